Source: an optimization exercise on an open RTL-to-GDS flow (aim: a short achievable clock period and few clock cycles). Production flows keep margins and buffers that such runs may drop. Where RTL was checked, it was by simulation tests only, not by an equivalence proof against the original. Runs are listed by start time; runs that overlapped did not see each other's results, and the first one shown may already differ from the original design. Not every run is shown, and edits may drop behaviour that the tests do not exercise. For runs 1 to 3, only the layout was checked, not whether the RTL still works. Power figures rest on the tool's default switching activity, not on a simulated workload.

==> design.v <==
`timescale 1ns / 1ps
module Mux1_2#(parameter DATA_BITS = 32)(mux_select,mux_data_in_0,mux_data_in_1,mux_data_out);
    input mux_select;
    input [DATA_BITS-1:0]mux_data_in_0;
    input [DATA_BITS-1:0]mux_data_in_1;
    output reg[DATA_BITS-1:0]mux_data_out;
    always@(*)
    begin
        if (mux_select)
            mux_data_out = mux_data_in_1;
        else
            mux_data_out = mux_data_in_0;
    end
endmodule
`timescale 1ns / 1ps
module Mux2_4#(parameter DATA_BITS = 32)(mux_select,mux_data_in_0,mux_data_in_1,mux_data_in_2,mux_data_in_3,mux_data_out);
    input [1:0]mux_select;
    input [DATA_BITS-1:0]mux_data_in_0;
    input [DATA_BITS-1:0]mux_data_in_1;
    input [DATA_BITS-1:0]mux_data_in_2;
    input [DATA_BITS-1:0]mux_data_in_3;
    output reg[DATA_BITS-1:0]mux_data_out;
    integer i;
    always@(*)
    begin
        case(mux_select)
            2'b00:mux_data_out = mux_data_in_0;
            2'b01:mux_data_out = mux_data_in_1;
            2'b10:mux_data_out = mux_data_in_2;
            2'b11:mux_data_out = mux_data_in_3;
            default:mux_data_out = 0;
        endcase
    end
endmodule
`timescale 1ns / 1ps
module Extender 
#(  parameter BIT_WIDTH_IN=16,
    parameter BIT_WIDTH_OUT = 32,
    parameter TYPE=0
 )
(
    input [BIT_WIDTH_IN-1:0] ext_data_in,
    output [BIT_WIDTH_OUT-1:0] ext_data_out
); 
    wire [BIT_WIDTH_OUT-1:0]signed_ext;
    wire [BIT_WIDTH_OUT-1:0]unsigned_ext;
    assign signed_ext=({{( BIT_WIDTH_OUT - BIT_WIDTH_IN){ ext_data_in[BIT_WIDTH_IN-1] } }, ext_data_in });
    assign unsigned_ext=({{( BIT_WIDTH_OUT - BIT_WIDTH_IN){ 1'b0 } }, ext_data_in });
    assign ext_data_out = TYPE?signed_ext:unsigned_ext;
endmodule
`timescale 1ns / 1ps
module Register #(parameter DATA_BITS = 32)(clk, rst, reg_enable, reg_data_in, reg_data_out);
  input clk;
  input rst;
  input reg_enable;
  input [DATA_BITS - 1: 0] reg_data_in;
  output [DATA_BITS - 1: 0] reg_data_out;
  reg [DATA_BITS - 1: 0] reg_data;
  always @(posedge clk or posedge rst)
  begin
  	if (rst == 1)
  	begin
  		reg_data <= 0;
  	end
  	else if (reg_enable == 1)
  	begin
  	  reg_data <= reg_data_in;
  	end
  end
  assign reg_data_out = reg_data;
endmodule
`timescale 1ns / 1ps
module RegFile(clk, reg1_no, reg2_no, reg_no_in,
reg_write, reg_data_in, reg1_data, reg2_data);
  input clk;
  input [4:0] reg1_no;
  input [4:0] reg2_no;
  input [4:0] reg_no_in;
  input reg_write;
  input [31:0] reg_data_in;
  output [31:0] reg1_data;
  output [31:0] reg2_data;
  reg [31:0] register [31:0];
  wire wr = reg_write && (reg_no_in != 0);
  always @(posedge clk)
  begin
    if (wr)
    begin
      register[reg_no_in] <= reg_data_in;
    end
  end
  assign reg1_data = (reg1_no == 0) ? 32'd0 : ((wr && reg_no_in == reg1_no) ? reg_data_in : register[reg1_no]);
  assign reg2_data = (reg2_no == 0) ? 32'd0 : ((wr && reg_no_in == reg2_no) ? reg_data_in : register[reg2_no]);
endmodule
`timescale 1ns / 1ps
module ALU(
	input[31:0] alu_a_data,
	input[31:0] alu_b_data,
	input[3:0] alu_op,
	input[4:0] alu_shmat,
	output alu_equal,
	output reg[31:0] alu_result1,
	output reg[31:0] alu_result2
    );
assign alu_equal = ((alu_a_data == alu_b_data) ? 1 :0);
always @(alu_a_data or alu_b_data or alu_op or alu_shmat)
begin
case(alu_op[3:0])
	4'b0000: 
	begin
		alu_result1 = alu_b_data << alu_shmat;
		alu_result2 = 0;
	end
 	4'b0001: 
 	begin
 		alu_result1 = (($signed(alu_b_data)) >>> alu_shmat);
 		alu_result2 = 0;
 	end
 	4'b0010:
	begin
		alu_result1 = alu_b_data >> alu_shmat;
		alu_result2 = 0;
	end 
 	4'b0101: 
	begin
		alu_result1 = alu_a_data + alu_b_data;
		alu_result2 = 0;
	end 
 	4'b0110:
	begin
		alu_result1 = alu_a_data - alu_b_data;
		alu_result2 = 0;
	end 
 	4'b0111:
	begin
		alu_result1 = alu_a_data & alu_b_data;
		alu_result2 = 0;
	end 
 	4'b1000:
	begin
		alu_result1 = alu_a_data | alu_b_data;
		alu_result2 = 0;
	end 
 	4'b1001:
	begin
		alu_result1 = alu_a_data ^ alu_b_data;
		alu_result2 = 0;
	end 
 	4'b1010:
	begin
		alu_result1 = ~(alu_a_data | alu_b_data);
		alu_result2 = 0;
	end 
 	4'b1011:
	begin
	alu_result1 = ($signed(alu_a_data) < $signed(alu_b_data)) ? 1 : 0;
    alu_result2 = 0;
	end 
 	4'b1100:
	begin
		alu_result1 = (alu_a_data < alu_b_data) ? 1 : 0;
		alu_result2 = 0;
	end 
 	default:  
 	begin
 		alu_result1 = 0;
 		alu_result2 = 0;
 	end
endcase
end
endmodule
`timescale 1ns / 1ps
module Controller(
	input[5:0] op,
	input[5:0] func,
	output beq,
	output bne,
	output mem_to_reg,
	output mem_write,
	output[3:0] alu_op,
	output alu_src_b,
	output reg_write,
	output reg_dst,
	output signed_ext,
	output jal,
	output jmp,
	output jr,
	output [1:0]my_A_signal,
	output syscall,
	output my_B_signal
    );
	assign my_B_signal = 0;	 
	assign my_A_signal = 2'b00;	
    wire SLL, SRA, SRL, ADD, ADDU, SUB, AND, OR, NOR, SLT, SLTU, JR, SYSCALL;
	wire J, JAL, BEQ, BNE, ADDI, ADDIU, SLTI, ANDI, ORI, LW, SRAV, SLTIU, SW;
	wire S3, S2, S1, S0;
	assign SLL = (op == 6'd0) & (func == 6'd0);
	assign SRA = (op == 6'd0) & (func == 6'd3);
	assign SRL = (op == 6'd0) & (func == 6'd2);
	assign ADD = (op == 6'd0) & (func == 6'd32);
	assign ADDU = (op == 6'd0) & (func == 6'd33);
	assign SUB = (op == 6'd0) & (func == 6'd34);
	assign AND = (op == 6'd0) & (func == 6'd36);
	assign OR = (op == 6'd0) & (func == 6'd37);
	assign NOR = (op == 6'd0) & (func == 6'd39);
	assign SLT = (op == 6'd0) & (func == 6'd42);
	assign SLTU = (op == 6'd0) & (func == 6'd43);
	assign JR = (op == 6'd0) & (func == 6'd8);
	assign SYSCALL = (op == 6'd0) & (func == 6'd12);
	assign J = (op == 6'd2);
	assign JAL = (op == 6'd3);
	assign BEQ = (op == 6'd4);
	assign BNE = (op == 6'd5);
	assign ADDI = (op == 6'd8);
	assign ANDI = (op == 6'd12);
	assign ADDIU = (op == 6'd9);
	assign SLTI = (op == 6'd10);
	assign ORI = (op == 6'd13);
	assign LW = (op == 6'd35);
	assign SW = (op == 6'd43);
	assign mem_to_reg = LW;
	assign mem_write = SW;
	assign alu_src_b = ADDI | ANDI | ADDIU | SLTI | ORI | LW | SW;
	assign reg_write = SLL | SRA | SRL | ADD | ADDU | SUB | AND | OR | NOR | SLT | SLTU | JAL | ADDI | ANDI | ADDIU | SLTI | ORI | LW;
	assign syscall = SYSCALL;
	assign signed_ext = BEQ | BNE | ADDI | SLTI | LW | SW;
	assign reg_dst = SLL | SRA | SRL | ADD | ADDU | SUB | AND | OR | NOR | SLT | SLTU ;
	assign beq = BEQ;
	assign bne = BNE;
	assign jr = JR;
	assign jmp = J;
	assign jal = JAL;
	assign S3 = OR | NOR | SLT | SLTU | SLTI | ORI;
	assign S2 = ADD | ADDU | SUB | AND | SLTU | ADDI | ANDI | ADDIU | LW | SW;
	assign S1 = SRL | SUB | AND | NOR | SLT | ANDI | SLTI;
	assign S0 = SRA | ADD | ADDU | AND | SLT | ADDI | ANDI | ADDIU | SLTI | LW | SW;
	assign alu_op = {S3,S2,S1,S0};
endmodule
`timescale 1ns / 1ps
module RegisterUsage(
	input [5:0]OP,
	input [5:0]Func,
	output R1_Used,
	output R2_Used);
	assign R1_Used = (OP == 0)? (Func == 8 || Func == 12 || Func == 32 || Func == 33 || Func == 34 ||
                                 Func == 36 || Func == 37 || Func == 39 || Func == 42 || Func == 43):
                    (OP == 4 || OP == 5 || OP == 8 || OP == 12 || OP == 9 || OP == 10 || OP == 13 || OP == 35 || OP == 43);
    assign R2_Used = (OP == 0)? (Func == 0 || Func == 2 || Func == 3 || Func == 32 || Func == 33 || Func == 34 ||
                                 Func == 36 || Func == 37 || Func == 39 || Func == 42 || Func == 43 || Func == 12):         
                     (OP == 4 || OP == 5 || OP == 43);
endmodule
`timescale 1ns / 1ps
module CorrelationDetec(
    input R1_Used,
    input R2_Used,
    input EX_RegWrite,
    input MEM_RegWrite,
    input [4:0]R1_no,
    input [4:0]R2_no,
    input [4:0]EX_WriteReg,
    input [4:0]MEM_WriteReg,
    output R1_EX_Related,
    output R1_MEM_Related,
    output R2_EX_Related,
    output R2_MEM_Related
    );
    assign R1_EX_Related = R1_Used && (~(R1_no==0)) && (EX_RegWrite && (R1_no==EX_WriteReg));
    assign R1_MEM_Related = R1_Used && (~(R1_no==0)) && (MEM_RegWrite && (R1_no==MEM_WriteReg));
    assign R2_EX_Related = R2_Used && (~(R2_no==0)) && (EX_RegWrite && (R2_no==EX_WriteReg));
    assign R2_MEM_Related = R2_Used && (~(R2_no==0)) && (MEM_RegWrite && (R2_no==MEM_WriteReg));
endmodule
`timescale 1ns / 1ps
module IF_ID(
	input clk,
	input Enable,
	input rst,
	input Effective_in,
	input [31:0]PC_in,
	input [31:0]IR_in,
	output reg Effective_out,
    output reg [31:0]PC_out,
	output reg [31:0]IR_out
	);
	always@ (posedge clk) begin
		if (!Enable && !rst) begin
			PC_out <= PC_in;
			IR_out <= IR_in;
			Effective_out <= Effective_in;
			end
		else if (!Enable && rst) begin
			PC_out <= 0;
			IR_out <= 0;
			Effective_out <= 0;
			end
		end
endmodule
`timescale 1ns / 1ps
module ID_EX(
	input clk,
	input Enable,
	input rst,
	input Effective_in,
	input [31:0]PC_in,
	input [31:0]IR_in,
	input Syscall_in,
	input JAL_in,
	input RegWrite_in,
	input MemToReg_in,
	input MemWrite_in,
	input JR_in,
	input JMP_in,
	input Beq_in,
	input Bne_in,
	input [3:0]AluOP_in,
	input AluSrcB_in,
	input [1:0]My_A_Signal_in,
	input My_B_Signal_in,
	input [31:0]R1_in,
	input [31:0]R2_in,
	input [4:0]Rd_no_in,
	input [31:0]Imm_in,
	input [4:0]Shamt_in,
	input [25:0]J_Addr_in,
	input[1:0] R1_forward_in,
	input[1:0] R2_forward_in,	
	output reg Effective_out,
	output reg [31:0]PC_out,
	output reg [31:0]IR_out,
	output reg Syscall_out,
	output reg JAL_out,
	output reg RegWrite_out,
	output reg MemToReg_out,
	output reg MemWrite_out,
	output reg JR_out,
	output reg JMP_out,
	output reg Beq_out,
	output reg Bne_out,
	output reg [3:0]AluOP_out,
	output reg AluSrcB_out,
	output reg [1:0]My_A_Signal_out,
	output reg My_B_Signal_out,
	output reg [31:0]R1_out,
	output reg [31:0]R2_out,
	output reg [4:0]Rd_no_out,
	output reg [31:0]Imm_out,
	output reg [4:0]Shamt_out,
	output reg [25:0]J_Addr_out,
	output reg [1:0]R1_forward_out,	
	output reg [1:0]R2_forward_out
	);
	always@ (posedge clk) begin
		if (!Enable && !rst) begin
			PC_out <= PC_in;
			IR_out <= IR_in;
			Effective_out <= Effective_in;
			Syscall_out <= Syscall_in;
			JAL_out <= JAL_in;
			RegWrite_out <= RegWrite_in;
			MemToReg_out <= MemToReg_in;
			MemWrite_out <= MemWrite_in;
			JR_out <= JR_in;
			JMP_out <= JMP_in;
			Beq_out <= Beq_in;
			Bne_out <= Bne_in;
			AluOP_out <= AluOP_in;
			AluSrcB_out <= AluSrcB_in;
			My_A_Signal_out <= My_A_Signal_in;
			My_B_Signal_out <= My_B_Signal_in;
			R1_out <= R1_in;
			R2_out <= R2_in;
			Rd_no_out <= Rd_no_in;
			Imm_out <= Imm_in;
			Shamt_out <= Shamt_in;
			J_Addr_out <= J_Addr_in;	
			R1_forward_out <= R1_forward_in;
			R2_forward_out <= R2_forward_in;
			end
		else if (!Enable && rst) begin
			PC_out <= 0;
			IR_out <= 0;
			Effective_out <= 0;
			Syscall_out <= 0;
			JAL_out <= 0;
			RegWrite_out <= 0;
			MemToReg_out <= 0;
			MemWrite_out <= 0;
			JR_out <= 0;
			JMP_out <= 0;
			Beq_out <= 0;
			Bne_out <= 0;
			AluOP_out <= 0;
			AluSrcB_out <= 0;
			My_A_Signal_out <= 0;
			My_B_Signal_out <= 0;
			R1_out <= 0;
			R2_out <= 0;
			Rd_no_out <= 0;
			Imm_out <= 0;
			Shamt_out <= 0;
			J_Addr_out <= 0;
			R1_forward_out <= 0;
			R2_forward_out <= 0;
			end
		end
endmodule
`timescale 1ns / 1ps
module EX_MEM(
    input clk,   
    input Enable,    
    input rst,   
    input Effective_in,      
    input [31:0]IR_in,       
    input [31:0]PC_in,       
    input Syscall_in,        
    input JAL_in,            
    input RegWrite_in,       
    input MemToReg_in,       
    input MemWrite_in,       
    input [1:0]My_A_SIgnal_in,       
    input [31:0]Alu_Result_in,       
    input [31:0]R1_in,               
    input [31:0]R2_in,               
    input [4:0]Rd_no_in,             
    output reg Effective_out,
    output reg [31:0]IR_out,
    output reg [31:0]PC_out,
    output reg Syscall_out,
    output reg JAL_out,
    output reg RegWrite_out,
    output reg MemToReg_out,
    output reg MemWrite_out,
    output reg [1:0]My_A_SIgnal_out,
    output reg [31:0]Alu_Result_out,
    output reg [31:0]R1_out,
    output reg [31:0]R2_out,
    output reg [4:0]Rd_no_out
    );
    always@ (posedge clk) begin
        if (!Enable && !rst) begin       
        Effective_out <= Effective_in;
        IR_out <= IR_in;
        PC_out <= PC_in;
        Syscall_out <= Syscall_in;
        JAL_out <= JAL_in;
        RegWrite_out <= RegWrite_in;
        MemToReg_out <= MemToReg_in;
        MemWrite_out <= MemWrite_in;
        My_A_SIgnal_out <= My_A_SIgnal_in;
        Alu_Result_out <= Alu_Result_in;
        R1_out <= R1_in;
        R2_out <= R2_in;
        Rd_no_out <= Rd_no_in;
        end
        else if (rst) begin      
        Effective_out <= 0;
        IR_out <= 0;
        PC_out <= 0;
        Syscall_out <= 0;
        JAL_out <= 0;
        RegWrite_out <= 0;
        MemToReg_out <= 0;
        MemWrite_out <= 0;
        My_A_SIgnal_out <= 0;
        Alu_Result_out <= 0;
        R1_out <= 0;
        R2_out <= 0;
        Rd_no_out <= 0;
        end
    end
endmodule
`timescale 1ns / 1ps
module MEM_WB(
    input clk,   
    input Enable,    
    input rst,   
    input Effective_in,      
    input [31:0]IR_in,       
    input [31:0]PC_in,       
    input Syscall_in,        
    input JAL_in,            
    input RegWrite_in,       
    input [31:0]WriteBack_in,       
    input [31:0]R1_in,               
    input [31:0]R2_in,               
    input [4:0]Rd_no_in,             
    output reg Effective_out,
    output reg [31:0]IR_out,
    output reg [31:0]PC_out,
    output reg Syscall_out,
    output reg JAL_out,
    output reg RegWrite_out,
    output reg [31:0]WriteBack_out,
    output reg [31:0]R1_out,
    output reg [31:0]R2_out,
    output reg [4:0]Rd_no_out
    );
    always@ (posedge clk) begin
        if (!Enable && !rst) begin       
        Effective_out <= Effective_in;
        IR_out <= IR_in;
        PC_out <= PC_in;
        Syscall_out <= Syscall_in;
        JAL_out <= JAL_in;
        RegWrite_out <= RegWrite_in;
        WriteBack_out <= WriteBack_in;
        R1_out <= R1_in;
        R2_out <= R2_in;
        Rd_no_out <= Rd_no_in;
        end
        else if (rst) begin      
        Effective_out <= 0;
        IR_out <= 0;
        PC_out <= 0;
        Syscall_out <= 0;
        JAL_out <= 0;
        RegWrite_out <= 0;
        WriteBack_out <= 0;
        R1_out <= 0;
        R2_out <= 0;
        Rd_no_out <= 0;
        end
    end
endmodule
`timescale 1ns / 1ps
module CPU#(parameter ADDR_BITS=12)(clk, rst, go, rom_data_out, ram_data_out, rom_addr, ram_addr,
            ram_data_in, ram_rw, led_data_in, halt);
	input clk, rst, go;
	input [31:0]rom_data_out;
	input [31:0]ram_data_out;
	output [9:0]rom_addr;
	output [ADDR_BITS-3:0]ram_addr;
	output [31:0]ram_data_in;
	output [31:0]led_data_in;
	output ram_rw;
	output halt;
    wire JR;
    wire HALT;
    wire LoadUse;
    wire con_if,uncon_if;
    wire Rst1,Rst2,Rst3,Rst4;
    wire Enable1,Enable2,Enable3,Enable4;
    wire IF_Effective,ID_Effective,EX_Effective,MEM_Effective,WB_Effective;
    wire [31:0]IF_IR,ID_IR,EX_IR,MEM_IR,WB_IR;
    wire [31:0]IF_PC,ID_PC,EX_PC,MEM_PC,WB_PC;
    wire pc_enable;
    wire [1:0]pc_select;
    wire [31:0]next_pc,b_pc,j_pc,jr_pc,right_pc,cur_pc;
    assign pc_select = {uncon_if,{con_if|JR}};
    assign pc_enable = (~LoadUse)&(go|(~HALT));
    Mux2_4 #(32)pc_mux(pc_select,next_pc,b_pc,j_pc,jr_pc,right_pc);                                                                                                                    
    Register #(32)PC(clk, rst, pc_enable, right_pc, cur_pc);
    assign rom_addr=cur_pc[11:2];
    assign next_pc = cur_pc+4;
    assign Rst1=rst|con_if|uncon_if;
    assign Enable1=LoadUse|((~go)&HALT);
    assign IF_Effective=1'b1;
    assign IF_PC=next_pc;
    assign IF_IR=rom_data_out;
    wire [5:0]OP;
    wire [5:0]Func;
    wire [4:0]RS,RT,RD,ID_Shamt,R1_no,R2_no;
    wire [15:0]Imm;
    wire [25:0]ID_J_Addr;
    wire R1_Used,R2_Used;
    wire EX_RegWrite,MEM_RegWrite,WB_RegWrite;
    wire [4:0]EX_WriteReg,MEM_WriteReg;
    wire R1_EX_Related,R2_EX_Related,R1_MEM_Related,R2_MEM_Related;
    wire EX_MemToReg;
    wire SignedExt,RegDst;
    wire ID_RegWrite,ID_MemToReg,ID_MemWrite,ID_JMP,ID_JR,ID_Beq,ID_Bne,ID_My_B_Signal,ID_AluSrcB,ID_JAL,ID_Syscall;
    wire [1:0]ID_MemAccess;
    wire [3:0]ID_AluOP;
    wire [4:0]Dst_no,ID_RD_no,WB_RD_no;
    wire [31:0]signedImm,unsignedImm,ID_Imm;
    wire [1:0]ID_R1_Forward,ID_R2_Forward;
    wire [31:0]ID_R1_Data,ID_R2_Data,WB_RD_Data;
    assign OP=ID_IR[31:26];
    assign Func=ID_IR[5:0];
    assign RS=ID_IR[25:21];
    assign RT=ID_IR[20:16];
    assign RD=ID_IR[15:11];
    assign Imm=ID_IR[15:0];
    assign ID_Shamt=ID_IR[10:6];
    assign ID_J_Addr=ID_IR[25:0];
    RegisterUsage usage(OP,Func,R1_Used,R2_Used);
    CorrelationDetec detec(R1_Used,R2_Used,EX_RegWrite,MEM_RegWrite,R1_no,R2_no,EX_WriteReg,MEM_WriteReg,
                           R1_EX_Related,R1_MEM_Related,R2_EX_Related,R2_MEM_Related);
    Controller controller(OP,Func,ID_Beq,ID_Bne,ID_MemToReg,ID_MemWrite,
                          ID_AluOP,ID_AluSrcB,ID_RegWrite,RegDst,SignedExt,ID_JAL,
                          ID_JMP,ID_JR,ID_MemAccess,ID_Syscall,ID_My_B_Signal);  
    Mux1_2 #(5)selRS(ID_Syscall,RS,5'b00010,R1_no);
    Mux1_2 #(5)selRT(ID_Syscall,RT,5'b00100,R2_no);
    Mux1_2 #(5)selRD(RegDst,RT,RD,Dst_no);
    Mux1_2 #(5)selID_RD(ID_JAL,Dst_no,5'b11111,ID_RD_no);
    RegFile regfile(clk,R1_no, R2_no, WB_RD_no,WB_RegWrite,WB_RD_Data,ID_R1_Data,ID_R2_Data);
    Extender #(16,32,0)unsignedExt(Imm,unsignedImm);
    Extender #(16,32,1)signedExt(Imm,signedImm);
    Mux1_2 #(32)selExt(SignedExt,unsignedImm,signedImm,ID_Imm);
    assign LoadUse=EX_MemToReg&(R1_EX_Related|R2_EX_Related);
    assign ID_R1_Forward={R1_EX_Related,R1_MEM_Related};
    assign ID_R2_Forward={R2_EX_Related,R2_MEM_Related};
    assign Rst2=rst|con_if|uncon_if|LoadUse;
    assign Enable2=(~go)&HALT;
    wire EX_Syscall, EX_JAL, EX_MemWrite, EX_JR, EX_JMP, EX_Beq, EX_Bne, EX_AluSrcB, EX_My_B_Signal;
    wire [1:0] EX_MemAccess;
    wire [1:0] EX_R1_Forward;
    wire [1:0] EX_R2_Forward;
    wire [31:0] EX_R1_Data;
    wire [31:0] EX_R2_Data;
    wire [4:0] EX_RD_no;
    wire [31:0] EX_Imm;
    wire [4:0] EX_Shamt;
    wire [25:0] EX_J_Addr;
    wire [3:0] EX_AluOP;
    wire [31:0]MEM_Redirect;
    wire [31:0]EX_Redirect;
    wire [31:0]EX_jump_addr_extend;
    wire [31:0]EX_alu_a_input;
    wire [31:0]EX_alu_b_input;
    wire [31:0]EX_alu_b_final_input;
    wire EX_alu_equal;
    wire [31:0]EX_alu_result1;
    wire [31:0]EX_alu_result2;
    Mux2_4 #(32)alu_src_a_mux(EX_R1_Forward, EX_R1_Data, MEM_Redirect, EX_Redirect, EX_Redirect, EX_alu_a_input);
    Mux2_4 #(32)alu_src_b_mux(EX_R2_Forward, EX_R2_Data, MEM_Redirect, EX_Redirect, EX_Redirect, EX_alu_b_input);
    Mux1_2 #(32)alu_src_b_final_mux(EX_AluSrcB, EX_alu_b_input, EX_Imm, EX_alu_b_final_input);
    ALU EX_alu(.alu_a_data(EX_alu_a_input), .alu_b_data(EX_alu_b_final_input), 
    .alu_op(EX_AluOP), .alu_shmat(EX_Shamt), .alu_equal(EX_alu_equal), .alu_result1(EX_alu_result1), .alu_result2(EX_alu_result2));
    assign con_if = (EX_Beq & EX_alu_equal) | (EX_Bne & (~EX_alu_equal))  ;
    assign uncon_if = EX_JAL | EX_JR | EX_JMP;
    assign b_pc = (EX_Imm << 2) + EX_PC;  
    Extender #(26, 32, 0)j_addr_ext
            (.ext_data_in(EX_J_Addr), .ext_data_out(EX_jump_addr_extend));
    assign j_pc = EX_jump_addr_extend << 2;
    assign jr_pc = EX_alu_a_input;
    assign JR = EX_JR;
    assign Enable3 = (~go) & HALT;
    assign Rst3 = rst;
    assign EX_WriteReg = EX_RD_no;
    wire MEM_Syscall;
    wire MEM_JAL;
    wire MEM_MemWrite;
    wire MEM_MemToReg;
    wire [31:0]MEM_Alu_Result;
    wire [31:0]MEM_R1_data;
    wire [31:0]MEM_R2_data;
    wire [4:0]MEM_RD_no;
    wire [1:0]MEM_MemAccess;
    assign ram_addr = MEM_Alu_Result[11:2];
    assign ram_data_in = MEM_R2_data;
    assign ram_rw = MEM_MemWrite;
    assign MEM_WriteReg = MEM_RD_no;
    Mux1_2 #(32)MEM_result(MEM_MemToReg, MEM_Alu_Result, ram_data_out, EX_Redirect);
    assign Enable4 = (~go) & HALT;
    assign Rst4 = rst;
    wire WB_Syscall,WB_JAL;
    wire [31:0]WB_R1_Data,WB_R2_Data;
    Mux1_2 #(32)selWBData(WB_JAL,MEM_Redirect,WB_PC,WB_RD_Data);
    wire led_cpu_enable;
    assign HALT=(~(WB_R1_Data==34))&(WB_Syscall);
    assign led_cpu_enable=(WB_R1_Data==34)&WB_Syscall;
    assign halt = HALT;
    Register #(32)ledData(clk, rst, led_cpu_enable, WB_R2_Data, led_data_in);
    IF_ID if_id(clk,Enable1,Rst1,IF_Effective,IF_PC,IF_IR,ID_Effective,ID_PC,ID_IR);
    ID_EX id_ex(clk,Enable2,Rst2,
                ID_Effective,ID_PC,ID_IR,ID_Syscall,ID_JAL,ID_RegWrite,ID_MemToReg,ID_MemWrite,ID_JR,ID_JMP,
                ID_Beq,ID_Bne,ID_AluOP,ID_AluSrcB,ID_MemAccess,ID_My_B_Signal,ID_R1_Data,ID_R2_Data,
                ID_RD_no,ID_Imm,ID_Shamt,ID_J_Addr,ID_R1_Forward,ID_R2_Forward,
                EX_Effective,EX_PC,EX_IR,EX_Syscall,EX_JAL,EX_RegWrite,EX_MemToReg,EX_MemWrite,EX_JR,EX_JMP,
                EX_Beq,EX_Bne,EX_AluOP,EX_AluSrcB,EX_MemAccess,EX_My_B_Signal,EX_R1_Data,EX_R2_Data,
                EX_RD_no,EX_Imm,EX_Shamt,EX_J_Addr,EX_R1_Forward,EX_R2_Forward);
    EX_MEM ex_mem(clk, Enable3, Rst3,
                  EX_Effective, EX_IR, EX_PC, EX_Syscall, EX_JAL, EX_RegWrite, EX_MemToReg, EX_MemWrite,
                  EX_MemAccess, EX_alu_result1, EX_alu_a_input, EX_alu_b_input, EX_RD_no, 
                  MEM_Effective, MEM_IR, MEM_PC, MEM_Syscall, MEM_JAL, MEM_RegWrite, MEM_MemToReg, MEM_MemWrite,
                  MEM_MemAccess, MEM_Alu_Result, MEM_R1_data, MEM_R2_data, MEM_RD_no);
    MEM_WB mem_wb(clk, Enable4, Rst4,
                  MEM_Effective, MEM_IR, MEM_PC, MEM_Syscall, MEM_JAL, MEM_RegWrite, EX_Redirect,
                  MEM_R1_data, MEM_R2_data, MEM_RD_no, 
                  WB_Effective, WB_IR, WB_PC, WB_Syscall, WB_JAL, WB_RegWrite, MEM_Redirect, 
                  WB_R1_Data, WB_R2_Data, WB_RD_no);
endmodule
==> run.sh <==
#!/bin/bash
# synth_recipe.tcl (not shown) runs the flow's synth.tcl, then flattens the netlist and writes it again
# the make line also repeats each setting of config.mk as NAME=value (left out here)
make -C /OpenROAD-flow-scripts/flow DESIGN_CONFIG=/design/flow/config.mk WORK_HOME=/design/flow/orfs CLKGATE_MAP_FILE= SYNTH_SCRIPT=/design/flow/synth_recipe.tcl finish
==> config.mk <==
export PLATFORM = sky130hd
export DESIGN_NAME = CPU
export DESIGN_NICKNAME = CPU
export VERILOG_FILES = /design/flow/design.v
export SDC_FILE = /design/flow/constraint.sdc
export NUM_CORES = 4
export LEC_CHECK = 0
export CAP_MARGIN = 20
export CORE_MARGIN = 2
export CORE_UTILIZATION = 40
export SLEW_MARGIN = 20
==> constraint.sdc <==
create_clock -name core_clock -period 10.0 [get_ports {clk}]
set_input_delay 2.0000 -clock core_clock [delete_from_list [all_inputs] [get_ports {clk}]]
set_output_delay 2.0000 -clock core_clock [all_outputs]
set_load 0.01 [all_outputs]
==> results of run 1 <==
## Yosys cell counts (all sizes together) (24+ instances only)
library cell  instances
inv                 123
nor2                508
mux2i               392
a211oi              103
a221oi               36
and2                252
ha                  134
a21o                 31
nand2b               30
nand2              1163
mux4                 24
a21oi               345
o32ai                39
nor3                164
o221ai              258
clkbuf              464
a31oi               127
mux2                253
dfrtp                64
xnor2                61
o22ai               115
o31ai                25
o21ai               303
nor2b                49
and3                208
buf                 181
o211ai              119
edfxtp             1508
nand3               228
a311oi               93
nor4                 87
## layout make-up
cell class / instances / area, sq um / share of cell area
Tap cell: 2821 / 3530 / 0.03690
Timing Repair Buffer: 343 / 3128 / 0.03270
Multi-Input combinational cell: 5496 / 35660 / 0.3728
Inverter: 126 / 484.2 / 0.005063
Antenna cell: 9 / 22.52 / 0.0002355
Clock inverter: 105 / 1236 / 0.01292
Sequential cell: 1572 / 46890 / 0.4902
Clock buffer: 219 / 4701 / 0.04915
## worst paths after layout
check,to
worst max-delay path,id_ex.R2_forward_out[0]$_SDFFCE_PN0P_
worst min-delay path,ledData.reg_data[24]$_DFFE_PP0P_
worst max register to register,id_ex.R2_forward_out[0]$_SDFFCE_PN0P_
worst min register to register,ledData.reg_data[24]$_DFFE_PP0P_
max in group asynchronous,PC.reg_data[30]$_DFFE_PP0P_
min in group asynchronous,ledData.reg_data[31]$_DFFE_PP0P_
## stage by stage
stage	area (sq um)	setup slack (ps)
finish	95640	2332
global route	95620	1865
CTS	95620	2509
detailed placement	89680	1649
global placement	89670	1680
floorplan	85240	326.5
## worst max-delay path, stage by stage
cell             delay (ps)
clkdlybuf4s50_1         570
mux2_2                  370
mux2i_1                 590
o21ai_0                 260
inv_1                   130
ha_1                    470
nor4_1                  580
nand3_1                 220
nor4_4                  580
mux2i_1                 250
buf_4                   250
nand2_2                 330
a211oi_4                490
buf_4                   720
nand2_1                 170
nor4_1                  290
## where the power goes
| group | switching [mW] | total (mW) | internal [mW] | leakage [nW] |
|---|---|---|---|---|
| Sequential | 0.298 | 7.86 | 7.56 | 16.1 |
| Combinational | 2.31 | 3.37 | 1.07 | 15.3 |
| Clock | 2.81 | 6.70 | 3.89 | 2.87 |
| Total | 5.41 | 17.9 | 12.5 | 34.3 |
## logic make-up after synthesis
| logic type | Yosys count |
|---|---|
| simple gates | 2780 |
| compound gates | 1796 |
| flops | 1572 |
| buf+inv | 771 |
| mux | 669 |
| fa+ha+maj | 137 |
| xor+xnor | 82 |
| other cells | 1 |
## metal layers
layer / wire (um) / GRT usage / vias up / part of all wire
met2: 158500 / 0.4923 / 4754 / 0.44
met3: 37260 / 0.06737 / 1056 / 0.10
met5: 101 / 0 / - / 0.00028
li1: - / - / 29410 / -
met1: 137200 / 0.4175 / 34820 / 0.38
met4: 23840 / 0.1827 / 14 / 0.067
==> out/results.ini, run 1 <==
[drt]
drt-total-wl_um = 356900
drc = 0
ant_nets = 0
initialDrtViolationCount = 10220
num_vias = 70060
dr.pass1.iters = 9
wl_per_cell_um = 33.38
viasPerCell = 6.553

[yosys]
synthCells = 7808
synth_xor_area_frac = 0.008437
async_flop_share = 0.04071
yosysUniqueCellTypes = 105
ys.flop_type = edfxtp_1
syn_area_per_cell_sq_um = 10.90
synth_compound_gate_area_share = 0.1454
synth-simple-area-share = 0.1514
synth.top_cell.area_share = 0.5320
syn-cell-area_sq_um = 85120
netlist_top_cells_area = edfxtp_1 (53%), nand2_1 (5.1%), mux2i_1 (4.6%)
synth_warnings = 10
ys_seq_elements = 1572
yosys.area_share.adder = 0.02040
synth-edff-count = 1508
synth.largest_area_cell = edfxtp_1
synth_seq_area_share = 0.5508
synth_top_family_by_area = simple AND/OR/NAND/NOR gates
synthMuxAreaShare = 0.08600

[place]
io_buffers = 152
dp_cells = 10360
dp_hpwl_um = 225300
routabilityCongestion = 1.010

[layout]
largest_reg_flops = 1024
final_common_cell = edfxtp_1
largest-register = regfile.register
layout-drive-gt1-share = 0.1066
fin_nets = 7917
post-route-util = 0.4514
final_cell_mix = edfxtp_1 (1508), nand2_1 (1151), nor2_1 (466)
fin_cells = 10690
n_fill_cell = 19340
area_growth_pct = 12.36

[sta]
tightest_slew_ps = 1196
hold_viol_final = 0
fin_setup_tns_ps = 0
fin_crit_ps = 7668
fmax_ghz = 0.1304
whs_ps = 466.4
finalSetupViolCount = 0
fin_skew_ps = 71.22
slew_headroom = 0.1963
rsz0062_at_grt = no
slew_violations = 0
period_share = 0.7668

[worst_setup_path]
timing.rr.start = id_ex.R2_forward_out[0]$_SDFFCE_PN0P_
startpoint_type = input pin
crit_type = in -> reg
end_kind = flop
worstPathArrival_ps = 8310
cp_max_fo = 89
startpoint = ram_data_out[19]
reg2reg_depth = 15
crit_required_ps = 10640
rrSetupSlack_ps = 2410

[global_route]
grt_pass1_vias = 65590
grt_overflow = 0
antenna_found_initial = 27
grt_usage = 0.3195
grt_max_degree = 129
grt_pass1_wl_um = 498600

[worst_hold_path]
min_path_cells = 1
worstHoldStart = mem_wb.R2_out[24]$_SDFFCE_PN0P_
hold_path_class = reg -> reg

[clock_network]
cts_inserted_buffers = 174
cts.repair.resized = 0
cts_setup_buffers = 0
clkSinkCount = 1572
htree_levels = 4
clock_latency_ps = 860
cts_hold_buf = 0
root_buffer = clkbuf_16
cts.clk_slew.worst_paths_ps = 70
cts_tree = built
cts_buffer_depth = 3

[run_status]
status = finished clean

[floorplanning]
coreArea_sq_um = 211900
initial_core_util = 0.4018
die_area_sq_um = 216500
die_x_um = 465.3
std_cell_rows = 169
num_io_pins = 153
fp.dieH_um = 465.3

[power_and_ir_drop]
p_leak_nw = 34.31
power_mw = 17.93
ir_worst_vdd_uv = 187.5
powerDensity_nw_per_um2 = 187.5

[run]
cap_violations = 0

==> inputs of run 2 (changes only) <==
==> design.v (replaced) <==
`timescale 1ns / 1ps
module CPU#(parameter ADDR_BITS=12)(clk, rst, go, rom_data_out, ram_data_out, rom_addr, ram_addr,
            ram_data_in, ram_rw, led_data_in, halt);
    input clk, rst, go;
    input [31:0]rom_data_out;
    input [31:0]ram_data_out;
    output [9:0]rom_addr;
    output [ADDR_BITS-3:0]ram_addr;
    output [31:0]ram_data_in;
    output [31:0]led_data_in;
    output ram_rw;
    output halt;
    reg         e_valid;
    reg  [31:0] e_A, e_B, e_B2, e_v0, e_a0;
    reg  [4:0]  e_shamt, e_rd;
    reg         e_wr;
    reg         s_add, s_sub, s_and, s_or, s_nor, s_slt, s_sltu, s_sll, s_srl, s_sra, s_link, s_lw;
    reg         e_sw, e_br, e_bne, e_pt, e_jr, e_sys;
    reg  [31:0] e_alt, e_jrp, e_link;
    wire        redirect;
    wire [31:0] redir_tgt;
    wire        stall;
    wire [31:0] e_res;
    reg  [9:0]  pc_lo;
    reg         f_abs;
    reg  [19:0] f_hi;
    reg  [1:0]  f_b10;
    reg  [5:0]  f_dhi;
    reg         f_c;
    reg  [31:0] ras;
    assign rom_addr = pc_lo;
    wire [31:0] fi = rom_data_out;
    wire [5:0]  f_op = fi[31:26];
    wire        f_isj  = (f_op == 6'd2) | (f_op == 6'd3);
    wire        f_isbr = (f_op == 6'd4) | (f_op == 6'd5);
    wire        f_isjr = (f_op == 6'd0) & (fi[5:0] == 6'd8);
    wire        f_same = (fi[25:21] == fi[20:16]);
    wire        f_pt   = f_isbr & (f_same ? ~fi[26] : (fi[15] | fi[26]));
    wire [10:0] f_seq  = {1'b0, pc_lo} + 11'd1;
    wire [10:0] f_bt   = {1'b0, pc_lo} + {1'b0, fi[9:0]} + 11'd1;
    always @(posedge clk or posedge rst) begin
        if (rst) begin
            pc_lo <= 10'd0; f_abs <= 1'b1; f_hi <= 20'd0; f_b10 <= 2'd0; f_dhi <= 6'd0; f_c <= 1'b0;
        end else if (redirect) begin
            pc_lo <= redir_tgt[11:2]; f_abs <= 1'b1; f_hi <= redir_tgt[31:12]; f_b10 <= redir_tgt[1:0];
        end else if (!stall) begin
            if (f_isj) begin
                pc_lo <= fi[9:0]; f_abs <= 1'b1; f_hi <= {4'b0000, fi[25:10]}; f_b10 <= 2'd0;
            end else if (f_isjr) begin
                pc_lo <= ras[11:2]; f_abs <= 1'b1; f_hi <= ras[31:12]; f_b10 <= ras[1:0];
            end else if (f_pt) begin
                pc_lo <= f_bt[9:0]; f_abs <= 1'b0; f_dhi <= fi[15:10]; f_c <= f_bt[10];
            end else begin
                pc_lo <= f_seq[9:0]; f_abs <= 1'b0; f_dhi <= 6'd0; f_c <= f_seq[10];
            end
        end
    end
    reg         d_valid;
    reg  [31:0] d_ir;
    reg  [9:0]  d_lo;
    reg         d_abs;
    reg  [19:0] d_hiabs;
    reg  [1:0]  d_b10abs;
    reg  [5:0]  d_dhi;
    reg         d_c;
    reg         d_pt;
    reg  [31:0] d_jrp;
    always @(posedge clk) begin
        if (rst | redirect) d_valid <= 1'b0;
        else if (!stall) d_valid <= 1'b1;
        if (!stall) begin
            d_ir <= fi; d_lo <= pc_lo; d_abs <= f_abs; d_hiabs <= f_hi; d_b10abs <= f_b10;
            d_dhi <= f_dhi; d_c <= f_c; d_pt <= f_pt; d_jrp <= ras;
        end
    end
    reg  [19:0] last_hi;
    reg  [1:0]  last_b10;
    wire [19:0] d_hi  = d_abs ? d_hiabs : (last_hi + {{14{d_dhi[5]}}, d_dhi} + {19'd0, d_c});
    wire [1:0]  d_b10 = d_abs ? d_b10abs : last_b10;
    wire [31:0] d_pc  = {d_hi, d_lo, d_b10};
    wire [31:0] d_pc4 = d_pc + 32'd4;
    wire [5:0] op = d_ir[31:26];
    wire [5:0] fn = d_ir[5:0];
    wire [4:0] rs = d_ir[25:21];
    wire [4:0] rt = d_ir[20:16];
    wire [4:0] rd = d_ir[15:11];
    wire [15:0] imm = d_ir[15:0];
    wire rtype = (op == 6'd0);
    wire i_sll  = rtype & (fn == 6'd0);
    wire i_srl  = rtype & (fn == 6'd2);
    wire i_sra  = rtype & (fn == 6'd3);
    wire i_jr   = rtype & (fn == 6'd8);
    wire i_sys  = rtype & (fn == 6'd12);
    wire i_add  = rtype & ((fn == 6'd32) | (fn == 6'd33));
    wire i_sub  = rtype & (fn == 6'd34);
    wire i_and  = rtype & (fn == 6'd36);
    wire i_or   = rtype & (fn == 6'd37);
    wire i_nor  = rtype & (fn == 6'd39);
    wire i_slt  = rtype & (fn == 6'd42);
    wire i_sltu = rtype & (fn == 6'd43);
    wire i_jal  = (op == 6'd3);
    wire i_beq  = (op == 6'd4);
    wire i_bne  = (op == 6'd5);
    wire i_addi = (op == 6'd8);
    wire i_addiu= (op == 6'd9);
    wire i_slti = (op == 6'd10);
    wire i_andi = (op == 6'd12);
    wire i_ori  = (op == 6'd13);
    wire i_lw   = (op == 6'd35);
    wire i_sw   = (op == 6'd43);
    wire r_alu  = i_sll | i_srl | i_sra | i_add | i_sub | i_and | i_or | i_nor | i_slt | i_sltu;
    wire i_alu  = i_addi | i_addiu | i_slti | i_andi | i_ori | i_lw;
    wire [4:0] dst = i_jal ? 5'd31 : (r_alu ? rd : rt);
    wire wr = (r_alu | i_alu | i_jal) & (dst != 5'd0);
    wire use_imm = i_addi | i_addiu | i_slti | i_andi | i_ori | i_lw | i_sw;
    wire sext = i_addi | i_slti | i_lw | i_sw;
    wire [31:0] immv = {{16{sext & imm[15]}}, imm};
    wire [31:0] d_bt = d_pc4 + {{14{imm[15]}}, imm, 2'b00};
    reg [31:0] rf [1:31];
    wire e_w = e_valid & e_wr;
    wire [31:0] rf_s  = (rs == 5'd0) ? 32'd0 : rf[rs];
    wire [31:0] rf_t  = (rt == 5'd0) ? 32'd0 : rf[rt];
    wire byp_s = e_w & (e_rd == rs);
    wire byp_t = e_w & (e_rd == rt);
    wire [31:0] rs_v  = byp_s ? e_res : rf_s;
    wire [31:0] rt_v  = byp_t ? e_res : rf_t;
    wire [31:0] b2_v  = (byp_t & ~use_imm) ? e_res : (use_imm ? immv : rf_t);
    wire [31:0] v0_v  = (e_w & (e_rd == 5'd2)) ? e_res : rf[2];
    wire [31:0] a0_v  = (e_w & (e_rd == 5'd4)) ? e_res : rf[4];
    always @(posedge clk) begin
        if (e_w) rf[e_rd] <= e_res;
    end
    always @(posedge clk) begin
        if (!stall) begin
            last_hi <= d_hi; last_b10 <= d_b10;
        end
        if (!stall & d_valid & i_jal) ras <= d_pc4;
    end
    always @(posedge clk) begin
        if (rst | redirect) e_valid <= 1'b0;
        else if (!stall) e_valid <= d_valid;
        if (!stall) begin
            e_A <= rs_v; e_B <= rt_v; e_B2 <= b2_v; e_v0 <= v0_v; e_a0 <= a0_v;
            e_shamt <= d_ir[10:6]; e_rd <= dst; e_wr <= wr;
            s_add <= i_add | i_addi | i_addiu; s_sub <= i_sub; s_and <= i_and | i_andi;
            s_or <= i_or | i_ori; s_nor <= i_nor; s_slt <= i_slt | i_slti; s_sltu <= i_sltu;
            s_sll <= i_sll; s_srl <= i_srl; s_sra <= i_sra; s_link <= i_jal; s_lw <= i_lw;
            e_sw <= i_sw; e_br <= i_beq | i_bne; e_bne <= i_bne; e_pt <= d_pt;
            e_jr <= i_jr; e_sys <= i_sys;
            e_alt <= d_pt ? d_pc4 : d_bt;
            e_jrp <= d_jrp; e_link <= d_pc4;
        end
    end
    wire [31:0] sum  = e_A + e_B2;
    wire [31:0] diff = e_A - e_B2;
    wire        lt   = $signed(e_A) < $signed(e_B2);
    wire        ltu  = e_A < e_B2;
    wire [31:0] shl  = e_B2 << e_shamt;
    wire [31:0] shr  = e_B2 >> e_shamt;
    wire [31:0] sar  = $signed(e_B2) >>> e_shamt;
    assign e_res = ({32{s_add}} & sum) | ({32{s_sub}} & diff) | ({32{s_and}} & (e_A & e_B2)) |
                   ({32{s_or}} & (e_A | e_B2)) | ({32{s_nor}} & ~(e_A | e_B2)) |
                   ({32{s_slt}} & {31'd0, lt}) | ({32{s_sltu}} & {31'd0, ltu}) |
                   ({32{s_sll}} & shl) | ({32{s_srl}} & shr) | ({32{s_sra}} & sar) |
                   ({32{s_link}} & e_link) | ({32{s_lw}} & ram_data_out);
    wire [11:0] maddr = e_A[11:0] + e_B2[11:0];
    assign ram_addr    = maddr[11:2];
    assign ram_data_in = e_B;
    assign ram_rw      = e_valid & e_sw;
    wire eq    = (e_A == e_B);
    wire taken = eq ^ e_bne;
    assign redirect  = e_valid & ((e_br & (taken ^ e_pt)) | (e_jr & (e_A != e_jrp)));
    assign redir_tgt = e_jr ? e_A : e_alt;
    wire is34  = (e_v0 == 32'd34);
    wire pause = e_valid & e_sys & ~is34;
    reg  [1:0] hst;
    assign stall = pause & (hst != 2'd2);
    assign halt  = (hst == 2'd1);
    always @(posedge clk) begin
        if (rst) hst <= 2'd0;
        else case (hst)
            2'd0: if (pause) hst <= 2'd1;
            2'd1: if (go) hst <= 2'd2;
            default: hst <= 2'd0;
        endcase
    end
    reg [31:0] led;
    always @(posedge clk or posedge rst) begin
        if (rst) led <= 32'd0;
        else if (e_valid & e_sys & is34) led <= e_a0;
    end
    assign led_data_in = led;
endmodule
==> run 2 against run 1 <==
Clock skew down 34 ps. Non-clock buffer count down 42. Worst hold slack worse by 50 ps. Combinational power up 5%. Count of clock-buffer cells in the layout down 14. Final cell count down 23%. Sequential power up 0.9%. Critical endpoint is now ram_addr[9].
==> out/results.ini, run 2 <==
[run_status]
status = finished clean  ; unchanged

[worst_setup_path]
end_kind = primary output  ; was flop
crit_required_ps = 8000  ; was 10640 ps
startpoint_type = flop  ; was input pin
crit_type = reg -> out  ; was in -> reg
cp_max_fo = 7  ; was 89
slowest_stage = edfxtp_1  ; was buf_4
reg2reg_depth = 22  ; was 15
cpPeakStageDelay_ps = 730  ; was 720 ps
worstPathArrival_ps = 4240  ; was 8310 ps
path_cells = inv_1 > ha_1 > a211oi_1 > o21ai_0 > a31oi_1 > o21bai_1 > nand3_1 > nand2_1 > xnor2_1 > clkdlybuf4s50_1  ; was clkdlybuf4s50_1 > mux2_2 > mux2i_1 > o21ai_0 > inv_1 > ha_1 > nor4_1 > nand3_1 > nor4_4 > mux2i_1 > buf_4 > nand2_2 > a211oi_4 > buf_4 > nand2_1 > nor4_1

[power_and_ir_drop]
p_leak_nw = 30.87  ; was 34.31 nW
powerDensity_nw_per_um2 = 194.5  ; was 187.5 nW/um^2
power_mw = 17.34  ; was 17.93 mW
ir_worst_vdd_uv = 186.7  ; was 187.5 uV

[drt]
viasPerCell = 6.389  ; was 6.553
wl_per_cell_um = 33.93  ; was 33.38 um
ant_nets = 0  ; unchanged
dr.pass1.iters = 12  ; was 9
drc = 0  ; unchanged
initialDrtViolationCount = 7074  ; was 10220
num_vias = 52430  ; was 70060
drt-total-wl_um = 278400  ; was 356900 um

[layout]
final_common_cell = edfxtp_1  ; unchanged
fin_cells = 8206  ; was 10690
layout-drive-gt1-share = 0.2127  ; was 0.1066
n_fill_cell = 17290  ; was 19340
area_growth_pct = 12.74  ; was 12.36%
largest-register = rf  ; was regfile.register
fin_nets = 5668  ; was 7917
largest_reg_flops = 992  ; was 1024
final_cell_mix = edfxtp_1 (1432), mux4_2 (588), nor2_1 (302)  ; was edfxtp_1 (1508), nand2_1 (1151), nor2_1 (466)

[global_route]
grt_max_degree = 143  ; was 129
antenna_found_initial = 14  ; was 27
grt_overflow = 0  ; unchanged
grt_usage = 0.2717  ; was 0.3195
grt_pass1_vias = 51590  ; was 65590
grt_pass1_wl_um = 392200  ; was 498600 um

[yosys]
synth_commonest_cells = edfxtp_1 (1432), mux4_2 (588), nor2_1 (331), nand2_1 (291), clkbuf_1 (254)  ; was edfxtp_1 (1508), nand2_1 (1160), nor2_1 (506), clkbuf_1 (464), mux2i_1 (390)
synth.largest_area_cell = edfxtp_1  ; unchanged
synthCells = 5331  ; was 7808
synth-edff-count = 1432  ; was 1508
syn_area_per_cell_sq_um = 14.84  ; was 10.90 sq um
synth.top_cell.area_share = 0.5436  ; was 0.5320
synthMostInstantiatedCell = edfxtp_1  ; unchanged
ys.flop_type = edfxtp_1  ; unchanged
ys_seq_elements = 1518  ; was 1572
synth_seq_area_share = 0.5699  ; was 0.5508
async_flop_share = 0.04743  ; was 0.04071
synth_warnings = 1  ; was 10
syn-cell-area_sq_um = 79110  ; was 85120 sq um
yosysUniqueCellTypes = 95  ; was 105
netlist_top_cells_area = edfxtp_1 (54%), mux4_2 (17%), mux2i_1 (3.0%)  ; was edfxtp_1 (53%), nand2_1 (5.1%), mux2i_1 (4.6%)

[sta]
tightest_slew_ps = 1168  ; was 1196 ps
hold_viol_final = 0  ; unchanged
fmax_ghz = 0.1602  ; was 0.1304 GHz
whs_ps = 416.8  ; was 466.4 ps
finalSetupViolCount = 0  ; unchanged
slew_violations = 0  ; unchanged
slew_headroom = 0.2160  ; was 0.1963
period_share = 0.6241  ; was 0.7668
fin_setup_tns_ps = 0  ; unchanged
fin_crit_ps = 6241  ; was 7668 ps
rsz0062_at_grt = no  ; unchanged
fin_skew_ps = 37.24  ; was 71.22 ps

[clock_network]
clkSinkCount = 1518  ; was 1572
cts_hold_buf = 0  ; unchanged
cts_setup_buffers = 0  ; unchanged
cts.clk_slew.worst_paths_ps = 60  ; was 70 ps
clock_latency_ps = 820  ; was 860 ps
cts_inserted_buffers = 162  ; was 174
cts_tree = built  ; unchanged
root_buffer = clkbuf_16  ; unchanged
cts.repair.resized = 0  ; unchanged
cts_buffer_depth = 3  ; unchanged
htree_levels = 4  ; unchanged

[floorplanning]
die_area_sq_um = 201300  ; was 216500 sq um
num_io_pins = 153  ; unchanged
fp.dieH_um = 448.7  ; was 465.3 um
die_x_um = 448.7  ; was 465.3 um
initial_core_util = 0.4015  ; was 0.4018
std_cell_rows = 163  ; was 169
coreArea_sq_um = 197000  ; was 211900 sq um

[place]
dp_cells = 7912  ; was 10360
routabilityCongestion = 1.016  ; was 1.010
io_buffers = 152  ; unchanged
dp_hpwl_um = 182800  ; was 225300 um

[worst_hold_path]
hold_path_class = reg -> reg  ; unchanged
min_path_cells = 0  ; was 1

[run]
cap_violations = 0  ; unchanged

-- run 2: cell types whose count changed after synthesis, moves of 98 or more --
cell	previous run	this run
a21oi_1	345	211
a31oi_1	127	29
and2_1	249	21
and3_1	208	19
clkbuf_1	464	254
mux2_2	251	118
mux2i_1	390	238
mux4_2	24	588
nand2_1	1160	291
nand3_1	228	105
nor2_1	506	331
nor3_1	164	50
o221ai_1	257	15
-- run 2: path summary, 6_finish.rpt --
path,start,to,slack (ps)
worst max register to register,d_dhi[0]$_DFFE_PN_,e_alt[30]$_DFFE_PN_,4290
worst max-delay path,e_A[1]$_DFFE_PN_,ram_addr[9],3760
worst min-delay path,d_jrp[11]$_DFFE_PN_,e_jrp[11]$_DFFE_PN_,420
min in group asynchronous,rst,led[29]$_DFFE_PP0P_,1880
max in group asynchronous,rst,f_hi[14]$_DFFE_PP0P_,6840
worst min register to register,d_jrp[11]$_DFFE_PN_,e_jrp[11]$_DFFE_PN_,420
-- run 2: cell families after synthesis --
family,share of synthesized area
AO/OA/AOI/OAI,0.08326
XOR/XNOR,0.02026
adder cells (fa/ha/maj),0.02667
buffers and inverters,0.02542
flip-flops,0.5699
multiplexers,0.2151
AND/OR/NAND/NOR,0.05934
-- run 2: layer usage --
metal,part of all wire,wire (um),global-route usage
met2,0.47,131700,0.4369
met5,0.00014,40,0
met4,0.065,18200,0.1524
met1,0.38,105600,0.3494
met3,0.082,22890,0.04702
-- run 2: metrics by stage --
step,instance area [sq um],utilization,setup slack (ps)
finish,89180,0.4527,3759
global route,89170,0.4526,3586
CTS,89170,0.4526,3764
detailed placement,84090,0.4269,4272
global placement,84090,0.4268,4317
floorplan,79110,-,1727
-- run 2: worst max-delay path, delay by kind of cell (launching register included) --
family,cells,cell delay [ps]
AO/OA/AOI/OAI,4,1020
buffers and inverters,2,760
flip-flops,1,730
adder cells (fa/ha/maj),1,360
AND/OR/NAND/NOR,2,280
XOR/XNOR,1,250
-- run 2: cell type report --
type                    count  area, sq um  share of cell area
repair buffers            301         2728             0.03058
clock inverters            85        790.8            0.008867
well taps                2640         3303             0.03704
multi-input cells        3290        32330              0.3626
clock buffers             205         4287             0.04807
diodes                      4        10.01           0.0001122
inverters                 163        613.1            0.006875
flip-flops and latches   1518        45120              0.5059
-- run 2: power by group --
| part | internal [mW] | switching [mW] |
|---|---|---|
| clock | 3.33 | 2.55 |
| combinational | 1.41 | 2.13 |
| sequential | 7.46 | 0.473 |
==> inputs of run 3 (changes only) <==
--- a/config.mk
+++ b/config.mk
@@ -8,4 +8,5 @@
 export CAP_MARGIN = 20
 export CORE_MARGIN = 2
 export CORE_UTILIZATION = 40
+export SETUP_SLACK_MARGIN = 5
 export SLEW_MARGIN = 20
==> run 3 against run 2 <==
Combinational power increased by 14%. Critical endpoint unchanged. Maximum frequency is 17% higher. Critical path type unchanged. Die area stayed put. Still clean.
==> out/results.ini, run 3 <==
[worst_setup_path]
startpoint_type = flop  ; unchanged
worstPathArrival_ps = 3320  ; was 4240 ps
crit_family = compound AO/OA/AOI/OAI gates  ; unchanged
reg2reg_depth = 21  ; was 22
slowest_stage = edfxtp_1  ; unchanged
end_kind = primary output  ; unchanged
cp_max_fo = 3  ; was 7
crit_type = reg -> out  ; unchanged
cp_num_cells = 12  ; was 10
cpPeakStageDelay_ps = 530  ; was 730 ps
crit_buf_inv = 4  ; was 2
crit_required_ps = 8000  ; about the same
path_cells = buf_4 > buf_6 > inv_2 > ha_4 > a211oi_4 > o21ai_2 > a31oi_1 > o21bai_1 > nand3_1 > nand2_2 > xnor2_2 > buf_2  ; was inv_1 > ha_1 > a211oi_1 > o21ai_0 > a31oi_1 > o21bai_1 > nand3_1 > nand2_1 > xnor2_1 > clkdlybuf4s50_1

[layout]
largest_reg_flops = 992  ; unchanged
final_common_cell = edfxtp_1  ; unchanged
largest-register = rf  ; unchanged
layout-drive-gt1-share = 0.2499  ; was 0.2127
area_growth_pct = 15.25  ; was 12.74%
multiInputGateArea_sq_um = 33160  ; was 32330 sq um
fin_cells = 8315  ; was 8206
regArea_sq_um = 45120  ; unchanged
fin_nets = 5770  ; was 5668
final_cell_mix = edfxtp_1 (1432), mux4_2 (588), nor2_1 (294)  ; was edfxtp_1 (1432), mux4_2 (588), nor2_1 (302)
n_fill_cell = 17170  ; was 17290

[sta]
fin_crit_ps = 5317  ; was 6241 ps
slew_headroom = 0.1997  ; was 0.2160
fin_setup_tns_ps = 0  ; unchanged
fin_skew_ps = 52.59  ; was 37.24 ps
worst_slack_ps = 4683  ; was 3759 ps
slew_violations = 0  ; unchanged
fmax_ghz = 0.1881  ; was 0.1602 GHz
finalSetupViolCount = 0  ; unchanged
rsz0062_at_grt = yes  ; was no
tightest_slew_ps = 1189  ; was 1168 ps
hold_viol_final = 0  ; unchanged
period_share = 0.5317  ; was 0.6241

[yosys]
synth_compound_gate_area_share = 0.08326  ; unchanged
synth-edff-count = 1432  ; unchanged
synth.top_cell.area_share = 0.5436  ; unchanged
yosys.area_share.adder = 0.02667  ; unchanged
ys.flop_type = edfxtp_1  ; unchanged
synthCells = 5331  ; unchanged
synth_warnings = 1  ; unchanged
synth_commonest_cells = edfxtp_1 (1432), mux4_2 (588), nor2_1 (331), nand2_1 (291), clkbuf_1 (254)  ; unchanged
synth-simple-area-share = 0.05934  ; unchanged
netlist_top_cells_area = edfxtp_1 (54%), mux4_2 (17%), mux2i_1 (3.0%)  ; unchanged
async_flop_share = 0.04743  ; unchanged
synthMuxAreaShare = 0.2151  ; unchanged
synthMostInstantiatedCell = edfxtp_1  ; unchanged
synth_top_family_by_area = multiplexers  ; unchanged
ys_seq_elements = 1518  ; unchanged
syn_area_per_cell_sq_um = 14.84  ; unchanged
yosysUniqueCellTypes = 95  ; unchanged
syn-cell-area_sq_um = 79110  ; unchanged
synth_seq_area_share = 0.5699  ; unchanged
synth_xor_area_frac = 0.02026  ; unchanged
synth.largest_area_cell = edfxtp_1  ; unchanged

[power_and_ir_drop]
p_leak_nw = 31.65  ; was 30.87 nW
powerDensity_nw_per_um2 = 197.8  ; was 194.5 nW/um^2
power_mw = 18.04  ; was 17.34 mW
ir_worst_vdd_uv = 154.0  ; was 186.7 uV

[place]
dp_hpwl_um = 187500  ; was 182800 um
routabilityCongestion = 0.9879  ; was 1.016
io_buffers = 152  ; unchanged
dp_cells = 7915  ; was 7912
pre_cts_slack_ps = 4063  ; was 4272 ps

[floorplanning]
die_x_um = 448.7  ; unchanged
num_io_pins = 153  ; unchanged
std_cell_rows = 163  ; unchanged
initial_core_util = 0.4015  ; unchanged
coreArea_sq_um = 197000  ; unchanged
fp.dieH_um = 448.7  ; unchanged
die_area_sq_um = 201300  ; unchanged

[clock_network]
clock_latency_ps = 840  ; was 820 ps
clkSinkCount = 1518  ; unchanged
root_buffer = clkbuf_16  ; unchanged
cts_tree = built  ; unchanged
cts_inserted_buffers = 163  ; was 162
cts_buffer_depth = 3  ; unchanged
cts_hold_buf = 0  ; unchanged
htree_levels = 4  ; unchanged
cts.clk_slew.worst_paths_ps = 60  ; about the same

[run_status]
status = finished clean  ; unchanged

[global_route]
grt_pass1_wl_um = 396000  ; was 392200 um
grt_max_degree = 160  ; was 143
grt_overflow = 0  ; unchanged
grt_usage = 0.2749  ; was 0.2717
antenna_found_initial = 9  ; was 14
grt_pass1_vias = 51420  ; was 51590

[worst_hold_path]
min_path_cells = 0  ; unchanged
hold_path_class = reg -> reg  ; unchanged

[drt]
dr.pass1.iters = 10  ; was 12
drt-total-wl_um = 281900  ; was 278400 um
viasPerCell = 6.344  ; was 6.389
wl_per_cell_um = 33.90  ; was 33.93 um
num_vias = 52750  ; was 52430
initialDrtViolationCount = 7046  ; was 7074
ant_nets = 0  ; unchanged
drc = 0  ; unchanged

[run]
cap_violations = 0  ; unchanged

## run 3: routing by layer
layer	part of all wire	GRT usage	wire [um]	vias to the layer above
met1	0.38	0.3601	108200	27590
met2	0.48	0.4461	134900	2711
li1	-	-	-	21880
met3	0.081	0.04346	22840	561
met4	0.057	0.1357	16030	2
met5	0.000046	0	13	-
## run 3: path summary, 6_finish.rpt
check	from	slack, ps	end
max in group asynchronous	rst	6950	led[9]$_DFFE_PP0P_
worst min-delay path	d_jrp[1]$_DFFE_PN_	420	e_jrp[1]$_DFFE_PN_
worst max register to register	last_hi[0]$_DFFE_PN_	4790	e_alt[31]$_DFFE_PN_
min in group asynchronous	rst	1780	f_b10[1]$_DFFE_PP0P_
worst max-delay path	e_A[1]$_DFFE_PN_	4680	ram_addr[9]
worst min register to register	d_jrp[1]$_DFFE_PN_	420	e_jrp[1]$_DFFE_PN_
## run 3: cell type report
class,instances,area share
flip-flops and latches,1518,0.4949
multi-input cells,3290,0.3637
clock buffers,211,0.04910
repair buffers,397,0.03827
well taps,2640,0.03623
clock inverters,82,0.01013
inverters,163,0.007013
repair inverters,5,0.0004117
diodes,9,0.0002470
## run 3: per-stage QoR
step,hold slack [ps],cell area (sq um),utilization
finish,418.5,91170,0.4628
global route,424.7,91150,0.4627
CTS,416.4,90510,0.4594
detailed placement,405.6,84140,0.4271
global placement,403.4,84140,0.4271
floorplan,400.3,79130,-
## run 3: power by group
group          switching [mW]  internal [mW]  leakage [nW]
combinational            2.39           1.63          14.1
sequential              0.434           7.45          14.9
clock                    2.61           3.52          2.62
total                    5.43           12.6          31.6
## run 3: timing repair
action	4_1_cts	5_1_grt
buffers inserted	56	37
cloned	1	4
pin swaps	27	30
resized for setup	129	81
endpoints found under the setup margin	483	354
## run 3: kinds of logic (layout without fill, tap and decap cells)
| family | after synthesis | in the layout |
|---|---|---|
| DFF | 1518 | 1518 |
| and+or+nand+nor | 1012 | 1012 |
| AOI/OAI and AO/OA | 981 | 981 |
| muxes | 949 | 949 |
| buffers and inverters | 523 | 858 |
| xor gates and xnor gates | 183 | 183 |
| adders and majority gates | 165 | 165 |
| other | 0 | 9 |
==> inputs of run 4 (changes only) <==
--- a/design.v
+++ b/design.v
@@ -17,8 +17,13 @@
     reg         s_add, s_sub, s_and, s_or, s_nor, s_slt, s_sltu, s_sll, s_srl, s_sra, s_link, s_lw;
     reg         e_sw, e_br, e_bne, e_pt, e_jr, e_sys;
     reg  [31:0] e_alt, e_jrp, e_link;
+    reg  [9:0]  e_maddr;
+    reg         e_rw;
     wire        redirect;
     wire [31:0] redir_tgt;
+    wire        d_redir;           
+    wire        d_taken;
+    wire [10:0] d_rlo;             
     wire        stall;
     wire [31:0] e_res;
     reg  [9:0]  pc_lo;
@@ -43,6 +48,8 @@
             pc_lo <= 10'd0; f_abs <= 1'b1; f_hi <= 20'd0; f_b10 <= 2'd0; f_dhi <= 6'd0; f_c <= 1'b0;
         end else if (redirect) begin
             pc_lo <= redir_tgt[11:2]; f_abs <= 1'b1; f_hi <= redir_tgt[31:12]; f_b10 <= redir_tgt[1:0];
+        end else if (d_redir) begin
+            pc_lo <= d_rlo[9:0]; f_abs <= 1'b0; f_dhi <= d_taken ? d_ir[15:10] : 6'd0; f_c <= d_rlo[10];
         end else if (!stall) begin
             if (f_isj) begin
                 pc_lo <= fi[9:0]; f_abs <= 1'b1; f_hi <= {4'b0000, fi[25:10]}; f_b10 <= 2'd0;
@@ -66,7 +73,7 @@
     reg         d_pt;
     reg  [31:0] d_jrp;
     always @(posedge clk) begin
-        if (rst | redirect) d_valid <= 1'b0;
+        if (rst | redirect | d_redir) d_valid <= 1'b0;
         else if (!stall) d_valid <= 1'b1;
         if (!stall) begin
             d_ir <= fi; d_lo <= pc_lo; d_abs <= f_abs; d_hiabs <= f_hi; d_b10abs <= f_b10;
@@ -116,6 +123,15 @@
     wire sext = i_addi | i_slti | i_lw | i_sw;
     wire [31:0] immv = {{16{sext & imm[15]}}, imm};
     wire [31:0] d_bt = d_pc4 + {{14{imm[15]}}, imm, 2'b00};
+    wire [31:0] zk = {e_A[30:0] | e_B2[30:0], 1'b0};
+    wire        sum0 = ((e_A ^ e_B2) == zk);
+    wire        d_fast = d_valid & (i_beq | i_bne) & e_valid & e_wr & s_add &
+                         (((e_rd == rs) & (rt == 5'd0)) | ((e_rd == rt) & (rs == 5'd0)));
+    assign d_taken = sum0 ^ i_bne;
+    assign d_redir = d_fast & (d_taken ^ d_pt) & ~redirect;
+    wire [10:0] d_seq = {1'b0, d_lo} + 11'd1;
+    wire [10:0] d_tk  = {1'b0, d_lo} + {1'b0, imm[9:0]} + 11'd1;
+    assign d_rlo = d_taken ? d_tk : d_seq;
     reg [31:0] rf [1:31];
     wire e_w = e_valid & e_wr;
     wire [31:0] rf_s  = (rs == 5'd0) ? 32'd0 : rf[rs];
@@ -125,30 +141,32 @@
     wire [31:0] rs_v  = byp_s ? e_res : rf_s;
     wire [31:0] rt_v  = byp_t ? e_res : rf_t;
     wire [31:0] b2_v  = (byp_t & ~use_imm) ? e_res : (use_imm ? immv : rf_t);
+    wire [11:0] d_maddr = rs_v[11:0] + imm[11:0];
     wire [31:0] v0_v  = (e_w & (e_rd == 5'd2)) ? e_res : rf[2];
     wire [31:0] a0_v  = (e_w & (e_rd == 5'd4)) ? e_res : rf[4];
     always @(posedge clk) begin
         if (e_w) rf[e_rd] <= e_res;
     end
     always @(posedge clk) begin
-        if (!stall) begin
+        if (!stall & d_valid) begin
             last_hi <= d_hi; last_b10 <= d_b10;
         end
         if (!stall & d_valid & i_jal) ras <= d_pc4;
     end
     always @(posedge clk) begin
-        if (rst | redirect) e_valid <= 1'b0;
-        else if (!stall) e_valid <= d_valid;
+        if (rst | redirect) begin e_valid <= 1'b0; e_rw <= 1'b0; end
+        else if (!stall) begin e_valid <= d_valid; e_rw <= d_valid & i_sw; end
         if (!stall) begin
             e_A <= rs_v; e_B <= rt_v; e_B2 <= b2_v; e_v0 <= v0_v; e_a0 <= a0_v;
             e_shamt <= d_ir[10:6]; e_rd <= dst; e_wr <= wr;
             s_add <= i_add | i_addi | i_addiu; s_sub <= i_sub; s_and <= i_and | i_andi;
             s_or <= i_or | i_ori; s_nor <= i_nor; s_slt <= i_slt | i_slti; s_sltu <= i_sltu;
             s_sll <= i_sll; s_srl <= i_srl; s_sra <= i_sra; s_link <= i_jal; s_lw <= i_lw;
-            e_sw <= i_sw; e_br <= i_beq | i_bne; e_bne <= i_bne; e_pt <= d_pt;
+            e_sw <= i_sw; e_br <= i_beq | i_bne; e_bne <= i_bne; e_pt <= d_fast ? d_taken : d_pt;
             e_jr <= i_jr; e_sys <= i_sys;
             e_alt <= d_pt ? d_pc4 : d_bt;
             e_jrp <= d_jrp; e_link <= d_pc4;
+            e_maddr <= d_maddr[11:2];
         end
     end
     wire [31:0] sum  = e_A + e_B2;
@@ -163,26 +181,23 @@
                    ({32{s_slt}} & {31'd0, lt}) | ({32{s_sltu}} & {31'd0, ltu}) |
                    ({32{s_sll}} & shl) | ({32{s_srl}} & shr) | ({32{s_sra}} & sar) |
                    ({32{s_link}} & e_link) | ({32{s_lw}} & ram_data_out);
-    wire [11:0] maddr = e_A[11:0] + e_B2[11:0];
-    assign ram_addr    = maddr[11:2];
+    assign ram_addr    = e_maddr;
     assign ram_data_in = e_B;
-    assign ram_rw      = e_valid & e_sw;
+    assign ram_rw      = e_rw;
     wire eq    = (e_A == e_B);
     wire taken = eq ^ e_bne;
     assign redirect  = e_valid & ((e_br & (taken ^ e_pt)) | (e_jr & (e_A != e_jrp)));
     assign redir_tgt = e_jr ? e_A : e_alt;
     wire is34  = (e_v0 == 32'd34);
     wire pause = e_valid & e_sys & ~is34;
-    reg  [1:0] hst;
-    assign stall = pause & (hst != 2'd2);
-    assign halt  = (hst == 2'd1);
-    always @(posedge clk) begin
-        if (rst) hst <= 2'd0;
-        else case (hst)
-            2'd0: if (pause) hst <= 2'd1;
-            2'd1: if (go) hst <= 2'd2;
-            default: hst <= 2'd0;
-        endcase
+    reg  h_halt, h_rel;
+    assign stall = pause & ~h_rel;
+    assign halt  = h_halt;
+    always @(posedge clk) begin
+        if (rst) begin h_halt <= 1'b0; h_rel <= 1'b0; end
+        else if (h_halt) begin if (go) begin h_halt <= 1'b0; h_rel <= 1'b1; end end
+        else if (h_rel) h_rel <= 1'b0;
+        else if (pause) h_halt <= 1'b1;
     end
     reg [31:0] led;
     always @(posedge clk or posedge rst) begin
==> flow/run.sh (new file) <==
#!/bin/bash
# Own flow: the standard layout (standard synthesis included), with the
# setup repair asked to leave a larger slack margin at the design's own clock
# period and constraints, so that repair_timing keeps working below 5 ns.
set -euo pipefail
export SETUP_SLACK_MARGIN=6.8
bash standard.sh > standard_flow.log 2>&1
==> standard.sh (new file) <==
#!/bin/bash
# synth_recipe.tcl (not shown) runs the flow's synth.tcl, then flattens the netlist and writes it again
# the make line also repeats each setting of config.mk as NAME=value (left out here)
make -C /OpenROAD-flow-scripts/flow DESIGN_CONFIG=/design/flow/config.mk WORK_HOME=/design/flow/orfs CLKGATE_MAP_FILE= SYNTH_SCRIPT=/design/flow/synth_recipe.tcl "${@:-finish}"
--- a/config.mk
+++ b/config.mk
@@ -8,5 +8,4 @@
 export CAP_MARGIN = 20
 export CORE_MARGIN = 2
 export CORE_UTILIZATION = 40
-export SETUP_SLACK_MARGIN = 5
 export SLEW_MARGIN = 20
removed: run.sh
==> run 4 against run 3 <==
Maximum frequency is 2.8% higher. First-iteration DRC count is 22% higher. Routed wire length is 18% higher. Setup slack better by 140 ps. Critical endpoint is now e_alt[30]$_DFFE_PN_. Highest routed layer unchanged.
==> out/results.ini, run 4 <==
[clock_network]
cts.clk_slew.worst_paths_ps = 60  ; about the same
cts_hold_buf = 0  ; unchanged
clkSinkCount = 1530  ; was 1518
root_buffer = clkbuf_16  ; unchanged
htree_levels = 4  ; unchanged
cts_buffer_depth = 3  ; unchanged
cts_inserted_buffers = 164  ; was 163
clock_latency_ps = 850  ; was 840 ps
cts_tree = built  ; unchanged

[yosys]
synth_warnings = 1  ; unchanged
synth_seq_area_share = 0.5637  ; was 0.5699
ys.flop_type = edfxtp_1  ; unchanged
synth-edff-count = 1443  ; was 1432
synthCells = 5502  ; was 5331
synth.largest_area_cell = edfxtp_1  ; unchanged
netlist_top_cells_area = edfxtp_1 (54%), mux4_2 (17%), mux2i_1 (3.4%)  ; was edfxtp_1 (54%), mux4_2 (17%), mux2i_1 (3.0%)
synth_commonest_cells = edfxtp_1 (1443), mux4_2 (592), nor2_1 (337), nand2_1 (322), mux2i_1 (275)  ; was edfxtp_1 (1432), mux4_2 (588), nor2_1 (331), nand2_1 (291), clkbuf_1 (254)
yosysUniqueCellTypes = 101  ; was 95
synthMostInstantiatedCell = edfxtp_1  ; unchanged
syn_area_per_cell_sq_um = 14.65  ; was 14.84 sq um
ys_seq_elements = 1530  ; was 1518
synth.top_cell.area_share = 0.5376  ; was 0.5436
syn-cell-area_sq_um = 80600  ; was 79110 sq um
async_flop_share = 0.04706  ; was 0.04743

[place]
pre_cts_slack_ps = 4181  ; was 4063 ps
dp_cells = 8116  ; was 7915
io_buffers = 152  ; unchanged
dp_hpwl_um = 195400  ; was 187500 um
routabilityCongestion = 1.028  ; was 0.9879

[layout]
final_cell_mix = edfxtp_1 (1443), mux4_2 (592), buf_4 (461)  ; was edfxtp_1 (1432), mux4_2 (588), nor2_1 (294)
final_common_cell = edfxtp_1  ; unchanged
layout-drive-gt1-share = 0.4274  ; was 0.2499
fin_cells = 9185  ; was 8315
largest-register = rf  ; unchanged
area_growth_pct = 32.07  ; was 15.25%
largest_reg_flops = 992  ; unchanged
fin_nets = 6641  ; was 5770

[worst_setup_path]
cp_max_fo = 4  ; was 3
crit_family = compound AO/OA/AOI/OAI gates  ; unchanged
crit_type = reg -> reg  ; was reg -> out
worstPathArrival_ps = 5750  ; was 3320 ps
end_kind = flop  ; was primary output
crit_buf_inv = 2  ; was 4
slowest_stage = fa_2  ; was edfxtp_1
path_cells = fa_2 > a211o_1 > a211oi_4 > nor2_2 > o21a_1 > o21a_1 > o31ai_4 > buf_4 > buf_6 > xor2_4 > ha_4 > a21o_1 > a21oi_2 > nand2_1 > or4_4 > a31oi_4 > o21ai_2 > nand4_1 > nand3_2 > o41ai_2 > xnor2_1 > mux2_2  ; was buf_4 > buf_6 > inv_2 > ha_4 > a211oi_4 > o21ai_2 > a31oi_1 > o21bai_1 > nand3_1 > nand2_2 > xnor2_2 > buf_2
cpPeakStageDelay_ps = 460  ; was 530 ps
crit_required_ps = 10570  ; was 8000 ps
startpoint_type = flop  ; unchanged
timing.rr.start = d_dhi[0]$_DFFE_PN_  ; was last_hi[0]$_DFFE_PN_
cpMostUsedCell = o21a_1
startpoint = d_dhi[0]$_DFFE_PN_  ; was e_A[1]$_DFFE_PN_

[drt]
wl_per_cell_um = 36.33  ; was 33.90 um
drc = 0  ; unchanged
viasPerCell = 6.478  ; was 6.344
dr.pass1.iters = 9  ; was 10
drt-total-wl_um = 333700  ; was 281900 um
num_vias = 59500  ; was 52750
initialDrtViolationCount = 8566  ; was 7046
ant_nets = 0  ; unchanged

[power_and_ir_drop]
ir_worst_vdd_uv = 152.0  ; was 154.0 uV
powerDensity_nw_per_um2 = 182.1  ; was 197.8 nW/um^2
p_leak_nw = 38.40  ; was 31.65 nW

[sta]
fin_crit_ps = 5173  ; was 5317 ps
slew_violations = 0  ; unchanged
finalSetupViolCount = 0  ; unchanged
fin_skew_ps = 65.63  ; was 52.59 ps
hold_viol_final = 0  ; unchanged
whs_ps = 416.8  ; was 418.5 ps
rsz0062_at_grt = yes  ; unchanged
fin_setup_tns_ps = 0  ; unchanged
period_share = 0.5173  ; was 0.5317
tightest_slew_ps = 1152  ; was 1189 ps
fmax_ghz = 0.1933  ; was 0.1881 GHz
slew_headroom = 0.2323  ; was 0.1997
worst_slack_ps = 4827  ; was 4683 ps

[run_status]
status = finished clean  ; unchanged

[global_route]
grt_pass1_vias = 57710  ; was 51420
grt_usage = 0.3172  ; was 0.2749
antenna_found_initial = 6  ; was 9
grt_overflow = 0  ; unchanged
grt_pass1_wl_um = 455100  ; was 396000 um
grt_max_degree = 75  ; was 160

[run]
cap_violations = 0  ; unchanged

[worst_hold_path]
worstHoldStart = d_jrp[2]$_DFFE_PN_  ; was d_jrp[1]$_DFFE_PN_
hold_path_class = reg -> reg  ; unchanged

[floorplanning]
initial_core_util = 0.4029  ; was 0.4015
coreArea_sq_um = 200100  ; was 197000 sq um
num_io_pins = 153  ; unchanged
fp.dieH_um = 452.9  ; was 448.7 um
die_area_sq_um = 205100  ; was 201300 sq um
std_cell_rows = 164  ; was 163
die_x_um = 452.9  ; was 448.7 um

-- run 4: changes by cell type after synthesis, sizes merged, moves of 24 or more --
cell,before,now
a21o,35,59
a211oi,136,88
clkbuf,254,224
o21ai,229,272
mux2i,238,275
xnor2,100,147
nand2,291,323
a21oi,211,270
nand3,105,77
-- run 4: cell families (layout without fill, tap and decap cells) --
family,after synthesis,in the layout,share of synthesized area
flip-flops,1530,1530,0.5637
AND/OR/NAND/NOR,1032,1033,0.05868
AO/OA/AOI/OAI,1017,1029,0.08133
multiplexers,981,981,0.2155
buffers and inverters,519,1529,0.02555
XOR/XNOR,240,240,0.02617
adder cells (fa/ha/maj),183,183,0.02906
other,0,4,0
-- run 4: area by class of cell --
class / instances / area (sq um)
Fill cell: 15970 / 93620
Tap cell: 2656 / 3323
Timing Repair Buffer: 1050 / 12390
Clock buffer: 217 / 4394
Antenna cell: 4 / 10.01
Clock inverter: 83 / 847.1
Inverter: 166 / 738.2
Sequential cell: 1530 / 45490
Multi-Input combinational cell: 3466 / 39160
Timing Repair inverter: 13 / 97.59
-- run 4: path summary, 6_finish.rpt --
check	end	slack [ps]	cells past startpoint
max	e_alt[30]$_DFFE_PN_	4830	22
min	e_jrp[2]$_DFFE_PN_	420	0
max reg2reg	e_alt[30]$_DFFE_PN_	4830	22
min reg2reg	e_jrp[2]$_DFFE_PN_	420	0
max in group asynchronous	f_hi[18]$_DFFE_PP0P_	7170	3
min in group asynchronous	pc_lo[3]$_DFFE_PP0P_	1760	2
-- run 4: worst register-to-register path, cell delays in order, from the launching register on --
cell and delay (ps):
edfxtp_1 400, fa_2 460, a211o_1 340, a211oi_4 240, nor2_2 100, o21a_1 210, o21a_1 200, o31ai_4 250
buf_4 160, buf_6 100, xor2_4 220, ha_4 260, a21o_1 190, a21oi_2 160, nand2_1 70, or4_4 430
a31oi_4 190, o21ai_2 120, nand4_1 120, nand3_2 90, o41ai_2 240, xnor2_1 100, mux2_2 260
-- run 4: routing by layer --
metal	up-vias	share of wire	track usage
met5	-	0.000024	0
met4	2	0.079	0.1994
met3	1015	0.11	0.08881
met2	3993	0.45	0.4832
met1	30680	0.36	0.4001
li1	23800	-	-
-- run 4: per-stage QoR --
step,utilization,cell area (sq um),power [mW]
6_report,0.5321,106400,19.38
3_3_place_gp,0.4312,86260,11.32
4_1_cts,0.5138,102800,18.77
2_1_floorplan,-,81350,9.923
3_5_place_dp,0.4313,86290,11.32
5_1_grt,0.5320,106400,19.89
-- run 4: timing repair --
| action | CTS | global route |
|---|---|---|
| endpoints found under the setup margin | 2034 | 1548 |
| gates resized for setup | 1685 | 459 |
| pin swaps | 267 | 217 |
| buffers inserted | 496 | 160 |
| cloned | 90 | 18 |
-- run 4: power by group --
group / total (mW) / leakage [nW] / switching [mW] / internal [mW]
Clock: 5.98 / 2.52 / 2.65 / 3.33
Sequential: 7.74 / 14.9 / 0.328 / 7.41
Combinational: 5.66 / 20.9 / 3.11 / 2.55
Total: 19.4 / 38.4 / 6.09 / 13.3
Testbench counts for the RTL of run 4, summed over its fixed seeds: cycles 72,601.
==> inputs of run 5 (changes only) <==
==> run.sh (new file) <==
#!/bin/bash
# synth_recipe.tcl (not shown) runs the flow's synth.tcl, then flattens the netlist and writes it again
# the make line also repeats each setting of config.mk as NAME=value (left out here)
make -C /OpenROAD-flow-scripts/flow DESIGN_CONFIG=/design/flow/config.mk WORK_HOME=/design/flow/orfs CLKGATE_MAP_FILE= SYNTH_SCRIPT=/design/flow/synth_recipe.tcl finish
--- a/config.mk
+++ b/config.mk
@@ -8,4 +8,5 @@
 export CAP_MARGIN = 20
 export CORE_MARGIN = 2
 export CORE_UTILIZATION = 40
+export SETUP_SLACK_MARGIN = 5
 export SLEW_MARGIN = 20
removed: flow/run.sh
removed: standard.sh
==> run 5 against run 4 <==
Still clean. Power down 8.5%. Count of clock-buffer cells in the layout down 14. Via count decreased by 9.5%. Worst hold slack about the same. Global-route usage decreased by 4.0 points. Routed wire length decreased by 14%. Highest routed layer unchanged.
==> out/results.ini, run 5 <==
[layout]
final_common_cell = edfxtp_1  ; unchanged
layout-drive-gt1-share = 0.2423  ; was 0.4274
largest-register = rf  ; unchanged
largest_reg_flops = 992  ; unchanged
post-route-util = 0.4639  ; was 0.5321
fin_nets = 5967  ; was 6641
finalInstanceArea_sq_um = 92810  ; was 106400 sq um
fin_cells = 8515  ; was 9185
final_cell_mix = edfxtp_1 (1443), mux4_2 (592), nand2_1 (320)  ; was edfxtp_1 (1443), mux4_2 (592), buf_4 (461)
area_growth_pct = 15.14  ; was 32.07%

[clock_network]
root_buffer = clkbuf_16  ; unchanged
clkSinkCount = 1530  ; unchanged
clock_latency_ps = 840  ; was 850 ps
htree_levels = 4  ; unchanged
cts_tree = built  ; unchanged
cts_inserted_buffers = 165  ; was 164
cts_buffer_depth = 3  ; unchanged
cts.clk_slew.worst_paths_ps = 60  ; about the same

[drt]
ant_nets = 0  ; unchanged
dr.pass1.iters = 8  ; was 9
drc = 0  ; unchanged
drt-total-wl_um = 288000  ; was 333700 um
viasPerCell = 6.326  ; was 6.478
initialDrtViolationCount = 7050  ; was 8566
num_vias = 53860  ; was 59500
wl_per_cell_um = 33.82  ; was 36.33 um

[worst_hold_path]
hold_path_class = reg -> reg  ; unchanged

[place]
pre_cts_slack_ps = 3747  ; was 4181 ps
routabilityCongestion = 0.9901  ; was 1.028
dp_cells = 8114  ; was 8116
place_area_sq_um = 85720  ; was 86290 sq um
dp_hpwl_um = 191600  ; was 195400 um
io_buffers = 152  ; unchanged

[yosys]
syn_area_per_cell_sq_um = 14.65  ; unchanged
synthMostInstantiatedCell = edfxtp_1  ; unchanged
synth_commonest_cells = edfxtp_1 (1443), mux4_2 (592), nor2_1 (337), nand2_1 (322), mux2i_1 (275)  ; unchanged
synth_seq_area_share = 0.5637  ; unchanged
netlist_top_cells_area = edfxtp_1 (54%), mux4_2 (17%), mux2i_1 (3.4%)  ; unchanged
syn-cell-area_sq_um = 80600  ; unchanged
ys_seq_elements = 1530  ; unchanged
yosysUniqueCellTypes = 101  ; unchanged
synth-edff-count = 1443  ; unchanged
ys.flop_type = edfxtp_1  ; unchanged
synthCells = 5502  ; unchanged
synth.largest_area_cell = edfxtp_1  ; unchanged
async_flop_share = 0.04706  ; unchanged
synth_warnings = 1  ; unchanged
synth.top_cell.area_share = 0.5376  ; unchanged

[sta]
tightest_slew_ps = 1135  ; was 1152 ps
fin_crit_ps = 5151  ; was 5173 ps
slew_headroom = 0.2371  ; was 0.2323
slew_violations = 0  ; unchanged
finalSetupViolCount = 0  ; unchanged
period_share = 0.5151  ; was 0.5173
fin_skew_ps = 55.20  ; was 65.63 ps
whs_ps = 416.8  ; about the same
fin_setup_tns_ps = 0  ; unchanged
worst_slack_ps = 4849  ; was 4827 ps
hold_viol_final = 0  ; unchanged
rsz0062_at_grt = yes  ; unchanged
fmax_ghz = 0.1942  ; was 0.1933 GHz

[run]
cap_violations = 0  ; unchanged

[worst_setup_path]
cp_max_fo = 6  ; was 4
crit_required_ps = 10560  ; was 10570 ps
end_kind = flop  ; unchanged
slowest_stage = fa_2  ; unchanged
worstPathArrival_ps = 5710  ; was 5750 ps
startpoint_type = flop  ; unchanged
crit_type = reg -> reg  ; unchanged
cpPeakStageDelay_ps = 460  ; about the same

[global_route]
grt_usage = 0.2774  ; was 0.3172
grt_pass1_wl_um = 403600  ; was 455100 um
antenna_found_initial = 7  ; was 6
grt_pass1_vias = 52620  ; was 57710
grt_max_degree = 178  ; was 75
grt_overflow = 0  ; unchanged

[floorplanning]
die_x_um = 452.9  ; unchanged
die_area_sq_um = 205100  ; unchanged
fp.dieH_um = 452.9  ; unchanged
initial_core_util = 0.4029  ; unchanged
std_cell_rows = 164  ; unchanged
coreArea_sq_um = 200100  ; unchanged
num_io_pins = 153  ; unchanged

[run_status]
status = finished clean  ; unchanged

[power_and_ir_drop]
p_leak_nw = 32.52  ; was 38.40 nW
powerDensity_nw_per_um2 = 191.2  ; was 182.1 nW/um^2
power_mw = 17.74  ; was 19.38 mW
ir_worst_vdd_uv = 222.4  ; was 152.0 uV

run 5: cell counts after synthesis:
No cell type changed its count.
run 5: layout make-up:
type / instances / area (sq um)
Clock inverter: 104 / 1247
Tap cell: 2656 / 3323
Fill cell: 17300 / 107300
Clock buffer: 203 / 4437
Antenna cell: 2 / 5.005
Multi-Input combinational cell: 3453 / 34100
Sequential cell: 1530 / 45470
Inverter: 166 / 644.4
Timing Repair inverter: 4 / 30.03
Timing Repair Buffer: 397 / 3548
run 5: cells by family after synthesis:
kind of cell / share of synthesized area
AND/OR/NAND/NOR: 0.05868
buffers and inverters: 0.02555
adder cells (fa/ha/maj): 0.02906
XOR/XNOR: 0.02617
flip-flops: 0.5637
AO/OA/AOI/OAI: 0.08133
multiplexers: 0.2155
run 5: critical path: cells and delay by family (launching register included):
kind	cells	cell delay (ps)
AOI/OAI and AO/OA	8	1530
and+or+nand+nor	8	1060
DFF	1	410
xor gates and xnor gates	3	500
adders and majority gates	3	920
muxes	1	260
buffers and inverters	2	210
run 5: final timing paths:
check	startpoint	to	slack [ps]	cells after the start
min in group asynchronous	rst	pc_lo[2]$_DFFE_PP0P_	1660	2
setup / recovery	d_dhi[0]$_DFFE_PN_	e_alt[30]$_DFFE_PN_	4850	25
setup reg to reg	d_dhi[0]$_DFFE_PN_	e_alt[30]$_DFFE_PN_	4850	25
hold reg to reg	d_jrp[23]$_DFFE_PN_	e_jrp[23]$_DFFE_PN_	420	0
hold / removal	d_jrp[23]$_DFFE_PN_	e_jrp[23]$_DFFE_PN_	420	0
max in group asynchronous	rst	f_dhi[3]$_DFFE_PP0P_	7260	3
run 5: repair_timing:
action | 4_1_cts | 5_1_grt
endpoints found under the setup margin | 209 | 147
gates resized for setup | 88 | 60
buffers inserted | 33 | 54
pin swaps | 13 | 25
endpoints found under the hold margin | 0 | 0
hold buffers | 0 | 0
cloned | 3 | 1
run 5: layer usage:
| metal | vias to the layer above | part of all wire | track usage |
|---|---|---|---|
| li1 | 22390 | - | - |
| met1 | 27970 | 0.38 | 0.3657 |
| met2 | 2933 | 0.47 | 0.4437 |
| met3 | 570 | 0.085 | 0.04562 |
| met4 | 4 | 0.060 | 0.1420 |
| met5 | - | 0.00012 | 0 |
run 5: power breakdown:
part / internal (mW) / switching (mW)
registers: 7.41 / 0.395
logic: 1.39 / 2.12
clock network: 3.79 / 2.64
total: 12.6 / 5.16
==> inputs of run 6 (changes only) <==
--- a/design.v
+++ b/design.v
@@ -11,12 +11,16 @@
     output ram_rw;
     output halt;
     reg         e_valid;
-    reg  [31:0] e_A, e_B, e_B2, e_v0, e_a0;
+    reg  [31:0] e_A, e_B, e_B2;
     reg  [4:0]  e_shamt, e_rd;
     reg         e_wr;
     reg         s_add, s_sub, s_and, s_or, s_nor, s_slt, s_sltu, s_sll, s_srl, s_sra, s_link, s_lw;
     reg         e_sw, e_br, e_bne, e_pt, e_jr, e_sys;
-    reg  [31:0] e_alt, e_jrp, e_link;
+    reg  [31:0] e_jrp, e_link;
+    reg  [19:0] e_hi;              
+    reg  [1:0]  e_b10;
+    reg  [10:0] e_alo;             
+    reg  [5:0]  e_adhi;            
     reg  [9:0]  e_maddr;
     reg         e_rw;
     wire        redirect;
@@ -88,8 +92,6 @@
     wire [31:0] d_pc4 = d_pc + 32'd4;
     wire [5:0] op = d_ir[31:26];
     wire [5:0] fn = d_ir[5:0];
-    wire [4:0] rs = d_ir[25:21];
-    wire [4:0] rt = d_ir[20:16];
     wire [4:0] rd = d_ir[15:11];
     wire [15:0] imm = d_ir[15:0];
     wire rtype = (op == 6'd0);
@@ -115,14 +117,15 @@
     wire i_ori  = (op == 6'd13);
     wire i_lw   = (op == 6'd35);
     wire i_sw   = (op == 6'd43);
+    wire [4:0] rs = i_sys ? 5'd2 : d_ir[25:21];
+    wire [4:0] rt = i_sys ? 5'd4 : d_ir[20:16];
     wire r_alu  = i_sll | i_srl | i_sra | i_add | i_sub | i_and | i_or | i_nor | i_slt | i_sltu;
     wire i_alu  = i_addi | i_addiu | i_slti | i_andi | i_ori | i_lw;
-    wire [4:0] dst = i_jal ? 5'd31 : (r_alu ? rd : rt);
+    wire [4:0] dst = i_jal ? 5'd31 : (r_alu ? rd : d_ir[20:16]);
     wire wr = (r_alu | i_alu | i_jal) & (dst != 5'd0);
     wire use_imm = i_addi | i_addiu | i_slti | i_andi | i_ori | i_lw | i_sw;
     wire sext = i_addi | i_slti | i_lw | i_sw;
     wire [31:0] immv = {{16{sext & imm[15]}}, imm};
-    wire [31:0] d_bt = d_pc4 + {{14{imm[15]}}, imm, 2'b00};
     wire [31:0] zk = {e_A[30:0] | e_B2[30:0], 1'b0};
     wire        sum0 = ((e_A ^ e_B2) == zk);
     wire        d_fast = d_valid & (i_beq | i_bne) & e_valid & e_wr & s_add &
@@ -132,21 +135,44 @@
     wire [10:0] d_seq = {1'b0, d_lo} + 11'd1;
     wire [10:0] d_tk  = {1'b0, d_lo} + {1'b0, imm[9:0]} + 11'd1;
     assign d_rlo = d_taken ? d_tk : d_seq;
-    reg [31:0] rf [1:31];
-    wire e_w = e_valid & e_wr;
-    wire [31:0] rf_s  = (rs == 5'd0) ? 32'd0 : rf[rs];
-    wire [31:0] rf_t  = (rt == 5'd0) ? 32'd0 : rf[rt];
+    reg  [31:0] rf [1:31];
+    reg         w_wr;
+    reg  [4:0]  w_rd;
+    reg  [31:0] w_res;
+    always @(posedge clk) begin
+        if (w_wr) rf[w_rd] <= w_res;
+    end
+    wire [31:0] rf_s = (rs == 5'd0) ? 32'd0 : ((w_wr & (w_rd == rs)) ? w_res : rf[rs]);
+    wire [31:0] rf_t = (rt == 5'd0) ? 32'd0 : ((w_wr & (w_rd == rt)) ? w_res : rf[rt]);
+    wire e_w   = e_valid & e_wr;
     wire byp_s = e_w & (e_rd == rs);
     wire byp_t = e_w & (e_rd == rt);
-    wire [31:0] rs_v  = byp_s ? e_res : rf_s;
-    wire [31:0] rt_v  = byp_t ? e_res : rf_t;
-    wire [31:0] b2_v  = (byp_t & ~use_imm) ? e_res : (use_imm ? immv : rf_t);
-    wire [11:0] d_maddr = rs_v[11:0] + imm[11:0];
-    wire [31:0] v0_v  = (e_w & (e_rd == 5'd2)) ? e_res : rf[2];
-    wire [31:0] a0_v  = (e_w & (e_rd == 5'd4)) ? e_res : rf[4];
-    always @(posedge clk) begin
-        if (e_w) rf[e_rd] <= e_res;
-    end
+    wire [31:0] sum, diff, oth;
+    wire        lt, ltu;
+    wire e_cadd = s_add, e_csub = s_sub, e_cslt = s_slt | s_sltu;
+    wire e_coth = ~(s_add | s_sub);
+    wire a_add = byp_s & e_cadd, a_sub = byp_s & e_csub, a_oth = byp_s & e_coth, a_rf = ~byp_s;
+    wire bt    = byp_t & ~use_imm;
+    wire b_add = byp_t & e_cadd, b_sub = byp_t & e_csub, b_oth = byp_t & e_coth, b_rf = ~byp_t;
+    wire c_add = bt & e_cadd, c_sub = bt & e_csub, c_oth = bt & e_coth, c_rf = ~bt & ~use_imm;
+    wire [31:0] rs_v = ({32{a_add}} & sum) | ({32{a_sub}} & diff) | ({32{a_oth}} & oth) | ({32{a_rf}} & rf_s);
+    wire [31:0] rt_v = ({32{b_add}} & sum) | ({32{b_sub}} & diff) | ({32{b_oth}} & oth) | ({32{b_rf}} & rf_t);
+    wire [31:0] b2_v = ({32{c_add}} & sum) | ({32{c_sub}} & diff) | ({32{c_oth}} & oth) | ({32{c_rf}} & rf_t) |
+                       ({32{use_imm}} & immv);
+    wire [11:0] ad_rf  = rf_s[11:0] + imm[11:0];
+    wire [11:0] ad_oth = oth[11:0] + imm[11:0];
+    wire [11:0] ad_i1  = imm[11:0] + 12'd1;
+    wire [11:0] ad_slt = ((s_slt ? lt : ltu) ? ad_i1 : imm[11:0]);
+    wire [11:0] cs_s   = e_A[11:0] ^ e_B2[11:0] ^ imm[11:0];
+    wire [11:0] cs_c   = (e_A[11:0] & e_B2[11:0]) | (e_A[11:0] & imm[11:0]) | (e_B2[11:0] & imm[11:0]);
+    wire [11:0] ad_add = cs_s + {cs_c[10:0], 1'b0};
+    wire [11:0] nb     = ~e_B2[11:0];
+    wire [11:0] cd_s   = e_A[11:0] ^ nb ^ imm[11:0];
+    wire [11:0] cd_c   = (e_A[11:0] & nb) | (e_A[11:0] & imm[11:0]) | (nb & imm[11:0]);
+    wire [11:0] ad_sub = cd_s + {cd_c[10:0], 1'b1};
+    wire [11:0] d_maddr = ({12{~byp_s}} & ad_rf) | ({12{byp_s & e_cadd}} & ad_add) |
+                          ({12{byp_s & e_csub}} & ad_sub) | ({12{byp_s & e_cslt}} & ad_slt) |
+                          ({12{byp_s & e_coth & ~e_cslt}} & ad_oth);
     always @(posedge clk) begin
         if (!stall & d_valid) begin
             last_hi <= d_hi; last_b10 <= d_b10;
@@ -156,42 +182,53 @@
     always @(posedge clk) begin
         if (rst | redirect) begin e_valid <= 1'b0; e_rw <= 1'b0; end
         else if (!stall) begin e_valid <= d_valid; e_rw <= d_valid & i_sw; end
+        e_A <= rs_v; e_B <= rt_v; e_B2 <= b2_v;
+        e_shamt <= d_ir[10:6]; e_rd <= dst;
+        e_maddr <= d_maddr[11:2];
+        s_add <= i_add | i_addi | i_addiu; s_sub <= i_sub; s_and <= i_and | i_andi;
+        s_or <= i_or | i_ori; s_nor <= i_nor; s_slt <= i_slt | i_slti; s_sltu <= i_sltu;
+        s_sll <= i_sll; s_srl <= i_srl; s_sra <= i_sra; s_link <= i_jal; s_lw <= i_lw;
+        e_link <= d_pc4;
         if (!stall) begin
-            e_A <= rs_v; e_B <= rt_v; e_B2 <= b2_v; e_v0 <= v0_v; e_a0 <= a0_v;
-            e_shamt <= d_ir[10:6]; e_rd <= dst; e_wr <= wr;
-            s_add <= i_add | i_addi | i_addiu; s_sub <= i_sub; s_and <= i_and | i_andi;
-            s_or <= i_or | i_ori; s_nor <= i_nor; s_slt <= i_slt | i_slti; s_sltu <= i_sltu;
-            s_sll <= i_sll; s_srl <= i_srl; s_sra <= i_sra; s_link <= i_jal; s_lw <= i_lw;
+            e_wr <= wr;
             e_sw <= i_sw; e_br <= i_beq | i_bne; e_bne <= i_bne; e_pt <= d_fast ? d_taken : d_pt;
             e_jr <= i_jr; e_sys <= i_sys;
-            e_alt <= d_pt ? d_pc4 : d_bt;
-            e_jrp <= d_jrp; e_link <= d_pc4;
-            e_maddr <= d_maddr[11:2];
-        end
-    end
-    wire [31:0] sum  = e_A + e_B2;
-    wire [31:0] diff = e_A - e_B2;
-    wire        lt   = $signed(e_A) < $signed(e_B2);
-    wire        ltu  = e_A < e_B2;
+            e_hi <= d_hi; e_b10 <= d_b10;
+            e_alo <= d_pt ? d_seq : d_tk; e_adhi <= d_pt ? 6'd0 : d_ir[15:10];
+            e_jrp <= d_jrp;
+        end
+    end
+    wire        c_sum, c_diff;
+    Add32 u_sum (.a(e_A), .b(e_B2), .ci(1'b0), .s(sum), .co(c_sum));
+    Add32 u_diff(.a(e_A), .b(~e_B2), .ci(1'b1), .s(diff), .co(c_diff));
+    assign ltu = ~c_diff;
+    assign lt  = (e_A[31] ^ e_B2[31]) ? e_A[31] : diff[31];
     wire [31:0] shl  = e_B2 << e_shamt;
     wire [31:0] shr  = e_B2 >> e_shamt;
     wire [31:0] sar  = $signed(e_B2) >>> e_shamt;
-    assign e_res = ({32{s_add}} & sum) | ({32{s_sub}} & diff) | ({32{s_and}} & (e_A & e_B2)) |
-                   ({32{s_or}} & (e_A | e_B2)) | ({32{s_nor}} & ~(e_A | e_B2)) |
-                   ({32{s_slt}} & {31'd0, lt}) | ({32{s_sltu}} & {31'd0, ltu}) |
-                   ({32{s_sll}} & shl) | ({32{s_srl}} & shr) | ({32{s_sra}} & sar) |
-                   ({32{s_link}} & e_link) | ({32{s_lw}} & ram_data_out);
+    assign oth = ({32{s_and}} & (e_A & e_B2)) |
+                 ({32{s_or}} & (e_A | e_B2)) | ({32{s_nor}} & ~(e_A | e_B2)) |
+                 ({32{s_slt}} & {31'd0, lt}) | ({32{s_sltu}} & {31'd0, ltu}) |
+                 ({32{s_sll}} & shl) | ({32{s_srl}} & shr) | ({32{s_sra}} & sar) |
+                 ({32{s_link}} & e_link) | ({32{s_lw}} & ram_data_out);
+    assign e_res = ({32{s_add}} & sum) | ({32{s_sub}} & diff) | oth;
+    always @(posedge clk) begin
+        w_wr <= ~rst & e_w;
+        w_rd <= e_rd;
+        w_res <= e_res;
+    end
     assign ram_addr    = e_maddr;
     assign ram_data_in = e_B;
     assign ram_rw      = e_rw;
     wire eq    = (e_A == e_B);
     wire taken = eq ^ e_bne;
     assign redirect  = e_valid & ((e_br & (taken ^ e_pt)) | (e_jr & (e_A != e_jrp)));
-    assign redir_tgt = e_jr ? e_A : e_alt;
-    wire is34  = (e_v0 == 32'd34);
+    wire [19:0] alt_hi = e_hi + {{14{e_adhi[5]}}, e_adhi} + {19'd0, e_alo[10]};
+    assign redir_tgt = e_jr ? e_A : {alt_hi, e_alo[9:0], e_b10};
+    wire is34  = (e_A == 32'd34);
     wire pause = e_valid & e_sys & ~is34;
     reg  h_halt, h_rel;
-    assign stall = pause & ~h_rel;
+    assign stall = h_halt | (pause & ~h_rel);
     assign halt  = h_halt;
     always @(posedge clk) begin
         if (rst) begin h_halt <= 1'b0; h_rel <= 1'b0; end
@@ -202,7 +239,30 @@
     reg [31:0] led;
     always @(posedge clk or posedge rst) begin
         if (rst) led <= 32'd0;
-        else if (e_valid & e_sys & is34) led <= e_a0;
+        else if (e_valid & e_sys & is34 & ~h_halt & ~h_rel) led <= e_B;
     end
     assign led_data_in = led;
 endmodule
+module Add32(input [31:0] a, input [31:0] b, input ci, output [31:0] s, output co);
+    wire [31:0] p0 = a ^ b;
+    wire [31:0] g0 = (a & b);
+    wire [31:0] gi = {g0[31:1], g0[0] | (p0[0] & ci)};
+    wire [31:0] g1, p1, g2, p2, g3, p3, g4, p4, g5, p5;
+    genvar i;
+    generate
+        for (i = 0; i < 32; i = i + 1) begin : lv
+            if (i >= 1)  begin assign g1[i] = gi[i] | (p0[i] & gi[i-1]);  assign p1[i] = p0[i] & p0[i-1]; end
+            else         begin assign g1[i] = gi[i];                       assign p1[i] = p0[i]; end
+            if (i >= 2)  begin assign g2[i] = g1[i] | (p1[i] & g1[i-2]);  assign p2[i] = p1[i] & p1[i-2]; end
+            else         begin assign g2[i] = g1[i];                       assign p2[i] = p1[i]; end
+            if (i >= 4)  begin assign g3[i] = g2[i] | (p2[i] & g2[i-4]);  assign p3[i] = p2[i] & p2[i-4]; end
+            else         begin assign g3[i] = g2[i];                       assign p3[i] = p2[i]; end
+            if (i >= 8)  begin assign g4[i] = g3[i] | (p3[i] & g3[i-8]);  assign p4[i] = p3[i] & p3[i-8]; end
+            else         begin assign g4[i] = g3[i];                       assign p4[i] = p3[i]; end
+            if (i >= 16) begin assign g5[i] = g4[i] | (p4[i] & g4[i-16]); assign p5[i] = p4[i] & p4[i-16]; end
+            else         begin assign g5[i] = g4[i];                       assign p5[i] = p4[i]; end
+        end
+    endgenerate
+    assign s  = p0 ^ {g5[30:0], ci};
+    assign co = g5[31];
+endmodule
==> flow/run.sh (new file) <==
#!/bin/bash
# Own flow: the standard layout (standard synthesis included), with the
# setup repair asked to leave a larger slack margin at the design's own clock
# period and constraints, so that repair_timing keeps working below 5 ns.
set -euo pipefail
export SETUP_SLACK_MARGIN=6.8
bash standard.sh > standard_flow.log 2>&1
==> standard.sh (new file) <==
#!/bin/bash
# synth_recipe.tcl (not shown) runs the flow's synth.tcl, then flattens the netlist and writes it again
# the make line also repeats each setting of config.mk as NAME=value (left out here)
make -C /OpenROAD-flow-scripts/flow DESIGN_CONFIG=/design/flow/config.mk WORK_HOME=/design/flow/orfs CLKGATE_MAP_FILE= SYNTH_SCRIPT=/design/flow/synth_recipe.tcl "${@:-finish}"
--- a/config.mk
+++ b/config.mk
@@ -8,5 +8,4 @@
 export CAP_MARGIN = 20
 export CORE_MARGIN = 2
 export CORE_UTILIZATION = 40
-export SETUP_SLACK_MARGIN = 5
 export SLEW_MARGIN = 20
removed: run.sh
==> run 6 against run 5 <==
Via count up 44%. Sequential power shrank 2%. Power grew 10%. Core utilization grew 6.2 points. Maximum frequency grew 6.7%. Final cell count is 31% higher. Critical path depth down 11. Largest cell class unchanged. Highest routed layer unchanged.
==> out/results.ini, run 6 <==
[global_route]
grt_usage = 0.3767  ; was 0.2774
grt_overflow = 0  ; unchanged
grt_pass1_vias = 71450  ; was 52620
grt_pass1_wl_um = 559100  ; was 403600 um
antenna_found_initial = 21  ; was 7
grt_max_degree = 75  ; was 178

[layout]
final_common_cell = edfxtp_1  ; unchanged
fin_nets = 8606  ; was 5967
largest_reg_flops = 992  ; unchanged
final_cell_mix = edfxtp_1 (1228), nand2_1 (1102), buf_4 (495)  ; was edfxtp_1 (1443), mux4_2 (592), nand2_1 (320)
area_growth_pct = 30.53  ; was 15.14%
layout-drive-gt1-share = 0.2778  ; was 0.2423
largest-register = rf  ; unchanged

[run]
cap_violations = 0  ; unchanged

[yosys]
ys_seq_elements = 1503  ; was 1530
netlist_top_cells_area = edfxtp_1 (45%), nand2_1 (5.2%), dfxtp_1 (4.9%)  ; was edfxtp_1 (54%), mux4_2 (17%), mux2i_1 (3.4%)
synth.largest_area_cell = edfxtp_1  ; unchanged
synth_warnings = 1  ; unchanged
syn_area_per_cell_sq_um = 10.68  ; was 14.65 sq um
synth_seq_area_share = 0.5182  ; was 0.5637
synth_xor_area_frac = 0.02884  ; was 0.02617
synth-edff-count = 1228  ; was 1443
synth-simple-area-share = 0.1365  ; was 0.05868
yosysUniqueCellTypes = 101  ; unchanged
synthMostInstantiatedCell = edfxtp_1  ; unchanged
synth.top_cell.area_share = 0.4471  ; was 0.5376
ys.flop_type = edfxtp_1  ; unchanged
yosys.area_share.adder = 0.03704  ; was 0.02906
synth_top_family_by_area = compound AO/OA/AOI/OAI gates  ; was multiplexers
synthMuxAreaShare = 0.06829  ; was 0.2155
synth_compound_gate_area_share = 0.1721  ; was 0.08133
syn-cell-area_sq_um = 82480  ; was 80600 sq um
synth_commonest_cells = edfxtp_1 (1228), nand2_1 (1142), a21oi_1 (437), nor2_1 (405), clkbuf_1 (366)  ; was edfxtp_1 (1443), mux4_2 (592), nor2_1 (337), nand2_1 (322), mux2i_1 (275)
async_flop_share = 0.04790  ; was 0.04706
synthCells = 7720  ; was 5502

[drt]
drc = 0  ; unchanged
num_vias = 77520  ; was 53860
ant_nets = 0  ; unchanged
wl_per_cell_um = 37.67  ; was 33.82 um
initialDrtViolationCount = 14470  ; was 7050
dr.pass1.iters = 13  ; was 8
drt-total-wl_um = 419800  ; was 288000 um
viasPerCell = 6.956  ; was 6.326

[power_and_ir_drop]
powerDensity_nw_per_um2 = 181.5  ; was 191.2 nW/um^2
p_leak_nw = 40.26  ; was 32.52 nW
pwr-share-seq = 0.390  ; was 0.440
swShare = 0.3321  ; was 0.2905
clockPowerShare = 0.329  ; was 0.362
p_sw_mw = 6.490  ; was 5.155 mW
ir_worst_vdd_uv = 202.4  ; was 222.4 uV
p_comb_frac = 0.280  ; was 0.198
p_int_mw = 13.05  ; was 12.59 mW
power_mw = 19.54  ; was 17.74 mW

[floorplanning]
std_cell_rows = 166  ; was 164
coreArea_sq_um = 204800  ; was 200100 sq um
initial_core_util = 0.4028  ; was 0.4029
die_x_um = 458.1  ; was 452.9 um
fp.dieH_um = 458.1  ; was 452.9 um
die_area_sq_um = 209900  ; was 205100 sq um
num_io_pins = 153  ; unchanged

[place]
routabilityCongestion = 1.079  ; was 0.9901
pre_cts_slack_ps = 4134  ; was 3747 ps
dp_hpwl_um = 227500  ; was 191600 um
io_buffers = 152  ; unchanged

[clock_network]
cts_tree = built  ; unchanged
root_buffer = clkbuf_16  ; unchanged
cts.clk_slew.worst_paths_ps = 60  ; about the same
cts_inserted_buffers = 166  ; was 165
cts_buffer_depth = 3  ; unchanged
htree_levels = 4  ; unchanged
clkSinkCount = 1503  ; was 1530
cts_hold_buf = 0  ; unchanged
clock_latency_ps = 870  ; was 840 ps

[sta]
period_share = 0.4829  ; was 0.5151
tightest_slew_ps = 1183  ; was 1135 ps
worst_slack_ps = 5171  ; was 4849 ps
hold_viol_final = 0  ; unchanged
finalSetupViolCount = 0  ; unchanged
fin_skew_ps = 68.76  ; was 55.20 ps
slew_violations = 0  ; unchanged
fin_setup_tns_ps = 0  ; unchanged
fmax_ghz = 0.2071  ; was 0.1942 GHz
rsz0062_at_grt = yes  ; unchanged
slew_headroom = 0.2116  ; was 0.2371
fin_crit_ps = 4829  ; was 5151 ps

[worst_setup_path]
worstPathArrival_ps = 5550  ; was 5710 ps
cp_max_fo = 71  ; was 6
crit_required_ps = 10720  ; was 10560 ps
end_kind = flop  ; unchanged
rrSetupSlack_ps = 5170  ; was 4850 ps
startpoint_type = flop  ; unchanged
crit_type = reg -> reg  ; unchanged

[run_status]
status = finished clean  ; unchanged

[worst_hold_path]
hold_path_class = reg -> reg  ; unchanged

-- run 6: cell count changes after synthesis, sizes merged, moves of 106 or more --
cell	delta
edfxtp	-215
dfxtp	+188
a21oi	+167
a211oi	+122
clkbuf	+142
and3	+106
a221oi	+162
mux4	-526
nor3	+108
nand3	+227
nand2	+819
-- run 6: logic make-up (layout without fill, tap and decap cells) --
group,count (synthesis),after routing
xor+xnor,270,270
buf+inv,796,1521
compound gates,1974,1976
flops,1503,1503
other cells,0,4
fa+ha+maj,225,225
simple gates,2489,2494
mux,463,463
-- run 6: per-stage QoR --
step	hold slack [ps]	utilization	std cells	area (sq um)
CTS	413.9	0.5032	10930	103100
finish	399.0	0.5257	11140	107700
global placement	403.1	0.4291	10180	87880
global route	414.2	0.5257	11140	107700
floorplan	382.5	-	7720	83840
detailed placement	404.5	0.4292	10180	87900
-- run 6: critical path, cell delays in order (launching register included) --
cell      delay (ps)
edfxtp_1         860
inv_1            560
a41oi_4          360
buf_12           410
a31oi_4          330
a211oi_2         350
ha_2             340
o21a_1           110
o21ai_1          110
nand2b_1         100
and2_4           170
a31oi_4          140
o21bai_1         110
xor2_1           170
a211o_1          250
-- run 6: path summary, 6_finish.rpt --
kind / start / endpoint / cells after the start
setup reg to reg: d_ir[24]$_DFFE_PP_ / e_maddr[6]$_DFF_P_ / 14
hold reg to reg: d_jrp[5]$_DFFE_PP_ / e_jrp[5]$_DFFE_PP_ / 0
setup / recovery: d_ir[24]$_DFFE_PP_ / e_maddr[6]$_DFF_P_ / 14
hold / removal: d_jrp[5]$_DFFE_PP_ / e_jrp[5]$_DFFE_PP_ / 0
max in group asynchronous: rst / pc_lo[5]$_DFFE_PP0P_ / 4
min in group asynchronous: rst / led[11]$_DFFE_PP0P_ / 2
-- run 6: per-layer routing --
layer,vias to the layer above,GRT usage,share of wire
met5,-,0,0.00032
met4,22,0.3082,0.099
met3,1941,0.1370,0.16
met2,7116,0.5362,0.41
met1,37710,0.4556,0.33
li1,30730,-,-
-- run 6: power groups by stage --
stage / sequential (mW) / clock, mW / combinational, mW
floorplan: 7.52 / 0 / 2.55
global placement: 7.77 / 0 / 3.95
detailed placement: 7.77 / 0 / 3.95
CTS: 7.60 / 6.42 / 4.86
global route: 7.62 / 6.67 / 5.64
finish: 7.63 / 6.44 / 5.48
-- run 6: area by class of cell --
type	instances	area (sq um)
Fill cell	17120	97130
Timing Repair Buffer	991	12230
Antenna cell	4	10.01
Inverter	219	963.4
Multi-Input combinational cell	5428	42370
Clock inverter	81	1035
Timing Repair inverter	5	48.80
Tap cell	2688	3363
Clock buffer	225	4542
Sequential cell	1503	43100
-- run 6: repair_timing --
item / in CTS / in global routing
resized for setup: 1446 / 512
cloned: 94 / 26
buffers inserted: 344 / 186
endpoints found under the setup margin: 625 / 506
pin swaps: 254 / 311
Testbench counts for the RTL of run 6, summed over its fixed seeds: cycles 72,601.
==> inputs of run 7 (changes only) <==
--- a/design.v
+++ b/design.v
@@ -11,7 +11,7 @@
     output ram_rw;
     output halt;
     reg         e_valid;
-    reg  [31:0] e_A, e_B, e_B2;
+    reg  [31:0] e_A, e_B, e_B2, e_Ax, e_B2x;
     reg  [4:0]  e_shamt, e_rd;
     reg         e_wr;
     reg         s_add, s_sub, s_and, s_or, s_nor, s_slt, s_sltu, s_sll, s_srl, s_sra, s_link, s_lw;
@@ -46,6 +46,28 @@
     wire        f_same = (fi[25:21] == fi[20:16]);
     wire        f_pt   = f_isbr & (f_same ? ~fi[26] : (fi[15] | fi[26]));
     wire [10:0] f_seq  = {1'b0, pc_lo} + 11'd1;
+    wire        d_wrn;             
+    wire [4:0]  d_dst;
+    wire        e_w;
+    wire        f_sys  = (f_op == 6'd0) & (fi[5:0] == 6'd12);
+    wire [4:0]  f_rs   = f_sys ? 5'd2 : fi[25:21];
+    wire [4:0]  f_rt   = f_sys ? 5'd4 : fi[20:16];
+    wire        f_eS   = d_wrn & (d_dst == f_rs);
+    wire        f_eT   = d_wrn & (d_dst == f_rt);
+    wire        f_wS   = e_w & (e_rd == f_rs) & ~f_eS;
+    wire        f_wT   = e_w & (e_rd == f_rt) & ~f_eT;
+    wire [31:0] f_oS, f_oT;
+    genvar gk;
+    generate
+        for (gk = 0; gk < 32; gk = gk + 1) begin : sel
+            if (gk == 0) begin
+                assign f_oS[gk] = 1'b0; assign f_oT[gk] = 1'b0;
+            end else begin
+                assign f_oS[gk] = (f_rs == gk) & ~f_eS & ~f_wS;
+                assign f_oT[gk] = (f_rt == gk) & ~f_eT & ~f_wT;
+            end
+        end
+    endgenerate
     wire [10:0] f_bt   = {1'b0, pc_lo} + {1'b0, fi[9:0]} + 11'd1;
     always @(posedge clk or posedge rst) begin
         if (rst) begin
@@ -76,12 +98,16 @@
     reg         d_c;
     reg         d_pt;
     reg  [31:0] d_jrp;
+    reg         d_eS, d_eT, d_wS, d_wT, d_rs0, d_rt0;
+    reg  [31:0] d_oS, d_oT;
     always @(posedge clk) begin
         if (rst | redirect | d_redir) d_valid <= 1'b0;
         else if (!stall) d_valid <= 1'b1;
         if (!stall) begin
             d_ir <= fi; d_lo <= pc_lo; d_abs <= f_abs; d_hiabs <= f_hi; d_b10abs <= f_b10;
             d_dhi <= f_dhi; d_c <= f_c; d_pt <= f_pt; d_jrp <= ras;
+            d_eS <= f_eS; d_eT <= f_eT; d_wS <= f_wS; d_wT <= f_wT; d_oS <= f_oS; d_oT <= f_oT;
+            d_rs0 <= (f_rs == 5'd0); d_rt0 <= (f_rt == 5'd0);
         end
     end
     reg  [19:0] last_hi;
@@ -117,37 +143,46 @@
     wire i_ori  = (op == 6'd13);
     wire i_lw   = (op == 6'd35);
     wire i_sw   = (op == 6'd43);
-    wire [4:0] rs = i_sys ? 5'd2 : d_ir[25:21];
-    wire [4:0] rt = i_sys ? 5'd4 : d_ir[20:16];
     wire r_alu  = i_sll | i_srl | i_sra | i_add | i_sub | i_and | i_or | i_nor | i_slt | i_sltu;
     wire i_alu  = i_addi | i_addiu | i_slti | i_andi | i_ori | i_lw;
     wire [4:0] dst = i_jal ? 5'd31 : (r_alu ? rd : d_ir[20:16]);
     wire wr = (r_alu | i_alu | i_jal) & (dst != 5'd0);
+    assign d_wrn = d_valid & wr;
+    assign d_dst = dst;
     wire use_imm = i_addi | i_addiu | i_slti | i_andi | i_ori | i_lw | i_sw;
     wire sext = i_addi | i_slti | i_lw | i_sw;
     wire [31:0] immv = {{16{sext & imm[15]}}, imm};
-    wire [31:0] zk = {e_A[30:0] | e_B2[30:0], 1'b0};
-    wire        sum0 = ((e_A ^ e_B2) == zk);
+    wire [31:0] zk = {e_Ax[30:0] | e_B2x[30:0], 1'b0};
+    wire        sum0 = ((e_Ax ^ e_B2x) == zk);
     wire        d_fast = d_valid & (i_beq | i_bne) & e_valid & e_wr & s_add &
-                         (((e_rd == rs) & (rt == 5'd0)) | ((e_rd == rt) & (rs == 5'd0)));
+                         ((d_eS & d_rt0) | (d_eT & d_rs0));
     assign d_taken = sum0 ^ i_bne;
     assign d_redir = d_fast & (d_taken ^ d_pt) & ~redirect;
     wire [10:0] d_seq = {1'b0, d_lo} + 11'd1;
     wire [10:0] d_tk  = {1'b0, d_lo} + {1'b0, imm[9:0]} + 11'd1;
     assign d_rlo = d_taken ? d_tk : d_seq;
     reg  [31:0] rf [1:31];
-    reg         w_wr;
-    reg  [4:0]  w_rd;
+    reg  [31:0] w_oh;              
     reg  [31:0] w_res;
-    always @(posedge clk) begin
-        if (w_wr) rf[w_rd] <= w_res;
-    end
-    wire [31:0] rf_s = (rs == 5'd0) ? 32'd0 : ((w_wr & (w_rd == rs)) ? w_res : rf[rs]);
-    wire [31:0] rf_t = (rt == 5'd0) ? 32'd0 : ((w_wr & (w_rd == rt)) ? w_res : rf[rt]);
-    wire e_w   = e_valid & e_wr;
-    wire byp_s = e_w & (e_rd == rs);
-    wire byp_t = e_w & (e_rd == rt);
+    integer k;
+    always @(posedge clk) begin
+        for (k = 1; k < 32; k = k + 1)
+            if (w_oh[k]) rf[k] <= w_res;
+    end
+    reg  [31:0] rf_s, rf_t;
+    always @(*) begin
+        rf_s = {32{d_wS}} & w_res;
+        rf_t = {32{d_wT}} & w_res;
+        for (k = 1; k < 32; k = k + 1) begin
+            rf_s = rf_s | ({32{d_oS[k]}} & rf[k]);
+            rf_t = rf_t | ({32{d_oT[k]}} & rf[k]);
+        end
+    end
+    assign e_w = e_valid & e_wr;
+    wire byp_s = d_eS;
+    wire byp_t = d_eT;
     wire [31:0] sum, diff, oth;
+    wire [11:0] oth12;             
     wire        lt, ltu;
     wire e_cadd = s_add, e_csub = s_sub, e_cslt = s_slt | s_sltu;
     wire e_coth = ~(s_add | s_sub);
@@ -160,7 +195,7 @@
     wire [31:0] b2_v = ({32{c_add}} & sum) | ({32{c_sub}} & diff) | ({32{c_oth}} & oth) | ({32{c_rf}} & rf_t) |
                        ({32{use_imm}} & immv);
     wire [11:0] ad_rf  = rf_s[11:0] + imm[11:0];
-    wire [11:0] ad_oth = oth[11:0] + imm[11:0];
+    wire [11:0] ad_oth = oth12 + imm[11:0];
     wire [11:0] ad_i1  = imm[11:0] + 12'd1;
     wire [11:0] ad_slt = ((s_slt ? lt : ltu) ? ad_i1 : imm[11:0]);
     wire [11:0] cs_s   = e_A[11:0] ^ e_B2[11:0] ^ imm[11:0];
@@ -190,7 +225,7 @@
         s_sll <= i_sll; s_srl <= i_srl; s_sra <= i_sra; s_link <= i_jal; s_lw <= i_lw;
         e_link <= d_pc4;
         if (!stall) begin
-            e_wr <= wr;
+            e_wr <= wr; e_Ax <= rs_v; e_B2x <= b2_v;
             e_sw <= i_sw; e_br <= i_beq | i_bne; e_bne <= i_bne; e_pt <= d_fast ? d_taken : d_pt;
             e_jr <= i_jr; e_sys <= i_sys;
             e_hi <= d_hi; e_b10 <= d_b10;
@@ -198,34 +233,35 @@
             e_jrp <= d_jrp;
         end
     end
-    wire        c_sum, c_diff;
-    Add32 u_sum (.a(e_A), .b(e_B2), .ci(1'b0), .s(sum), .co(c_sum));
-    Add32 u_diff(.a(e_A), .b(~e_B2), .ci(1'b1), .s(diff), .co(c_diff));
-    assign ltu = ~c_diff;
-    assign lt  = (e_A[31] ^ e_B2[31]) ? e_A[31] : diff[31];
-    wire [31:0] shl  = e_B2 << e_shamt;
-    wire [31:0] shr  = e_B2 >> e_shamt;
-    wire [31:0] sar  = $signed(e_B2) >>> e_shamt;
-    assign oth = ({32{s_and}} & (e_A & e_B2)) |
-                 ({32{s_or}} & (e_A | e_B2)) | ({32{s_nor}} & ~(e_A | e_B2)) |
-                 ({32{s_slt}} & {31'd0, lt}) | ({32{s_sltu}} & {31'd0, ltu}) |
+    assign sum  = e_A + e_B2;
+    assign diff = e_A - e_B2;
+    assign ltu  = e_Ax < e_B2x;
+    assign lt   = $signed(e_Ax) < $signed(e_B2x);
+    wire [31:0] shl  = e_B2x << e_shamt;
+    wire [31:0] shr  = e_B2x >> e_shamt;
+    wire [31:0] sar  = $signed(e_B2x) >>> e_shamt;
+    wire [31:0] oth0 = ({32{s_and}} & (e_Ax & e_B2x)) |
+                 ({32{s_or}} & (e_Ax | e_B2x)) | ({32{s_nor}} & ~(e_Ax | e_B2x)) |
                  ({32{s_sll}} & shl) | ({32{s_srl}} & shr) | ({32{s_sra}} & sar) |
                  ({32{s_link}} & e_link) | ({32{s_lw}} & ram_data_out);
+    assign oth12 = oth0[11:0];
+    assign oth = oth0 | ({32{s_slt}} & {31'd0, lt}) | ({32{s_sltu}} & {31'd0, ltu});
     assign e_res = ({32{s_add}} & sum) | ({32{s_sub}} & diff) | oth;
-    always @(posedge clk) begin
-        w_wr <= ~rst & e_w;
-        w_rd <= e_rd;
-        w_res <= e_res;
+    integer j;
+    always @(posedge clk) begin
+        if (rst) w_oh <= 32'd0;
+        else if (!stall) for (j = 0; j < 32; j = j + 1) w_oh[j] <= e_w & (e_rd == j) & (j != 0);
+        if (!stall) w_res <= e_res;
     end
     assign ram_addr    = e_maddr;
     assign ram_data_in = e_B;
     assign ram_rw      = e_rw;
-    wire eq    = (e_A == e_B);
+    wire eq    = (e_Ax == e_B);
     wire taken = eq ^ e_bne;
-    assign redirect  = e_valid & ((e_br & (taken ^ e_pt)) | (e_jr & (e_A != e_jrp)));
+    assign redirect  = e_valid & ((e_br & (taken ^ e_pt)) | (e_jr & (e_Ax != e_jrp)));
     wire [19:0] alt_hi = e_hi + {{14{e_adhi[5]}}, e_adhi} + {19'd0, e_alo[10]};
-    assign redir_tgt = e_jr ? e_A : {alt_hi, e_alo[9:0], e_b10};
-    wire is34  = (e_A == 32'd34);
+    assign redir_tgt = e_jr ? e_Ax : {alt_hi, e_alo[9:0], e_b10};
+    wire is34  = (e_Ax == 32'd34);
     wire pause = e_valid & e_sys & ~is34;
     reg  h_halt, h_rel;
     assign stall = h_halt | (pause & ~h_rel);
==> run 7 against run 6 <==
Synthesized cell count fell by 15%. Via count fell by 7.4%. Register-to-register slack improved by 930 ps. Sequential power rose by 9.4%. Critical path type unchanged. Critical endpoint is now e_maddr[7]$_DFF_P_. Largest cell class unchanged. Largest power group unchanged.
==> out/results.ini, run 7 <==
[global_route]
grt_max_degree = 92  ; was 75
grt_pass1_vias = 67850  ; was 71450
grt_pass1_wl_um = 543300  ; was 559100 um
antenna_found_initial = 15  ; was 21
grt_overflow = 0  ; unchanged
grt_usage = 0.3706  ; was 0.3767

[sta]
finalSetupViolCount = 0  ; unchanged
tightest_slew_ps = 1256  ; was 1183 ps
fin_setup_tns_ps = 0  ; unchanged
fin_skew_ps = 111.4  ; was 68.76 ps
period_share = 0.3899  ; was 0.4829
fin_crit_ps = 3899  ; was 4829 ps
hold_viol_final = 0  ; unchanged
slew_violations = 0  ; unchanged
fmax_ghz = 0.2565  ; was 0.2071 GHz
rsz0062_at_grt = yes  ; unchanged
slew_headroom = 0.1626  ; was 0.2116

[worst_setup_path]
end_kind = flop  ; unchanged
startpoint = s_sra$_DFF_P_  ; was d_ir[24]$_DFFE_PP_
startpoint_type = flop  ; unchanged
crit_required_ps = 10770  ; was 10720 ps
cp_max_fo = 14  ; was 71
timing.rr.start = s_sra$_DFF_P_  ; was d_ir[24]$_DFFE_PP_
worstPathArrival_ps = 4660  ; was 5550 ps
timing.rr.end = e_maddr[7]$_DFF_P_  ; was e_maddr[6]$_DFF_P_
crit_type = reg -> reg  ; unchanged
rrSetupSlack_ps = 6100  ; was 5170 ps
reg2reg_depth = 12  ; was 14

[layout]
largest_reg_flops = 992  ; unchanged
n_fill_cell = 17130  ; was 17120
layout-drive-gt1-share = 0.2817  ; was 0.2778
final_cell_mix = edfxtp_1 (1387), buf_4 (572), a22oi_1 (394)  ; was edfxtp_1 (1228), nand2_1 (1102), buf_4 (495)
fin_nets = 7604  ; was 8606
final_common_cell = edfxtp_1  ; unchanged
largest-register = rf  ; unchanged
finalInstanceArea_sq_um = 103300  ; was 107700 sq um
area_growth_pct = 26.33  ; was 30.53%

[power_and_ir_drop]
powerDensity_nw_per_um2 = 199.2  ; was 181.5 nW/um^2
ir_worst_vdd_uv = 155.6  ; was 202.4 uV
p_leak_nw = 38.02  ; was 40.26 nW

[drt]
initialDrtViolationCount = 14100  ; was 14470
dr.pass1.iters = 14  ; was 13
num_vias = 71760  ; was 77520
drt-total-wl_um = 402300  ; was 419800 um
viasPerCell = 7.117  ; was 6.956
wl_per_cell_um = 39.91  ; was 37.67 um
ant_nets = 0  ; unchanged
drc = 0  ; unchanged

[clock_network]
root_buffer = clkbuf_16  ; unchanged
htree_levels = 4  ; unchanged
cts_inserted_buffers = 176  ; was 166
clkSinkCount = 1655  ; was 1503
cts_hold_buf = 0  ; unchanged
cts_buffer_depth = 3  ; unchanged
cts_tree = built  ; unchanged
clock_latency_ps = 910  ; was 870 ps
cts.clk_slew.worst_paths_ps = 70  ; was 60 ps

[yosys]
synth_compound_gate_area_share = 0.1820  ; was 0.1721
ys.flop_type = edfxtp_1  ; unchanged
netlist_top_cells_area = edfxtp_1 (51%), dfxtp_1 (4.8%), ha_1 (3.9%)  ; was edfxtp_1 (45%), nand2_1 (5.2%), dfxtp_1 (4.9%)
synth_top_family_by_area = compound AO/OA/AOI/OAI gates  ; unchanged
async_flop_share = 0.04350  ; was 0.04790
synthCells = 6551  ; was 7720
synth_xor_area_frac = 0.02976  ; was 0.02884
synth_seq_area_share = 0.5791  ; was 0.5182
synth.top_cell.area_share = 0.5091  ; was 0.4471
synth_warnings = 2  ; was 1
synth-edff-count = 1387  ; was 1228
ys_seq_elements = 1655  ; was 1503
syn-cell-area_sq_um = 81800  ; was 82480 sq um
synth-simple-area-share = 0.08640  ; was 0.1365
synthMostInstantiatedCell = edfxtp_1  ; unchanged
synthMuxAreaShare = 0.04345  ; was 0.06829
yosysUniqueCellTypes = 107  ; was 101
synth_commonest_cells = edfxtp_1 (1387), a22oi_1 (402), nand2_1 (319), a21oi_1 (301), nor2_1 (301)  ; was edfxtp_1 (1228), nand2_1 (1142), a21oi_1 (437), nor2_1 (405), clkbuf_1 (366)
synth.largest_area_cell = edfxtp_1  ; unchanged
yosys.area_share.adder = 0.04659  ; was 0.03704
syn_area_per_cell_sq_um = 12.49  ; was 10.68 sq um

[worst_hold_path]
min_path_cells = 0  ; unchanged
worstHoldStart = d_jrp[31]$_DFFE_PP_  ; was d_jrp[5]$_DFFE_PP_
hold_path_class = reg -> reg  ; unchanged
min_to = e_jrp[31]$_DFFE_PP_  ; was e_jrp[5]$_DFFE_PP_

[floorplanning]
die_x_um = 456.2  ; was 458.1 um
die_area_sq_um = 208100  ; was 209900 sq um
coreArea_sq_um = 202700  ; was 204800 sq um
std_cell_rows = 165  ; was 166
initial_core_util = 0.4035  ; was 0.4028
num_io_pins = 153  ; unchanged
fp.dieH_um = 456.2  ; was 458.1 um

[place]
place_area_sq_um = 87350  ; was 87900 sq um
routabilityCongestion = 1.012  ; was 1.079
io_buffers = 152  ; unchanged
dp_hpwl_um = 234100  ; was 227500 um

[run]
cap_violations = 0  ; unchanged

[run_status]
status = finished clean  ; unchanged

## run 7: worst max-delay path: stages (launching register included)
cell and delay, ps:
dfxtp_1 1000, or2_2 520, a21oi_2 110, a21oi_2 260, a221o_1 390, ha_4 270
a21o_1 180, a21oi_2 200, o31ai_4 110, buf_12 150, a31oi_4 180, xnor2_1 90
a221o_1 300
## run 7: logic make-up (layout without fill, tap and decap cells)
kind of cell | after synthesis | in the layout
AND/OR/NAND/NOR | 1415 | 1422
buffers and inverters | 675 | 1516
adder cells (fa/ha/maj) | 286 | 286
other | 0 | 8
multiplexers | 257 | 257
flip-flops | 1655 | 1655
AO/OA/AOI/OAI | 1985 | 1988
XOR/XNOR | 278 | 278
## run 7: per-stage QoR
step / power, mW / hold slack [ps] / std cells / utilization / setup slack, ps
2_1_floorplan: 10.72 / 400.3 / 6551 / - / 5780
4_1_cts: 20.04 / 412.8 / 9946 / 0.4979 / 6205
6_report: 20.58 / 413.4 / 10080 / 0.5098 / 6101
3_5_place_dp: 12.24 / 404.5 / 9200 / 0.4308 / 3643
5_1_grt: 21.08 / 423.8 / 10070 / 0.5097 / 6000
3_3_place_gp: 12.21 / 401.0 / 9200 / 0.4308 / 3697
## run 7: routing by layer
| layer | global-route usage | share of wire | up-vias |
|---|---|---|---|
| li1 | - | - | 27590 |
| met1 | 0.4387 | 0.33 | 34990 |
| met2 | 0.5471 | 0.42 | 6970 |
| met3 | 0.1535 | 0.16 | 2180 |
| met4 | 0.2555 | 0.093 | 28 |
| met5 | 0.001148 | 0.00066 | - |
## run 7: how the worst max path moves through the flow
stage                          to  slack [ps]  depth (start not counted)
4_1_cts        e_maddr[7]$_DFF_P_        6200                         14
3_5_place_dp   d_oT[28]$_DFFE_PP_        3640                         10
6_report       e_maddr[7]$_DFF_P_        6100                         12
5_1_grt        e_maddr[9]$_DFF_P_        6000                         17
2_1_floorplan  e_maddr[7]$_DFF_P_        5780                         12
3_3_place_gp   d_oT[20]$_DFFE_PP_        3700                         10
## run 7: power by group
part           internal [mW]  switching [mW]
Clock                   4.01            3.04
Combinational           2.19            2.99
Sequential              7.91           0.438
## run 7: what timing repair did
item                                     CTS  global route
endpoints found under the setup margin   898           698
setup buffers                            394           124
pin swaps                                308           185
cloned                                    23             2
gates resized for setup                 1458           276
## run 7: area by class of cell
cell class              count  area, sq um  area share
clock buffers             222         4825     0.04668
repair inverters            3        25.02   0.0002421
multi-input cells        4231        36440      0.3526
flip-flops and latches   1655        47640      0.4610
well taps                2672         3343     0.03235
repair buffers            911         8539     0.08263
inverters                 273         1112     0.01076
diodes                      8        20.02   0.0001937
clock inverters           107         1401     0.01356
Testbench counts for the RTL of run 7, summed over its fixed seeds: cycles 72,601.
==> inputs of run 8 (changes only) <==
--- a/design.v
+++ b/design.v
@@ -16,7 +16,11 @@
     reg         e_wr;
     reg         s_add, s_sub, s_and, s_or, s_nor, s_slt, s_sltu, s_sll, s_srl, s_sra, s_link, s_lw;
     reg         e_sw, e_br, e_bne, e_pt, e_jr, e_sys;
-    reg  [31:0] e_jrp, e_link;
+    reg  [31:0] e_jrp;
+    reg  [9:0]  e_llo;             
+    reg         e_lc;
+    wire [31:0] e_link;            
+    wire        e_jal;
     reg  [19:0] e_hi;              
     reg  [1:0]  e_b10;
     reg  [10:0] e_alo;             
@@ -26,6 +30,9 @@
     wire        redirect;
     wire [31:0] redir_tgt;
     wire        d_redir;           
+    wire        replay;            
+    wire [19:0] d_hi;
+    wire [1:0]  d_b10;
     wire        d_taken;
     wire [10:0] d_rlo;             
     wire        stall;
@@ -38,6 +45,7 @@
     reg         f_c;
     reg  [31:0] ras;
     assign rom_addr = pc_lo;
+    wire [31:0] ras_f = e_jal ? e_link : ras;
     wire [31:0] fi = rom_data_out;
     wire [5:0]  f_op = fi[31:26];
     wire        f_isj  = (f_op == 6'd2) | (f_op == 6'd3);
@@ -74,13 +82,15 @@
             pc_lo <= 10'd0; f_abs <= 1'b1; f_hi <= 20'd0; f_b10 <= 2'd0; f_dhi <= 6'd0; f_c <= 1'b0;
         end else if (redirect) begin
             pc_lo <= redir_tgt[11:2]; f_abs <= 1'b1; f_hi <= redir_tgt[31:12]; f_b10 <= redir_tgt[1:0];
+        end else if (replay) begin
+            pc_lo <= d_lo; f_abs <= 1'b1; f_hi <= d_hi; f_b10 <= d_b10;
         end else if (d_redir) begin
             pc_lo <= d_rlo[9:0]; f_abs <= 1'b0; f_dhi <= d_taken ? d_ir[15:10] : 6'd0; f_c <= d_rlo[10];
         end else if (!stall) begin
             if (f_isj) begin
                 pc_lo <= fi[9:0]; f_abs <= 1'b1; f_hi <= {4'b0000, fi[25:10]}; f_b10 <= 2'd0;
             end else if (f_isjr) begin
-                pc_lo <= ras[11:2]; f_abs <= 1'b1; f_hi <= ras[31:12]; f_b10 <= ras[1:0];
+                pc_lo <= ras_f[11:2]; f_abs <= 1'b1; f_hi <= ras_f[31:12]; f_b10 <= ras_f[1:0];
             end else if (f_pt) begin
                 pc_lo <= f_bt[9:0]; f_abs <= 1'b0; f_dhi <= fi[15:10]; f_c <= f_bt[10];
             end else begin
@@ -101,21 +111,21 @@
     reg         d_eS, d_eT, d_wS, d_wT, d_rs0, d_rt0;
     reg  [31:0] d_oS, d_oT;
     always @(posedge clk) begin
-        if (rst | redirect | d_redir) d_valid <= 1'b0;
+        if (rst | redirect | d_redir | replay) d_valid <= 1'b0;
         else if (!stall) d_valid <= 1'b1;
         if (!stall) begin
             d_ir <= fi; d_lo <= pc_lo; d_abs <= f_abs; d_hiabs <= f_hi; d_b10abs <= f_b10;
-            d_dhi <= f_dhi; d_c <= f_c; d_pt <= f_pt; d_jrp <= ras;
+            d_dhi <= f_dhi; d_c <= f_c; d_pt <= f_pt; d_jrp <= ras_f;
             d_eS <= f_eS; d_eT <= f_eT; d_wS <= f_wS; d_wT <= f_wT; d_oS <= f_oS; d_oT <= f_oT;
             d_rs0 <= (f_rs == 5'd0); d_rt0 <= (f_rt == 5'd0);
         end
     end
     reg  [19:0] last_hi;
     reg  [1:0]  last_b10;
-    wire [19:0] d_hi  = d_abs ? d_hiabs : (last_hi + {{14{d_dhi[5]}}, d_dhi} + {19'd0, d_c});
-    wire [1:0]  d_b10 = d_abs ? d_b10abs : last_b10;
+    assign      d_hi  = d_abs ? d_hiabs : (last_hi + {{14{d_dhi[5]}}, d_dhi} + {19'd0, d_c});
+    assign      d_b10 = d_abs ? d_b10abs : last_b10;
     wire [31:0] d_pc  = {d_hi, d_lo, d_b10};
-    wire [31:0] d_pc4 = d_pc + 32'd4;
+    wire [10:0] d_seq = {1'b0, d_lo} + 11'd1;
     wire [5:0] op = d_ir[31:26];
     wire [5:0] fn = d_ir[5:0];
     wire [4:0] rd = d_ir[15:11];
@@ -158,7 +168,6 @@
                          ((d_eS & d_rt0) | (d_eT & d_rs0));
     assign d_taken = sum0 ^ i_bne;
     assign d_redir = d_fast & (d_taken ^ d_pt) & ~redirect;
-    wire [10:0] d_seq = {1'b0, d_lo} + 11'd1;
     wire [10:0] d_tk  = {1'b0, d_lo} + {1'b0, imm[9:0]} + 11'd1;
     assign d_rlo = d_taken ? d_tk : d_seq;
     reg  [31:0] rf [1:31];
@@ -182,7 +191,7 @@
     wire byp_s = d_eS;
     wire byp_t = d_eT;
     wire [31:0] sum, diff, oth;
-    wire [11:0] oth12;             
+    wire [11:0] log12, sh12;       
     wire        lt, ltu;
     wire e_cadd = s_add, e_csub = s_sub, e_cslt = s_slt | s_sltu;
     wire e_coth = ~(s_add | s_sub);
@@ -194,8 +203,11 @@
     wire [31:0] rt_v = ({32{b_add}} & sum) | ({32{b_sub}} & diff) | ({32{b_oth}} & oth) | ({32{b_rf}} & rf_t);
     wire [31:0] b2_v = ({32{c_add}} & sum) | ({32{c_sub}} & diff) | ({32{c_oth}} & oth) | ({32{c_rf}} & rf_t) |
                        ({32{use_imm}} & immv);
+    assign replay  = d_valid & (i_lw | i_sw) & byp_s & (s_sll | s_srl | s_sra) & ~redirect;
     wire [11:0] ad_rf  = rf_s[11:0] + imm[11:0];
-    wire [11:0] ad_oth = oth12 + imm[11:0];
+    wire [11:0] ad_log = log12 + imm[11:0];
+    wire [11:0] ad_lw  = ram_data_out[11:0] + imm[11:0];
+    wire [11:0] ad_lnk = {e_llo, e_b10} + imm[11:0];
     wire [11:0] ad_i1  = imm[11:0] + 12'd1;
     wire [11:0] ad_slt = ((s_slt ? lt : ltu) ? ad_i1 : imm[11:0]);
     wire [11:0] cs_s   = e_A[11:0] ^ e_B2[11:0] ^ imm[11:0];
@@ -207,23 +219,24 @@
     wire [11:0] ad_sub = cd_s + {cd_c[10:0], 1'b1};
     wire [11:0] d_maddr = ({12{~byp_s}} & ad_rf) | ({12{byp_s & e_cadd}} & ad_add) |
                           ({12{byp_s & e_csub}} & ad_sub) | ({12{byp_s & e_cslt}} & ad_slt) |
-                          ({12{byp_s & e_coth & ~e_cslt}} & ad_oth);
+                          ({12{byp_s & (s_and | s_or | s_nor)}} & ad_log) |
+                          ({12{byp_s & s_lw}} & ad_lw) | ({12{byp_s & s_link}} & ad_lnk);
     always @(posedge clk) begin
         if (!stall & d_valid) begin
-            last_hi <= d_hi; last_b10 <= d_b10;
+            if (!replay) begin last_hi <= d_hi; last_b10 <= d_b10; end
         end
-        if (!stall & d_valid & i_jal) ras <= d_pc4;
+        if (!stall & e_jal) ras <= e_link;
     end
     always @(posedge clk) begin
         if (rst | redirect) begin e_valid <= 1'b0; e_rw <= 1'b0; end
-        else if (!stall) begin e_valid <= d_valid; e_rw <= d_valid & i_sw; end
+        else if (!stall) begin e_valid <= d_valid & ~replay; e_rw <= d_valid & i_sw & ~replay; end
         e_A <= rs_v; e_B <= rt_v; e_B2 <= b2_v;
         e_shamt <= d_ir[10:6]; e_rd <= dst;
         e_maddr <= d_maddr[11:2];
         s_add <= i_add | i_addi | i_addiu; s_sub <= i_sub; s_and <= i_and | i_andi;
         s_or <= i_or | i_ori; s_nor <= i_nor; s_slt <= i_slt | i_slti; s_sltu <= i_sltu;
         s_sll <= i_sll; s_srl <= i_srl; s_sra <= i_sra; s_link <= i_jal; s_lw <= i_lw;
-        e_link <= d_pc4;
+        e_llo <= d_seq[9:0]; e_lc <= d_seq[10];
         if (!stall) begin
             e_wr <= wr; e_Ax <= rs_v; e_B2x <= b2_v;
             e_sw <= i_sw; e_br <= i_beq | i_bne; e_bne <= i_bne; e_pt <= d_fast ? d_taken : d_pt;
@@ -240,11 +253,15 @@
     wire [31:0] shl  = e_B2x << e_shamt;
     wire [31:0] shr  = e_B2x >> e_shamt;
     wire [31:0] sar  = $signed(e_B2x) >>> e_shamt;
-    wire [31:0] oth0 = ({32{s_and}} & (e_Ax & e_B2x)) |
-                 ({32{s_or}} & (e_Ax | e_B2x)) | ({32{s_nor}} & ~(e_Ax | e_B2x)) |
-                 ({32{s_sll}} & shl) | ({32{s_srl}} & shr) | ({32{s_sra}} & sar) |
-                 ({32{s_link}} & e_link) | ({32{s_lw}} & ram_data_out);
-    assign oth12 = oth0[11:0];
+    wire [31:0] logr = ({32{s_and}} & (e_Ax & e_B2x)) |
+                 ({32{s_or}} & (e_Ax | e_B2x)) | ({32{s_nor}} & ~(e_Ax | e_B2x));
+    wire [31:0] shr_ = ({32{s_sll}} & shl) | ({32{s_srl}} & shr) | ({32{s_sra}} & sar);
+    assign log12 = logr[11:0];
+    assign sh12  = shr_[11:0];
+    wire [19:0] lhi = e_hi + {19'd0, e_lc};
+    assign e_link = {lhi, e_llo, e_b10};
+    assign e_jal  = e_valid & s_link;
+    wire [31:0] oth0 = logr | shr_ | ({32{s_link}} & e_link) | ({32{s_lw}} & ram_data_out);
     assign oth = oth0 | ({32{s_slt}} & {31'd0, lt}) | ({32{s_sltu}} & {31'd0, ltu});
     assign e_res = ({32{s_add}} & sum) | ({32{s_sub}} & diff) | oth;
     integer j;
==> run 8 against run 7 <==
Synthesized area grew 1.3%. Global-route usage about the same. Via count rose by 3.4%. Sequential power down 0.8%. Design area rose by 2.1%. Register-to-register slack barely moved. Critical path type unchanged. Largest cell class unchanged. Highest routed layer unchanged.
==> out/results.ini, run 8 <==
[yosys]
synth-edff-count = 1387  ; unchanged
synth.top_cell.area_share = 0.5028  ; was 0.5091
synthCells = 6770  ; was 6551
syn_area_per_cell_sq_um = 12.24  ; was 12.49 sq um
synthMostInstantiatedCell = edfxtp_1  ; unchanged
syn-cell-area_sq_um = 82840  ; was 81800 sq um
synth_seq_area_share = 0.5669  ; was 0.5791
ys.flop_type = edfxtp_1  ; unchanged
synth_commonest_cells = edfxtp_1 (1387), a22oi_1 (457), a21oi_1 (333), nor2_1 (333), clkbuf_1 (322)  ; was edfxtp_1 (1387), a22oi_1 (402), nand2_1 (319), a21oi_1 (301), nor2_1 (301)
synth_warnings = 2  ; unchanged
yosysUniqueCellTypes = 99  ; was 107
synth.largest_area_cell = edfxtp_1  ; unchanged
netlist_top_cells_area = edfxtp_1 (50%), dfxtp_1 (4.2%), ha_1 (4.2%)  ; was edfxtp_1 (51%), dfxtp_1 (4.8%), ha_1 (3.9%)
ys_seq_elements = 1634  ; was 1655
async_flop_share = 0.04406  ; was 0.04350

[drt]
num_vias = 74210  ; was 71760
dr.pass1.iters = 12  ; was 14
drc = 0  ; unchanged
wl_per_cell_um = 39.63  ; was 39.91 um
ant_nets = 0  ; unchanged
viasPerCell = 7.184  ; was 7.117
initialDrtViolationCount = 14340  ; was 14100
drt-total-wl_um = 409400  ; was 402300 um

[worst_setup_path]
crit_required_ps = 10720  ; was 10770 ps
path_cells = buf_4 > buf_6 > a22oi_1 > nand4_1 > or4_4 > ha_1 > nand2_1 > o31ai_4 > a21oi_2 > buf_4 > a311oi_2 > o2111a_1 > o211ai_1  ; was or2_2 > a21oi_2 > a21oi_2 > a221o_1 > ha_4 > a21o_1 > a21oi_2 > o31ai_4 > buf_12 > a31oi_4 > xnor2_1 > a221o_1
crit_type = reg -> reg  ; unchanged
timing.rr.start = d_oS[24]$_DFFE_PN_  ; was s_sra$_DFF_P_
cpMostUsedCell = buf_4  ; was a21oi_2
cpPeakStageDelay_ps = 620  ; was 1000 ps
crit_family = compound AO/OA/AOI/OAI gates  ; unchanged
timing.rr.end = e_maddr[9]$_DFF_P_  ; was e_maddr[7]$_DFF_P_
worstPathArrival_ps = 4630  ; was 4660 ps
startpoint_type = flop  ; unchanged
reg2reg_depth = 13  ; was 12
slowest_stage = or4_4  ; was dfxtp_1
end_kind = flop  ; unchanged
rrSetupSlack_ps = 6090  ; was 6100 ps
crit_buf_inv = 3  ; was 1
cp_max_fo = 19  ; was 14

[clock_network]
root_buffer = clkbuf_16  ; unchanged
cts.clk_slew.worst_paths_ps = 70  ; about the same
cts_buffer_depth = 3  ; unchanged
htree_levels = 4  ; unchanged
cts_inserted_buffers = 170  ; was 176
cts_tree = built  ; unchanged
clock_latency_ps = 880  ; was 910 ps
clkSinkCount = 1634  ; was 1655

[floorplanning]
die_area_sq_um = 210700  ; was 208100 sq um
die_x_um = 459.1  ; was 456.2 um
std_cell_rows = 167  ; was 165
num_io_pins = 153  ; unchanged
initial_core_util = 0.4013  ; was 0.4035
fp.dieH_um = 459.1  ; was 456.2 um
coreArea_sq_um = 206400  ; was 202700 sq um

[sta]
period_share = 0.3910  ; was 0.3899
fin_setup_tns_ps = 0  ; unchanged
fin_skew_ps = 80.65  ; was 111.4 ps
tightest_slew_ps = 1183  ; was 1256 ps
slew_headroom = 0.2114  ; was 0.1626
hold_viol_final = 0  ; unchanged
fmax_ghz = 0.2558  ; was 0.2565 GHz
worst_slack_ps = 6090  ; was 6101 ps
slew_violations = 0  ; unchanged
fin_crit_ps = 3910  ; was 3899 ps
rsz0062_at_grt = yes  ; unchanged
finalSetupViolCount = 0  ; unchanged

[run_status]
status = finished clean  ; unchanged

[global_route]
grt_pass1_vias = 68420  ; was 67850
grt_usage = 0.3707  ; was 0.3706
grt_max_degree = 83  ; was 92
grt_pass1_wl_um = 548300  ; was 543300 um
antenna_found_initial = 23  ; was 15
grt_overflow = 0  ; unchanged

[place]
dp_hpwl_um = 239700  ; was 234100 um
pre_cts_slack_ps = 4563  ; was 3643 ps
io_buffers = 152  ; unchanged
routabilityCongestion = 0.9836  ; was 1.012

[worst_hold_path]
min_to = e_jrp[29]$_DFFE_PN_  ; was e_jrp[31]$_DFFE_PP_
min_path_cells = 0  ; unchanged
hold_path_class = reg -> reg  ; unchanged
worstHoldStart = d_jrp[29]$_DFFE_PN_  ; was d_jrp[31]$_DFFE_PP_

[layout]
post-route-util = 0.5113  ; was 0.5098
final_common_cell = edfxtp_1  ; unchanged
largest-register = rf  ; unchanged
area_growth_pct = 27.41  ; was 26.33%
layout-drive-gt1-share = 0.2958  ; was 0.2817
final_cell_mix = edfxtp_1 (1387), buf_4 (555), a22oi_1 (429)  ; was edfxtp_1 (1387), buf_4 (572), a22oi_1 (394)
largest_reg_flops = 992  ; unchanged
fin_nets = 7848  ; was 7604

[power_and_ir_drop]
p_leak_nw = 38.27  ; was 38.02 nW
ir_worst_vdd_uv = 210.1  ; was 155.6 uV
powerDensity_nw_per_um2 = 194.0  ; was 199.2 nW/um^2

[run]
cap_violations = 0  ; unchanged

==> run 8: cell types whose count changed in the layout (fill, tap and decap cells not counted), sizes merged, moves of 31 or more <==
cell	change
nor2	+32
mux2i	-40
o21ai	+39
a21oi	+31
a22oi	+55
nor4	+56
nor3	-33
==> run 8: timing repair <==
action | CTS | global route
endpoints found under the setup margin | 836 | 611
pin swaps | 280 | 279
setup buffers | 343 | 168
gates cloned | 39 | 5
gates resized for setup | 1516 | 586
hold buffers | 0 | 0
==> run 8: worst max path at each step <==
stage | from | end | slack, ps | cells after the start
after floorplan | rom_data_out[30] | d_wS$_DFFE_PN_ | 6040 | 11
after global placement | rom_data_out[0] | d_oT[12]$_DFFE_PN_ | 4580 | 11
after detailed placement | rom_data_out[0] | d_oS[8]$_DFFE_PN_ | 4560 | 9
after CTS | d_oS[17]$_DFFE_PN_ | e_maddr[7]$_DFF_P_ | 6180 | 14
after global routing | d_oS[13]$_DFFE_PN_ | e_maddr[6]$_DFF_P_ | 6040 | 15
final | d_oS[24]$_DFFE_PN_ | e_maddr[9]$_DFF_P_ | 6090 | 13
==> run 8: power breakdown <==
group          leakage [nW]  total [mW]  switching (mW)  internal [mW]
Sequential             15.9        8.28           0.457           7.82
Combinational          19.6        5.57            3.21           2.36
Clock                  2.77        6.63            2.96           3.66
==> run 8: cell families (layout without fill, tap and decap cells) <==
family                     Yosys count  in the layout  share of synthesized area
adders and majority gates          308            308                    0.04933
buffers and inverters              664           1495                    0.03124
muxes                              250            250                    0.04306
and+or+nand+nor                   1536           1548                    0.09368
DFF                               1634           1634                     0.5669
AOI/OAI and AO/OA                 2089           2093                     0.1853
xor gates and xnor gates           289            289                    0.03056
other                                0              9                          0
==> run 8: final cells by class <==
| type | count | area [sq um] |
|---|---|---|
| Antenna cell | 9 | 22.52 |
| Clock buffer | 204 | 4433 |
| Clock inverter | 112 | 1329 |
| Fill cell | 17360 | 100900 |
| Inverter | 240 | 991.0 |
| Multi-Input combinational cell | 4488 | 38900 |
| Sequential cell | 1634 | 47210 |
| Tap cell | 2704 | 3383 |
| Timing Repair Buffer | 935 | 9244 |
| Timing Repair inverter | 4 | 31.28 |
==> run 8: per-layer routing <==
metal,vias to the layer above,global-route usage,share of wire
met5,-,0.005281,0.00098
met1,36190,0.4421,0.33
met4,26,0.2469,0.089
met2,7321,0.5515,0.42
li1,28500,-,-
met3,2165,0.1474,0.16
==> run 8: worst reg2reg max path, cell delays in order (launching register included) <==
cell,delay (ps)
edfxtp_1,360
buf_4,300
buf_6,390
a22oi_1,270
nand4_1,130
or4_4,620
ha_1,390
nand2_1,110
o31ai_4,350
a21oi_2,140
buf_4,160
a311oi_2,190
o2111a_1,240
o211ai_1,160
==> run 8: stage by stage <==
| step | instances | hold slack (ps) | total power [mW] | instance area (sq um) |
|---|---|---|---|---|
| 6_report | 10330 | 418.9 | 20.48 | 105500 |
| 2_1_floorplan | 6770 | 400.3 | 10.89 | 83220 |
| 5_1_grt | 10320 | 421.3 | 20.99 | 105500 |
| 3_3_place_gp | 9447 | 400.6 | 12.48 | 88230 |
| 3_5_place_dp | 9449 | 405.6 | 12.51 | 88260 |
| 4_1_cts | 10150 | 419.1 | 19.81 | 101400 |
Testbench counts for the RTL of run 8, summed over its fixed seeds: cycles 72,897.
==> inputs of run 9 (changes only) <==
--- a/design.v
+++ b/design.v
@@ -65,6 +65,7 @@
     wire        f_wS   = e_w & (e_rd == f_rs) & ~f_eS;
     wire        f_wT   = e_w & (e_rd == f_rt) & ~f_eT;
     wire [31:0] f_oS, f_oT;
+    wire [11:0] f_rf12;            
     genvar gk;
     generate
         for (gk = 0; gk < 32; gk = gk + 1) begin : sel
@@ -110,6 +111,7 @@
     reg  [31:0] d_jrp;
     reg         d_eS, d_eT, d_wS, d_wT, d_rs0, d_rt0;
     reg  [31:0] d_oS, d_oT;
+    reg  [11:0] d_rf12;
     always @(posedge clk) begin
         if (rst | redirect | d_redir | replay) d_valid <= 1'b0;
         else if (!stall) d_valid <= 1'b1;
@@ -117,6 +119,7 @@
             d_ir <= fi; d_lo <= pc_lo; d_abs <= f_abs; d_hiabs <= f_hi; d_b10abs <= f_b10;
             d_dhi <= f_dhi; d_c <= f_c; d_pt <= f_pt; d_jrp <= ras_f;
             d_eS <= f_eS; d_eT <= f_eT; d_wS <= f_wS; d_wT <= f_wT; d_oS <= f_oS; d_oT <= f_oT;
+            d_rf12 <= f_rf12;
             d_rs0 <= (f_rs == 5'd0); d_rt0 <= (f_rt == 5'd0);
         end
     end
@@ -204,7 +207,15 @@
     wire [31:0] b2_v = ({32{c_add}} & sum) | ({32{c_sub}} & diff) | ({32{c_oth}} & oth) | ({32{c_rf}} & rf_t) |
                        ({32{use_imm}} & immv);
     assign replay  = d_valid & (i_lw | i_sw) & byp_s & (s_sll | s_srl | s_sra) & ~redirect;
-    wire [11:0] ad_rf  = rf_s[11:0] + imm[11:0];
+    reg  [11:0] f_rd12;
+    integer ka;
+    always @(*) begin
+        f_rd12 = 12'd0;
+        for (ka = 1; ka < 32; ka = ka + 1)
+            f_rd12 = f_rd12 | ({12{fi[25:21] == ka}} & (w_oh[ka] ? w_res[11:0] : rf[ka][11:0]));
+    end
+    assign f_rf12 = f_rd12;
+    wire [11:0] ad_rf  = (d_wS ? w_res[11:0] : d_rf12) + imm[11:0];
     wire [11:0] ad_log = log12 + imm[11:0];
     wire [11:0] ad_lw  = ram_data_out[11:0] + imm[11:0];
     wire [11:0] ad_lnk = {e_llo, e_b10} + imm[11:0];
==> run 9 against run 8 <==
Still clean on timing, DRC and antenna. Core utilization fell by 0.48 points. Register-to-register slack improved by 300 ps. Synthesized area rose by 7.6%. Die area is 7.6% higher. Combinational power increased by 4.7%. Count of clock-buffer cells in the layout up 19. Largest cell class unchanged.
==> out/results.ini, run 9 <==
[run_status]
status = finished clean  ; unchanged

[layout]
finalInstanceArea_sq_um = 112400  ; was 105500 sq um
n_fill_cell = 18890  ; was 17360
final_cell_mix = edfxtp_1 (1399), buf_4 (569), mux2i_1 (414)  ; was edfxtp_1 (1387), buf_4 (555), a22oi_1 (429)
area_growth_pct = 26.03  ; was 27.41%
fin_nets = 8532  ; was 7848
largest_reg_flops = 992  ; unchanged
largest-register = rf  ; unchanged
fin_cells = 11320  ; was 10330
final_common_cell = edfxtp_1  ; unchanged
layout-drive-gt1-share = 0.2828  ; was 0.2958

[yosys]
netlist_top_cells_area = edfxtp_1 (47%), mux2i_1 (4.9%), dfxtp_1 (3.9%)  ; was edfxtp_1 (50%), dfxtp_1 (4.2%), ha_1 (4.2%)
syn-cell-area_sq_um = 89150  ; was 82840 sq um
synth_warnings = 2  ; unchanged
synth_seq_area_share = 0.5308  ; was 0.5669
ys.flop_type = edfxtp_1  ; unchanged
synth-edff-count = 1399  ; was 1387
yosysUniqueCellTypes = 109  ; was 99
synth_commonest_cells = edfxtp_1 (1399), clkbuf_1 (441), mux2i_1 (435), nand2_1 (391), a22oi_1 (381)  ; was edfxtp_1 (1387), a22oi_1 (457), a21oi_1 (333), nor2_1 (333), clkbuf_1 (322)
synthMostInstantiatedCell = edfxtp_1  ; unchanged
syn_area_per_cell_sq_um = 11.80  ; was 12.24 sq um
synth.largest_area_cell = edfxtp_1  ; unchanged
async_flop_share = 0.04374  ; was 0.04406
ys_seq_elements = 1646  ; was 1634
synthCells = 7557  ; was 6770
synth.top_cell.area_share = 0.4712  ; was 0.5028

[global_route]
grt_max_degree = 72  ; was 83
grt_pass1_wl_um = 630000  ; was 548300 um
antenna_found_initial = 23  ; unchanged
grt_usage = 0.4011  ; was 0.3707
grt_overflow = 0  ; unchanged
grt_pass1_vias = 76550  ; was 68420

[floorplanning]
num_io_pins = 153  ; unchanged
coreArea_sq_um = 221900  ; was 206400 sq um
std_cell_rows = 173  ; was 167
fp.dieH_um = 476.1  ; was 459.1 um
initial_core_util = 0.4018  ; was 0.4013
die_x_um = 476.1  ; was 459.1 um
die_area_sq_um = 226700  ; was 210700 sq um

[sta]
worst_slack_ps = 6321  ; was 6090 ps
fin_skew_ps = 60.39  ; was 80.65 ps
finalSetupViolCount = 0  ; unchanged
slew_headroom = 0.1458  ; was 0.2114
slew_violations = 0  ; unchanged
fmax_ghz = 0.2718  ; was 0.2558 GHz
fin_setup_tns_ps = 0  ; unchanged
period_share = 0.3679  ; was 0.3910
tightest_slew_ps = 1271  ; was 1183 ps
hold_viol_final = 0  ; unchanged
rsz0062_at_grt = yes  ; unchanged
fin_crit_ps = 3679  ; was 3910 ps

[clock_network]
clock_latency_ps = 900  ; was 880 ps
cts_inserted_buffers = 174  ; was 170
htree_levels = 4  ; unchanged
clkSinkCount = 1646  ; was 1634
cts_tree = built  ; unchanged
root_buffer = clkbuf_16  ; unchanged
cts.clk_slew.worst_paths_ps = 60  ; was 70 ps
cts_buffer_depth = 3  ; unchanged

[worst_setup_path]
startpoint_type = input pin  ; was flop
cp_max_fo = 6  ; was 19
crit_required_ps = 10580  ; was 10720 ps
worstPathArrival_ps = 4260  ; was 4630 ps
end_kind = flop  ; unchanged
crit_type = in -> reg  ; was reg -> reg

[place]
dp_hpwl_um = 279000  ; was 239700 um
routabilityCongestion = 1.036  ; was 0.9836
pre_cts_slack_ps = 4451  ; was 4563 ps
io_buffers = 152  ; unchanged
place_area_sq_um = 94790  ; was 88260 sq um
dp_cells = 10370  ; was 9449

[drt]
dr.pass1.iters = 13  ; was 12
drc = 0  ; unchanged
wl_per_cell_um = 41.92  ; was 39.63 um
num_vias = 83770  ; was 74210
drt-total-wl_um = 474300  ; was 409400 um
initialDrtViolationCount = 17070  ; was 14340
ant_nets = 0  ; unchanged
viasPerCell = 7.403  ; was 7.184

[worst_hold_path]
hold_path_class = reg -> reg  ; unchanged

[power_and_ir_drop]
pwr-share-seq = 0.397  ; was 0.404
p_sw_mw = 6.854  ; was 6.630 mW
power_mw = 20.85  ; was 20.48 mW
clockPowerShare = 0.323  ; was 0.324
ir_worst_vdd_uv = 152.5  ; was 210.1 uV
powerDensity_nw_per_um2 = 185.6  ; was 194.0 nW/um^2
p_leak_nw = 40.02  ; was 38.27 nW
p_comb_frac = 0.280  ; was 0.272
swShare = 0.3287  ; was 0.3238
p_int_mw = 14.00  ; was 13.85 mW

[run]
cap_violations = 0  ; unchanged

==> run 9: cell count changes after synthesis, sizes merged, moves of 34 or more <==
| cell | delta |
|---|---|
| xor2 | +37 |
| nand2 | +85 |
| a221oi | +34 |
| o22ai | +176 |
| mux2i | +363 |
| a21oi | -44 |
| clkbuf | +120 |
| a22oi | -76 |
==> run 9: worst max-delay path: stages <==
cell and delay [ps]:
buf_8 100, nor4_4 320, nand4_1 190, buf_4 190, nor2_4 160, buf_6 130
buf_6 100, o21ai_2 50, o21ai_1 110, nand4_1 140, buf_6 160, buf_12 120
or3b_4 300, buf_12 150, nor2_2 30
==> run 9: power groups by stage <==
stage,registers (mW),logic [mW],clock network [mW]
CTS,8.26,5.04,6.71
detailed placement,8.51,4.01,0
global route,8.30,6.05,6.96
global placement,8.50,3.99,0
finish,8.29,5.83,6.74
floorplan,8.31,2.59,0
==> run 9: per-stage QoR <==
stage | util | hold WS [ps]
2_1_floorplan | - | 400.3
4_1_cts | 0.4876 | 415.1
6_report | 0.5064 | 415.5
3_3_place_gp | 0.4272 | 401.4
5_1_grt | 0.5061 | 420.0
3_5_place_dp | 0.4272 | 404.5
==> run 9: repair_timing <==
| item | in CTS | in global routing |
|---|---|---|
| hold endpoints to repair | 0 | 0 |
| hold buffers | 0 | 0 |
| pin swaps | 255 | 288 |
| setup buffers | 379 | 163 |
| gates cloned | 35 | 7 |
| resized for setup | 1435 | 561 |
| setup endpoints to repair | 855 | 599 |
==> run 9: area by class of cell <==
cell class | instances | area, sq um | share of cell area
diodes | 36 | 90.09 | 0.0008018
clock buffers | 223 | 4712 | 0.04194
flip-flops and latches | 1646 | 47630 | 0.4239
inverters | 266 | 1096 | 0.009755
repair inverters | 5 | 41.29 | 0.0003675
clock inverters | 101 | 1132 | 0.01008
repair buffers | 975 | 9663 | 0.08600
well taps | 2975 | 3722 | 0.03313
multi-input cells | 5089 | 44270 | 0.3940
==> run 9: final timing paths <==
kind                                           from                    to  slack (ps)  cells past startpoint
worst min-delay path            d_jrp[10]$_DFFE_PN_   e_jrp[10]$_DFFE_PN_         420                      0
worst min register to register  d_jrp[10]$_DFFE_PN_   e_jrp[10]$_DFFE_PN_         420                      0
min in group asynchronous                       rst  pc_lo[3]$_DFFE_PP0P_        1940                      4
worst max register to register  e_B2x[31]$_DFFE_PN_    e_maddr[5]$_DFF_P_        6390                     15
worst max-delay path               rom_data_out[31]    d_oS[11]$_DFFE_PN_        6320                     15
max in group asynchronous                       rst   led[23]$_DFFE_PP0P_        7250                      5
==> run 9: metal layers <==
metal	track usage	vias to the layer above	wire [um]
li1	-	31330	-
met1	0.4624	40620	154300
met2	0.5726	8791	192800
met3	0.1849	3000	76750
met4	0.3168	29	50060
met5	0.008102	-	423
==> run 9: cell families (layout without fill, tap and decap cells) <==
group                    after synthesis  count (layout)  synth area share
AND/OR/NAND/NOR                     1623            1626           0.09273
flip-flops                          1646            1646            0.5308
buffers and inverters                830            1570           0.03645
other                                  0              36                 0
multiplexers                         602             602           0.07885
adder cells (fa/ha/maj)              308             308           0.04584
XOR/XNOR                             306             306           0.03023
AO/OA/AOI/OAI                       2242            2247            0.1852
Testbench counts for the RTL of run 9, summed over its fixed seeds: cycles 72,897.

-- separate check: timing with driven ports --
Ports are ideal in the flow. The routed layouts listed here were re-timed in OpenROAD.
Step 1: set_driving_cell puts a clkbuf_16 on clk and a buf_2 on each other input, an assumption about the parent block.
Step 2 also shifts input and output timing later by t, the mid clock arrival at the registers, as if the neighbouring blocks saw the same clock.
Slacks: ideal ports / drivers / drivers and shift; pairs: ideal ports / drivers.
run | t, ns | setup WS [ns] | hold WS [ns]
run 1 | 0.909 | 2.332 / 2.395 / 1.486 | 0.466 / 0.466 / 0.466
run 2 | 0.883 | 3.759 / 3.676 / 4.290 | 0.417 / 0.417 / 0.417
run 3 | 0.909 | 4.683 / 4.585 / 4.144 | 0.418 / 0.418 / 0.418
run 4 | 0.916 | 4.827 / 4.827 / 4.804 | 0.417 / 0.417 / 0.417
run 5 | 0.905 | 4.849 / 4.849 / 4.302 | 0.417 / 0.417 / 0.417
run 6 | 0.921 | 5.171 / 5.171 / 4.347 | 0.399 / 0.399 / 0.399
run 7 | 0.943 | 6.101 / 6.101 / 5.261 | 0.413 / 0.413 / 0.413
run 8 | 0.932 | 6.090 / 6.090 / 5.439 | 0.419 / 0.419 / 0.419
run 9 | 0.963 | 6.321 / 6.376 / 5.414 | 0.416 / 0.416 / 0.416
After both steps every run listed still meets setup and hold. For run 9, which loses most, drivers alone change the setup slack by +0.055 ns; drivers and shift together by -0.907 ns.
